Context: an optimization exercise on an open-source flow, tuned for small area. The choices shown serve that exercise and are no tape-out recipe.
RTL that was checked went through simulation tests only; none was proved equivalent to the original.
Runs are listed by start time; runs that overlapped did not see each other's results, and the first one shown may already differ from the original design.
Not every run is shown, and edits may drop behaviour that the tests do not exercise.
The RTL of runs 2 and 3 was laid out without a check of its function.
Power figures rest on the tool's default switching activity, not on a simulated workload.

--- flow/design.v ---
module ahb (
            hclk
           ,hresetn
           ,htrans
           ,haddr
           ,hwdata
           ,hready_in
           ,hsel
           ,hwrite
           ,hsize
           ,hresp
           ,hready_out
           ,hrdata
           ,frame_num    
           ,sample_in_frame
           ,com_2_ovl
           ,max_point_fft_core
           ,alpha
           ,quarter
           ,fft_num
           ,fft_stage_number
           ,mel_num
           ,cep_num
           ,trigger
           );
input hclk;                       
input hresetn;                    
input [1:0]htrans;
input [11:0]haddr;
input [31:0]hwdata;
input hready_in;
input hsel;
input hwrite;
input [2:0]hsize;
output [1:0]hresp;
output hready_out;
output [31:0]hrdata; 
output [31:0]frame_num;            
output [31:0]sample_in_frame;      
output [31:0]com_2_ovl;            
output [31:0]max_point_fft_core;   
output [31:0]alpha;                
output [31:0]quarter;              
output [31:0]fft_num;              
output [31:0]fft_stage_number;     
output [31:0]mel_num;              
output [31:0]cep_num;              
output trigger;                    
wire hclk;
wire hresetn;
wire [1:0]htrans;
wire [11:0]haddr;
wire [31:0]hwdata;
wire hready_in;
wire hsel;
wire hwrite;
wire [2:0]hsize;
wire [1:0]hresp;
wire hready_out;
reg [31:0]hrdata; 
reg [31:0]frame_num;
reg [31:0]sample_in_frame;
reg [31:0]com_2_ovl;
reg [31:0]max_point_fft_core;
reg [31:0]alpha;
reg [31:0]quarter;
reg [31:0]fft_num;
reg [31:0]fft_stage_number;
reg [31:0]mel_num;
reg [31:0]cep_num;
reg [31:0]trigger_reg;
wire trigger;
reg wr_frame_num_sel;          
reg wr_sample_in_frame_sel;
reg wr_com_2_ovl_sel;
reg wr_max_point_fft_core_sel;
reg wr_alpha_sel;
reg wr_quarter_sel;
reg wr_fft_num_sel;
reg wr_fft_stage_number_sel;
reg wr_mel_num_sel;
reg wr_cep_num_sel;
reg wr_trigger_sel;
wire rd_frame_num_sel;
wire rd_sample_in_frame_sel;
wire rd_com_2_ovl_sel;
wire rd_max_point_fft_core_sel;
wire rd_alpha_sel;
wire rd_quarter_sel;
wire rd_fft_num_sel;
wire rd_fft_stage_number_sel;
wire rd_mel_num_sel;
wire rd_cep_num_sel;
wire rd_trigger_sel;
wire [31:0]nxt_frame_num;
wire [31:0]nxt_sample_in_frame;
wire [31:0]nxt_com_2_ovl;
wire [31:0]nxt_max_point_fft_core;
wire [31:0]nxt_alpha;
wire [31:0]nxt_quarter;
wire [31:0]nxt_fft_num;
wire [31:0]nxt_fft_stage_number;
wire [31:0]nxt_mel_num;
wire [31:0]nxt_cep_num;
wire [31:0]nxt_trigger_reg;
reg [2:0]temp_hsize;
wire [10:0]rd_sel_reg;
reg [31:0]nxt_hrdata;
wire wr_en;
wire rd_en;
assign wr_en = htrans[1] & hready_in & hsel & hwrite;
assign rd_en = htrans[1] & hready_in & hsel & ~hwrite;
always @(posedge hclk or negedge hresetn) begin
  if (!hresetn) begin
    wr_frame_num_sel <= 1'b0; 
  end
  else begin
    if (wr_en && (haddr[11:0] == 12'h000)) begin      
      wr_frame_num_sel <= 1'b1;
    end
    else begin
      wr_frame_num_sel <= 1'b0;
    end        
  end        
end        
always @(posedge hclk or negedge hresetn) begin
  if (!hresetn) begin
    wr_sample_in_frame_sel <= 1'b0; 
  end
  else begin
    if (wr_en && (haddr[11:0] == 12'h001)) begin      
      wr_sample_in_frame_sel <= 1'b1;
    end
    else begin
      wr_sample_in_frame_sel <= 1'b0;
    end        
  end        
end        
always @(posedge hclk or negedge hresetn) begin
  if (!hresetn) begin
    wr_com_2_ovl_sel <= 1'b0; 
  end
  else begin
    if (wr_en && (haddr[11:0] == 12'h002)) begin      
      wr_com_2_ovl_sel <= 1'b1;
    end
    else begin
      wr_com_2_ovl_sel <= 1'b0;
    end        
  end        
end        
always @(posedge hclk or negedge hresetn) begin
  if (!hresetn) begin
    wr_max_point_fft_core_sel <= 1'b0; 
  end
  else begin
    if (wr_en && (haddr[11:0] == 12'h003)) begin      
      wr_max_point_fft_core_sel <= 1'b1;
    end
    else begin
      wr_max_point_fft_core_sel <= 1'b0;
    end        
  end        
end        
always @(posedge hclk or negedge hresetn) begin
  if (!hresetn) begin
    wr_alpha_sel <= 1'b0; 
  end
  else begin
    if (wr_en && (haddr[11:0] == 12'h004)) begin      
      wr_alpha_sel <= 1'b1;
    end
    else begin
      wr_alpha_sel <= 1'b0;
    end        
  end        
end        
always @(posedge hclk or negedge hresetn) begin
  if (!hresetn) begin
    wr_quarter_sel <= 1'b0; 
  end
  else begin
    if (wr_en && (haddr[11:0] == 12'h005)) begin      
      wr_quarter_sel <= 1'b1;
    end
    else begin
      wr_quarter_sel <= 1'b0;
    end        
  end        
end        
always @(posedge hclk or negedge hresetn) begin
  if (!hresetn) begin
    wr_fft_num_sel <= 1'b0; 
  end
  else begin
    if (wr_en && (haddr[11:0] == 12'h006)) begin      
      wr_fft_num_sel <= 1'b1;
    end
    else begin
      wr_fft_num_sel <= 1'b0;
    end        
  end        
end        
always @(posedge hclk or negedge hresetn) begin
  if (!hresetn) begin
    wr_fft_stage_number_sel <= 1'b0; 
  end
  else begin
    if (wr_en && (haddr[11:0] == 12'h007)) begin      
      wr_fft_stage_number_sel <= 1'b1;
    end
    else begin
      wr_fft_stage_number_sel <= 1'b0;
    end        
  end        
end        
always @(posedge hclk or negedge hresetn) begin
  if (!hresetn) begin
    wr_mel_num_sel <= 1'b0; 
  end
  else begin
    if (wr_en && (haddr[11:0] == 12'h008)) begin      
      wr_mel_num_sel <= 1'b1;
    end
    else begin
      wr_mel_num_sel <= 1'b0;
    end        
  end        
end        
always @(posedge hclk or negedge hresetn) begin
  if (!hresetn) begin
    wr_cep_num_sel <= 1'b0; 
  end
  else begin
    if (wr_en && (haddr[11:0] == 12'h009)) begin      
      wr_cep_num_sel <= 1'b1;
    end
    else begin
      wr_cep_num_sel <= 1'b0;
    end        
  end        
end        
always @(posedge hclk or negedge hresetn) begin
  if (!hresetn) begin
    wr_trigger_sel <= 1'b0; 
  end
  else begin
    if (wr_en && (haddr[11:0] == 12'h00a)) begin      
      wr_trigger_sel <= 1'b1;
    end
    else begin
      wr_trigger_sel <= 1'b0;
    end        
  end        
end        
assign rd_frame_num_sel =          (rd_en & (haddr[11:0] == 12'h000))? 1'b1:1'b0;
assign rd_sample_in_frame_sel =    (rd_en & (haddr[11:0] == 12'h001))? 1'b1:1'b0;
assign rd_com_2_ovl_sel =          (rd_en & (haddr[11:0] == 12'h002))? 1'b1:1'b0;
assign rd_max_point_fft_core_sel = (rd_en & (haddr[11:0] == 12'h003))? 1'b1:1'b0;
assign rd_alpha_sel =              (rd_en & (haddr[11:0] == 12'h004))? 1'b1:1'b0;
assign rd_quarter_sel =            (rd_en & (haddr[11:0] == 12'h005))? 1'b1:1'b0;
assign rd_fft_num_sel =            (rd_en & (haddr[11:0] == 12'h006))? 1'b1:1'b0;
assign rd_fft_stage_number_sel =   (rd_en & (haddr[11:0] == 12'h007))? 1'b1:1'b0;
assign rd_mel_num_sel =            (rd_en & (haddr[11:0] == 12'h008))? 1'b1:1'b0;
assign rd_cep_num_sel =            (rd_en & (haddr[11:0] == 12'h009))? 1'b1:1'b0;
assign rd_trigger_sel =            (rd_en & (haddr[11:0] == 12'h00a))? 1'b1:1'b0;
always @(posedge hclk or negedge hresetn) begin
  if (!hresetn) begin
    temp_hsize <= 3'b0; 
  end
  else begin
    temp_hsize <= hsize; 
  end
end        
assign nxt_frame_num =          (wr_frame_num_sel &          (temp_hsize == 2'h2))? hwdata[31:0]:frame_num;
assign nxt_sample_in_frame =    (wr_sample_in_frame_sel &    (temp_hsize == 2'h2))? hwdata[31:0]:sample_in_frame;
assign nxt_com_2_ovl =          (wr_com_2_ovl_sel &          (temp_hsize == 2'h2))? hwdata[31:0]:com_2_ovl;
assign nxt_max_point_fft_core = (wr_max_point_fft_core_sel & (temp_hsize == 2'h2))? hwdata[31:0]:max_point_fft_core;
assign nxt_alpha =              (wr_alpha_sel &              (temp_hsize == 2'h2))? hwdata[31:0]:alpha;
assign nxt_quarter =            (wr_quarter_sel &            (temp_hsize == 2'h2))? hwdata[31:0]:quarter;
assign nxt_fft_num =            (wr_fft_num_sel &            (temp_hsize == 2'h2))? hwdata[31:0]:fft_num;
assign nxt_fft_stage_number =   (wr_fft_stage_number_sel &   (temp_hsize == 2'h2))? hwdata[31:0]:fft_stage_number;
assign nxt_mel_num =            (wr_mel_num_sel &            (temp_hsize == 2'h2))? hwdata[31:0]:mel_num;
assign nxt_cep_num =            (wr_cep_num_sel &            (temp_hsize == 2'h2))? hwdata[31:0]:cep_num;
assign nxt_trigger_reg =        (wr_trigger_sel &            (temp_hsize == 2'h2))? {31'b0,hwdata[0]}:trigger_reg;
always @(posedge hclk or negedge hresetn) begin
  if (!hresetn) begin
    frame_num <= 32'b0; 
  end
  else begin
    frame_num <= nxt_frame_num;
  end        
end        
always @(posedge hclk or negedge hresetn) begin
  if (!hresetn) begin
    sample_in_frame <= 32'b0; 
  end
  else begin
    sample_in_frame <= nxt_sample_in_frame;
  end        
end        
always @(posedge hclk or negedge hresetn) begin
  if (!hresetn) begin
    com_2_ovl <= 32'b0; 
  end
  else begin
    com_2_ovl <= nxt_com_2_ovl;
  end        
end        
always @(posedge hclk or negedge hresetn) begin
  if (!hresetn) begin
    max_point_fft_core <= 32'b0; 
  end
  else begin
    max_point_fft_core <= nxt_max_point_fft_core;
  end        
end        
always @(posedge hclk or negedge hresetn) begin
  if (!hresetn) begin
    alpha <= 32'b0; 
  end
  else begin
    alpha <= nxt_alpha;
  end        
end        
always @(posedge hclk or negedge hresetn) begin
  if (!hresetn) begin
    quarter <= 32'b0; 
  end
  else begin
    quarter <= nxt_quarter;
  end        
end        
always @(posedge hclk or negedge hresetn) begin
  if (!hresetn) begin
    fft_num <= 32'b0; 
  end
  else begin
    fft_num <= nxt_fft_num;
  end        
end        
always @(posedge hclk or negedge hresetn) begin
  if (!hresetn) begin
    fft_stage_number <= 32'b0; 
  end
  else begin
    fft_stage_number <= nxt_fft_stage_number;
  end        
end        
always @(posedge hclk or negedge hresetn) begin
  if (!hresetn) begin
    mel_num <= 32'b0; 
  end
  else begin
    mel_num <= nxt_mel_num;
  end        
end        
always @(posedge hclk or negedge hresetn) begin
  if (!hresetn) begin
    cep_num <= 32'b0; 
  end
  else begin
    cep_num <= nxt_cep_num;
  end        
end        
always @(posedge hclk or negedge hresetn) begin
  if (!hresetn) begin
    trigger_reg <= 32'b0; 
  end
  else begin
    trigger_reg <= nxt_trigger_reg;
  end        
end        
assign trigger = trigger_reg[0];
assign rd_sel_reg = {rd_trigger_sel,rd_cep_num_sel,rd_mel_num_sel,rd_fft_stage_number_sel,rd_fft_num_sel,rd_quarter_sel,rd_alpha_sel,rd_max_point_fft_core_sel,rd_com_2_ovl_sel,rd_sample_in_frame_sel,rd_frame_num_sel}; 
always @(rd_sel_reg or nxt_frame_num or nxt_sample_in_frame or nxt_com_2_ovl or nxt_max_point_fft_core or nxt_alpha or nxt_quarter or nxt_fft_num or nxt_fft_stage_number or nxt_mel_num or nxt_cep_num or nxt_trigger_reg) begin
  case (rd_sel_reg)
    11'b000_0000_0001: nxt_hrdata = nxt_frame_num;
    11'b000_0000_0010: nxt_hrdata = nxt_sample_in_frame;
    11'b000_0000_0100: nxt_hrdata = nxt_com_2_ovl;
    11'b000_0000_1000: nxt_hrdata = nxt_max_point_fft_core;
    11'b000_0001_0000: nxt_hrdata = nxt_alpha;
    11'b000_0010_0000: nxt_hrdata = nxt_quarter;
    11'b000_0100_0000: nxt_hrdata = nxt_fft_num;
    11'b000_1000_0000: nxt_hrdata = nxt_fft_stage_number;
    11'b001_0000_0000: nxt_hrdata = nxt_mel_num;
    11'b010_0000_0000: nxt_hrdata = nxt_cep_num;
    11'b100_0000_0000: nxt_hrdata = {31'b0, nxt_trigger_reg[0]};
    default:           nxt_hrdata = 32'b0;
  endcase        
end        
always @(posedge hclk or negedge hresetn) begin
  if (!hresetn) begin
    hrdata <= 32'b0; 
  end
  else begin
    hrdata <= nxt_hrdata;
  end        
end        
assign hresp = 2'b0;
assign hready_out = 1'b1;
endmodule
--- flow/config.mk ---
export PLATFORM = sky130hd
export DESIGN_NAME = ahb
export DESIGN_NICKNAME = ahb
export VERILOG_FILES = /design/flow/design.v
export SDC_FILE = /design/flow/constraint.sdc
export NUM_CORES = 4
export LEC_CHECK = 0
export CAP_MARGIN = 20
export CORE_MARGIN = 2
export CORE_UTILIZATION = 40
export SLEW_MARGIN = 20
--- flow/run.sh ---
#!/bin/bash
# synth_recipe.tcl (not shown) runs the flow's synth.tcl, then flattens the netlist and writes it again
# the make line also repeats each setting of config.mk as NAME=value (left out here)
make -C /OpenROAD-flow-scripts/flow DESIGN_CONFIG=/design/flow/config.mk WORK_HOME=/design/flow/orfs CLKGATE_MAP_FILE= SYNTH_SCRIPT=/design/flow/synth_recipe.tcl finish
--- flow/constraint.sdc ---
create_clock -name core_clock -period 10.0 [get_ports {hclk}]
set_input_delay 2.0000 -clock core_clock [delete_from_list [all_inputs] [get_ports {hclk}]]
set_output_delay 2.0000 -clock core_clock [all_outputs]
set_load 0.01 [all_outputs]
==> results.txt, run 1 <==
Clocking:
- The number of levels in the clock H-tree is 2.
- Clock-pin slew was measured on the worst setup and hold paths at 0.06 ns.
- The number of setup buffers added after CTS is 0.
- Buffers inserted to repair hold after CTS numbered 0.
- The clock insertion delay at the later pin of the skew report is 0.56 ns.
- The maximum number of buffers from clock root to sink is 3.
- The CTS tree is built.
- The clock tree root buffer cell is sky130_fd_sc_hd__clkbuf_16.
- The total clock sinks is 367.
- TritonCTS created 41 clock buffers.
- Post-CTS repair changed the size of 0 cells.

Logic synthesis:
- After synthesis the netlist holds a flip-flop and latch count of 367.
- The warning count from the yosys run is 1.
- Synthesis produced a netlist whose cell count is 1100.
- The synthesized netlist occupies a cell area of 15900 um^2.
- The main flop type after synthesis is sky130_fd_sc_hd__dfrtp_1.
- The share of the Yosys chip area taken by registers is 0.579.
- The number of enable-type register cells in the synthesized netlist is 0.
- The async set-reset flop share out of synthesis is 1.00.
- The number of distinct library cell variants in the gate-level netlist after synthesis is 36.
- The average size of a mapped cell is 14.4 um^2.

Power:
- The ratio of total power to cell area is 143 nW/um^2.
- The clock network fraction of total power is 0.491.
- The fraction of power spent switching nets is 0.218.
- Internal power comes to 2410 uW.
- The leakage power is 0.0104 uW.
- Of the total power, combinational logic draws 0.026.
- The share of total power dissipated in sequential elements is 0.483.
- The worst IR drop on VDD is 111 uV.
- The total power consumption of the routed design is 3080 uW.
- The switching power summed over all nets is 672 uW.

STA:
- The setup-violating endpoint count in the final report is 0.
- The worst path needs 4.38 ns of the cycle, external delays included.
- The final-layout setup total negative slack is 0 ns.
- The final number of max-transition violations came to 0.
- For the pin with the worst max-slew slack, the measured transition is 1.16 ns.
- The ratio of final minimum period to clock period is 0.438.
- The worst clock skew is 0.0144 ns.
- Setup repair after global routing left no endpoint under its margin.
- The headroom to the max-slew limit is 0.225.
- The maximum achievable frequency is 229 MHz.
- The final number of hold-violating endpoints came to 0.

Detailed routing:
- After detailed routing, the number of remaining DRC violations is 0.
- The overall via count from detail_route is 11200.
- The final layout contains routed wiring with a total length of 56100 um.
- Using the TritonRoute via totals, the vias-per-cell ratio works out to 5.55.
- The detailed router finished its first iteration with 521 violations.
- The first TritonRoute pass finished after 5 iterations.
- The post-route antenna net violation count is 0.
- In the final routed layout, each cell accounts on average for 27.8 um.

Setup path:
- The signal on the critical path passes through clkdlybuf4s50_1, nor4bb_1, and4_2, buf_4, a22o_1, a2111o_1, a2111o_1.
- The family with the most delay on the worst path is compound AO/OA/AOI/OAI gates.
- The slowest stage of the critical path belongs to the cell sky130_fd_sc_hd__clkdlybuf4s50_1.
- The worst register-to-register path ends at hrdata[13].
- The type of element launching the critical path is a primary input.
- Along the worst path, the maximum fanout reaches 15.
- The critical path in this run is classified as primary input to flop.
- For this run, the slowest stage of the critical path takes 0.67 ns.
- The most numerous cell type found on the critical path is sky130_fd_sc_hd__a2111o_1.
- In this run the worst setup path terminates at hrdata[26].
- The number of cell instances on the worst register-to-register path is 6.
- The register-to-register path setup slack is 6.65 ns.
- STA classifies the critical path endpoint as a flop.
- At the worst endpoint, the arrival time is 4.80 ns.
- The number of gates on the worst path with buffers counted is 7.
- The critical path data required time is 10.42 ns.
- The number of buffers and inverters on the critical path is 2.
- In this run the worst setup path begins at haddr[3].
- The launching point of the worst reg2reg path is temp_hsize[2].

Global route:
- The first global-routing pass estimated 81000 um of wire.
- The global-route total usage across every layer is 0.269.
- The largest net degree at the start of global routing is 115.
- The number of global-route vias before repair is 11900.
- The number of antenna violations at the first check in global routing is 0.
- Summed over all layers, the global routing overflow is 0.

Finish:
- The share of post-route cells with drive strength above 1 is 0.261.
- The filler cell count is 3340.
- At the end of the flow, the number of nets in the layout was 1528.
- The finished cells cover 21600 um^2.
- The repair_antennas step left the layout with diodes totalling 0.
- The area growth from synthesis to final layout is 36.1%.

Die:
- The initialized floorplan defines 72 standard-cell rows.
- The number of ports placed on the die boundary is 410.
- The initial utilization of the core area, before any placement, comes to 0.408.
- The die covers 41300 um^2.
- The height of the die is 203 um.
- The die boundary width is 203 um.
- The placeable core region is 38900 um^2.

Status:
- The run finished with no timing, DRC or antenna violations.

Placed design:
- Buffers placed on the I/O ports in this run total 405.
- The weighted congestion at the end of routability-driven global placement is 0.835.
- The HPWL after detailed placement is 35400 um.
- The standard cell area after detailed placement is 20200 um^2.

Hold path:
- The class of the most critical hold timing path is flop to flop.

Run:
- The number of max-cap violations is 0.
[synthesized netlist by cell type (8+ instances only)]
library cell | n | area [um^2]
sky130_fd_sc_hd__dfrtp_1 | 367 | 9180
sky130_fd_sc_hd__nand4_1 | 8 | 50.1
sky130_fd_sc_hd__and4_1 | 12 | 105
sky130_fd_sc_hd__mux2i_1 | 26 | 260
sky130_fd_sc_hd__mux2_4 | 17 | 255
sky130_fd_sc_hd__inv_1 | 26 | 97.6
sky130_fd_sc_hd__mux2_2 | 274 | 3090
sky130_fd_sc_hd__a2111o_1 | 56 | 631
sky130_fd_sc_hd__buf_6 | 11 | 124
sky130_fd_sc_hd__buf_2 | 32 | 160
sky130_fd_sc_hd__o22ai_1 | 13 | 81.3
sky130_fd_sc_hd__clkbuf_1 | 41 | 154
sky130_fd_sc_hd__and2_1 | 51 | 319
sky130_fd_sc_hd__a22o_1 | 83 | 727
sky130_fd_sc_hd__nor2_1 | 13 | 48.8
[per-stage QoR]
| step | util | cells | setup WS (ns) | hold WS, ns |
|---|---|---|---|---|
| CTS | 0.554 | 2021 | 5.69 | 0.521 |
| global placement | 0.520 | 1948 | 5.13 | 0.500 |
| finish | 0.555 | 2022 | 5.62 | 0.517 |
| global route | 0.555 | 2022 | 5.53 | 0.537 |
| detailed placement | 0.520 | 1948 | 5.11 | 0.500 |
| floorplan | - | 1101 | 6.07 | 0.542 |
[worst min-delay path by stage]
stage	from	end	slack [ns]	cells past startpoint
2_1_floorplan	fft_stage_number[3]	fft_stage_number[3]	0.54	2
3_3_place_gp	quarter[4]	quarter[4]	0.50	2
3_5_place_dp	quarter[1]	quarter[1]	0.50	2
4_1_cts	com_2_ovl[2]	com_2_ovl[2]	0.52	2
5_1_grt	fft_num[11]	fft_num[11]	0.54	1
6_report	quarter[1]	quarter[1]	0.52	2
[power by group through the flow]
| stage | sequential, uW | clock [uW] | combinational, uW |
|---|---|---|---|
| after floorplan | 1510 | 0 | 13.6 |
| final | 1490 | 1510 | 81.3 |
| after detailed placement | 1510 | 0 | 81.2 |
| after global placement | 1510 | 0 | 80.4 |
| after CTS | 1490 | 1550 | 81.2 |
| after global routing | 1490 | 1600 | 90.0 |
[cells in the final DEF (no fill, tap or decap), drive strengths merged, types with 4 or more instances in the layout]
cell type	count
clkdlybuf4s50	404
dfrtp	367
mux2	295
a22o	83
clkbuf	64
a2111o	56
and2	54
inv	27
mux2i	26
buf	19
o22ai	13
nor2	13
and4	12
and4bb	11
nand4	8
nor2b	7
clkinv	6
nand2	5
nor4bb	5
nor4b	4
nor4	4
[cells by family after synthesis]
family                 count (synthesis)  share of synthesized area
multiplexers                         321                      0.230
buffers and inverters                119                     0.0380
other                                  2                   0.000473
flip-flops                           367                      0.579
AND/OR/NAND/NOR                      132                     0.0582
AO/OA/AOI/OAI                        159                     0.0945
[per-layer routing]
| layer | GRT usage | wire length, um | part of all wire |
|---|---|---|---|
| met5 | 0 | 0 | 0 |
| met4 | 0.0722 | 1380 | 0.025 |
| met3 | 0.0802 | 4360 | 0.078 |
| met2 | 0.428 | 26100 | 0.47 |
| met1 | 0.360 | 24300 | 0.43 |
[worst reg2reg max path: cells and delay by family (launching register included)]
family                 cells  cell delay [ns]
flip-flops                 1             0.47
multiplexers               1             0.42
buffers and inverters      1             0.53
AO/OA/AOI/OAI              3             0.97
AND/OR/NAND/NOR            1             0.84
[cell type report]
cell class	instances	area, um^2	area share
Clock buffer	64	1230	0.0572
Clock inverter	9	98.8	0.00458
Sequential cell	367	9180	0.426
Inverter	26	97.6	0.00452
Multi-Input combinational cell	615	6110	0.283
Timing Repair Buffer	423	4210	0.195
Tap cell	518	648	0.0300
==> inputs of run 2 (changes only) <==
==> flow/design.v (replaced) <==
module ahb (
            hclk
           ,hresetn
           ,htrans
           ,haddr
           ,hwdata
           ,hready_in
           ,hsel
           ,hwrite
           ,hsize
           ,hresp
           ,hready_out
           ,hrdata
           ,frame_num
           ,sample_in_frame
           ,com_2_ovl
           ,max_point_fft_core
           ,alpha
           ,quarter
           ,fft_num
           ,fft_stage_number
           ,mel_num
           ,cep_num
           ,trigger
           );
input hclk;                       
input hresetn;                    
input [1:0]htrans;
input [11:0]haddr;
input [31:0]hwdata;
input hready_in;
input hsel;
input hwrite;
input [2:0]hsize;
output [1:0]hresp;
output hready_out;
output [31:0]hrdata;
output [31:0]frame_num;            
output [31:0]sample_in_frame;      
output [31:0]com_2_ovl;            
output [31:0]max_point_fft_core;   
output [31:0]alpha;                
output [31:0]quarter;              
output [31:0]fft_num;              
output [31:0]fft_stage_number;     
output [31:0]mel_num;              
output [31:0]cep_num;              
output trigger;                    
reg [31:0]hrdata;
reg [31:0]frame_num;
reg [31:0]sample_in_frame;
reg [31:0]com_2_ovl;
reg [31:0]max_point_fft_core;
reg [31:0]alpha;
reg [31:0]quarter;
reg [31:0]fft_num;
reg [31:0]fft_stage_number;
reg [31:0]mel_num;
reg [31:0]cep_num;
reg trigger;
reg [3:0]addr_q;
reg wr_q;
wire xfer = htrans[1] & hready_in & hsel;
always @(posedge hclk) begin
  addr_q <= haddr[3:0] | {4{|haddr[11:4]}};
end
always @(posedge hclk or negedge hresetn) begin
  if (!hresetn) wr_q <= 1'b0;
  else          wr_q <= xfer & hwrite & (hsize == 3'b010);
end
wire we0  = wr_q & (addr_q == 4'h0);
wire we1  = wr_q & (addr_q == 4'h1);
wire we2  = wr_q & (addr_q == 4'h2);
wire we3  = wr_q & (addr_q == 4'h3);
wire we4  = wr_q & (addr_q == 4'h4);
wire we5  = wr_q & (addr_q == 4'h5);
wire we6  = wr_q & (addr_q == 4'h6);
wire we7  = wr_q & (addr_q == 4'h7);
wire we8  = wr_q & (addr_q == 4'h8);
wire we9  = wr_q & (addr_q == 4'h9);
wire we10 = wr_q & (addr_q == 4'ha);
always @(posedge hclk or negedge hresetn) begin
  if (!hresetn) begin
    frame_num          <= 32'b0;
    sample_in_frame    <= 32'b0;
    com_2_ovl          <= 32'b0;
    max_point_fft_core <= 32'b0;
    alpha              <= 32'b0;
    quarter            <= 32'b0;
    fft_num            <= 32'b0;
    fft_stage_number   <= 32'b0;
    mel_num            <= 32'b0;
    cep_num            <= 32'b0;
    trigger            <= 1'b0;
  end
  else begin
    if (we0)  frame_num          <= hwdata;
    if (we1)  sample_in_frame    <= hwdata;
    if (we2)  com_2_ovl          <= hwdata;
    if (we3)  max_point_fft_core <= hwdata;
    if (we4)  alpha              <= hwdata;
    if (we5)  quarter            <= hwdata;
    if (we6)  fft_num            <= hwdata;
    if (we7)  fft_stage_number   <= hwdata;
    if (we8)  mel_num            <= hwdata;
    if (we9)  cep_num            <= hwdata;
    if (we10) trigger            <= hwdata[0];
  end
end
always @(*) begin
  case (addr_q)
    4'h0:    hrdata = frame_num;
    4'h1:    hrdata = sample_in_frame;
    4'h2:    hrdata = com_2_ovl;
    4'h3:    hrdata = max_point_fft_core;
    4'h4:    hrdata = alpha;
    4'h5:    hrdata = quarter;
    4'h6:    hrdata = fft_num;
    4'h7:    hrdata = fft_stage_number;
    4'h8:    hrdata = mel_num;
    4'h9:    hrdata = cep_num;
    4'ha:    hrdata = {31'b0, trigger};
    default: hrdata = 32'b0;
  endcase
end
assign hresp = 2'b0;
assign hready_out = 1'b1;
endmodule
==> flow/flow/run.sh (new file) <==
#!/bin/bash
# Standard ORFS layout, but the port buffers are the smallest buffer
# (sky130_fd_sc_hd__buf_1) instead of the one buffer_ports picks itself.
set -euo pipefail
bash standard.sh 'BUFFER_PORTS_ARGS=-buffer_cell sky130_fd_sc_hd__buf_1' finish > make_finish.log 2>&1
==> flow/standard.sh (new file) <==
#!/bin/bash
# synth_recipe.tcl (not shown) runs the flow's synth.tcl, then flattens the netlist and writes it again
# the make line also repeats each setting of config.mk as NAME=value (left out here)
make -C /OpenROAD-flow-scripts/flow DESIGN_CONFIG=/design/flow/config.mk WORK_HOME=/design/flow/orfs CLKGATE_MAP_FILE= SYNTH_SCRIPT=/design/flow/synth_recipe.tcl "${@:-finish}"
removed: flow/run.sh
==> results.txt, run 2 <==
Detailed routing:
- The routed length per instance is 28.8 um (+3.7%).
- The total wire length after detailed routing came to 56500 um (+0.74%).
- The number of optimization iterations in the first detailed-route pass is 5 (unchanged).
- The overall via count from detail_route is 11300 (+0.77%).
- The detailed router's first-iteration violation count was 690 (+32%).
- The number of vias per cell after detailed routing is 5.76 (+3.7%).
- The remaining routing DRC violations is 0 (unchanged).
- The post-route antenna net violation count came to 0 (unchanged).

Clocking:
- The TritonCTS buffer count came to 37 (-9.8%).
- The CTS tree is built.
- The clock insertion delay at the later pin of the skew report is 0.55 ns (about the same).
- The total clock sinks is 326 (-11%).
- The number of buffers added to fix hold violations after cts came to 0 (unchanged).
- The number of gates resized after cts is 0 (unchanged).
- The number of levels in the clock H-tree came to 2 (unchanged).
- The clock transition time at the flip-flop clock pins of the worst setup and hold paths is 0.06 ns (about the same).
- The maximum number of buffers from clock root to sink is 3 (unchanged).
- The clock tree root buffer cell is sky130_fd_sc_hd__clkbuf_16.
- The number of setup buffers added after CTS is 0 (unchanged).

Global route:
- The largest net degree at the start of global routing was 81 (-30%).
- The total congestion overflow after global routing was 0 (unchanged).
- The global-route total usage across every layer was 0.288 (+0.0183).
- The wire length of the first global-routing pass is 80100 um (-1.2%).
- The number of antenna violations at the first check in global routing is 0 (unchanged).
- The number of global-route vias before repair is 11500 (-3.6%).

Power:
- The total power consumption of the routed design is 2870 uW (-6.9%).
- The worst IR drop on VDD is 130 uV (+17%).
- The leakage power is 0.00795 uW (-23%).
- The ratio of total power to cell area was 160 nW/um^2 (+12%).

STA:
- The ratio of final minimum period to clock period came to 0.578 (+0.140).
- The slew at the pin closest to its max-slew limit is 1.13 ns (-0.0352 ns).
- The worst clock skew was 0.0122 ns (-0.00215 ns).
- Setup repair after global routing left no endpoint under its margin.
- The final-layout setup total negative slack is 0 ns (unchanged).
- The final critical-path required period is 5.78 ns (+1.40 ns).
- The setup-violating endpoint count in the final report came to 0 (unchanged).
- The final worst hold slack came to 0.519 ns (+0.00188 ns).
- The maximum achievable frequency was 173 MHz (-24%).
- The final number of hold-violating endpoints is 0 (unchanged).
- The headroom to the max-slew limit is 0.248 (+0.0235).
- The final number of max-transition violations is 0 (unchanged).

Setup path:
- The type of destination of the critical path is an output pin.
- The standard cell with the maximum stage delay on the critical path is sky130_fd_sc_hd__dfxtp_4.
- The data arrival time of the worst path came to 3.78 ns (-1.02 ns).
- The register-to-register path setup slack came to 6.06 ns (-0.59 ns).
- The delay of the slowest cell on the worst path came to 0.63 ns (-0.04 ns).
- The critical path data required time is 8.00 ns (-2.42 ns).
- STA classifies the critical path startpoint as a flop.
- The critical path is of the flop to output pin type.
- The largest driver fanout on the critical path is 36 (+21).
- The signal on the critical path passes through buf_4, or2_2, nor2_1, a221oi_1, o221ai_1, buf_1.

Finish:
- The final non-filler cell area is 17900 um^2 (-17%).
- The share of post-route cells with drive strength above 1 is 0.295 (+0.0333).
- The final standard cell utilization of the core was 0.491 (-0.0639).
- The library cell used most frequently in the layout, excluding fill and tap cells, is sky130_fd_sc_hd__buf_1.
- The top cell types in the final layout, fill and taps aside, are sky130_fd_sc_hd__buf_1, sky130_fd_sc_hd__mux2_2, sky130_fd_sc_hd__dfrtp_1.
- The number of antenna repair diodes came to 0 (unchanged).
- Relative to the synthesized area, the layout overhead comes to 21.1%.
- The number of nets in the finished design is 1523 (-0.33%).

Logic synthesis:
- The portion of the post-synthesis area used by sequential elements is 0.550 (-0.0293).
- The synthesis-stage register bit count was 326 (-11%).
- The synthesized cell area is 14800 um^2 (-6.7%).
- The synthesized design spends more area on one cell type than any other, namely sky130_fd_sc_hd__dfrtp_1.
- The number of cells produced by synthesis was 1113 (+1.2%).
- The number of enable-type register cells in the synthesized netlist is 0 (unchanged).
- After synthesis, the cell types taking the most area are sky130_fd_sc_hd__dfrtp_1, sky130_fd_sc_hd__mux2_2, sky130_fd_sc_hd__a22oi_1.
- The async set-reset flop share out of synthesis was 0.988 (-0.0123).
- The average size of a mapped cell is 13.3 um^2 (-7.8%).
- Counting instances in the post-synthesis netlist gives the leading cell types as sky130_fd_sc_hd__dfrtp_1, sky130_fd_sc_hd__mux2_2, sky130_fd_sc_hd__a22oi_1, sky130_fd_sc_hd__buf_2, sky130_fd_sc_hd__buf_1.
- The warning count from the yosys run is 1 (unchanged).
- The portion of synthesized cell area occupied by the leading cell type is 0.544 (-0.0347).
- The main flop type after synthesis is sky130_fd_sc_hd__dfrtp_1.
- The number of distinct library cell variants in the gate-level netlist after synthesis is 49 (+36%).

Placed design:
- The weighted congestion at the end of routability-driven global placement is 0.815 (-2.4%).
- The standard cell area after detailed placement is 16700 um^2 (-17%).
- The number of buffer cells added on primary ports is 405 (unchanged).
- The HPWL after detailed placement is 36900 um (+4.2%).

Status:
- The run finished with no timing, DRC or antenna violations.

Die:
- The die boundary width is 196 um (-3.3%).
- The placeable core region was 36500 um^2 (-6.2%).
- The row count is 70 (-2.8%).
- The total die area is 38600 um^2 (-6.5%).
- The number of ports placed on the die boundary is 410 (unchanged).
- The starting utilization of the core area is 0.405 (-0.00222).
- The height of the die is 196 um (-3.3%).

Run:
- The number of max-cap violations is 0 (unchanged).

Hold path:
- In this run the worst hold path is classified as flop to flop.
## run 2: changes by cell type after synthesis, sizes merged, moves of 17 or more
cell | before | now
a2111o | 56 | 2
a21oi | 0 | 17
a22o | 83 | 7
a22oi | 1 | 81
and2 | 54 | 4
buf | 50 | 97
clkbuf | 43 | 17
dfrtp | 367 | 322
inv | 26 | 2
mux2 | 295 | 340
o22ai | 13 | 31
## run 2: final cells by class
| cell class | instances | area, um^2 |
|---|---|---|
| inverters | 2 | 7.51 |
| multi-input cells | 672 | 6230 |
| well taps | 468 | 586 |
| flip-flops and latches | 326 | 8150 |
| repair buffers | 430 | 1720 |
| clock buffers | 56 | 1140 |
| fillers | 3382 | 18600 |
| clock inverters | 11 | 92.6 |
## run 2: cell families after synthesis
family	synth area share
mux	0.276
flops	0.550
compound gates	0.103
buf+inv	0.0358
simple gates	0.0359
other cells	0.000507
## run 2: report_power, final
part	internal, uW	leakage, uW	switching [uW]
logic	39.2	0.00311	84.1
clock network	815	0.000608	565
registers	1350	0.00423	21.5
total	2200	0.00795	670
## run 2: through the flow
| stage | setup WS [ns] | std cells |
|---|---|---|
| after floorplan | 6.40 | 1114 |
| after global placement | 4.81 | 1898 |
| after detailed placement | 4.84 | 1898 |
| after CTS | 4.19 | 1965 |
| after global routing | 4.15 | 1965 |
| final | 4.22 | 1965 |
## run 2: worst paths after layout
kind | startpoint | cells after the start | end
max | addr_q[2] | 6 | hrdata[28]
max reg2reg | addr_q[2] | 6 | alpha[29]
max in group asynchronous | hresetn | 3 | frame_num[20]
min in group asynchronous | hresetn | 1 | frame_num[25]
min reg2reg | max_point_fft_core[6] | 1 | max_point_fft_core[6]
min | max_point_fft_core[6] | 1 | max_point_fft_core[6]
## run 2: worst max-delay path, delay by kind of cell (launching register included)
kind,cells,cell delay [ns]
buf+inv,2,0.77
flops,1,0.63
simple gates,2,0.98
compound gates,2,0.83
## run 2: per-layer routing
layer | vias up | GRT usage | share of wire
li1 | 4846 | - | -
met3 | 105 | 0.0631 | 0.070
met2 | 467 | 0.464 | 0.47
met1 | 5898 | 0.377 | 0.42
met5 | - | 0 | 0
met4 | 0 | 0.120 | 0.038
==> inputs of run 3 (changes only) <==
==> flow/run.sh (new file) <==
#!/bin/bash
# synth_recipe.tcl (not shown) runs the flow's synth.tcl, then flattens the netlist and writes it again
# the make line also repeats each setting of config.mk as NAME=value (left out here)
make -C /OpenROAD-flow-scripts/flow DESIGN_CONFIG=/design/flow/config.mk WORK_HOME=/design/flow/orfs CLKGATE_MAP_FILE= SYNTH_SCRIPT=/design/flow/synth_recipe.tcl finish
removed: flow/flow/run.sh
removed: flow/standard.sh
==> results.txt, run 3 <==
Detailed routing:
- The total wire length after detailed routing is 57200 um (+1.2%).
- The routed length per instance is 29.2 um (+1.4%).
- The detailed router's first-iteration violation count is 595 (-14%).
- The remaining routing DRC violations is 0 (unchanged).
- The post-route antenna net violation count is 0 (unchanged).
- The number of vias per cell after detailed routing is 5.77 (+0.26%).
- The overall via count from detail_route is 11300 (+0.0088%).
- The number of optimization iterations in the first detailed-route pass is 5 (unchanged).

Logic synthesis:
- The main flop type after synthesis is sky130_fd_sc_hd__dfrtp_1.
- By area the synthesized netlist is led by sky130_fd_sc_hd__dfrtp_1, sky130_fd_sc_hd__mux2_2, sky130_fd_sc_hd__a22oi_1.
- The average size of a mapped cell is 13.3 um^2 (unchanged).
- The number of cells produced by synthesis is 1113 (unchanged).
- The fraction of the mapped netlist area in compound gates came to 0.103 (unchanged).
- The synthesis-stage register bit count is 326 (unchanged).
- The post-synthesis xor/xnor area fraction is 0 (unchanged).
- The main combinational cell family by area after synthesis is multiplexers.
- sky130_fd_sc_hd__dfrtp_1 takes more of the synthesized area than any other cell.
- Ranked by instance count, the synthesized netlist is headed by sky130_fd_sc_hd__dfrtp_1, sky130_fd_sc_hd__mux2_2, sky130_fd_sc_hd__a22oi_1, sky130_fd_sc_hd__buf_2, sky130_fd_sc_hd__buf_1.
- The number of enable-type register cells in the synthesized netlist came to 0 (unchanged).
- The portion of the post-synthesis area used by sequential elements is 0.550 (unchanged).
- The multiplexer share of the synthesized area came to 0.276 (unchanged).
- The portion of synthesized cell area occupied by the leading cell type is 0.544 (unchanged).
- The number of distinct library cell variants in the gate-level netlist after synthesis came to 49 (unchanged).
- The warning count from the yosys run came to 1 (unchanged).
- The post-synthesis adder-cell area fraction is 0 (unchanged).
- The synthesized cell area was 14800 um^2 (unchanged).
- The simple-gate share of the synthesized area is 0.0359 (unchanged).
- The async set-reset flop share out of synthesis was 0.988 (unchanged).

Clocking:
- The maximum number of buffers from clock root to sink is 3 (unchanged).
- The number of levels in the clock H-tree is 2 (unchanged).
- The number of gates resized after cts is 0 (unchanged).
- The clock tree root buffer cell is sky130_fd_sc_hd__clkbuf_16.
- The total clock sinks was 326 (unchanged).
- The clock insertion delay at the later pin of the skew report is 0.52 ns (-0.03 ns).
- The number of setup buffers added after CTS came to 0 (unchanged).
- The number of buffers added to fix hold violations after cts is 0 (unchanged).
- The clock transition time at the flip-flop clock pins of the worst setup and hold paths is 0.06 ns (about the same).
- TritonCTS built the clock tree.
- The TritonCTS buffer count came to 38 (+2.7%).

STA:
- The headroom to the max-slew limit was 0.214 (-0.0337).
- The setup-violating endpoint count in the final report was 0 (unchanged).
- The final number of hold-violating endpoints came to 0 (unchanged).
- The final-layout setup total negative slack came to 0 ns (unchanged).
- The final number of max-transition violations is 0 (unchanged).
- The slew at the pin closest to its max-slew limit was 1.18 ns (+0.0477 ns).
- The ratio of final minimum period to clock period came to 0.606 (+0.0288).
- The final critical-path required period is 6.06 ns (+0.288 ns).
- The worst clock skew came to 0.0125 ns (+0.000295 ns).
- The final worst hold slack is 0.518 ns (-0.00163 ns).
- The maximum achievable frequency is 165 MHz (-4.8%).
- Setup repair after global routing left no endpoint under its margin.

Run:
- The number of max-cap violations came to 0 (unchanged).

Setup path:
- The critical path data required time is 8.00 ns (about the same).
- The critical path start-end classification is flop to output pin.
- The largest driver fanout on the critical path is 54 (+50%).
- The worst setup path is captured at an output pin.
- The type of element launching the critical path is a flop.
- The data arrival time of the worst path is 4.06 ns (+0.28 ns).

Global route:
- The number of global-route vias before repair is 11600 (+1.3%).
- The wire length of the first global-routing pass is 82200 um (+2.6%).
- The number of antenna violations at the first check in global routing is 0 (unchanged).
- The largest net degree at the start of global routing came to 143 (+77%).
- The total congestion overflow after global routing came to 0 (unchanged).
- The global-route total usage across every layer came to 0.293 (+0.00587).

Finish:
- The final standard cell utilization of the core is 0.562 (+0.0714).
- The number of antenna repair diodes is 0 (unchanged).
- The area growth from synthesis to final layout is 38.7%.
- The most frequent standard cell in the layout excluding fill and tap cells is sky130_fd_sc_hd__clkdlybuf4s50_1.
- The share of post-route cells with drive strength above 1 came to 0.292 (-0.00303).
- The library cells used most frequently in the layout, excluding fill and tap cells, are sky130_fd_sc_hd__clkdlybuf4s50_1, sky130_fd_sc_hd__mux2_2, sky130_fd_sc_hd__dfrtp_1.
- The non-filler instance count after layout is 1960 (-0.25%).
- The filler cell count came to 3092 (-8.6%).
- The number of nets in the finished design is 1521 (-0.13%).

Status:
- The run finished with no timing, DRC or antenna violations.

Die:
- The row count is 70 (unchanged).
- The starting utilization of the core area is 0.405 (unchanged).
- The number of ports placed on the die boundary is 410 (unchanged).
- The height of the die was 196 um (unchanged).
- The die boundary width is 196 um (unchanged).
- The total die area is 38600 um^2 (unchanged).
- The placeable core region is 36500 um^2 (unchanged).

Placed design:
- The cell total after placement came to 1895 (-0.16%).
- The weighted congestion at the end of routability-driven global placement was 0.805 (-1.2%).
- The number of buffer cells added on primary ports is 405 (unchanged).
- The HPWL after detailed placement is 37800 um (+2.3%).

Power:
- The worst IR drop on VDD came to 107 uV (-18%).
- The ratio of total power to cell area came to 144 nW/um^2 (-9.9%).
- The leakage power is 0.00896 uW (+13%).

Hold path:
- The worst hold path belongs to the class flop to flop.
[run 3: cell counts after synthesis]
Identical to the previous run, type by type.
[run 3: final cells by class]
class,instances,area [um^2],share of cell area
tap,468,586,0.0285
clock inverter,4,70.1,0.00341
inverter,2,7.51,0.000366
multi-input combinational,672,6240,0.304
sequential,326,8150,0.397
clock buffer,61,1220,0.0595
timing repair buffer,427,4260,0.208
[run 3: routing by layer]
metal | vias up | wire [um] | global-route usage
li1 | 4855 | - | -
met1 | 5926 | 23700 | 0.384
met2 | 437 | 27000 | 0.472
met3 | 99 | 4740 | 0.0825
met4 | 0 | 1820 | 0.0965
met5 | - | 0 | 0
[run 3: worst paths after layout]
kind                                    startpoint                 end  depth (start not counted)  slack [ns]
worst max-delay path                     addr_q[0]          hrdata[29]                          5        3.94
worst min-delay path            sample_in_frame[7]  sample_in_frame[7]                          1        0.52
worst max register to register           addr_q[2]           alpha[14]                          7        5.87
worst min register to register  sample_in_frame[7]  sample_in_frame[7]                          1        0.52
max in group asynchronous                  hresetn         mel_num[11]                          2        7.05
min in group asynchronous                  hresetn         quarter[27]                          1        1.54
[run 3: logic make-up after synthesis]
group,count (synthesis)
AOI/OAI and AO/OA,206
buffers and inverters,116
DFF,326
muxes,365
other,2
and+or+nand+nor,98
[run 3: metrics by stage]
| step | power, uW | instance area, um^2 | setup slack, ns |
|---|---|---|---|
| final | 2960 | 20500 | 3.94 |
| after global routing | 3050 | 20500 | 3.91 |
| after CTS | 2990 | 20500 | 4.03 |
| after detailed placement | 1560 | 19200 | 4.58 |
| after global placement | 1560 | 19200 | 4.45 |
| after floorplan | 1440 | 14800 | 6.40 |
[run 3: critical path, cell delays in order (launching register included)]
cell                              delay [ns]
sky130_fd_sc_hd__dfxtp_2                0.31
sky130_fd_sc_hd__buf_4                  0.58
sky130_fd_sc_hd__and3b_1                0.96
sky130_fd_sc_hd__and2_1                 0.81
sky130_fd_sc_hd__a211o_1                0.25
sky130_fd_sc_hd__clkdlybuf4s50_1        0.57
[run 3: report_power, final]
part / internal (uW) / switching, uW
combinational: 86.1 / 85.4
sequential: 1350 / 22.1
clock: 882 / 541
==> inputs of run 4 (changes only) <==
--- a/flow/design.v
+++ b/flow/design.v
@@ -47,5 +47,5 @@
 output [31:0]cep_num;              
 output trigger;                    
-reg [31:0]hrdata;
+wire [31:0]hrdata;
 reg [31:0]frame_num;
 reg [31:0]sample_in_frame;
@@ -69,15 +69,30 @@
   else          wr_q <= xfer & hwrite & (hsize == 3'b010);
 end
-wire we0  = wr_q & (addr_q == 4'h0);
-wire we1  = wr_q & (addr_q == 4'h1);
-wire we2  = wr_q & (addr_q == 4'h2);
-wire we3  = wr_q & (addr_q == 4'h3);
-wire we4  = wr_q & (addr_q == 4'h4);
-wire we5  = wr_q & (addr_q == 4'h5);
-wire we6  = wr_q & (addr_q == 4'h6);
-wire we7  = wr_q & (addr_q == 4'h7);
-wire we8  = wr_q & (addr_q == 4'h8);
-wire we9  = wr_q & (addr_q == 4'h9);
-wire we10 = wr_q & (addr_q == 4'ha);
+wire [10:0]sel;
+wire [10:0]we;
+wire [10:0]nwe;
+ahb_dec u_dec (.a(addr_q), .w(wr_q), .sel(sel), .we(we), .nwe(nwe));
+wire [31:0]rv [0:9];
+wire [31:0]nx [0:9];
+assign rv[0] = frame_num;
+assign rv[1] = sample_in_frame;
+assign rv[2] = com_2_ovl;
+assign rv[3] = max_point_fft_core;
+assign rv[4] = alpha;
+assign rv[5] = quarter;
+assign rv[6] = fft_num;
+assign rv[7] = fft_stage_number;
+assign rv[8] = mel_num;
+assign rv[9] = cep_num;
+genvar k, i;
+generate
+  for (k = 0; k < 10; k = k + 1) begin : g_reg
+    for (i = 0; i < 32; i = i + 1) begin : g_bit
+      ahb_wmux u_wm (.s(we[k]), .sn(nwe[k]), .d(hwdata[i]), .q(rv[k][i]), .y(nx[k][i]));
+    end
+  end
+endgenerate
+wire nx_trigger;
+ahb_wmux u_wm_trig (.s(we[10]), .sn(nwe[10]), .d(hwdata[0]), .q(trigger), .y(nx_trigger));
 always @(posedge hclk or negedge hresetn) begin
   if (!hresetn) begin
@@ -95,34 +110,78 @@
   end
   else begin
-    if (we0)  frame_num          <= hwdata;
-    if (we1)  sample_in_frame    <= hwdata;
-    if (we2)  com_2_ovl          <= hwdata;
-    if (we3)  max_point_fft_core <= hwdata;
-    if (we4)  alpha              <= hwdata;
-    if (we5)  quarter            <= hwdata;
-    if (we6)  fft_num            <= hwdata;
-    if (we7)  fft_stage_number   <= hwdata;
-    if (we8)  mel_num            <= hwdata;
-    if (we9)  cep_num            <= hwdata;
-    if (we10) trigger            <= hwdata[0];
+    frame_num          <= nx[0];
+    sample_in_frame    <= nx[1];
+    com_2_ovl          <= nx[2];
+    max_point_fft_core <= nx[3];
+    alpha              <= nx[4];
+    quarter            <= nx[5];
+    fft_num            <= nx[6];
+    fft_stage_number   <= nx[7];
+    mel_num            <= nx[8];
+    cep_num            <= nx[9];
+    trigger            <= nx_trigger;
   end
 end
-always @(*) begin
-  case (addr_q)
-    4'h0:    hrdata = frame_num;
-    4'h1:    hrdata = sample_in_frame;
-    4'h2:    hrdata = com_2_ovl;
-    4'h3:    hrdata = max_point_fft_core;
-    4'h4:    hrdata = alpha;
-    4'h5:    hrdata = quarter;
-    4'h6:    hrdata = fft_num;
-    4'h7:    hrdata = fft_stage_number;
-    4'h8:    hrdata = mel_num;
-    4'h9:    hrdata = cep_num;
-    4'ha:    hrdata = {31'b0, trigger};
-    default: hrdata = 32'b0;
-  endcase
-end
+ahb_rmux11 u_rm0 (.s(sel), .d({trigger, rv[9][0], rv[8][0], rv[7][0], rv[6][0], rv[5][0], rv[4][0], rv[3][0], rv[2][0], rv[1][0], rv[0][0]}), .y(hrdata[0]));
+generate
+  for (i = 1; i < 32; i = i + 1) begin : g_rd
+    ahb_rmux10 u_rm (.s(sel[9:0]), .d({rv[9][i], rv[8][i], rv[7][i], rv[6][i], rv[5][i], rv[4][i], rv[3][i], rv[2][i], rv[1][i], rv[0][i]}), .y(hrdata[i]));
+  end
+endgenerate
 assign hresp = 2'b0;
 assign hready_out = 1'b1;
 endmodule
+module ahb_dec (
+  input  [3:0]a,
+  input  w,
+  output [10:0]sel,
+  output [10:0]we,
+  output [10:0]nwe
+);
+genvar k;
+generate
+  for (k = 0; k < 11; k = k + 1) begin : g
+    assign sel[k] = (a == k);
+    assign we[k]  = w & sel[k];
+    assign nwe[k] = ~we[k];
+  end
+endgenerate
+endmodule
+module ahb_wmux (
+  input  s,
+  input  sn,
+  input  d,
+  input  q,
+  output y
+);
+assign y = (s & d) | (sn & q);
+endmodule
+module ahb_rmux10 (
+  input  [9:0]s,
+  input  [9:0]d,
+  output y
+);
+wire [2:0]n;
+ahb_aoi222 u_a0 (.a(s[2:0]), .b(d[2:0]), .y(n[0]));
+ahb_aoi222 u_a1 (.a(s[5:3]), .b(d[5:3]), .y(n[1]));
+ahb_aoi222 u_a2 (.a(s[8:6]), .b(d[8:6]), .y(n[2]));
+assign y = ~(n[0] & n[1] & n[2] & ~(s[9] & d[9]));
+endmodule
+module ahb_rmux11 (
+  input  [10:0]s,
+  input  [10:0]d,
+  output y
+);
+wire [2:0]n;
+ahb_aoi222 u_a0 (.a(s[2:0]), .b(d[2:0]), .y(n[0]));
+ahb_aoi222 u_a1 (.a(s[5:3]), .b(d[5:3]), .y(n[1]));
+ahb_aoi222 u_a2 (.a(s[8:6]), .b(d[8:6]), .y(n[2]));
+assign y = ~(n[0] & n[1] & n[2] & ~((s[9] & d[9]) | (s[10] & d[10])));
+endmodule
+module ahb_aoi222 (
+  input  [2:0]a,
+  input  [2:0]b,
+  output y
+);
+assign y = ~|(a & b);
+endmodule
==> flow/flow/run.sh (new file) <==
#!/bin/bash
# Standard ORFS layout, but the port buffers are the smallest buffer
# (sky130_fd_sc_hd__buf_1) instead of the one buffer_ports picks itself.
set -euo pipefail
bash standard.sh 'BUFFER_PORTS_ARGS=-buffer_cell sky130_fd_sc_hd__buf_1' finish > make_finish.log 2>&1
==> flow/standard.sh (new file) <==
#!/bin/bash
# synth_recipe.tcl (not shown) runs the flow's synth.tcl, then flattens the netlist and writes it again
# the make line also repeats each setting of config.mk as NAME=value (left out here)
make -C /OpenROAD-flow-scripts/flow DESIGN_CONFIG=/design/flow/config.mk WORK_HOME=/design/flow/orfs CLKGATE_MAP_FILE= SYNTH_SCRIPT=/design/flow/synth_recipe.tcl "${@:-finish}"
--- a/flow/config.mk
+++ b/flow/config.mk
@@ -10,2 +10,3 @@
 export CORE_UTILIZATION = 40
 export SLEW_MARGIN = 20
+export SYNTH_HIERARCHICAL = 1
removed: flow/run.sh
==> results.txt, run 4 <==
Status:
- The run finished with no timing, DRC or antenna violations.

Setup path:
- The number of buffers and inverters on the critical path is 2 (unchanged).
- The most critical setup path has its startpoint at addr_q[0].
- The number of cell instances on the worst register-to-register path was 3 (-4).
- The critical path start-end classification is flop to output pin.
- On the critical path, the stage with the largest delay is an instance of sky130_fd_sc_hd__nor3_2.
- The endpoint identified for the worst register-to-register timing path is max_point_fft_core[27].
- The family with the most delay on the worst path is simple AND/OR/NAND/NOR gates.
- The delay of the slowest cell on the worst path was 0.99 ns (+0.03 ns).
- The critical path data required time came to 8.00 ns (about the same).
- The data arrival time of the worst path is 3.45 ns (-0.61 ns).
- STA classifies the critical path startpoint as a flop.
- The largest driver fanout on the critical path is 22 (-59%).
- The register-to-register path setup slack is 7.23 ns (+1.36 ns).
- The type of destination of the critical path is an output pin.
- The worst register-to-register path begins at wr_q.
- The critical path goes through nand2b_1, nor3_2, buf_4, a222oi_1, nand4_1, buf_1.

STA:
- The final-layout setup total negative slack is 0 ns (unchanged).
- The ratio of final minimum period to clock period is 0.545 (-0.0617).
- The setup-violating endpoint count in the final report is 0 (unchanged).
- The maximum achievable frequency came to 184 MHz (+11%).
- The headroom to the max-slew limit is 0.219 (+0.00413).
- The final critical-path required period is 5.45 ns (-0.617 ns).
- Setup repair after global routing left no endpoint under its margin.
- The final worst hold slack is 0.517 ns (-0.000807 ns).
- The slew at the pin closest to its max-slew limit is 1.17 ns (-0.00970 ns).
- The setup slack of the critical path after layout was 4.55 ns (+0.617 ns).
- The final number of max-transition violations is 0 (unchanged).
- The final number of hold-violating endpoints is 0 (unchanged).
- The worst clock skew came to 0.0104 ns (-0.00213 ns).

Placed design:
- The pre-CTS setup slack is 5.14 ns (+0.555 ns).
- The weighted congestion at the end of routability-driven global placement is 0.800 (-0.71%).
- The number of buffer cells added on primary ports is 405 (unchanged).
- The HPWL after detailed placement came to 33700 um (-11%).

Logic synthesis:
- The most numerous cell in the Yosys netlist is sky130_fd_sc_hd__dfrtp_1.
- The average size of a mapped cell is 14.4 um^2 (+8.5%).
- The number of cells produced by synthesis is 873 (-22%).
- Yosys attributes the largest share of cell area to sky130_fd_sc_hd__dfrtp_1, sky130_fd_sc_hd__a22o_1, sky130_fd_sc_hd__a222oi_1.
- After synthesis, the most frequently instantiated cells are sky130_fd_sc_hd__dfrtp_1, sky130_fd_sc_hd__a22o_1, sky130_fd_sc_hd__a222oi_1, sky130_fd_sc_hd__nand2_1, sky130_fd_sc_hd__nand4_1.
- sky130_fd_sc_hd__dfrtp_1 takes more of the synthesized area than any other cell.
- For this run, the leading register cell type out of synthesis is sky130_fd_sc_hd__dfrtp_1.
- The synthesis-stage register bit count is 326 (unchanged).
- The async set-reset flop share out of synthesis is 0.988 (unchanged).
- The portion of the post-synthesis area used by sequential elements is 0.646 (+0.0961).
- The number of enable-type register cells in the synthesized netlist was 0 (unchanged).
- The portion of synthesized cell area occupied by the leading cell type is 0.639 (+0.0952).
- The synthesized cell area came to 12600 um^2 (-15%).
- The number of distinct library cell variants in the gate-level netlist after synthesis is 25 (-49%).
- The warning count from the yosys run is 7 (+6).

Detailed routing:
- The routed length per instance is 31.6 um (+8.3%).
- The detailed router's first-iteration violation count came to 1686 (+180%).
- The overall via count from detail_route is 11900 (+5.4%).
- The number of vias per cell after detailed routing was 6.77 (+17%).
- The total wire length after detailed routing is 55700 um (-2.6%).
- The post-route antenna net violation count is 0 (unchanged).
- The number of optimization iterations in the first detailed-route pass is 8 (+3).
- The remaining routing DRC violations is 0 (unchanged).

Hold path:
- The startpoint of the most critical hold path is fft_num[22].
- The count of cells along the worst hold path is 1 (unchanged).
- The endpoint of the worst hold-timing path is fft_num[22].
- The class of the most critical hold timing path is flop to flop.

Die:
- The height of the die is 181 um (-7.6%).
- The total die area is 32900 um^2 (-15%).
- The number of ports placed on the die boundary is 410 (unchanged).
- The starting utilization of the core area is 0.409 (+0.00339).
- The row count is 64 (-8.6%).
- The placeable core region is 30800 um^2 (-16%).
- The die boundary width is 181 um (-7.6%).

Clocking:
- The maximum number of buffers from clock root to sink was 3 (unchanged).
- The CTS tree is built.
- The number of setup buffers added after CTS is 0 (unchanged).
- The number of levels in the clock H-tree is 2 (unchanged).
- The number of gates resized after cts came to 0 (unchanged).
- The number of buffers added to fix hold violations after cts came to 0 (unchanged).
- The clock transition time at the flip-flop clock pins of the worst setup and hold paths is 0.06 ns (about the same).
- The root buffer cell chosen for the clock tree is sky130_fd_sc_hd__clkbuf_16.
- The clock insertion delay at the later pin of the skew report is 0.50 ns (-0.02 ns).
- The TritonCTS buffer count is 37 (-2.6%).
- The total clock sinks is 326 (unchanged).

Power:
- The leakage power is 0.00719 uW (-20%).
- The worst IR drop on VDD came to 120 uV (+12%).
- The ratio of total power to cell area is 168 nW/um^2 (+17%).

Finish:
- The filler cell count came to 2772 (-10%).
- The number of antenna repair diodes is 0 (unchanged).
- In the layout the commonest cells are sky130_fd_sc_hd__buf_1, sky130_fd_sc_hd__dfrtp_1, sky130_fd_sc_hd__a22o_1.
- The area growth from synthesis to layout is 29.1%.
- Leaving out fill and tap cells, the most frequent cell in the layout is sky130_fd_sc_hd__buf_1.
- The share of post-route cells with drive strength above 1 is 0.0900 (-0.202).
- The number of nets in the finished design is 1394 (-8.3%).

Global route:
- The wire length of the first global-routing pass is 80900 um (-1.5%).
- The number of global-route vias before repair is 11900 (+2.7%).
- The number of antenna violations at the first check in global routing is 0 (unchanged).
- The total congestion overflow after global routing came to 0 (unchanged).
- The largest net degree at the start of global routing is 150 (+4.9%).
- The global-route total usage across every layer is 0.332 (+0.0382).

Run:
- The number of max-cap violations is 0 (unchanged).
[run 4: cell types whose count changed in the layout (fill, tap and decap cells not counted), moves of 32 or more]
cell / delta
sky130_fd_sc_hd__nand4_1: +32
sky130_fd_sc_hd__clkdlybuf4s50_1: -404
sky130_fd_sc_hd__a222oi_1: +95
sky130_fd_sc_hd__a22oi_1: -80
sky130_fd_sc_hd__a22o_1: +314
sky130_fd_sc_hd__mux2_2: -322
sky130_fd_sc_hd__buf_1: +404
[run 4: cells by family (layout without fill, tap and decap cells)]
| logic type | after synthesis | in the layout | share of synthesized area |
|---|---|---|---|
| AOI/OAI and AO/OA | 418 | 418 | 0.300 |
| and+or+nand+nor | 119 | 119 | 0.0497 |
| buffers and inverters | 8 | 500 | 0.00397 |
| other | 2 | 3 | 0.000596 |
| DFF | 326 | 326 | 0.646 |
[run 4: cell type report]
type                    instances  area [um^2]  share of cell area
clock inverters                11          134             0.00823
flip-flops and latches        326         8140               0.500
repair buffers                435         1820               0.112
multi-input cells             540         4590               0.282
well taps                     396          495              0.0304
clock buffers                  54         1090              0.0670
[run 4: metrics by stage]
step	total power, uW	utilization	std cells	cell area (um^2)
6_report	2740	0.528	1762	16300
5_1_grt	2820	0.528	1762	16300
4_1_cts	2760	0.528	1762	16300
3_5_place_dp	1400	0.488	1697	15000
3_3_place_gp	1400	0.485	1694	15000
2_1_floorplan	1350	-	874	12600
[run 4: layer usage]
metal,up-vias,global-route usage,routed length (um)
li1,4743,-,-
met1,6165,0.452,22200
met2,874,0.514,25400
met3,151,0.0762,5910
met4,0,0.135,2180
met5,-,0,0
[run 4: worst max path at each step]
stage	to	slack [ns]	depth (start not counted)
final	hrdata[28]	4.55	6
after global routing	hrdata[17]	4.42	6
after CTS	hrdata[28]	4.60	6
after detailed placement	hrdata[28]	5.14	6
after global placement	hrdata[28]	5.11	6
after floorplan	hrdata[0]	5.06	6
[run 4: where the power goes]
part | leakage [uW] | switching (uW) | total, uW | internal (uW)
Combinational | 0.00205 | 48.4 | 56.7 | 8.27
Sequential | 0.00453 | 0.226 | 1320 | 1320
Clock | 0.000610 | 534 | 1370 | 832
[run 4: Yosys stat by module, one instance, submodules excluded]
module,flops+latches,times used
ahb_aoi222,0,96
ahb_rmux10,0,31
ahb,326,1
ahb_wmux,0,321
ahb_rmux11,0,1
ahb_dec,0,1
==> inputs of run 5 (changes only) <==
--- a/flow/config.mk
+++ b/flow/config.mk
@@ -8,5 +8,6 @@
 export CAP_MARGIN = 20
 export CORE_MARGIN = 2
-export CORE_UTILIZATION = 40
+export CORE_UTILIZATION = 70
+export CTS_BUF_LIST = sky130_fd_sc_hd__clkbuf_4
 export SLEW_MARGIN = 20
 export SYNTH_HIERARCHICAL = 1
==> results.txt, run 5 <==
Detailed routing:
- The remaining routing DRC violations is 0 (unchanged).
- The number of optimization iterations in the first detailed-route pass is 11 (+3).
- The post-route antenna net violation count is 0 (unchanged).
- The overall via count from detail_route came to 12900 (+8.0%).
- The detailed router's first-iteration violation count is 2825 (+68%).
- The routed length per instance is 31.2 um (-1.5%).
- The number of vias per cell after detailed routing is 7.79 (+15%).
- The total wire length after detailed routing is 51600 um (-7.5%).

Placed design:
- The weighted congestion at the end of routability-driven global placement was 0.886 (+11%).
- The HPWL after detailed placement is 28400 um (-16%).
- The number of buffer cells added on primary ports came to 405 (unchanged).
- The cell total after placement is 1510 (-11%).

Die:
- The starting utilization of the core area is 0.706 (+0.298).
- The number of ports placed on the die boundary was 410 (unchanged).
- The height of the die is 138 um (-24%).
- The total die area is 19100 um^2 (-42%).
- The die boundary width is 138 um (-24%).
- The placeable core region is 17800 um^2 (-42%).
- The row count is 49 (-23%).

Logic synthesis:
- The most common cell in the synthesized netlist is sky130_fd_sc_hd__dfrtp_1.
- The number of distinct library cell variants in the gate-level netlist after synthesis is 25 (unchanged).
- The leading area contributor after synthesis is sky130_fd_sc_hd__dfrtp_1.
- The warning count from the yosys run is 7 (unchanged).
- The number of cells produced by synthesis came to 873 (unchanged).
- After synthesis, the most frequently instantiated cells are sky130_fd_sc_hd__dfrtp_1, sky130_fd_sc_hd__a22o_1, sky130_fd_sc_hd__a222oi_1, sky130_fd_sc_hd__nand2_1, sky130_fd_sc_hd__nand4_1.
- The number of enable-type register cells in the synthesized netlist is 0 (unchanged).
- In the synthesized netlist the dominant register cell turns out to be sky130_fd_sc_hd__dfrtp_1.
- The synthesis-stage register bit count is 326 (unchanged).
- The async set-reset flop share out of synthesis came to 0.988 (unchanged).
- The synthesized cell area is 12600 um^2 (unchanged).
- The portion of synthesized cell area occupied by the leading cell type is 0.639 (unchanged).
- The average size of a mapped cell was 14.4 um^2 (unchanged).
- After synthesis, the cell types taking the most area are sky130_fd_sc_hd__dfrtp_1, sky130_fd_sc_hd__a22o_1, sky130_fd_sc_hd__a222oi_1.
- The portion of the post-synthesis area used by sequential elements came to 0.646 (unchanged).

Setup path:
- The delay of the slowest cell on the worst path is 1.06 ns (+0.07 ns).
- The launching point of the worst reg2reg path is wr_q.
- The number of cell instances on the worst register-to-register path was 3 (unchanged).
- The critical path is of the flop to output pin type.
- The standard cell with the maximum stage delay on the critical path is sky130_fd_sc_hd__nor2_4.
- The largest driver fanout on the critical path is 32 (+45%).
- The register-to-register path setup slack was 7.22 ns (about the same).
- The capture instance of the worst register-to-register path is max_point_fft_core[13].
- The data arrival time of the worst path is 3.47 ns (+0.02 ns).
- The critical path goes through nand2b_1, nor2_4, a222oi_1, nand4_1, buf_1.
- The critical path data required time was 8.00 ns (about the same).
- The worst setup path is launched from a flop.
- The type of destination of the critical path is an output pin.

Finish:
- The multi-input logic area is 4590 um^2 (unchanged).
- The most frequent standard cell in the layout excluding fill and tap cells is sky130_fd_sc_hd__buf_1.
- The number of nets in the finished design came to 1420 (+1.9%).
- The filler cell count came to 875 (-68%).
- The area growth from synthesis to layout is 24.6%.
- The non-filler instance count after layout was 1655 (-6.1%).
- The combined flip-flop and latch cell area came to 8140 um^2 (unchanged).
- The top cell types in the final layout, fill and taps aside, are sky130_fd_sc_hd__buf_1, sky130_fd_sc_hd__dfrtp_1, sky130_fd_sc_hd__a22o_1.
- The share of post-route cells with drive strength above 1 is 0.118 (+0.0276).

Power:
- The leakage power is 0.00708 uW (-1.6%).
- The fraction of power spent switching nets is 0.239 (+0.0268).
- The ratio of total power to cell area was 157 nW/um^2 (-6.9%).
- The share of total power in sequential cells is 0.535 (+0.054).
- The switching power summed over all nets is 589 uW (+1.2%).
- The cell internal power dissipation came to 1870 uW (-13%).
- The proportion of power drawn by combinational gates is 0.022 (about the same).
- The clock network fraction of total power was 0.442 (-0.056).
- The worst IR drop on VDD is 120 uV (about the same).

Clocking:
- CTS placed an instance of sky130_fd_sc_hd__clkbuf_4 at the clock tree root.
- The TritonCTS buffer count is 79 (+110%).
- The maximum number of buffers from clock root to sink came to 3 (unchanged).
- The clock insertion delay at the later pin of the skew report is 0.71 ns (+0.21 ns).
- The number of setup buffers added after CTS is 0 (unchanged).
- The clock transition time at the flip-flop clock pins of the worst setup and hold paths is 0.07 ns (about the same).
- TritonCTS built the clock tree.
- The number of levels in the clock H-tree came to 3 (+1).
- The number of buffers added to fix hold violations after cts is 0 (unchanged).
- The total clock sinks is 326 (unchanged).
- The number of gates resized after cts came to 0 (unchanged).

STA:
- The setup-violating endpoint count in the final report is 0 (unchanged).
- The maximum achievable frequency came to 183 MHz (-0.52%).
- The final number of max-transition violations is 0 (unchanged).
- Setup repair after global routing left no endpoint under its margin.
- The final number of hold-violating endpoints is 0 (unchanged).
- The final-layout setup total negative slack is 0 ns (unchanged).
- The headroom to the max-slew limit is 0.117 (-0.101).
- The final critical-path required period is 5.47 ns (+0.0286 ns).
- The slew at the pin closest to its max-slew limit came to 1.32 ns (+0.155 ns).
- The worst clock skew is 0.0369 ns (+0.0265 ns).
- The ratio of final minimum period to clock period is 0.547 (+0.00286).

Run:
- The number of max-cap violations is 0 (unchanged).

Global route:
- The largest net degree at the start of global routing came to 185 (+23%).
- The wire length of the first global-routing pass came to 76800 um (-5.1%).
- The number of antenna violations at the first check in global routing is 3 (+3).
- The global-route total usage across every layer is 0.530 (+0.199).
- The number of global-route vias before repair was 12900 (+8.1%).
- The total congestion overflow after global routing is 0 (unchanged).

Status:
- The flow ran to the end and the layout has no timing, DRC or antenna violations.

Hold path:
- The endpoint of the worst hold-timing path is frame_num[6].
- The class of the most critical hold timing path is flop to flop.
- The count of cells along the worst hold path is 1 (unchanged).
- The startpoint of the most critical hold path is frame_num[6].
[run 5: cell counts after synthesis]
Identical to the previous run, type by type.
[run 5: cell type report]
| type | instances | share of cell area |
|---|---|---|
| clock inverter | 21 | 0.00678 |
| antenna | 6 | 0.000957 |
| sequential | 326 | 0.518 |
| multi-input combinational | 540 | 0.293 |
| clock buffer | 114 | 0.0545 |
| timing repair buffer | 419 | 0.108 |
| tap | 229 | 0.0183 |
[run 5: modules after synthesis, one instance, submodules excluded]
module / times used / cell area, um^2 / flip-flops and latches / cells
ahb: 1 / 8240 / 326 / 339
ahb_rmux11: 1 / 13.8 / 0 / 2
ahb_wmux: 321 / 8.76 / 0 / 1
ahb_dec: 1 / 264 / 0 / 53
ahb_aoi222: 96 / 10.0 / 0 / 1
ahb_rmux10: 31 / 10.0 / 0 / 2
[run 5: worst max-delay path: cells and delay by family, from the launching register on]
family	cells	cell delay [ns]
AO/OA/AOI/OAI	1	0.36
flip-flops	1	0.61
AND/OR/NAND/NOR	3	1.58
buffers and inverters	1	0.22
[run 5: cells by family after synthesis]
group / after synthesis / synth area share
buffers and inverters: 8 / 0.00397
DFF: 326 / 0.646
other: 2 / 0.000596
AOI/OAI and AO/OA: 418 / 0.300
and+or+nand+nor: 119 / 0.0497
[run 5: per-layer routing]
metal / track usage / routed length (um) / share of wire / vias up
met3: 0.200 / 9430 / 0.18 / 392
met5: 0 / 0 / 0 / -
met1: 0.670 / 16000 / 0.31 / 6103
li1: - / - / - / 4855
met2: 0.760 / 22100 / 0.43 / 1540
met4: 0.381 / 4000 / 0.078 / 0
[run 5: worst max-delay path by stage]
stage                          from          to  slack, ns  depth (start not counted)
final                     addr_q[2]   hrdata[2]       4.53                          5
after global routing      addr_q[2]   hrdata[2]       4.57                          5
after CTS                 addr_q[2]  hrdata[11]       4.72                          5
after detailed placement  addr_q[2]  hrdata[11]       5.51                          5
after global placement    addr_q[2]  hrdata[11]       5.55                          5
after floorplan           addr_q[1]   hrdata[0]       5.06                          6
[run 5: metrics by stage]
step / setup WS, ns / total power [uW] / instance area (um^2) / util / hold slack, ns
2_1_floorplan: 5.06 / 1350 / 12600 / - / 0.551
3_3_place_gp: 5.55 / 1400 / 14600 / 0.820 / 0.501
3_5_place_dp: 5.51 / 1400 / 14600 / 0.820 / 0.503
4_1_cts: 4.72 / 2450 / 15600 / 0.874 / 0.523
5_1_grt: 4.57 / 2530 / 15700 / 0.879 / 0.536
6_report: 4.53 / 2460 / 15700 / 0.880 / 0.524
[run 5: power groups by stage]
stage / Clock [uW] / Sequential, uW / Combinational (uW)
6_report: 1090 / 1320 / 55.1
5_1_grt: 1150 / 1320 / 61.5
4_1_cts: 1080 / 1320 / 54.6
3_5_place_dp: 0 / 1340 / 54.6
3_3_place_gp: 0 / 1340 / 53.5
2_1_floorplan: 0 / 1340 / 4.10
==> inputs of run 6 (changes only) <==
--- a/flow/config.mk
+++ b/flow/config.mk
@@ -8,6 +8,8 @@
 export CAP_MARGIN = 20
 export CORE_MARGIN = 2
-export CORE_UTILIZATION = 70
-export CTS_BUF_LIST = sky130_fd_sc_hd__clkbuf_4
+export CORE_UTILIZATION = 55
+export CTS_BUF_LIST = sky130_fd_sc_hd__clkbuf_8
+export CTS_CLUSTER_DIAMETER = 60
+export CTS_CLUSTER_SIZE = 14
 export SLEW_MARGIN = 20
 export SYNTH_HIERARCHICAL = 1
==> results.txt, run 6 <==
Logic synthesis:
- The number of enable-type register cells in the synthesized netlist is 0 (unchanged).
- After synthesis, the largest family of logic cells by area is compound AO/OA/AOI/OAI gates.
- The warning count from the yosys run is 7 (unchanged).
- The number of distinct library cell variants in the gate-level netlist after synthesis is 25 (unchanged).
- The multiplexer share of the synthesized area is 0 (unchanged).
- The async set-reset flop share out of synthesis is 0.988 (unchanged).
- The number of cells produced by synthesis is 873 (unchanged).
- Counting instances in the post-synthesis netlist gives the leading cell types as sky130_fd_sc_hd__dfrtp_1, sky130_fd_sc_hd__a22o_1, sky130_fd_sc_hd__a222oi_1, sky130_fd_sc_hd__nand2_1, sky130_fd_sc_hd__nand4_1.
- Ranked by total cell area, the synthesized netlist is headed by sky130_fd_sc_hd__dfrtp_1, sky130_fd_sc_hd__a22o_1, sky130_fd_sc_hd__a222oi_1.
- The synthesized cell area is 12600 um^2 (unchanged).
- The synthesis-stage register bit count was 326 (unchanged).
- The average size of a mapped cell is 14.4 um^2 (unchanged).
- The simple-gate share of the synthesized area is 0.0497 (unchanged).
- The post-synthesis xor/xnor area fraction is 0 (unchanged).
- The portion of the post-synthesis area used by sequential elements is 0.646 (unchanged).
- The portion of synthesized cell area occupied by the leading cell type came to 0.639 (unchanged).
- The largest total area in the synthesized netlist belongs to sky130_fd_sc_hd__dfrtp_1.
- The main flop type after synthesis is sky130_fd_sc_hd__dfrtp_1.
- The fraction of the mapped netlist area in compound gates is 0.300 (unchanged).
- The post-synthesis adder-cell area fraction is 0 (unchanged).
- The most numerous cell in the Yosys netlist is sky130_fd_sc_hd__dfrtp_1.

Detailed routing:
- The number of optimization iterations in the first detailed-route pass is 10 (-1).
- The remaining routing DRC violations is 0 (unchanged).
- The number of vias per cell after detailed routing is 7.35 (-5.7%).
- The overall via count from detail_route is 11900 (-7.6%).
- The routed length per instance is 32.1 um (+3.1%).
- The post-route antenna net violation count came to 0 (unchanged).
- The detailed router's first-iteration violation count was 1939 (-31%).
- The total wire length after detailed routing is 52100 um (+0.95%).

Finish:
- The share of post-route cells with drive strength above 1 was 0.0667 (-0.0509).
- Compared with the post-synthesis result, the final layout area differs by 22.5%.
- The number of nets in the finished design is 1378 (-3.0%).
- The non-filler instance count after layout is 1621 (-2.1%).
- The library cell used most frequently in the layout, excluding fill and tap cells, is sky130_fd_sc_hd__buf_1.
- The filler cell count came to 1819 (+110%).
- Leaving out fill and tap cells, the most frequent cells in the layout are sky130_fd_sc_hd__buf_1, sky130_fd_sc_hd__dfrtp_1, sky130_fd_sc_hd__a22o_1.

STA:
- Setup repair after global routing left no endpoint under its margin.
- The setup-violating endpoint count in the final report is 0 (unchanged).
- The worst clock skew is 0.0324 ns (-0.00449 ns).
- The final number of hold-violating endpoints came to 0 (unchanged).
- The maximum achievable frequency was 182 MHz (-0.30%).
- The ratio of final minimum period to clock period is 0.549 (+0.00167).
- The final critical-path required period is 5.49 ns (+0.0167 ns).
- The setup slack of the critical path after layout was 4.51 ns (-0.0167 ns).
- The final number of max-transition violations was 0 (unchanged).
- The slew at the pin closest to its max-slew limit is 1.22 ns (-0.101 ns).
- The headroom to the max-slew limit is 0.185 (+0.0672).
- The final-layout setup total negative slack is 0 ns (unchanged).

Die:
- The row count came to 55 (+12%).
- The total die area was 24100 um^2 (+26%).
- The placeable core region came to 22600 um^2 (+27%).
- The number of ports placed on the die boundary is 410 (unchanged).
- The height of the die is 155 um (+12%).
- The die boundary width is 155 um (+12%).
- The starting utilization of the core area was 0.558 (-0.148).

Clocking:
- The number of setup buffers added after CTS is 0 (unchanged).
- The total clock sinks is 326 (unchanged).
- The CTS tree is built.
- The TritonCTS buffer count is 27 (-66%).
- The clock transition time at the flip-flop clock pins of the worst setup and hold paths is 0.08 ns (about the same).
- The number of levels in the clock H-tree came to 1 (-2).
- The number of gates resized after cts came to 0 (unchanged).
- Clock tree synthesis selected as its root buffer the cell sky130_fd_sc_hd__clkbuf_8.
- The maximum number of buffers from clock root to sink is 3 (unchanged).
- The number of buffers added to fix hold violations after cts is 0 (unchanged).
- The clock insertion delay at the later pin of the skew report came to 0.59 ns (-0.12 ns).

Placed design:
- The HPWL after detailed placement is 30900 um (+8.7%).
- The cell total after placement came to 1575 (+4.3%).
- The pre-CTS setup slack is 5.33 ns (-0.178 ns).
- The number of buffer cells added on primary ports is 405 (unchanged).
- The weighted congestion at the end of routability-driven global placement is 0.880 (-0.61%).

Power:
- The worst IR drop on VDD was 105 uV (-12%).
- The ratio of total power to cell area is 135 nW/um^2 (-14%).
- The leakage power is 0.00686 uW (-3.1%).

Hold path:
- The count of cells along the worst hold path is 1 (unchanged).
- The startpoint of the most critical hold path is frame_num[10].
- In this run the worst hold path is classified as flop to flop.
- For hold timing, the worst endpoint is frame_num[10].

Setup path:
- The worst setup path is launched from a flop.
- The critical path data required time came to 8.00 ns (about the same).
- The delay of the slowest cell on the worst path is 0.85 ns (-0.21 ns).
- The number of buffers and inverters on the critical path is 2 (+1).
- The register-to-register path setup slack was 7.18 ns (-0.04 ns).
- The largest driver fanout on the critical path is 25 (-22%).
- Walking the worst path, the cells encountered are nand2b_1, nor3_2, buf_4, a222oi_1, nand4_1, buf_1.
- The type of destination of the critical path is an output pin.
- The data arrival time of the worst path is 3.49 ns (+0.02 ns).
- The launching point of the worst reg2reg path is addr_q[3].
- Among cell families on the critical path, the largest total delay comes from simple AND/OR/NAND/NOR gates.
- The standard cell with the maximum stage delay on the critical path is sky130_fd_sc_hd__nor3_2.
- The number of gates on the worst path with buffers counted is 6 (+1).
- The critical path start-end classification is flop to output pin.
- The number of cell instances on the worst register-to-register path is 3 (unchanged).
- The worst register-to-register path ends at max_point_fft_core[31].

Global route:
- The number of global-route vias before repair is 11500 (-11%).
- The wire length of the first global-routing pass is 75500 um (-1.7%).
- The global-route total usage across every layer was 0.421 (-0.109).
- The total congestion overflow after global routing is 0 (unchanged).
- The largest net degree at the start of global routing is 78 (-58%).
- The number of antenna violations at the first check in global routing is 2 (-1).

Status:
- The flow ran to the end and the layout has no timing, DRC or antenna violations.

Run:
- The number of max-cap violations was 0 (unchanged).
## run 6: cell families (layout without fill, tap and decap cells)
family          Yosys count  after routing
simple gates            119            119
other cells               2              5
buf+inv                   8            468
compound gates          418            418
flops                   326            326
## run 6: layer usage
metal  vias to the layer above  GRT usage  wire, um
met5                         -          0         0
met4                         0      0.168      2120
met2                      1017      0.646     23900
li1                       4700          -         -
met1                      6034      0.569     19000
met3                       159      0.128      7020
## run 6: power breakdown
| group | leakage, uW | internal (uW) | total [uW] | switching [uW] |
|---|---|---|---|---|
| Sequential | 0.00453 | 1320 | 1320 | 0.236 |
| Clock | 0.000271 | 289 | 714 | 425 |
| Combinational | 0.00205 | 7.99 | 55.7 | 47.7 |
| Total | 0.00686 | 1610 | 2090 | 473 |
## run 6: worst max path at each step
| stage | slack, ns | endpoint | startpoint |
|---|---|---|---|
| floorplan | 5.06 | hrdata[0] | addr_q[1] |
| global placement | 5.40 | hrdata[14] | addr_q[0] |
| detailed placement | 5.33 | hrdata[14] | addr_q[0] |
| CTS | 4.70 | hrdata[14] | addr_q[0] |
| global route | 4.56 | hrdata[11] | addr_q[0] |
| finish | 4.51 | hrdata[14] | addr_q[0] |
## run 6: layout make-up
type	count	area [um^2]	area share
tap	285	357	0.0231
timing repair buffer	429	1880	0.122
antenna	2	5.00	0.000324
multi-input combinational	540	4590	0.298
sequential	326	8140	0.527
clock buffer	29	399	0.0259
clock inverter	10	63.8	0.00413
## run 6: Yosys stat by module, one instance, submodules excluded
module,flops+latches,cells,times used,cell area (um^2)
ahb,326,339,1,8240
ahb_aoi222,0,1,96,10.0
ahb_dec,0,53,1,264
ahb_rmux10,0,2,31,10.0
ahb_rmux11,0,2,1,13.8
ahb_wmux,0,1,321,8.76
## run 6: per-stage QoR
stage	utilization	area, um^2	hold WS, ns	total power (uW)
global placement	0.652	14700	0.499	1400
global route	0.684	15400	0.543	2140
floorplan	-	12600	0.551	1350
CTS	0.678	15300	0.527	2090
finish	0.684	15400	0.527	2090
detailed placement	0.657	14800	0.506	1400
==> inputs of run 7 (changes only) <==
==> flow/flow/run.sh (replaced) <==
#!/bin/bash
# Standard ORFS layout, with the smallest buffer (sky130_fd_sc_hd__buf_1)
# on every port and a clock tree built without dummy loads.
set -euo pipefail
CTS="-sink_clustering_enable -repair_clock_nets -dont_use_dummy_load -buf_list sky130_fd_sc_hd__clkbuf_16 -sink_clustering_size 30 -sink_clustering_max_diameter 100"
bash standard.sh 'BUFFER_PORTS_ARGS=-buffer_cell sky130_fd_sc_hd__buf_1' "CTS_ARGS=$CTS" finish > make_finish.log 2>&1
==> flow/config.mk (replaced) <==
export PLATFORM = sky130hd
export DESIGN_NAME = ahb
export DESIGN_NICKNAME = ahb
export VERILOG_FILES = /design/flow/design.v
export SDC_FILE = /design/flow/constraint.sdc
export NUM_CORES = 4
export LEC_CHECK = 0
export CAP_MARGIN = 0
export CORE_MARGIN = 2
export CORE_UTILIZATION = 55
export SLEW_MARGIN = 0
export SYNTH_HIERARCHICAL = 1
==> results.txt, run 7 <==
Status:
- The flow ran to the end and the layout has no timing, DRC or antenna violations.

STA:
- The ratio of final minimum period to clock period is 0.524 (-0.0249).
- The setup slack of the critical path after layout is 4.76 ns (+0.249 ns).
- The final worst hold slack came to 0.533 ns (+0.00560 ns).
- The maximum achievable frequency came to 191 MHz (+4.7%).
- The final number of max-transition violations is 0 (unchanged).
- Setup repair after global routing left no endpoint under its margin.
- The headroom to the max-slew limit is 0.0547 (-0.130).
- The slew at the pin closest to its max-slew limit is 1.41 ns (+0.194 ns).
- The final number of hold-violating endpoints came to 0 (unchanged).
- The setup-violating endpoint count in the final report is 0 (unchanged).
- The final-layout setup total negative slack was 0 ns (unchanged).
- The final critical-path required period is 5.24 ns (-0.249 ns).
- The worst clock skew is 0.0392 ns (+0.00680 ns).

Logic synthesis:
- The portion of synthesized cell area occupied by the leading cell type came to 0.639 (unchanged).
- The number of distinct library cell variants in the gate-level netlist after synthesis was 25 (unchanged).
- In the post-synthesis netlist, the cell with the most instances is sky130_fd_sc_hd__dfrtp_1.
- Ranked by instance count, the synthesized netlist is headed by sky130_fd_sc_hd__dfrtp_1, sky130_fd_sc_hd__a22o_1, sky130_fd_sc_hd__a222oi_1, sky130_fd_sc_hd__nand2_1, sky130_fd_sc_hd__nand4_1.
- The synthesis-stage register bit count is 326 (unchanged).
- Yosys attributes the largest share of cell area to sky130_fd_sc_hd__dfrtp_1, sky130_fd_sc_hd__a22o_1, sky130_fd_sc_hd__a222oi_1.
- The average size of a mapped cell is 14.4 um^2 (unchanged).
- The warning count from the yosys run is 7 (unchanged).
- The portion of the post-synthesis area used by sequential elements came to 0.646 (unchanged).
- The async set-reset flop share out of synthesis is 0.988 (unchanged).
- The synthesized cell area is 12600 um^2 (unchanged).
- The number of cells produced by synthesis is 873 (unchanged).
- The main flop type after synthesis is sky130_fd_sc_hd__dfrtp_1.
- sky130_fd_sc_hd__dfrtp_1 takes more of the synthesized area than any other cell.
- The number of enable-type register cells in the synthesized netlist is 0 (unchanged).

Clocking:
- The number of setup buffers added after CTS is 0 (unchanged).
- The total clock sinks is 326 (unchanged).
- The number of gates resized after cts is 0 (unchanged).
- The cell sitting at the root of the clock tree is a sky130_fd_sc_hd__clkbuf_16.
- The number of buffers added to fix hold violations after cts is 0 (unchanged).
- The number of levels in the clock H-tree came to 1 (unchanged).
- The clock insertion delay at the later pin of the skew report came to 0.51 ns (-0.08 ns).
- The maximum number of buffers from clock root to sink is 3 (unchanged).
- TritonCTS built the clock tree.
- The TritonCTS buffer count was 14 (-48%).
- The clock transition time at the flip-flop clock pins of the worst setup and hold paths is 0.11 ns (+0.03 ns).

Die:
- The number of ports placed on the die boundary is 410 (unchanged).
- The placeable core region came to 22600 um^2 (unchanged).
- The die boundary width was 155 um (unchanged).
- The starting utilization of the core area is 0.558 (unchanged).
- The total die area is 24100 um^2 (unchanged).
- The row count was 55 (unchanged).
- The height of the die is 155 um (unchanged).

Power:
- The total power consumption of the routed design came to 2020 uW (-3.3%).
- The ratio of total power to cell area is 134 nW/um^2 (-1.0%).
- The worst IR drop on VDD is 108 uV (+2.3%).
- The leakage power is 0.00666 uW (-2.9%).

Setup path:
- The critical path start-end classification is flop to output pin.
- The data arrival time of the worst path came to 3.24 ns (-0.25 ns).
- The critical path data required time is 8.00 ns (about the same).
- STA classifies the critical path startpoint as a flop.
- The delay of the slowest cell on the worst path was 0.74 ns (-0.11 ns).
- The type of destination of the critical path is an output pin.
- Traced cell by cell, the critical path runs through nand2b_1, nor3_2, buf_4, a222oi_1, nand4_1, buf_1.
- The standard cell with the maximum stage delay on the critical path is sky130_fd_sc_hd__nor3_2.
- The largest driver fanout on the critical path was 25 (unchanged).

Global route:
- The global-route total usage across every layer is 0.416 (-0.00515).
- The largest net degree at the start of global routing came to 78 (unchanged).
- The number of global-route vias before repair is 11400 (-1.3%).
- The number of antenna violations at the first check in global routing is 1 (-1).
- The total congestion overflow after global routing is 0 (unchanged).
- The wire length of the first global-routing pass came to 74500 um (-1.3%).

Detailed routing:
- The detailed router's first-iteration violation count is 1912 (-1.4%).
- The remaining routing DRC violations is 0 (unchanged).
- The total wire length after detailed routing came to 51300 um (-1.4%).
- The number of vias per cell after detailed routing is 7.46 (+1.5%).
- The number of optimization iterations in the first detailed-route pass was 9 (-1).
- The overall via count from detail_route is 11800 (-0.71%).
- The post-route antenna net violation count was 0 (unchanged).
- The routed length per instance is 32.4 um (+0.75%).

Finish:
- The area growth from synthesis to final layout is 19.6%.
- The final non-filler cell area came to 15100 um^2 (-2.3%).
- The number of nets in the finished design came to 1356 (-1.6%).
- The filler cell count is 1847 (+1.5%).
- The most frequent standard cell in the layout excluding fill and tap cells is sky130_fd_sc_hd__buf_1.
- The share of post-route cells with drive strength above 1 is 0.0492 (-0.0175).
- The top cell types in the final layout, fill and taps aside, are sky130_fd_sc_hd__buf_1, sky130_fd_sc_hd__dfrtp_1, sky130_fd_sc_hd__a22o_1.

Placed design:
- The weighted congestion at the end of routability-driven global placement is 0.880 (unchanged).
- The pre-CTS setup slack is 5.38 ns (+0.0498 ns).
- The standard cell area after detailed placement is 14700 um^2 (-0.74%).
- The number of buffer cells added on primary ports was 405 (unchanged).
- The HPWL after detailed placement was 30000 um (-2.8%).

Hold path:
- The class of the most critical hold timing path is flop to flop.

Run:
- The number of max-cap violations is 0 (unchanged).
run 7: cells by family after synthesis:
kind of cell,Yosys count,synth area share
AOI/OAI and AO/OA,418,0.300
buffers and inverters,8,0.00397
DFF,326,0.646
other,2,0.000596
and+or+nand+nor,119,0.0497
run 7: final timing paths:
kind | start | end | slack (ns) | cells after the start
max in group asynchronous | hresetn | alpha[22] | 6.45 | 3
min in group asynchronous | hresetn | frame_num[7] | 1.63 | 1
worst min-delay path | fft_num[7] | fft_num[7] | 0.53 | 1
worst max register to register | wr_q | max_point_fft_core[4] | 7.21 | 3
worst min register to register | fft_num[7] | fft_num[7] | 0.53 | 1
worst max-delay path | addr_q[0] | hrdata[11] | 4.76 | 6
run 7: layout make-up:
class                           count  area [um^2]  area share
Multi-Input combinational cell    540         4590       0.305
Antenna cell                        1         2.50    0.000166
Sequential cell                   326         8140       0.540
Timing Repair Buffer              420         1640       0.109
Tap cell                          285          357      0.0237
Clock buffer                       14          350      0.0232
run 7: routing by layer:
layer / global-route usage / vias to the layer above / share of wire
met5: 0 / - / 0
met4: 0.151 / 0 / 0.044
met3: 0.125 / 179 / 0.14
met2: 0.647 / 1024 / 0.46
met1: 0.561 / 5973 / 0.36
li1: - / 4649 / -
run 7: stage by stage:
step / util / std cells
4_1_cts: 0.668 / 1585
5_1_grt: 0.668 / 1586
2_1_floorplan: - / 874
3_5_place_dp: 0.652 / 1571
6_report: 0.668 / 1586
3_3_place_gp: 0.652 / 1571
run 7: worst max-delay path, delay by kind of cell (launching register included):
kind            cells  cell delay (ns)
flops               1             0.51
buf+inv             2             0.82
compound gates      1             0.16
simple gates        3             1.25
run 7: per-module statistics from Yosys, one instance, submodules excluded:
module,copies in the design,flip-flops and latches,area [um^2],cells inside
ahb_dec,1,0,264,53
ahb_rmux10,31,0,10.0,2
ahb_wmux,321,0,8.76,1
ahb_aoi222,96,0,10.0,1
ahb_rmux11,1,0,13.8,2
ahb,1,326,8240,339
run 7: power breakdown:
part	switching (uW)	total (uW)	internal [uW]
Combinational	47.7	55.7	7.99
Sequential	0.231	1320	1320
Clock	388	644	255
==> inputs of run 8 (changes only) <==
==> flow/flow/run.sh (replaced) <==
#!/bin/bash
# Standard ORFS layout, but the port buffers are the smallest buffer
# (sky130_fd_sc_hd__buf_1) instead of the one buffer_ports picks itself.
set -euo pipefail
bash standard.sh 'BUFFER_PORTS_ARGS=-buffer_cell sky130_fd_sc_hd__buf_1' finish > make_finish.log 2>&1
--- a/flow/config.mk
+++ b/flow/config.mk
@@ -6,7 +6,10 @@
 export NUM_CORES = 4
 export LEC_CHECK = 0
-export CAP_MARGIN = 0
+export CAP_MARGIN = 20
 export CORE_MARGIN = 2
 export CORE_UTILIZATION = 55
-export SLEW_MARGIN = 0
+export CTS_BUF_LIST = sky130_fd_sc_hd__clkbuf_16
+export CTS_CLUSTER_DIAMETER = 80
+export CTS_CLUSTER_SIZE = 24
+export SLEW_MARGIN = 20
 export SYNTH_HIERARCHICAL = 1
==> results.txt, run 8 <==
Placed design:
- The HPWL after detailed placement is 30900 um (+2.9%).
- The pre-CTS setup slack came to 5.33 ns (-0.0498 ns).
- The cell total after placement is 1575 (+0.25%).
- The weighted congestion at the end of routability-driven global placement is 0.880 (unchanged).
- The number of buffer cells added on primary ports was 405 (unchanged).

Logic synthesis:
- The fraction of the mapped netlist area in compound gates came to 0.300 (unchanged).
- The post-synthesis adder-cell area fraction is 0 (unchanged).
- The synthesis-stage register bit count is 326 (unchanged).
- The average size of a mapped cell was 14.4 um^2 (unchanged).
- The async set-reset flop share out of synthesis was 0.988 (unchanged).
- The synthesized cell area is 12600 um^2 (unchanged).
- The multiplexer share of the synthesized area is 0 (unchanged).
- The warning count from the yosys run was 7 (unchanged).
- The number of enable-type register cells in the synthesized netlist is 0 (unchanged).
- The most numerous cell in the Yosys netlist is sky130_fd_sc_hd__dfrtp_1.
- The simple-gate share of the synthesized area is 0.0497 (unchanged).
- The post-synthesis xor/xnor area fraction was 0 (unchanged).
- In the post-synthesis netlist, the biggest area contributors are sky130_fd_sc_hd__dfrtp_1, sky130_fd_sc_hd__a22o_1, sky130_fd_sc_hd__a222oi_1.
- Among all flip-flop cells after synthesis, the most frequent one is sky130_fd_sc_hd__dfrtp_1.
- By area, the combinational part of the netlist is dominated by compound AO/OA/AOI/OAI gates.
- The commonest cells after synthesis are sky130_fd_sc_hd__dfrtp_1, sky130_fd_sc_hd__a22o_1, sky130_fd_sc_hd__a222oi_1, sky130_fd_sc_hd__nand2_1, sky130_fd_sc_hd__nand4_1.
- The portion of synthesized cell area occupied by the leading cell type is 0.639 (unchanged).
- The portion of the post-synthesis area used by sequential elements is 0.646 (unchanged).
- The number of cells produced by synthesis is 873 (unchanged).
- The number of distinct library cell variants in the gate-level netlist after synthesis was 25 (unchanged).
- The leading area contributor after synthesis is sky130_fd_sc_hd__dfrtp_1.

STA:
- The final worst hold slack came to 0.532 ns (-0.000671 ns).
- The ratio of final minimum period to clock period is 0.537 (+0.0128).
- The headroom to the max-slew limit is 0.195 (+0.140).
- The maximum achievable frequency is 186 MHz (-2.4%).
- The worst clock skew is 0.0211 ns (-0.0182 ns).
- The setup-violating endpoint count in the final report is 0 (unchanged).
- The setup slack of the critical path after layout was 4.63 ns (-0.128 ns).
- The slew at the pin closest to its max-slew limit came to 1.20 ns (-0.210 ns).
- The final-layout setup total negative slack is 0 ns (unchanged).
- The final number of max-transition violations is 0 (unchanged).
- The final critical-path required period is 5.37 ns (+0.128 ns).
- Setup repair after global routing left no endpoint under its margin.
- The final number of hold-violating endpoints is 0 (unchanged).

Clocking:
- The total clock sinks is 326 (unchanged).
- The number of setup buffers added after CTS is 0 (unchanged).
- The clock transition time at the flip-flop clock pins of the worst setup and hold paths is 0.09 ns (-0.02 ns).
- The number of gates resized after cts is 0 (unchanged).
- The TritonCTS buffer count is 17 (+3).
- The number of levels in the clock H-tree is 1 (unchanged).
- The clock insertion delay at the later pin of the skew report is 0.52 ns (about the same).
- The maximum number of buffers from clock root to sink is 3 (unchanged).
- The number of buffers added to fix hold violations after cts came to 0 (unchanged).
- The clock tree root buffer cell is sky130_fd_sc_hd__clkbuf_16.
- TritonCTS built the clock tree.

Detailed routing:
- The overall via count from detail_route is 11900 (+0.47%).
- The total wire length after detailed routing came to 51900 um (+1.1%).
- The detailed router's first-iteration violation count was 2142 (+12%).
- The number of vias per cell after detailed routing is 7.40 (-0.72%).
- The number of optimization iterations in the first detailed-route pass was 7 (-2).
- The post-route antenna net violation count is 0 (unchanged).
- The routed length per instance is 32.3 um (about the same).
- The remaining routing DRC violations was 0 (unchanged).

Die:
- The total die area came to 24100 um^2 (unchanged).
- The placeable core region is 22600 um^2 (unchanged).
- The starting utilization of the core area is 0.558 (unchanged).
- The row count is 55 (unchanged).
- The number of ports placed on the die boundary came to 410 (unchanged).
- The height of the die is 155 um (unchanged).
- The die boundary width is 155 um (unchanged).

Setup path:
- The worst setup path endpoint is hrdata[14].
- The type of element launching the critical path is a flop.
- The startpoint identified for the worst register-to-register timing path is wr_q.
- The worst setup path is of the flop to output pin kind.
- The beginning of the critical path is addr_q[0].
- The largest driver fanout on the critical path came to 25 (unchanged).
- The register-to-register path setup slack is 7.25 ns (+0.04 ns).
- The critical path data required time is 8.00 ns (about the same).
- The type of destination of the critical path is an output pin.
- The capture instance of the worst register-to-register path is max_point_fft_core[31].
- The data arrival time of the worst path is 3.37 ns (+0.13 ns).
- The number of cell instances on the worst register-to-register path was 3 (unchanged).

Finish:
- The number of nets in the finished design is 1368 (+0.88%).
- Leaving out fill and tap cells, the most frequent cell in the layout is sky130_fd_sc_hd__buf_1.
- The non-filler instance count after layout was 1605 (+1.2%).
- The final standard cell utilization of the core is 0.683 (+0.0153).
- The library cells used most frequently in the layout, excluding fill and tap cells, are sky130_fd_sc_hd__buf_1, sky130_fd_sc_hd__dfrtp_1, sky130_fd_sc_hd__a22o_1.
- The multi-input logic area is 4590 um^2 (unchanged).
- The combined flip-flop and latch cell area is 8140 um^2 (unchanged).
- The share of post-route cells with drive strength above 1 was 0.0584 (+0.00919).
- Relative to the synthesized area, the layout overhead comes to 22.4%.
- The filler cell count is 1818 (-1.6%).

Global route:
- met2 is the most crowded layer.
- The number of global-route vias before repair is 11500 (+0.87%).
- The global-route total usage across every layer is 0.420 (+0.00390).
- The total congestion overflow after global routing was 0 (unchanged).
- The largest net degree at the start of global routing is 78 (unchanged).
- The met2 demand-to-capacity share in global routing was 0.643 (-0.00400).
- The met3 layer usage reported by global route was 0.125 (-0.000279).
- The wire length of the first global-routing pass is 74900 um (+0.67%).
- The met1 usage in global routing is 0.568 (+0.00608).
- The number of antenna violations at the first check in global routing is 2 (+1).

Power:
- The worst IR drop on VDD came to 133 uV (+24%).
- The ratio of total power to cell area is 136 nW/um^2 (+1.8%).
- The leakage power came to 0.00682 uW (+2.5%).

Status:
- The flow ran to the end and the layout has no timing, DRC or antenna violations.

Run:
- The number of max-cap violations is 0 (unchanged).

Hold path:
- The class of the most critical hold timing path is flop to flop.
[run 8: cell counts after synthesis]
Identical to the previous run, type by type.
[run 8: worst max-delay path, cell delays in order (launching register included)]
cell                       delay, ns
sky130_fd_sc_hd__dfxtp_1        0.53
sky130_fd_sc_hd__nand2b_1       0.41
sky130_fd_sc_hd__nor3_2         0.82
sky130_fd_sc_hd__buf_4          0.56
sky130_fd_sc_hd__a222oi_1       0.14
sky130_fd_sc_hd__nand4_1        0.12
sky130_fd_sc_hd__buf_1          0.29
[run 8: modules after synthesis, one instance, submodules excluded]
module / flops+latches / area [um^2]
ahb_rmux10: 0 / 10.0
ahb_aoi222: 0 / 10.0
ahb_dec: 0 / 264
ahb: 326 / 8240
ahb_rmux11: 0 / 13.8
ahb_wmux: 0 / 8.76
[run 8: how the worst min path moves through the flow]
stage	start	to	slack, ns	cells past startpoint
2_1_floorplan	fft_num[0]	fft_num[0]	0.55	1
3_3_place_gp	frame_num[13]	frame_num[13]	0.50	1
3_5_place_dp	fft_stage_number[17]	fft_stage_number[17]	0.51	1
4_1_cts	frame_num[10]	frame_num[10]	0.53	1
5_1_grt	frame_num[7]	frame_num[7]	0.54	1
6_report	quarter[7]	quarter[7]	0.53	1
[run 8: stage by stage]
stage / total power (uW) / cell area (um^2)
final: 2100 / 15400
after global placement: 1400 / 14700
after detailed placement: 1400 / 14800
after floorplan: 1350 / 12600
after global routing: 2160 / 15400
after CTS: 2100 / 15300
[run 8: cell type report]
class / instances / share of cell area
sequential: 326 / 0.528
tap: 285 / 0.0231
multi-input combinational: 540 / 0.298
clock inverter: 6 / 0.00178
antenna: 2 / 0.000325
timing repair buffer: 429 / 0.122
clock buffer: 17 / 0.0276
[run 8: logic make-up after synthesis]
logic type / Yosys count
buf+inv: 8
flops: 326
other cells: 2
simple gates: 119
compound gates: 418
[run 8: power by group]
group          switching (uW)  internal [uW]  total [uW]
Combinational            47.7           7.99        55.7
Clock                     417            311         728
Sequential              0.235           1320        1320
[run 8: layer usage]
| layer | part of all wire | wire length [um] |
|---|---|---|
| met5 | 0 | 0 |
| met4 | 0.048 | 2480 |
| met1 | 0.36 | 18600 |
| met2 | 0.46 | 23600 |
| met3 | 0.14 | 7180 |
==> inputs of run 9 (changes only) <==
==> flow/flow/run.sh (replaced) <==
#!/bin/bash
# Standard ORFS layout, with the smallest buffer (sky130_fd_sc_hd__buf_1)
# on every port and a clock tree built without dummy loads.
set -euo pipefail
CTS="-sink_clustering_enable -repair_clock_nets -dont_use_dummy_load -buf_list sky130_fd_sc_hd__clkbuf_16 -sink_clustering_size 28 -sink_clustering_max_diameter 90"
bash standard.sh 'BUFFER_PORTS_ARGS=-buffer_cell sky130_fd_sc_hd__buf_1' "CTS_ARGS=$CTS" finish > make_finish.log 2>&1
==> flow/config.mk (replaced) <==
export PLATFORM = sky130hd
export DESIGN_NAME = ahb
export DESIGN_NICKNAME = ahb
export VERILOG_FILES = /design/flow/design.v
export SDC_FILE = /design/flow/constraint.sdc
export NUM_CORES = 4
export LEC_CHECK = 0
export CAP_MARGIN = 0
export CORE_MARGIN = 2
export CORE_UTILIZATION = 45
export SLEW_MARGIN = 0
export SYNTH_HIERARCHICAL = 1
==> results.txt, run 9 <==
Logic synthesis:
- The multiplexer share of the synthesized area is 0 (unchanged).
- The post-synthesis xor/xnor area fraction is 0 (unchanged).
- The portion of the post-synthesis area used by sequential elements is 0.646 (unchanged).
- The leading area contributor after synthesis is sky130_fd_sc_hd__dfrtp_1.
- By count the netlist is led by sky130_fd_sc_hd__dfrtp_1, sky130_fd_sc_hd__a22o_1, sky130_fd_sc_hd__a222oi_1, sky130_fd_sc_hd__nand2_1, sky130_fd_sc_hd__nand4_1.
- The portion of synthesized cell area occupied by the leading cell type is 0.639 (unchanged).
- By area the synthesized netlist is led by sky130_fd_sc_hd__dfrtp_1, sky130_fd_sc_hd__a22o_1, sky130_fd_sc_hd__a222oi_1.
- The most numerous cell in the Yosys netlist is sky130_fd_sc_hd__dfrtp_1.
- The simple-gate share of the synthesized area was 0.0497 (unchanged).
- The warning count from the yosys run came to 7 (unchanged).
- After synthesis, the largest family of logic cells by area is compound AO/OA/AOI/OAI gates.
- The post-synthesis adder-cell area fraction came to 0 (unchanged).
- The number of cells produced by synthesis is 873 (unchanged).
- The average size of a mapped cell came to 14.4 um^2 (unchanged).
- The synthesis-stage register bit count is 326 (unchanged).
- The async set-reset flop share out of synthesis was 0.988 (unchanged).
- The main flop type after synthesis is sky130_fd_sc_hd__dfrtp_1.
- The fraction of the mapped netlist area in compound gates came to 0.300 (unchanged).
- The synthesized cell area was 12600 um^2 (unchanged).
- The number of distinct library cell variants in the gate-level netlist after synthesis is 25 (unchanged).
- The number of enable-type register cells in the synthesized netlist is 0 (unchanged).

Global route:
- The number of global-route vias before repair came to 11000 (-4.1%).
- The largest net degree at the start of global routing is 155 (+99%).
- The wire length of the first global-routing pass came to 74200 um (-0.97%).
- The number of antenna violations at the first check in global routing is 0 (-2).
- The global-route total usage across every layer was 0.346 (-0.0742).
- The total congestion overflow after global routing is 0 (unchanged).

Clocking:
- The maximum number of buffers from clock root to sink is 3 (unchanged).
- The TritonCTS buffer count came to 15 (-2).
- The total clock sinks is 326 (unchanged).
- The number of setup buffers added after CTS came to 0 (unchanged).
- The clock transition time at the flip-flop clock pins of the worst setup and hold paths is 0.11 ns (+0.02 ns).
- The number of gates resized after cts came to 0 (unchanged).
- The CTS tree is built.
- The clock insertion delay at the later pin of the skew report is 0.51 ns (about the same).
- The clock tree root buffer cell is sky130_fd_sc_hd__clkbuf_16.
- The number of buffers added to fix hold violations after cts is 0 (unchanged).
- The number of levels in the clock H-tree is 1 (unchanged).

Power:
- The total power consumption of the routed design was 2050 uW (-2.2%).
- The leakage power is 0.00674 uW (-1.2%).
- The ratio of total power to cell area is 134 nW/um^2 (-1.6%).
- The worst IR drop on VDD is 125 uV (-6.0%).

Setup path:
- The largest driver fanout on the critical path is 17 (-32%).
- The delay of the slowest cell on the worst path came to 0.68 ns (-0.14 ns).
- Walking the worst path, the cells encountered are nand2b_1, nor2_4, buf_4, a222oi_1, nand4_1, buf_1.
- The type of destination of the critical path is an output pin.
- The data arrival time of the worst path is 3.13 ns (-0.24 ns).
- The critical path data required time is 8.00 ns (about the same).
- By startpoint and endpoint, the worst setup path is classified as flop to output pin.
- The type of element launching the critical path is a flop.
- The slowest stage of the critical path belongs to the cell sky130_fd_sc_hd__nor2_4.

STA:
- The slew at the pin closest to its max-slew limit came to 1.19 ns (-0.0194 ns).
- The final worst hold slack is 0.528 ns (-0.00401 ns).
- The final number of max-transition violations was 0 (unchanged).
- The final critical-path required period is 5.13 ns (-0.245 ns).
- Setup repair after global routing left no endpoint under its margin.
- The headroom to the max-slew limit is 0.209 (+0.0140).
- The worst clock skew came to 0.0180 ns (-0.00310 ns).
- The ratio of final minimum period to clock period came to 0.513 (-0.0245).
- The final-layout setup total negative slack is 0 ns (unchanged).
- The setup-violating endpoint count in the final report is 0 (unchanged).
- The maximum achievable frequency was 195 MHz (+4.8%).
- The final number of hold-violating endpoints came to 0 (unchanged).

Die:
- The die boundary width is 171 um (+10%).
- The height of the die was 171 um (+10%).
- The starting utilization of the core area was 0.455 (-0.103).
- The total die area was 29400 um^2 (+22%).
- The placeable core region is 27700 um^2 (+23%).
- The row count came to 61 (+11%).
- The number of ports placed on the die boundary is 410 (unchanged).

Run:
- The number of max-cap violations is 0 (unchanged).

Placed design:
- The number of buffer cells added on primary ports is 405 (unchanged).
- The weighted congestion at the end of routability-driven global placement is 0.836 (-5.1%).
- The HPWL after detailed placement came to 31900 um (+3.3%).

Status:
- The run finished with no timing, DRC or antenna violations.

Detailed routing:
- The total wire length after detailed routing came to 52700 um (+1.6%).
- The number of vias per cell after detailed routing is 6.84 (-7.6%).
- The number of optimization iterations in the first detailed-route pass was 8 (+1).
- The routed length per instance is 31.2 um (-3.5%).
- The remaining routing DRC violations is 0 (unchanged).
- The post-route antenna net violation count was 0 (unchanged).
- The detailed router's first-iteration violation count is 1776 (-17%).
- The overall via count from detail_route is 11600 (-2.7%).

Finish:
- Leaving out fill and tap cells, the most frequent cell in the layout is sky130_fd_sc_hd__buf_1.
- The number of nets in the finished design is 1369 (+0.073%).
- The share of post-route cells with drive strength above 1 is 0.0586 (+0.000222).
- The filler cell count is 2507 (+38%).
- The number of antenna repair diodes came to 0 (-2).
- Compared with the post-synthesis result, the final layout area differs by 21.6%.
- The top cell types in the final layout, fill and taps aside, are sky130_fd_sc_hd__buf_1, sky130_fd_sc_hd__dfrtp_1, sky130_fd_sc_hd__a22o_1.
- The final standard cell utilization of the core is 0.553 (-0.130).

Hold path:
- The class of the most critical hold timing path is flop to flop.
run 9: logic make-up after synthesis:
logic type | after synthesis
compound gates | 418
buf+inv | 8
flops | 326
other cells | 2
simple gates | 119
run 9: final cells by class:
type | instances | area (um^2) | share of cell area
flip-flops and latches | 326 | 8140 | 0.531
multi-input cells | 540 | 4590 | 0.300
repair buffers | 432 | 1740 | 0.114
well taps | 378 | 473 | 0.0309
clock buffers | 15 | 375 | 0.0245
run 9: modules after synthesis, one instance, submodules excluded:
| module | times used | flip-flops and latches |
|---|---|---|
| ahb_rmux11 | 1 | 0 |
| ahb_rmux10 | 31 | 0 |
| ahb_dec | 1 | 0 |
| ahb | 1 | 326 |
| ahb_aoi222 | 96 | 0 |
| ahb_wmux | 321 | 0 |
run 9: path summary, 6_finish.rpt:
path	depth (start not counted)	slack (ns)	from	endpoint
hold / removal	1	0.53	max_point_fft_core[12]	max_point_fft_core[12]
setup / recovery	6	4.87	addr_q[2]	hrdata[2]
hold reg to reg	1	0.53	max_point_fft_core[12]	max_point_fft_core[12]
setup reg to reg	3	7.17	wr_q	max_point_fft_core[14]
min in group asynchronous	1	1.49	hresetn	max_point_fft_core[6]
max in group asynchronous	3	6.41	hresetn	alpha[0]
run 9: per-stage QoR:
step / cells / setup slack, ns / cell area, um^2
after floorplan: 874 / 5.06 / 12600
after global placement: 1676 / 5.54 / 14900
after detailed placement: 1676 / 5.54 / 14900
after CTS: 1691 / 4.97 / 15300
after global routing: 1691 / 4.82 / 15300
final: 1691 / 4.87 / 15300
run 9: per-layer routing:
metal / track usage / up-vias / share of wire
met5: 0 / - / 0
met4: 0.113 / 0 / 0.034
met3: 0.0835 / 117 / 0.11
met2: 0.526 / 877 / 0.45
met1: 0.490 / 5905 / 0.40
li1: - / 4663 / -
run 9: worst max-delay path: cells and delay by family (launching register included):
kind	cells	cell delay, ns
buffers and inverters	2	0.66
flip-flops	1	0.63
AO/OA/AOI/OAI	1	0.17
AND/OR/NAND/NOR	3	1.14
run 9: where the power goes:
part	switching, uW	internal [uW]
sequential	0.235	1320
combinational	48.0	8.27
clock	408	273
==> inputs of run 10 (changes only) <==
--- a/flow/config.mk
+++ b/flow/config.mk
@@ -8,5 +8,5 @@
 export CAP_MARGIN = 0
 export CORE_MARGIN = 2
-export CORE_UTILIZATION = 45
+export CORE_UTILIZATION = 55
 export SLEW_MARGIN = 0
 export SYNTH_HIERARCHICAL = 1
==> results.txt, run 10 <==
Placed design:
- The standard cell area after detailed placement is 14700 um^2 (-1.5%).
- The number of buffer cells added on primary ports is 405 (unchanged).
- The HPWL after detailed placement was 30000 um (-5.9%).
- The weighted congestion at the end of routability-driven global placement is 0.880 (+5.4%).

Hold path:
- The class of the most critical hold timing path is flop to flop.

Setup path:
- The type of destination of the critical path is an output pin.
- In this design, the largest share of critical-path delay is due to simple AND/OR/NAND/NOR gates.
- The number of gates on the worst path with buffers counted came to 6 (unchanged).
- The delay of the slowest cell on the worst path is 0.82 ns (+0.14 ns).
- The number of cell instances on the worst register-to-register path is 3 (unchanged).
- The critical path data required time was 8.00 ns (about the same).
- The register-to-register path setup slack was 7.26 ns (+0.09 ns).
- The worst setup path endpoint is hrdata[11].
- The critical path start-end classification is flop to output pin.
- The largest driver fanout on the critical path is 25 (+8).
- The number of buffers and inverters on the critical path is 2 (unchanged).
- The launching point of the worst reg2reg path is addr_q[3].
- The beginning of the critical path is addr_q[0].
- The signal on the critical path passes through nand2b_1, nor3_2, buf_4, a222oi_1, nand4_1, buf_1.
- The capture instance of the worst register-to-register path is max_point_fft_core[27].
- The data arrival time of the worst path is 3.30 ns (+0.17 ns).
- The standard cell with the maximum stage delay on the critical path is sky130_fd_sc_hd__nor3_2.
- The type of element launching the critical path is a flop.

Detailed routing:
- The detailed router's first-iteration violation count is 1967 (+11%).
- The routed length per instance is 32.3 um (+3.7%).
- The post-route antenna net violation count came to 0 (unchanged).
- The total wire length after detailed routing was 51300 um (-2.6%).
- The remaining routing DRC violations is 0 (unchanged).
- The overall via count from detail_route is 11900 (+2.9%).
- The number of optimization iterations in the first detailed-route pass is 10 (+2).
- The number of vias per cell after detailed routing is 7.50 (+9.6%).

STA:
- The worst clock skew is 0.0156 ns (-0.00234 ns).
- The final-layout setup total negative slack is 0 ns (unchanged).
- The final number of hold-violating endpoints was 0 (unchanged).
- The headroom to the max-slew limit is 0.0726 (-0.136).
- The setup-violating endpoint count in the final report is 0 (unchanged).
- The ratio of final minimum period to clock period is 0.530 (+0.0171).
- The slew at the pin closest to its max-slew limit is 1.39 ns (+0.203 ns).
- The final number of max-transition violations is 0 (unchanged).
- The final critical-path required period is 5.30 ns (+0.171 ns).
- Setup repair after global routing left no endpoint under its margin.
- The maximum achievable frequency is 189 MHz (-3.2%).

Finish:
- The final non-filler cell area came to 15100 um^2 (-1.4%).
- The area growth from synthesis to final layout is 19.8%.
- Leaving out fill and tap cells, the most frequent cell in the layout is sky130_fd_sc_hd__buf_1.
- The library cells used most frequently in the layout, excluding fill and tap cells, are sky130_fd_sc_hd__buf_1, sky130_fd_sc_hd__dfrtp_1, sky130_fd_sc_hd__a22o_1.
- The share of post-route cells with drive strength above 1 is 0.0500 (-0.00868).
- The number of nets in the finished design was 1357 (-0.88%).

Die:
- The die boundary width is 155 um (-9.3%).
- The number of ports placed on the die boundary is 410 (unchanged).
- The row count is 55 (-9.8%).
- The starting utilization of the core area is 0.558 (+0.103).
- The total die area is 24100 um^2 (-18%).
- The placeable core region is 22600 um^2 (-19%).
- The height of the die is 155 um (-9.3%).

Global route:
- The number of global-route vias before repair came to 11400 (+3.5%).
- met2 is the most crowded layer.
- The total congestion overflow after global routing is 0 (unchanged).
- The met2 demand-to-capacity share in global routing is 0.643 (+0.117).
- The number of antenna violations at the first check in global routing is 1 (+1).
- The met3 layer usage reported by global route is 0.111 (+0.0276).
- The global-route total usage across every layer came to 0.415 (+0.0695).
- The largest net degree at the start of global routing came to 78 (-50%).
- The met1 usage in global routing came to 0.568 (+0.0785).
- The wire length of the first global-routing pass is 74300 um (+0.17%).

Logic synthesis:
- The portion of the post-synthesis area used by sequential elements is 0.646 (unchanged).
- By count the netlist is led by sky130_fd_sc_hd__dfrtp_1, sky130_fd_sc_hd__a22o_1, sky130_fd_sc_hd__a222oi_1, sky130_fd_sc_hd__nand2_1, sky130_fd_sc_hd__nand4_1.
- The portion of synthesized cell area occupied by the leading cell type is 0.639 (unchanged).
- The number of distinct library cell variants in the gate-level netlist after synthesis is 25 (unchanged).
- The number of enable-type register cells in the synthesized netlist is 0 (unchanged).
- The most numerous cell in the Yosys netlist is sky130_fd_sc_hd__dfrtp_1.
- In the post-synthesis netlist, the biggest area contributors are sky130_fd_sc_hd__dfrtp_1, sky130_fd_sc_hd__a22o_1, sky130_fd_sc_hd__a222oi_1.
- The synthesized cell area came to 12600 um^2 (unchanged).
- Summed over all instances, the cell type with the most area after synthesis is sky130_fd_sc_hd__dfrtp_1.
- The async set-reset flop share out of synthesis was 0.988 (unchanged).
- The number of cells produced by synthesis is 873 (unchanged).
- The synthesis-stage register bit count is 326 (unchanged).
- The warning count from the yosys run is 7 (unchanged).
- The most used flip-flop cell after synthesis is sky130_fd_sc_hd__dfrtp_1.
- The average size of a mapped cell was 14.4 um^2 (unchanged).

Clocking:
- The CTS tree is built.
- The number of levels in the clock H-tree is 1 (unchanged).
- The clock transition time at the flip-flop clock pins of the worst setup and hold paths is 0.10 ns (about the same).
- The total clock sinks is 326 (unchanged).
- The TritonCTS buffer count is 15 (unchanged).
- The clock insertion delay at the later pin of the skew report is 0.50 ns (about the same).
- The clock tree root buffer cell is sky130_fd_sc_hd__clkbuf_16.
- The number of gates resized after cts is 0 (unchanged).
- The number of setup buffers added after CTS is 0 (unchanged).
- The maximum number of buffers from clock root to sink is 3 (unchanged).
- The number of buffers added to fix hold violations after cts was 0 (unchanged).

Run:
- The number of max-cap violations is 0 (unchanged).

Power:
- The worst IR drop on VDD is 117 uV (-6.7%).
- The leakage power is 0.00667 uW (-1.0%).
- The ratio of total power to cell area was 135 nW/um^2 (+0.77%).

Status:
- The flow ran to the end and the layout has no timing, DRC or antenna violations.
run 10: cell count changes in the layout (fill, tap and decap cells not counted):
| cell | change |
|---|---|
| sky130_fd_sc_hd__diode_2 | +1 |
| sky130_fd_sc_hd__buf_4 | -11 |
| sky130_fd_sc_hd__buf_12 | -1 |
run 10: area by class of cell:
type	instances	area (um^2)
sequential	326	8140
multi-input combinational	540	4590
timing repair buffer	420	1640
tap	285	357
antenna	1	2.50
fill	1838	7470
clock buffer	15	375
run 10: metrics by stage:
step           cells  setup WS, ns  utilization  total power (uW)  hold slack, ns
2_1_floorplan    874          5.06            -              1350           0.551
3_3_place_gp    1571          5.40        0.652              1400           0.499
3_5_place_dp    1571          5.38        0.652              1400           0.505
4_1_cts         1586          4.85        0.669              2040           0.530
5_1_grt         1587          4.71        0.669              2090           0.547
6_report        1587          4.70        0.669              2040           0.531
run 10: worst min-delay path by stage:
stage | slack [ns] | startpoint | depth (start not counted) | to
global placement | 0.50 | frame_num[13] | 1 | frame_num[13]
floorplan | 0.55 | fft_num[0] | 1 | fft_num[0]
finish | 0.53 | frame_num[10] | 1 | frame_num[10]
detailed placement | 0.51 | sample_in_frame[9] | 1 | sample_in_frame[9]
CTS | 0.53 | com_2_ovl[20] | 1 | com_2_ovl[20]
global route | 0.55 | alpha[27] | 1 | alpha[27]
run 10: Yosys stat by module, one instance, submodules excluded:
module / cells inside / flip-flops and latches / area (um^2) / times used
ahb_dec: 53 / 0 / 264 / 1
ahb_aoi222: 1 / 0 / 10.0 / 96
ahb_rmux10: 2 / 0 / 10.0 / 31
ahb_rmux11: 2 / 0 / 13.8 / 1
ahb_wmux: 1 / 0 / 8.76 / 321
ahb: 339 / 326 / 8240 / 1
run 10: cells by family (layout without fill, tap and decap cells):
logic type / count (synthesis) / in the layout / share of synthesized area
flops: 326 / 326 / 0.646
simple gates: 119 / 119 / 0.0497
other cells: 2 / 4 / 0.000596
compound gates: 418 / 418 / 0.300
buf+inv: 8 / 435 / 0.00397
run 10: where the power goes:
part	switching [uW]	internal, uW	leakage [uW]
logic	47.9	7.98	0.00195
clock network	395	272	0.000185
registers	0.227	1320	0.00453
run 10: metal layers:
layer / routed length [um] / vias to the layer above / part of all wire
met2: 23600 / 1058 / 0.46
met3: 6870 / 163 / 0.13
met1: 18800 / 6015 / 0.37
met5: 0 / - / 0
met4: 2120 / 0 / 0.041
li1: - / 4662 / -
==> inputs of run 11 (changes only) <==
--- a/flow/design.v
+++ b/flow/design.v
@@ -139,12 +139,42 @@
   output [10:0]nwe
 );
-genvar k;
+wire [3:0]lo;
+wire [3:0]nlo;
+wire [2:0]hi;
+wire [2:0]nhi;
+wire [2:0]hiw;
+wire [2:0]nhiw;
+genvar j, k;
 generate
+  for (j = 0; j < 4; j = j + 1) begin : g_lo
+    assign lo[j]  = (a[1:0] == j);
+    assign nlo[j] = ~lo[j];
+  end
+  for (j = 0; j < 3; j = j + 1) begin : g_hi
+    assign hi[j]   = (a[3:2] == j);
+    assign nhi[j]  = ~hi[j];
+    assign hiw[j]  = hi[j] & w;
+    assign nhiw[j] = ~hiw[j];
+  end
   for (k = 0; k < 11; k = k + 1) begin : g
-    assign sel[k] = (a == k);
-    assign we[k]  = w & sel[k];
-    assign nwe[k] = ~we[k];
+    ahb_nor2  u_sel (.a(nlo[k % 4]), .b(nhi[k / 4]),  .y(sel[k]));
+    ahb_nor2  u_we  (.a(nlo[k % 4]), .b(nhiw[k / 4]), .y(we[k]));
+    ahb_nand2 u_nwe (.a(lo[k % 4]),  .b(hiw[k / 4]),  .y(nwe[k]));
   end
 endgenerate
+endmodule
+module ahb_nor2 (
+  input  a,
+  input  b,
+  output y
+);
+assign y = ~(a | b);
+endmodule
+module ahb_nand2 (
+  input  a,
+  input  b,
+  output y
+);
+assign y = ~(a & b);
 endmodule
 module ahb_wmux (
==> results.txt, run 11 <==
Logic synthesis:
- The portion of the post-synthesis area used by sequential elements is 0.647 (+0.00109).
- The number of enable-type register cells in the synthesized netlist is 0 (unchanged).
- The number of distinct library cell variants in the gate-level netlist after synthesis is 23 (-8.0%).
- For this run, the leading register cell type out of synthesis is sky130_fd_sc_hd__dfrtp_1.
- Ranked by total cell area, the synthesized netlist is headed by sky130_fd_sc_hd__dfrtp_1, sky130_fd_sc_hd__a22o_1, sky130_fd_sc_hd__a222oi_1.
- The most numerous cell in the Yosys netlist is sky130_fd_sc_hd__dfrtp_1.
- The number of cells produced by synthesis is 870 (-0.34%).
- The synthesis-stage register bit count came to 326 (unchanged).
- The biggest area contributor in the post-synthesis netlist is sky130_fd_sc_hd__dfrtp_1.
- The async set-reset flop share out of synthesis was 0.988 (unchanged).
- In the synthesized netlist, the cells that appear most often are sky130_fd_sc_hd__dfrtp_1, sky130_fd_sc_hd__a22o_1, sky130_fd_sc_hd__a222oi_1, sky130_fd_sc_hd__nand2_1, sky130_fd_sc_hd__nand4_1.
- The warning count from the yosys run is 7 (unchanged).
- The synthesized cell area came to 12600 um^2 (-0.17%).
- The average size of a mapped cell was 14.5 um^2 (+0.18%).
- The portion of synthesized cell area occupied by the leading cell type is 0.640 (+0.00108).

Detailed routing:
- The number of vias per cell after detailed routing came to 7.31 (-2.5%).
- The overall via count from detail_route is 11600 (-2.5%).
- The routed length per instance is 31.6 um (-2.2%).
- The remaining routing DRC violations came to 0 (unchanged).
- The detailed router's first-iteration violation count is 1780 (-9.5%).
- The number of optimization iterations in the first detailed-route pass is 9 (-1).
- The total wire length after detailed routing is 50200 um (-2.2%).
- The post-route antenna net violation count came to 0 (unchanged).

Clocking:
- The number of gates resized after cts was 0 (unchanged).
- The total clock sinks is 326 (unchanged).
- The TritonCTS buffer count is 15 (unchanged).
- The number of setup buffers added after CTS is 0 (unchanged).
- The number of buffers added to fix hold violations after cts is 0 (unchanged).
- The clock tree root buffer cell is sky130_fd_sc_hd__clkbuf_16.
- The number of levels in the clock H-tree is 1 (unchanged).
- The maximum number of buffers from clock root to sink is 3 (unchanged).
- The clock insertion delay at the later pin of the skew report came to 0.50 ns (about the same).
- TritonCTS built the clock tree.
- The clock transition time at the flip-flop clock pins of the worst setup and hold paths is 0.11 ns (about the same).

Finish:
- The area growth from synthesis to final layout is 19.9% (about the same).
- The number of nets in the finished design is 1358 (+0.074%).
- The number of antenna repair diodes was 0 (-1).
- The final standard cell utilization of the core is 0.668 (-0.000943).
- The final non-filler cell area came to 15100 um^2 (-0.14%).
- The share of post-route cells with drive strength above 1 was 0.0461 (-0.00388).
- The filler cell count came to 1781 (-3.1%).
- The library cell used most frequently in the layout, excluding fill and tap cells, is sky130_fd_sc_hd__buf_1.
- In the layout the commonest cells are sky130_fd_sc_hd__buf_1, sky130_fd_sc_hd__dfrtp_1, sky130_fd_sc_hd__a22o_1.

Die:
- The row count is 55 (unchanged).
- The placeable core region is 22600 um^2 (unchanged).
- The height of the die was 155 um (about the same).
- The number of ports placed on the die boundary came to 410 (unchanged).
- The starting utilization of the core area is 0.557 (-0.000942).
- The total die area was 24100 um^2 (-0.17%).
- The die boundary width is 155 um (about the same).

Global route:
- The largest net degree at the start of global routing is 82 (+5.1%).
- The number of antenna violations at the first check in global routing is 0 (-1).
- The number of global-route vias before repair is 11200 (-1.6%).
- The wire length of the first global-routing pass was 72700 um (-2.2%).
- The global-route total usage across every layer is 0.405 (-0.0102).
- The total congestion overflow after global routing is 0 (unchanged).

Placed design:
- The standard cell area after detailed placement is 14700 um^2 (-0.13%).
- The HPWL after detailed placement is 29400 um (-2.1%).
- The weighted congestion at the end of routability-driven global placement is 0.872 (-0.95%).
- The number of buffer cells added on primary ports is 405 (unchanged).

Setup path:
- The family with the most delay on the worst path is simple AND/OR/NAND/NOR gates.
- STA classifies the critical path endpoint as an output pin.
- The slowest stage of the critical path belongs to the cell sky130_fd_sc_hd__nor2_4.
- The type of element launching the critical path is a flop.
- The data arrival time of the worst path came to 3.25 ns (-0.05 ns).
- Walking the worst path, the cells encountered are or2b_2, nor2_4, a222oi_1, nand4_1, buf_1.
- The number of buffers and inverters on the critical path is 1 (-1).
- The critical path in this run is classified as flop to output pin.
- The delay of the slowest cell on the worst path was 1.06 ns (+0.24 ns).
- The critical path data required time is 8.00 ns (about the same).
- The largest driver fanout on the critical path is 32 (+28%).

STA:
- The final number of max-transition violations is 0 (unchanged).
- The worst clock skew is 0.0183 ns (+0.00266 ns).
- The maximum achievable frequency came to 190 MHz (+0.82%).
- The ratio of final minimum period to clock period is 0.525 (-0.00431).
- The final number of hold-violating endpoints is 0 (unchanged).
- The final-layout setup total negative slack is 0 ns (unchanged).
- The setup-violating endpoint count in the final report is 0 (unchanged).
- The slew at the pin closest to its max-slew limit is 1.35 ns (-0.0363 ns).
- The final critical-path required period is 5.25 ns (-0.0431 ns).
- The headroom to the max-slew limit is 0.0969 (+0.0242).
- Setup repair after global routing left no endpoint under its margin.

Status:
- The run finished with no timing, DRC or antenna violations.

Power:
- The leakage power was 0.00666 uW (-0.13%).
- The worst IR drop on VDD is 97.5 uV (-16%).
- The ratio of total power to cell area is 135 nW/um^2 (+0.10%).

Run:
- The number of max-cap violations came to 0 (unchanged).

Hold path:
- The class of the most critical hold timing path is flop to flop.
[run 11: changes by cell type after synthesis, sizes merged, moves of 3 or more]
cell / previous run / this run
nor3: 4 / 0
buf: 6 / 3
nor2: 19 / 23
nand2: 38 / 43
nand3: 5 / 0
[run 11: cells by family (layout without fill, tap and decap cells)]
kind of cell / after synthesis / count (layout) / synth area share
AO/OA/AOI/OAI: 418 / 418 / 0.300
other: 2 / 3 / 0.000597
buffers and inverters: 3 / 434 / 0.00179
AND/OR/NAND/NOR: 121 / 121 / 0.0503
flip-flops: 326 / 326 / 0.647
[run 11: path summary, 6_finish.rpt]
check | from | cells past startpoint | slack [ns] | end
max reg2reg | wr_q | 3 | 7.62 | max_point_fft_core[26]
min reg2reg | com_2_ovl[25] | 1 | 0.53 | com_2_ovl[25]
max in group asynchronous | hresetn | 3 | 6.22 | cep_num[18]
min | com_2_ovl[25] | 1 | 0.53 | com_2_ovl[25]
min in group asynchronous | hresetn | 1 | 1.52 | com_2_ovl[22]
max | addr_q[2] | 5 | 4.75 | hrdata[12]
[run 11: area by class of cell]
| class | instances | area, um^2 | share of cell area |
|---|---|---|---|
| tap | 285 | 357 | 0.0236 |
| clock buffer | 15 | 375 | 0.0249 |
| sequential | 326 | 8140 | 0.540 |
| timing repair buffer | 419 | 1630 | 0.108 |
| multi-input combinational | 542 | 4580 | 0.304 |
[run 11: per-layer routing]
metal  routed length (um)  vias to the layer above  global-route usage  share of wire
met5                    0                        -                   0              0
met4                 2470                        0               0.187          0.049
met3                 6170                      200              0.0916           0.12
met2                23400                      987               0.648           0.47
met1                18200                     5786               0.534           0.36
li1                     -                     4631                   -              -
[run 11: where the power goes]
part           leakage [uW]  internal [uW]  switching, uW  total (uW)
Combinational       0.00194           7.98           47.4        55.3
Sequential          0.00453           1320          0.171        1320
Clock              0.000185            272            395         667
[run 11: stage by stage]
stage	hold WS [ns]	total power, uW	setup slack, ns	instances
finish	0.530	2040	4.75	1587
global route	0.547	2090	4.77	1587
CTS	0.531	2050	4.88	1587
detailed placement	0.506	1400	5.44	1572
global placement	0.503	1400	5.48	1572
floorplan	0.551	1350	5.80	871
[run 11: Yosys stat by module (local to each module, per instance)]
module,times used,cell area [um^2],flops+latches
ahb,1,8240,326
ahb_nor2,22,3.75,0
ahb_rmux11,1,13.8,0
ahb_nand2,11,3.75,0
ahb_aoi222,96,10.0,0
ahb_wmux,321,8.76,0
ahb_rmux10,31,10.0,0
ahb_dec,1,119,0
==> inputs of run 12 (changes only) <==
==> flow/flow/run.sh (replaced) <==
#!/bin/bash
# Standard ORFS layout, with the smallest buffer (sky130_fd_sc_hd__buf_1)
# on every port and a clock tree built without dummy loads.
set -euo pipefail
CTS="-sink_clustering_enable -repair_clock_nets -dont_use_dummy_load -buf_list sky130_fd_sc_hd__clkbuf_16 -sink_clustering_size 34 -sink_clustering_max_diameter 60"
bash standard.sh 'BUFFER_PORTS_ARGS=-buffer_cell sky130_fd_sc_hd__buf_1' "CTS_ARGS=$CTS" finish > make_finish.log 2>&1
==> results.txt, run 12 <==
Status:
- The flow ran to the end and the layout has no timing, DRC or antenna violations.

Logic synthesis:
- The portion of the post-synthesis area used by sequential elements came to 0.647 (unchanged).
- The most numerous cell in the Yosys netlist is sky130_fd_sc_hd__dfrtp_1.
- The simple-gate share of the synthesized area was 0.0503 (unchanged).
- The async set-reset flop share out of synthesis came to 0.988 (unchanged).
- The post-synthesis adder-cell area fraction is 0 (unchanged).
- The synthesized cell area is 12600 um^2 (unchanged).
- The leading area contributor after synthesis is sky130_fd_sc_hd__dfrtp_1.
- In the post-synthesis netlist, the biggest area contributors are sky130_fd_sc_hd__dfrtp_1, sky130_fd_sc_hd__a22o_1, sky130_fd_sc_hd__a222oi_1.
- The portion of synthesized cell area occupied by the leading cell type is 0.640 (unchanged).
- The fraction of the mapped netlist area in compound gates came to 0.300 (unchanged).
- The average size of a mapped cell is 14.5 um^2 (unchanged).
- The warning count from the yosys run was 7 (unchanged).
- The synthesis-stage register bit count is 326 (unchanged).
- In the synthesized netlist, the cells that appear most often are sky130_fd_sc_hd__dfrtp_1, sky130_fd_sc_hd__a22o_1, sky130_fd_sc_hd__a222oi_1, sky130_fd_sc_hd__nand2_1, sky130_fd_sc_hd__nand4_1.
- The number of cells produced by synthesis is 870 (unchanged).
- The main flop type after synthesis is sky130_fd_sc_hd__dfrtp_1.
- The number of distinct library cell variants in the gate-level netlist after synthesis is 23 (unchanged).
- The post-synthesis xor/xnor area fraction came to 0 (unchanged).
- After synthesis, the largest family of logic cells by area is compound AO/OA/AOI/OAI gates.
- The number of enable-type register cells in the synthesized netlist was 0 (unchanged).
- The multiplexer share of the synthesized area was 0 (unchanged).

Placed design:
- The cell total after placement is 1572 (unchanged).
- The HPWL after detailed placement came to 29400 um (unchanged).
- The number of buffer cells added on primary ports came to 405 (unchanged).
- The standard cell area after detailed placement was 14700 um^2 (unchanged).
- The weighted congestion at the end of routability-driven global placement is 0.872 (unchanged).

Setup path:
- In this run the critical register-to-register path is captured at max_point_fft_core[18].
- STA classifies the critical path endpoint as an output pin.
- The data arrival time of the worst path is 3.24 ns (about the same).
- The critical path is of the flop to output pin type.
- The beginning of the critical path is addr_q[2].
- The delay of the slowest cell on the worst path was 1.04 ns (-0.02 ns).
- The number of cell instances on the worst register-to-register path was 3 (unchanged).
- The critical path data required time is 8.00 ns (about the same).
- Walking the worst path, the cells encountered are or2b_2, nor2_4, a222oi_1, nand4_1, buf_1.
- The type of element launching the critical path is a flop.
- The standard cell with the maximum stage delay on the critical path is sky130_fd_sc_hd__nor2_4.
- The number of gates on the worst path with buffers counted came to 5 (unchanged).
- The worst register-to-register path begins at wr_q.
- Following the worst setup path forward leads to its endpoint at hrdata[12].
- The number of buffers and inverters on the critical path is 1 (unchanged).
- The register-to-register path setup slack is 7.62 ns (about the same).
- In this design, the largest share of critical-path delay is due to simple AND/OR/NAND/NOR gates.
- The largest driver fanout on the critical path is 32 (unchanged).

Die:
- The height of the die came to 155 um (unchanged).
- The number of ports placed on the die boundary came to 410 (unchanged).
- The starting utilization of the core area came to 0.557 (unchanged).
- The total die area came to 24100 um^2 (unchanged).
- The row count is 55 (unchanged).
- The placeable core region is 22600 um^2 (unchanged).
- The die boundary width is 155 um (unchanged).

Hold path:
- The startpoint identified for the worst hold timing path is fft_stage_number[22].
- The class of the most critical hold timing path is flop to flop.

Power:
- The ratio of total power to cell area is 142 nW/um^2 (+5.0%).
- The worst IR drop on VDD came to 116 uV (+19%).
- The total power consumption of the routed design is 2160 uW (+6.1%).
- The leakage power is 0.00673 uW (+1.1%).

Detailed routing:
- The number of vias per cell after detailed routing is 7.31 (about the same).
- The number of optimization iterations in the first detailed-route pass is 9 (unchanged).
- The overall via count from detail_route is 11600 (+0.39%).
- The detailed router's first-iteration violation count is 1575 (-12%).
- The routed length per instance is 31.6 um (about the same).
- The remaining routing DRC violations is 0 (unchanged).
- The post-route antenna net violation count is 0 (unchanged).
- The total wire length after detailed routing is 50400 um (+0.33%).

Global route:
- The largest net degree at the start of global routing is 82 (unchanged).
- The number of global-route vias before repair was 11300 (+0.60%).
- The number of antenna violations at the first check in global routing is 0 (unchanged).
- The total congestion overflow after global routing was 0 (unchanged).
- The wire length of the first global-routing pass is 72900 um (+0.31%).
- The global-route total usage across every layer is 0.407 (+0.00169).

STA:
- The maximum achievable frequency is 191 MHz (+0.31%).
- The final number of hold-violating endpoints is 0 (unchanged).
- The final-layout setup total negative slack is 0 ns (unchanged).
- The slew at the pin closest to its max-slew limit was 1.37 ns (+0.0180 ns).
- The final number of max-transition violations is 0 (unchanged).
- The final critical-path required period is 5.24 ns (-0.0160 ns).
- Setup repair after global routing left no endpoint under its margin.
- The ratio of final minimum period to clock period is 0.524 (-0.00160).
- The setup-violating endpoint count in the final report is 0 (unchanged).
- The headroom to the max-slew limit is 0.0848 (-0.0120).
- The worst clock skew is 0.0567 ns (+0.0384 ns).

Finish:
- The number of antenna repair diodes is 0 (unchanged).
- The share of post-route cells with drive strength above 1 was 0.0505 (+0.00438).
- The final non-filler cell area is 15200 um^2 (+1.0%).
- The library cell used most frequently in the layout, excluding fill and tap cells, is sky130_fd_sc_hd__buf_1.
- The filler cell count came to 1768 (-0.73%).
- The area growth from synthesis to final layout is 21.1%.
- The final standard cell utilization of the core is 0.675 (+0.00665).
- The combined flip-flop and latch cell area is 8140 um^2 (unchanged).
- The number of nets in the finished design came to 1364 (+0.44%).
- The multi-input logic area is 4580 um^2 (unchanged).
- The library cells used most frequently in the layout, excluding fill and tap cells, are sky130_fd_sc_hd__buf_1, sky130_fd_sc_hd__dfrtp_1, sky130_fd_sc_hd__a22o_1.
- The non-filler instance count after layout was 1593 (+0.38%).

Clocking:
- The TritonCTS buffer count is 21 (+6).
- The number of setup buffers added after CTS is 0 (unchanged).
- The clock tree root buffer cell is sky130_fd_sc_hd__clkbuf_16.
- The clock transition time at the flip-flop clock pins of the worst setup and hold paths is 0.07 ns (-0.04 ns).
- The number of gates resized after cts is 0 (unchanged).
- The number of buffers added to fix hold violations after cts came to 0 (unchanged).
- The clock insertion delay at the later pin of the skew report is 0.54 ns (+0.04 ns).
- The number of levels in the clock H-tree was 1 (unchanged).
- TritonCTS built the clock tree.
- The total clock sinks is 326 (unchanged).
- The maximum number of buffers from clock root to sink came to 3 (unchanged).

Run:
- The number of max-cap violations is 0 (unchanged).
run 12: cell types whose count changed in the layout (fill, tap and decap cells not counted), sizes merged:
cell and change:
clkbuf +6
run 12: worst register-to-register path, stage by stage (launching register included):
cell	delay [ns]
sky130_fd_sc_hd__dfrtp_1	0.43
sky130_fd_sc_hd__or3b_1	0.54
sky130_fd_sc_hd__nor2_4	1.05
sky130_fd_sc_hd__a22o_1	0.30
run 12: power breakdown:
part | internal (uW) | total (uW) | leakage, uW | switching [uW]
clock | 373 | 792 | 0.000259 | 418
sequential | 1320 | 1320 | 0.00453 | 0.172
combinational | 7.98 | 55.1 | 0.00194 | 47.2
total | 1700 | 2160 | 0.00673 | 466
run 12: per-layer routing:
metal / vias to the layer above / share of wire / track usage
met3: 177 / 0.12 / 0.0930
met2: 997 / 0.47 / 0.657
met1: 5830 / 0.37 / 0.535
met5: - / 0 / 0
met4: 0 / 0.045 / 0.177
li1: 4645 / - / -
run 12: layout make-up:
cell class / count / share of cell area
flip-flops and latches: 326 / 0.534
multi-input cells: 542 / 0.301
repair buffers: 419 / 0.107
clock buffers: 21 / 0.0345
well taps: 285 / 0.0234
run 12: cell families after synthesis:
family,count (synthesis)
compound gates,418
buf+inv,3
flops,326
other cells,2
simple gates,121
run 12: per-module statistics from Yosys (local to each module, per instance), excerpt:
module      flops+latches  copies in the design  cell area (um^2)  cells
ahb_aoi222              0                    96              10.0      1
ahb_nand2               0                    11              3.75      1
ahb_wmux                0                   321              8.76      1
ahb_rmux10              0                    31              10.0      2
ahb_rmux11              0                     1              13.8      2
ahb                   326                     1              8240    339
ahb_dec                 0                     1               119     17
run 12: worst min-delay path by stage:
stage	endpoint	slack, ns	cells past startpoint
after floorplan	fft_num[0]	0.55	1
after global placement	mel_num[12]	0.50	1
after detailed placement	fft_stage_number[12]	0.51	1
after CTS	fft_stage_number[1]	0.52	1
after global routing	com_2_ovl[25]	0.54	1
final	fft_stage_number[22]	0.53	1
run 12: per-stage QoR:
stage                     setup WS [ns]  hold WS, ns
after floorplan                    5.80        0.551
final                              4.76        0.527
after CTS                          4.90        0.525
after detailed placement           5.44        0.506
after global routing               4.79        0.538
after global placement             5.48        0.503
==> inputs of run 13 (changes only) <==
==> flow/flow/run.sh (replaced) <==
#!/bin/bash
# Standard ORFS layout, with the smallest buffer (sky130_fd_sc_hd__buf_1)
# on every port and a clock tree built without dummy loads.
set -euo pipefail
CTS="-sink_clustering_enable -repair_clock_nets -dont_use_dummy_load -buf_list sky130_fd_sc_hd__clkbuf_16 -sink_clustering_size 28 -sink_clustering_max_diameter 90"
bash standard.sh 'BUFFER_PORTS_ARGS=-buffer_cell sky130_fd_sc_hd__buf_1' "CTS_ARGS=$CTS" finish > make_finish.log 2>&1
--- a/flow/config.mk
+++ b/flow/config.mk
@@ -8,5 +8,5 @@
 export CAP_MARGIN = 0
 export CORE_MARGIN = 2
-export CORE_UTILIZATION = 55
+export CORE_UTILIZATION = 65
 export SLEW_MARGIN = 0
 export SYNTH_HIERARCHICAL = 1
==> results.txt, run 13 <==
STA:
- The final number of hold-violating endpoints is 0 (unchanged).
- The final number of max-transition violations is 0 (unchanged).
- The ratio of final minimum period to clock period is 0.521 (-0.00221).
- The final critical-path required period is 5.21 ns (-0.0221 ns).
- The maximum achievable frequency is 192 MHz (+0.42%).
- The headroom to the max-slew limit is 0.0753 (-0.00958).
- The setup-violating endpoint count in the final report was 0 (unchanged).
- The setup slack of the critical path after layout is 4.79 ns (+0.0221 ns).
- The slew at the pin closest to its max-slew limit is 1.38 ns (+0.0143 ns).
- The worst clock skew is 0.0317 ns (-0.0250 ns).
- Setup repair after global routing left no endpoint under its margin.
- The final-layout setup total negative slack is 0 ns (unchanged).

Setup path:
- The critical path data required time is 8.00 ns (about the same).
- The data arrival time of the worst path is 3.21 ns (-0.03 ns).
- STA classifies the critical path startpoint as a flop.
- The worst setup path is captured at an output pin.
- The largest driver fanout on the critical path is 32 (unchanged).
- The critical path is of the flop to output pin type.

Clocking:
- The total clock sinks is 326 (unchanged).
- The TritonCTS buffer count came to 15 (-29%).
- The number of gates resized after cts came to 0 (unchanged).
- The number of setup buffers added after CTS is 0 (unchanged).
- The clock insertion delay at the later pin of the skew report was 0.50 ns (-0.04 ns).
- The clock transition time at the flip-flop clock pins of the worst setup and hold paths came to 0.11 ns (+0.04 ns).
- The maximum number of buffers from clock root to sink is 3 (unchanged).
- TritonCTS built the clock tree.
- The number of buffers added to fix hold violations after cts is 0 (unchanged).
- The tree is rooted in a sky130_fd_sc_hd__clkbuf_16.
- The number of levels in the clock H-tree is 1 (unchanged).

Finish:
- The final standard cell utilization of the core was 0.797 (+0.122).
- The share of post-route cells with drive strength above 1 is 0.0426 (-0.00786).
- The combined flip-flop and latch cell area was 8140 um^2 (unchanged).
- The final non-filler cell area is 15000 um^2 (-1.5%).
- Leaving out fill and tap cells, the most frequent cells in the layout are sky130_fd_sc_hd__buf_1, sky130_fd_sc_hd__dfrtp_1, sky130_fd_sc_hd__a22o_1.
- The number of nets in the finished design is 1347 (-1.2%).
- The area growth from synthesis to layout is 19.2%.
- The multi-input logic area is 4600 um^2 (+0.33%).
- The filler cell count is 1209 (-32%).
- The most frequent standard cell in the layout excluding fill and tap cells is sky130_fd_sc_hd__buf_1.

Logic synthesis:
- The number of enable-type register cells in the synthesized netlist is 0 (unchanged).
- The most numerous cell in the Yosys netlist is sky130_fd_sc_hd__dfrtp_1.
- By count the netlist is led by sky130_fd_sc_hd__dfrtp_1, sky130_fd_sc_hd__a22o_1, sky130_fd_sc_hd__a222oi_1, sky130_fd_sc_hd__nand2_1, sky130_fd_sc_hd__nand4_1.
- The synthesis-stage register bit count came to 326 (unchanged).
- The portion of synthesized cell area occupied by the leading cell type was 0.640 (unchanged).
- The warning count from the yosys run is 7 (unchanged).
- The main flop type after synthesis is sky130_fd_sc_hd__dfrtp_1.
- The average size of a mapped cell is 14.5 um^2 (unchanged).
- The async set-reset flop share out of synthesis is 0.988 (unchanged).
- The number of distinct library cell variants in the gate-level netlist after synthesis is 23 (unchanged).
- The portion of the post-synthesis area used by sequential elements is 0.647 (unchanged).
- By area the synthesized netlist is led by sky130_fd_sc_hd__dfrtp_1, sky130_fd_sc_hd__a22o_1, sky130_fd_sc_hd__a222oi_1.
- The leading area contributor after synthesis is sky130_fd_sc_hd__dfrtp_1.
- The synthesized cell area is 12600 um^2 (unchanged).
- The number of cells produced by synthesis came to 870 (unchanged).

Global route:
- The total congestion overflow after global routing came to 0 (unchanged).
- The largest net degree at the start of global routing is 176 (+110%).
- The global-route total usage across every layer is 0.476 (+0.0694).
- The number of antenna violations at the first check in global routing is 0 (unchanged).
- The wire length of the first global-routing pass is 72300 um (-0.79%).
- The number of global-route vias before repair was 11900 (+5.3%).

Run:
- The number of max-cap violations is 0 (unchanged).

Placed design:
- The standard cell area after detailed placement is 14600 um^2 (-0.59%).
- The number of buffer cells added on primary ports was 405 (unchanged).
- The weighted congestion at the end of routability-driven global placement is 0.901 (+3.4%).
- The HPWL after detailed placement is 27700 um (-5.9%).
- The pre-CTS setup slack is 5.56 ns (+0.118 ns).

Detailed routing:
- The post-route antenna net violation count is 0 (unchanged).
- The routed length per instance is 31.9 um (+0.94%).
- The number of optimization iterations in the first detailed-route pass is 10 (+1).
- The detailed router's first-iteration violation count is 2290 (+45%).
- The total wire length after detailed routing is 49600 um (-1.6%).
- The remaining routing DRC violations is 0 (unchanged).
- The overall via count from detail_route was 12100 (+3.6%).
- The number of vias per cell after detailed routing is 7.77 (+6.2%).

Die:
- The number of ports placed on the die boundary came to 410 (unchanged).
- The starting utilization of the core area is 0.668 (+0.111).
- The placeable core region is 18800 um^2 (-17%).
- The die boundary width was 143 um (-7.8%).
- The height of the die is 143 um (-7.8%).
- The row count is 50 (-9.1%).
- The total die area is 20500 um^2 (-15%).

Status:
- The flow ran to the end and the layout has no timing, DRC or antenna violations.

Power:
- The share of total power in sequential cells is 0.647 (+0.038).
- The ratio of total power to cell area came to 136 nW/um^2 (-4.4%).
- The total power consumption of the routed design was 2040 uW (-5.9%).
- The worst IR drop on VDD was 105 uV (-9.1%).
- The fraction of power spent switching nets is 0.216 (+0.000732).
- The cell internal power dissipation is 1600 uW (-6.0%).
- The switching power summed over all nets is 440 uW (-5.6%).
- The clock network fraction of total power is 0.326 (-0.040).
- The leakage power is 0.00662 uW (-1.7%).
- The proportion of power drawn by combinational gates is 0.027 (+0.002).

Hold path:
- The path class of the tightest hold or removal check is flop to flop.
## run 13: cell type report
cell class / instances / area share
repair buffers: 408 / 0.104
diodes: 2 / 0.000334
multi-input cells: 542 / 0.306
flip-flops and latches: 326 / 0.543
clock buffers: 15 / 0.0250
well taps: 260 / 0.0217
## run 13: cells by family after synthesis
logic type             after synthesis  share of synthesized area
other                                2                   0.000597
AOI/OAI and AO/OA                  418                      0.300
and+or+nand+nor                    121                     0.0503
buffers and inverters                3                    0.00179
DFF                                326                      0.647
## run 13: metrics by stage
| step | instances | hold WS [ns] |
|---|---|---|
| 5_1_grt | 1551 | 0.545 |
| 3_5_place_dp | 1536 | 0.501 |
| 3_3_place_gp | 1536 | 0.501 |
| 6_report | 1553 | 0.525 |
| 2_1_floorplan | 871 | 0.551 |
| 4_1_cts | 1551 | 0.523 |
## run 13: layer usage
metal / wire length (um) / track usage
met5: 0 / 0
met2: 22000 / 0.702
met3: 8310 / 0.169
met1: 15700 / 0.623
met4: 3530 / 0.260
## run 13: worst max-delay path: stages (launching register included)
cell                       delay, ns
sky130_fd_sc_hd__dfxtp_1        0.46
sky130_fd_sc_hd__or2b_2         0.42
sky130_fd_sc_hd__nor2_4         1.04
sky130_fd_sc_hd__a222oi_1       0.32
sky130_fd_sc_hd__nand4_1        0.18
sky130_fd_sc_hd__buf_1          0.27
## run 13: worst paths after layout
| kind | startpoint | to | slack (ns) | cells after the start |
|---|---|---|---|---|
| max in group asynchronous | hresetn | mel_num[9] | 6.76 | 2 |
| worst min-delay path | cep_num[18] | cep_num[18] | 0.52 | 1 |
| worst max-delay path | addr_q[2] | hrdata[28] | 4.79 | 5 |
| min in group asynchronous | hresetn | fft_stage_number[21] | 1.70 | 1 |
| worst max register to register | wr_q | com_2_ovl[1] | 7.54 | 3 |
| worst min register to register | cep_num[18] | cep_num[18] | 0.52 | 1 |
## run 13: power groups by stage
| stage | logic, uW | clock network [uW] | registers [uW] |
|---|---|---|---|
| final | 55.1 | 664 | 1320 |
| after global routing | 61.7 | 714 | 1320 |
| after CTS | 55.1 | 665 | 1320 |
| after detailed placement | 55.0 | 0 | 1340 |
| after global placement | 54.3 | 0 | 1340 |
| after floorplan | 4.04 | 0 | 1340 |
## run 13: Yosys stat by module, one instance, submodules excluded
module | flip-flops and latches | area, um^2 | cells | times used
ahb_aoi222 | 0 | 10.0 | 1 | 96
ahb_nor2 | 0 | 3.75 | 1 | 22
ahb_dec | 0 | 119 | 17 | 1
ahb_rmux11 | 0 | 13.8 | 2 | 1
ahb_nand2 | 0 | 3.75 | 1 | 11
ahb | 326 | 8240 | 339 | 1
ahb_wmux | 0 | 8.76 | 1 | 321
ahb_rmux10 | 0 | 10.0 | 2 | 31
==> inputs of run 14 (changes only) <==
==> flow/flow/run.sh (replaced) <==
#!/bin/bash
# Standard ORFS layout, with the smallest buffer (sky130_fd_sc_hd__buf_1)
# on every port and a clock tree built without dummy loads.
set -euo pipefail
CTS="-sink_clustering_enable -repair_clock_nets -dont_use_dummy_load -buf_list sky130_fd_sc_hd__clkbuf_16 -root_buf sky130_fd_sc_hd__clkbuf_4 -tree_buf sky130_fd_sc_hd__clkbuf_4 -sink_clustering_size 28 -sink_clustering_max_diameter 150"
bash standard.sh 'BUFFER_PORTS_ARGS=-buffer_cell sky130_fd_sc_hd__buf_1' "CTS_ARGS=$CTS" finish > make_finish.log 2>&1
==> results.txt, run 14 <==
Power:
- The total power consumption of the routed design came to 1990 uW (-2.4%).
- The ratio of total power to cell area is 133 nW/um^2 (-2.0%).
- The worst IR drop on VDD is 104 uV (-0.92%).
- The leakage power is 0.00660 uW (-0.35%).

Clocking:
- The number of buffers added to fix hold violations after cts is 0 (unchanged).
- The maximum number of buffers from clock root to sink is 3 (unchanged).
- The total clock sinks is 326 (unchanged).
- The tree is rooted in a sky130_fd_sc_hd__clkbuf_4.
- TritonCTS built the clock tree.
- The TritonCTS buffer count was 15 (unchanged).
- The number of gates resized after cts is 0 (unchanged).
- The clock transition time at the flip-flop clock pins of the worst setup and hold paths was 0.11 ns (about the same).
- The number of levels in the clock H-tree was 1 (unchanged).
- The clock insertion delay at the later pin of the skew report is 0.70 ns (+0.20 ns).
- The number of setup buffers added after CTS came to 0 (unchanged).

Status:
- The run finished with no timing, DRC or antenna violations.

Setup path:
- The critical path start-end classification is flop to output pin.
- The beginning of the critical path is addr_q[2].
- The worst setup path is captured at an output pin.
- The launching point of the worst reg2reg path is wr_q.
- The largest driver fanout on the critical path is 32 (unchanged).
- The number of cell instances on the worst register-to-register path is 3 (unchanged).
- The critical path data required time is 8.00 ns (about the same).
- The data arrival time of the worst path is 3.43 ns (+0.22 ns).
- STA classifies the critical path startpoint as a flop.
- The register-to-register path setup slack is 7.54 ns (about the same).
- The capture instance of the worst register-to-register path is com_2_ovl[1].
- The critical path ends at hrdata[28].

Logic synthesis:
- The synthesized cell area is 12600 um^2 (unchanged).
- The synthesized design spends more area on one cell type than any other, namely sky130_fd_sc_hd__dfrtp_1.
- The most numerous cell in the Yosys netlist is sky130_fd_sc_hd__dfrtp_1.
- The post-synthesis adder-cell area fraction is 0 (unchanged).
- By area, the combinational part of the netlist is dominated by compound AO/OA/AOI/OAI gates.
- The number of distinct library cell variants in the gate-level netlist after synthesis was 23 (unchanged).
- The number of cells produced by synthesis is 870 (unchanged).
- The post-synthesis xor/xnor area fraction is 0 (unchanged).
- The portion of the post-synthesis area used by sequential elements is 0.647 (unchanged).
- The main flop type after synthesis is sky130_fd_sc_hd__dfrtp_1.
- The warning count from the yosys run came to 7 (unchanged).
- After synthesis, the cell types taking the most area are sky130_fd_sc_hd__dfrtp_1, sky130_fd_sc_hd__a22o_1, sky130_fd_sc_hd__a222oi_1.
- The average size of a mapped cell is 14.5 um^2 (unchanged).
- The number of enable-type register cells in the synthesized netlist was 0 (unchanged).
- The fraction of the mapped netlist area in compound gates is 0.300 (unchanged).
- The portion of synthesized cell area occupied by the leading cell type came to 0.640 (unchanged).
- By count the netlist is led by sky130_fd_sc_hd__dfrtp_1, sky130_fd_sc_hd__a22o_1, sky130_fd_sc_hd__a222oi_1, sky130_fd_sc_hd__nand2_1, sky130_fd_sc_hd__nand4_1.
- The multiplexer share of the synthesized area is 0 (unchanged).
- The synthesis-stage register bit count was 326 (unchanged).
- The async set-reset flop share out of synthesis is 0.988 (unchanged).
- The simple-gate share of the synthesized area came to 0.0503 (unchanged).

Finish:
- The filler cell count is 1210 (+0.083%).
- The number of nets in the finished design was 1347 (unchanged).
- The area growth from synthesis to final layout is 18.8%.
- In the layout the commonest cells are sky130_fd_sc_hd__buf_1, sky130_fd_sc_hd__dfrtp_1, sky130_fd_sc_hd__a22o_1.
- The non-filler instance count after layout is 1552 (-0.064%).
- The share of post-route cells with drive strength above 1 was 0.0426 (unchanged).
- Leaving out fill and tap cells, the most frequent cell in the layout is sky130_fd_sc_hd__buf_1.

Die:
- The placeable core region is 18800 um^2 (unchanged).
- The die boundary width is 143 um (unchanged).
- The number of ports placed on the die boundary was 410 (unchanged).
- The height of the die was 143 um (unchanged).
- The row count came to 50 (unchanged).
- The starting utilization of the core area came to 0.668 (unchanged).
- The total die area came to 20500 um^2 (unchanged).

Detailed routing:
- The remaining routing DRC violations is 0 (unchanged).
- The number of vias per cell after detailed routing is 7.80 (+0.36%).
- The post-route antenna net violation count is 0 (unchanged).
- The routed length per instance came to 31.9 um (about the same).
- The number of optimization iterations in the first detailed-route pass is 8 (-2).
- The overall via count from detail_route is 12100 (+0.30%).
- The detailed router's first-iteration violation count came to 2263 (-1.2%).
- The total wire length after detailed routing was 49600 um (about the same).

STA:
- The ratio of final minimum period to clock period is 0.543 (+0.0216).
- The final-layout setup total negative slack came to 0 ns (unchanged).
- The final number of max-transition violations came to 0 (unchanged).
- The final number of hold-violating endpoints is 0 (unchanged).
- The final worst hold slack came to 0.524 ns (-0.000833 ns).
- The slew at the pin closest to its max-slew limit came to 1.37 ns (-0.0157 ns).
- The worst clock skew is 0.0291 ns (-0.00266 ns).
- The setup-violating endpoint count in the final report was 0 (unchanged).
- Setup repair after global routing left no endpoint under its margin.
- The headroom to the max-slew limit was 0.0857 (+0.0105).
- The maximum achievable frequency is 184 MHz (-4.0%).
- The final critical-path required period is 5.43 ns (+0.216 ns).

Global route:
- The number of antenna violations at the first check in global routing came to 0 (unchanged).
- The global-route total usage across every layer came to 0.475 (-0.00173).
- The wire length of the first global-routing pass came to 72000 um (-0.47%).
- The number of global-route vias before repair came to 11900 (+0.10%).
- The largest net degree at the start of global routing was 176 (unchanged).
- The total congestion overflow after global routing came to 0 (unchanged).

Run:
- The number of max-cap violations is 0 (unchanged).

Hold path:
- The tightest min-delay check is of the flop to flop type.

Placed design:
- The cell total after placement is 1536 (unchanged).
- The number of buffer cells added on primary ports is 405 (unchanged).
- The HPWL after detailed placement is 27700 um (unchanged).
- The weighted congestion at the end of routability-driven global placement was 0.901 (unchanged).
## run 14: worst min-delay path by stage
stage                            from                endpoint  slack [ns]  cells past startpoint
3_3_place_gp   max_point_fft_core[21]  max_point_fft_core[21]        0.50                      1
5_1_grt                    fft_num[0]              fft_num[0]        0.55                      1
6_report                  cep_num[18]             cep_num[18]        0.52                      1
4_1_cts                   cep_num[18]             cep_num[18]        0.52                      1
2_1_floorplan              fft_num[0]              fft_num[0]        0.55                      1
3_5_place_dp   max_point_fft_core[25]  max_point_fft_core[25]        0.50                      1
## run 14: cell families (layout without fill, tap and decap cells)
family          Yosys count  in the layout
simple gates            121            121
other cells               2              4
flops                   326            326
buf+inv                   3            423
compound gates          418            418
## run 14: critical path: stages, from the launching register on
cell and delay (ns):
sky130_fd_sc_hd__dfxtp_1 0.46, sky130_fd_sc_hd__or2b_2 0.42, sky130_fd_sc_hd__nor2_4 1.06, sky130_fd_sc_hd__a222oi_1 0.33
sky130_fd_sc_hd__nand4_1 0.18, sky130_fd_sc_hd__buf_1 0.27
## run 14: modules after synthesis (local to each module, per instance)
module | area (um^2) | cells | flops+latches
ahb | 8240 | 339 | 326
ahb_dec | 119 | 17 | 0
ahb_rmux11 | 13.8 | 2 | 0
ahb_aoi222 | 10.0 | 1 | 0
ahb_rmux10 | 10.0 | 2 | 0
ahb_wmux | 8.76 | 1 | 0
ahb_nand2 | 3.75 | 1 | 0
ahb_nor2 | 3.75 | 1 | 0
## run 14: layout make-up
cell class / instances / area [um^2] / share of cell area
tap: 260 / 325 / 0.0218
sequential: 326 / 8140 / 0.545
timing repair buffer: 408 / 1560 / 0.104
antenna: 1 / 2.50 / 0.000167
multi-input combinational: 542 / 4600 / 0.308
clock buffer: 15 / 323 / 0.0216
## run 14: where the power goes
part | total [uW] | switching, uW | internal, uW
Clock | 616 | 389 | 227
Combinational | 55.2 | 47.2 | 8.03
Sequential | 1320 | 0.170 | 1320
## run 14: stage by stage
step / setup WS [ns] / area (um^2) / util
6_report: 4.57 / 14900 / 0.794
5_1_grt: 4.60 / 14900 / 0.793
4_1_cts: 4.80 / 14900 / 0.793
3_5_place_dp: 5.56 / 14600 / 0.776
3_3_place_gp: 5.55 / 14600 / 0.776
2_1_floorplan: 5.80 / 12600 / -
## run 14: layer usage
layer | up-vias | track usage | part of all wire
met5 | - | 0.00752 | 0
met4 | 0 | 0.257 | 0.063
met3 | 288 | 0.176 | 0.17
met2 | 1308 | 0.695 | 0.45
met1 | 5899 | 0.619 | 0.32
li1 | 4604 | - | -
==> inputs of run 15 (changes only) <==
--- a/flow/config.mk
+++ b/flow/config.mk
@@ -9,4 +9,5 @@
 export CORE_MARGIN = 2
 export CORE_UTILIZATION = 65
+export GPL_TIMING_DRIVEN = 0
 export SLEW_MARGIN = 0
 export SYNTH_HIERARCHICAL = 1
==> results.txt, run 15 <==
Status:
- The flow ran to the end and the layout has no timing, DRC or antenna violations.

Setup path:
- The capture instance of the worst register-to-register path is frame_num[31].
- The data arrival time of the worst path was 3.03 ns (-0.40 ns).
- STA classifies the critical path endpoint as an output pin.
- STA classifies the critical path startpoint as a flop.
- The startpoint identified for the worst register-to-register timing path is wr_q.
- The largest driver fanout on the critical path came to 18 (-44%).
- The worst setup path is of the flop to output pin kind.
- The critical path data required time is 8.00 ns (about the same).
- The register-to-register path setup slack came to 7.45 ns (-0.09 ns).
- The number of cell instances on the worst register-to-register path came to 3 (unchanged).

Logic synthesis:
- The portion of synthesized cell area occupied by the leading cell type was 0.640 (unchanged).
- The number of cells produced by synthesis was 870 (unchanged).
- Summed over all instances, the cell type with the most area after synthesis is sky130_fd_sc_hd__dfrtp_1.
- The synthesized cell area is 12600 um^2 (unchanged).
- The async set-reset flop share out of synthesis was 0.988 (unchanged).
- By instance count, the leading cell after synthesis is sky130_fd_sc_hd__dfrtp_1.
- The average size of a mapped cell is 14.5 um^2 (unchanged).
- The number of distinct library cell variants in the gate-level netlist after synthesis is 23 (unchanged).
- The commonest cells after synthesis are sky130_fd_sc_hd__dfrtp_1, sky130_fd_sc_hd__a22o_1, sky130_fd_sc_hd__a222oi_1, sky130_fd_sc_hd__nand2_1, sky130_fd_sc_hd__nand4_1.
- The portion of the post-synthesis area used by sequential elements is 0.647 (unchanged).
- The synthesis-stage register bit count is 326 (unchanged).
- By area the synthesized netlist is led by sky130_fd_sc_hd__dfrtp_1, sky130_fd_sc_hd__a22o_1, sky130_fd_sc_hd__a222oi_1.
- For this run, the leading register cell type out of synthesis is sky130_fd_sc_hd__dfrtp_1.
- The warning count from the yosys run was 7 (unchanged).
- The number of enable-type register cells in the synthesized netlist came to 0 (unchanged).

Global route:
- The total congestion overflow after global routing is 0 (unchanged).
- The number of global-route vias before repair is 12300 (+3.4%).
- The largest net degree at the start of global routing is 42 (-76%).
- The number of antenna violations at the first check in global routing is 2 (+2).
- The global-route total usage across every layer is 0.492 (+0.0175).
- The wire length of the first global-routing pass is 74800 um (+3.9%).

Power:
- The ratio of total power to cell area is 128 nW/um^2 (-3.6%).
- The leakage power is 0.00689 uW (+4.4%).
- The worst IR drop on VDD is 125 uV (+20%).

STA:
- The setup-violating endpoint count in the final report is 0 (unchanged).
- The final number of hold-violating endpoints came to 0 (unchanged).
- The final number of max-transition violations is 0 (unchanged).
- The final worst hold slack is 0.528 ns (+0.00460 ns).
- The headroom to the max-slew limit came to 0.238 (+0.152).
- The final-layout setup total negative slack came to 0 ns (unchanged).
- The final critical-path required period is 5.03 ns (-0.406 ns).
- The maximum achievable frequency is 199 MHz (+8.1%).
- The worst clock skew is 0.0297 ns (+0.000648 ns).
- Setup repair after global routing left no endpoint under its margin.
- The slew at the pin closest to its max-slew limit was 1.14 ns (-0.229 ns).
- The ratio of final minimum period to clock period was 0.503 (-0.0406).
- The setup slack of the critical path after layout is 4.97 ns (+0.406 ns).

Clocking:
- The maximum number of buffers from clock root to sink is 3 (unchanged).
- The number of levels in the clock H-tree is 1 (unchanged).
- The number of buffers added to fix hold violations after cts is 0 (unchanged).
- TritonCTS built the clock tree.
- The clock transition time at the flip-flop clock pins of the worst setup and hold paths was 0.11 ns (about the same).
- The number of gates resized after cts came to 0 (unchanged).
- The total clock sinks is 326 (unchanged).
- The clock insertion delay at the later pin of the skew report is 0.69 ns (about the same).
- The tree is rooted in a sky130_fd_sc_hd__clkbuf_4.
- The number of setup buffers added after CTS came to 0 (unchanged).
- The TritonCTS buffer count was 15 (unchanged).

Finish:
- The share of post-route cells with drive strength above 1 is 0.0658 (+0.0232).
- The top cell types in the final layout, fill and taps aside, are sky130_fd_sc_hd__buf_1, sky130_fd_sc_hd__dfrtp_1, sky130_fd_sc_hd__a22o_1.
- The combined flip-flop and latch cell area is 8140 um^2 (unchanged).
- The number of nets in the finished design is 1378 (+2.3%).
- From synthesis to final layout, the design area changed by 24.1%.
- The non-filler instance count after layout is 1584 (+2.1%).
- The multi-input logic area was 4600 um^2 (about the same).
- The library cell used most frequently in the layout, excluding fill and tap cells, is sky130_fd_sc_hd__buf_1.
- The filler cell count is 1079 (-11%).

Placed design:
- The weighted congestion at the end of routability-driven global placement came to 0.882 (-2.2%).
- The number of buffer cells added on primary ports is 405 (unchanged).
- The cell total after placement is 1567 (+2.0%).
- The HPWL after detailed placement is 31800 um (+15%).
- The pre-CTS setup slack is 5.81 ns (+0.247 ns).

Detailed routing:
- The overall via count from detail_route was 12400 (+2.3%).
- The routed length per instance is 32.4 um (+1.4%).
- The number of vias per cell after detailed routing is 7.82 (+0.26%).
- The detailed router's first-iteration violation count is 2263 (unchanged).
- The total wire length after detailed routing is 51300 um (+3.4%).
- The post-route antenna net violation count is 0 (unchanged).
- The number of optimization iterations in the first detailed-route pass is 8 (unchanged).
- The remaining routing DRC violations is 0 (unchanged).

Run:
- The number of max-cap violations came to 0 (unchanged).

Die:
- The die boundary width is 143 um (unchanged).
- The height of the die was 143 um (unchanged).
- The starting utilization of the core area is 0.668 (unchanged).
- The total die area was 20500 um^2 (unchanged).
- The row count is 50 (unchanged).
- The number of ports placed on the die boundary came to 410 (unchanged).
- The placeable core region came to 18800 um^2 (unchanged).

Hold path:
- The startpoint of the most critical hold path is mel_num[26].
- The count of cells along the worst hold path is 1 (unchanged).
- The class of the most critical hold timing path is flop to flop.
- The endpoint of the worst hold-timing path is mel_num[26].
-- run 15: report_power, final --
group	switching [uW]	internal (uW)
sequential	0.186	1320
clock	394	228
combinational	48.9	14.8
total	443	1560
-- run 15: kinds of logic (layout without fill, tap and decap cells) --
family	count (synthesis)	after routing	share of synthesized area
and+or+nand+nor	121	121	0.0503
other	2	5	0.000597
AOI/OAI and AO/OA	418	418	0.300
DFF	326	326	0.647
buffers and inverters	3	454	0.00179
-- run 15: critical path, stage by stage (launching register included) --
cell	delay, ns
sky130_fd_sc_hd__dfxtp_1	0.46
sky130_fd_sc_hd__nand2b_1	0.59
sky130_fd_sc_hd__nor2_4	0.29
sky130_fd_sc_hd__buf_16	0.26
sky130_fd_sc_hd__a222oi_1	0.33
sky130_fd_sc_hd__nand4_1	0.22
sky130_fd_sc_hd__buf_1	0.19
-- run 15: worst max path at each step --
stage / startpoint / to / slack, ns / cells after the start
finish: addr_q[1] / hrdata[6] / 4.97 / 6
global route: addr_q[1] / hrdata[20] / 4.92 / 6
CTS: addr_q[1] / hrdata[6] / 5.05 / 6
detailed placement: addr_q[1] / hrdata[6] / 5.81 / 6
global placement: hresetn / cep_num[13] / -8.55 / 1
floorplan: addr_q[2] / hrdata[0] / 5.80 / 4
-- run 15: per-module statistics from Yosys (local to each module, per instance) --
module | cell area [um^2] | copies in the design
ahb | 8240 | 1
ahb_aoi222 | 10.0 | 96
ahb_dec | 119 | 1
ahb_nand2 | 3.75 | 11
ahb_nor2 | 3.75 | 22
ahb_rmux10 | 10.0 | 31
ahb_rmux11 | 13.8 | 1
ahb_wmux | 8.76 | 321
-- run 15: routing by layer --
layer	GRT usage	vias to the layer above	share of wire
li1	-	4679	-
met1	0.621	5984	0.32
met2	0.731	1384	0.44
met3	0.182	333	0.16
met4	0.295	0	0.072
met5	0	-	0
-- run 15: through the flow --
| stage | area (um^2) | power, uW | util |
|---|---|---|---|
| 2_1_floorplan | 12600 | 1350 | - |
| 3_3_place_gp | 14400 | 1400 | 0.766 |
| 3_5_place_dp | 15300 | 1410 | 0.812 |
| 4_1_cts | 15600 | 1990 | 0.829 |
| 5_1_grt | 15600 | 2050 | 0.829 |
| 6_report | 15600 | 2000 | 0.829 |
-- run 15: final cells by class --
type | count | area share
sequential | 326 | 0.521
multi-input combinational | 542 | 0.295
timing repair buffer | 436 | 0.141
tap | 260 | 0.0208
clock buffer | 15 | 0.0207
buffer | 3 | 0.00144
antenna | 2 | 0.000321
==> inputs of run 16 (changes only) <==
--- a/flow/config.mk
+++ b/flow/config.mk
@@ -9,5 +9,5 @@
 export CORE_MARGIN = 2
 export CORE_UTILIZATION = 65
-export GPL_TIMING_DRIVEN = 0
+export PLACE_DENSITY = 0.85
 export SLEW_MARGIN = 0
 export SYNTH_HIERARCHICAL = 1
==> results.txt, run 16 <==
Power:
- The leakage power came to 0.00663 uW (-3.8%).
- The worst IR drop on VDD is 121 uV (-2.9%).
- The ratio of total power to cell area is 132 nW/um^2 (+3.1%).

STA:
- The setup-violating endpoint count in the final report was 0 (unchanged).
- The ratio of final minimum period to clock period is 0.539 (+0.0365).
- The worst clock skew is 0.0257 ns (-0.00403 ns).
- The slew at the pin closest to its max-slew limit is 1.33 ns (+0.186 ns).
- The maximum achievable frequency is 186 MHz (-6.8%).
- Setup repair after global routing left no endpoint under its margin.
- The headroom to the max-slew limit is 0.115 (-0.123).
- The final-layout setup total negative slack is 0 ns (unchanged).
- The final number of hold-violating endpoints is 0 (unchanged).
- The final critical-path required period is 5.39 ns (+0.365 ns).
- The final number of max-transition violations is 0 (unchanged).
- The final worst hold slack came to 0.529 ns (+0.00123 ns).

Logic synthesis:
- By count the netlist is led by sky130_fd_sc_hd__dfrtp_1, sky130_fd_sc_hd__a22o_1, sky130_fd_sc_hd__a222oi_1, sky130_fd_sc_hd__nand2_1, sky130_fd_sc_hd__nand4_1.
- The number of distinct library cell variants in the gate-level netlist after synthesis was 23 (unchanged).
- The portion of the post-synthesis area used by sequential elements was 0.647 (unchanged).
- The async set-reset flop share out of synthesis is 0.988 (unchanged).
- In the post-synthesis netlist, the biggest area contributors are sky130_fd_sc_hd__dfrtp_1, sky130_fd_sc_hd__a22o_1, sky130_fd_sc_hd__a222oi_1.
- The most numerous cell in the Yosys netlist is sky130_fd_sc_hd__dfrtp_1.
- The warning count from the yosys run was 7 (unchanged).
- The leading area contributor after synthesis is sky130_fd_sc_hd__dfrtp_1.
- The number of cells produced by synthesis is 870 (unchanged).
- The average size of a mapped cell is 14.5 um^2 (unchanged).
- The number of enable-type register cells in the synthesized netlist is 0 (unchanged).
- The most used flip-flop cell after synthesis is sky130_fd_sc_hd__dfrtp_1.
- The synthesis-stage register bit count was 326 (unchanged).
- The portion of synthesized cell area occupied by the leading cell type is 0.640 (unchanged).
- The synthesized cell area is 12600 um^2 (unchanged).

Finish:
- The most frequent standard cell in the layout excluding fill and tap cells is sky130_fd_sc_hd__buf_1.
- The share of post-route cells with drive strength above 1 was 0.0423 (-0.0235).
- In the layout the commonest cells are sky130_fd_sc_hd__buf_1, sky130_fd_sc_hd__dfrtp_1, sky130_fd_sc_hd__a22o_1.
- The multi-input logic area is 4570 um^2 (-0.54%).
- The combined flip-flop and latch cell area is 8140 um^2 (unchanged).
- The filler cell count came to 1194 (+11%).
- The number of nets in the finished design is 1356 (-1.6%).
- From synthesis to final layout, the design area changed by 19.2%.

Detailed routing:
- The total wire length after detailed routing is 49300 um (-3.8%).
- The number of optimization iterations in the first detailed-route pass came to 9 (+1).
- The number of vias per cell after detailed routing is 7.71 (-1.3%).
- The met3 wire length is 8030 um (-4.8%).
- The met2 layer wire length in the routed design came to 21700 um (-4.7%).
- The overall via count from detail_route was 12100 (-2.6%).
- The routed length per instance was 31.5 um (-2.5%).
- The post-route antenna net violation count is 0 (unchanged).
- The detailed router's first-iteration violation count is 2051 (-9.4%).
- The remaining routing DRC violations came to 0 (unchanged).
- The routed metal-1 wirelength is 16500 um (+0.75%).
- The detailed router used layers up to and including met4.

Die:
- The height of the die was 143 um (unchanged).
- The total die area came to 20500 um^2 (unchanged).
- The starting utilization of the core area was 0.668 (unchanged).
- The placeable core region is 18800 um^2 (unchanged).
- The row count is 50 (unchanged).
- The die boundary width was 143 um (unchanged).
- The number of ports placed on the die boundary is 410 (unchanged).

Clocking:
- The number of setup buffers added after CTS came to 0 (unchanged).
- The maximum number of buffers from clock root to sink came to 3 (unchanged).
- TritonCTS built the clock tree.
- The TritonCTS buffer count is 15 (unchanged).
- The clock tree root buffer cell is sky130_fd_sc_hd__clkbuf_4.
- The total clock sinks is 326 (unchanged).
- The number of buffers added to fix hold violations after cts is 0 (unchanged).
- The clock insertion delay at the later pin of the skew report is 0.68 ns (about the same).
- The number of gates resized after cts was 0 (unchanged).
- The clock transition time at the flip-flop clock pins of the worst setup and hold paths is 0.11 ns (about the same).
- The number of levels in the clock H-tree is 1 (unchanged).

Placed design:
- The HPWL after detailed placement is 28900 um (-9.3%).
- The number of buffer cells added on primary ports is 405 (unchanged).
- The weighted congestion at the end of routability-driven global placement is 0.939 (+6.5%).

Status:
- The run finished with no timing, DRC or antenna violations.

Setup path:
- The critical path data required time is 8.00 ns (about the same).
- The worst setup path is launched from a flop.
- The most critical setup path has its startpoint at addr_q[2].
- The worst register-to-register path ends at max_point_fft_core[1].
- The number of cell instances on the worst register-to-register path is 3 (unchanged).
- The data arrival time of the worst path came to 3.39 ns (+0.36 ns).
- The register-to-register path setup slack came to 7.61 ns (+0.16 ns).
- The critical path start-end classification is flop to output pin.
- The worst setup path is captured at an output pin.
- The launching point of the worst reg2reg path is wr_q.
- The largest driver fanout on the critical path was 32 (+14).

Hold path:
- The tightest min-delay check is of the flop to flop type.
- The worst hold path begins at alpha[13].
- The endpoint of the worst hold-timing path is alpha[13].
- The count of cells along the worst hold path is 1 (unchanged).

Run:
- The number of max-cap violations is 0 (unchanged).

Global route:
- The number of antenna violations at the first check in global routing was 3 (+1).
- The number of global-route vias before repair came to 11500 (-6.3%).
- The largest net degree at the start of global routing is 182 (+330%).
- The wire length of the first global-routing pass is 71500 um (-4.5%).
- The global-route total usage across every layer is 0.474 (-0.0181).
- The total congestion overflow after global routing was 0 (unchanged).
## run 16: cell type report
type | instances | share of cell area
well taps | 260 | 0.0217
clock buffers | 15 | 0.0215
diodes | 3 | 0.000501
multi-input cells | 542 | 0.305
repair buffers | 417 | 0.108
flip-flops and latches | 326 | 0.543
## run 16: logic make-up (layout without fill, tap and decap cells)
group | count (synthesis) | count (layout) | synth area share
buffers and inverters | 3 | 432 | 0.00179
other | 2 | 6 | 0.000597
AOI/OAI and AO/OA | 418 | 418 | 0.300
DFF | 326 | 326 | 0.647
and+or+nand+nor | 121 | 121 | 0.0503
## run 16: routing by layer
| layer | GRT usage | up-vias |
|---|---|---|
| li1 | - | 4635 |
| met1 | 0.648 | 5900 |
| met2 | 0.688 | 1283 |
| met3 | 0.148 | 238 |
| met4 | 0.249 | 0 |
| met5 | 0.0100 | - |
## run 16: power by group
group          switching (uW)  total [uW]  internal (uW)
sequential              0.185        1320           1320
clock                     383         611            228
combinational            47.1        55.2           8.02
## run 16: worst max-delay path by stage
stage,to,slack [ns],cells past startpoint
after floorplan,hrdata[0],5.80,4
after global routing,hrdata[20],4.63,5
after detailed placement,hrdata[20],5.55,5
final,hrdata[20],4.61,5
after CTS,hrdata[20],4.83,5
after global placement,hrdata[20],5.60,5
## run 16: modules after synthesis (local to each module, per instance), a selection
module	copies in the design	cells	cell area [um^2]	flip-flops and latches
ahb_aoi222	96	1	10.0	0
ahb_dec	1	17	119	0
ahb	1	339	8240	326
ahb_nand2	11	1	3.75	0
ahb_rmux10	31	2	10.0	0
ahb_rmux11	1	2	13.8	0
ahb_nor2	22	1	3.75	0
## run 16: worst max-delay path, cell delays in order, from the launching register on
cell and delay, ns:
sky130_fd_sc_hd__dfxtp_1 0.47, sky130_fd_sc_hd__or2b_2 0.43, sky130_fd_sc_hd__nor2_4 1.04, sky130_fd_sc_hd__a222oi_1 0.34
sky130_fd_sc_hd__nand4_1 0.18, sky130_fd_sc_hd__buf_1 0.23
## run 16: per-stage QoR
step	area, um^2	power, uW	setup WS (ns)	std cells	utilization
finish	15000	1980	4.61	1563	0.796
global route	15000	2040	4.63	1562	0.796
CTS	15000	1980	4.83	1560	0.796
detailed placement	14700	1400	5.55	1545	0.779
global placement	14700	1400	5.60	1545	0.779
floorplan	12600	1350	5.80	871	-
==> inputs of run 17 (changes only) <==
--- a/flow/config.mk
+++ b/flow/config.mk
@@ -8,6 +8,5 @@
 export CAP_MARGIN = 0
 export CORE_MARGIN = 2
-export CORE_UTILIZATION = 65
-export PLACE_DENSITY = 0.85
+export CORE_UTILIZATION = 72
 export SLEW_MARGIN = 0
 export SYNTH_HIERARCHICAL = 1
==> results.txt, run 17 <==
Finish:
- The combined flip-flop and latch cell area was 8140 um^2 (unchanged).
- In the layout the commonest cells are sky130_fd_sc_hd__buf_1, sky130_fd_sc_hd__dfrtp_1, sky130_fd_sc_hd__a22o_1.
- The non-filler instance count after layout is 1519 (-2.8%).
- Leaving out fill and tap cells, the most frequent cell in the layout is sky130_fd_sc_hd__buf_1.
- The area growth from synthesis to final layout is 18.5%.
- The share of post-route cells with drive strength above 1 is 0.0434 (+0.00107).
- The final non-filler cell area is 14900 um^2 (-0.58%).
- The number of nets in the finished design is 1347 (-0.66%).
- The filler cell count is 898 (-25%).
- The multi-input logic area is 4600 um^2 (+0.55%).

Setup path:
- The type of destination of the critical path is an output pin.
- The worst setup path is of the flop to output pin kind.
- The most critical setup path has its startpoint at addr_q[0].
- STA classifies the critical path startpoint as a flop.
- The slowest stage of the critical path belongs to the cell sky130_fd_sc_hd__nor2_4.
- The number of cell instances on the worst register-to-register path was 3 (unchanged).
- The signal on the critical path passes through nand2b_1, nor2_4, a222oi_1, nand4_1, buf_1.
- The register-to-register path setup slack came to 7.50 ns (-0.11 ns).
- The critical path data required time is 8.00 ns (about the same).
- The delay of the slowest cell on the worst path is 1.12 ns (+0.08 ns).
- The data arrival time of the worst path is 3.33 ns (-0.06 ns).
- The capture instance of the worst register-to-register path is com_2_ovl[0].
- The largest driver fanout on the critical path is 32 (unchanged).
- The launching point of the worst reg2reg path is wr_q.

Global route:
- The number of global-route vias before repair is 11900 (+3.3%).
- The total congestion overflow after global routing is 0 (unchanged).
- The number of antenna violations at the first check in global routing is 2 (-1).
- The largest net degree at the start of global routing came to 161 (-12%).
- The global-route total usage across every layer is 0.516 (+0.0416).
- The wire length of the first global-routing pass is 70600 um (-1.2%).

Clocking:
- The number of buffers added to fix hold violations after cts was 0 (unchanged).
- TritonCTS built the clock tree.
- The clock insertion delay at the later pin of the skew report is 0.68 ns (about the same).
- The number of setup buffers added after CTS is 0 (unchanged).
- The clock transition time at the flip-flop clock pins of the worst setup and hold paths is 0.10 ns (about the same).
- The maximum number of buffers from clock root to sink is 3 (unchanged).
- The total clock sinks is 326 (unchanged).
- The TritonCTS buffer count is 15 (unchanged).
- The number of levels in the clock H-tree is 1 (unchanged).
- The clock tree root buffer cell is sky130_fd_sc_hd__clkbuf_4.
- The number of gates resized after cts is 0 (unchanged).

Power:
- The proportion of power drawn by combinational gates is 0.028 (about the same).
- The share of total power in sequential cells is 0.664 (about the same).
- The switching power summed over all nets is 432 uW (+0.34%).
- The fraction of power spent switching nets is 0.218 (+0.000559).
- The leakage power is 0.00660 uW (-0.41%).
- The ratio of total power to cell area is 133 nW/um^2 (+0.66%).
- The clock network fraction of total power is 0.309 (about the same).
- The worst IR drop on VDD is 122 uV (+0.73%).
- The cell internal power dissipation came to 1550 uW (about the same).

Hold path:
- The worst hold path terminates at fft_stage_number[10].
- The count of cells along the worst hold path came to 1 (unchanged).
- The startpoint of the most critical hold path is fft_stage_number[10].
- The tightest min-delay check is of the flop to flop type.

Logic synthesis:
- The post-synthesis xor/xnor area fraction was 0 (unchanged).
- The fraction of the mapped netlist area in compound gates was 0.300 (unchanged).
- Ranked by total cell area, the synthesized netlist is headed by sky130_fd_sc_hd__dfrtp_1, sky130_fd_sc_hd__a22o_1, sky130_fd_sc_hd__a222oi_1.
- The post-synthesis adder-cell area fraction is 0 (unchanged).
- The warning count from the yosys run came to 7 (unchanged).
- The most numerous cell in the Yosys netlist is sky130_fd_sc_hd__dfrtp_1.
- After synthesis, the largest family of logic cells by area is compound AO/OA/AOI/OAI gates.
- The synthesized cell area was 12600 um^2 (unchanged).
- The number of enable-type register cells in the synthesized netlist was 0 (unchanged).
- The portion of synthesized cell area occupied by the leading cell type is 0.640 (unchanged).
- By count the netlist is led by sky130_fd_sc_hd__dfrtp_1, sky130_fd_sc_hd__a22o_1, sky130_fd_sc_hd__a222oi_1, sky130_fd_sc_hd__nand2_1, sky130_fd_sc_hd__nand4_1.
- The number of distinct library cell variants in the gate-level netlist after synthesis is 23 (unchanged).
- The number of cells produced by synthesis is 870 (unchanged).
- The async set-reset flop share out of synthesis came to 0.988 (unchanged).
- The simple-gate share of the synthesized area is 0.0503 (unchanged).
- The main flop type after synthesis is sky130_fd_sc_hd__dfrtp_1.
- The multiplexer share of the synthesized area came to 0 (unchanged).
- The leading area contributor after synthesis is sky130_fd_sc_hd__dfrtp_1.
- The average size of a mapped cell is 14.5 um^2 (unchanged).
- The synthesis-stage register bit count is 326 (unchanged).
- The portion of the post-synthesis area used by sequential elements was 0.647 (unchanged).

Die:
- The total die area is 18500 um^2 (-9.5%).
- The placeable core region came to 17200 um^2 (-8.8%).
- The row count is 48 (-4.0%).
- The starting utilization of the core area is 0.732 (+0.0643).
- The number of ports placed on the die boundary is 410 (unchanged).
- The die boundary width is 136 um (-4.8%).
- The height of the die is 136 um (-4.8%).

Detailed routing:
- The number of vias per cell after detailed routing is 8.10 (+5.0%).
- The overall via count from detail_route is 12300 (+2.0%).
- The post-route antenna net violation count came to 0 (unchanged).
- The total wire length after detailed routing came to 49100 um (-0.42%).
- The routed length per instance is 32.3 um (+2.5%).
- The remaining routing DRC violations is 0 (unchanged).
- The met3 wire length is 8310 um (+3.5%).
- The met2 layer wire length in the routed design was 21400 um (-1.6%).
- The detailed router's first-iteration violation count is 2655 (+29%).
- The number of optimization iterations in the first detailed-route pass is 14 (+5).
- The uppermost layer routed is met4.
- The routed metal-1 wirelength is 15200 um (-7.8%).

STA:
- The ratio of final minimum period to clock period was 0.533 (-0.00626).
- The final critical-path required period came to 5.33 ns (-0.0626 ns).
- The final number of hold-violating endpoints is 0 (unchanged).
- The setup-violating endpoint count in the final report is 0 (unchanged).
- The final number of max-transition violations was 0 (unchanged).
- Setup repair after global routing left no endpoint under its margin.
- The worst clock skew came to 0.0298 ns (+0.00411 ns).
- The headroom to the max-slew limit is 0.122 (+0.00748).
- The final-layout setup total negative slack is 0 ns (unchanged).
- The slew at the pin closest to its max-slew limit is 1.31 ns (-0.0112 ns).
- The maximum achievable frequency was 188 MHz (+1.2%).
- The final worst hold slack came to 0.533 ns (+0.00354 ns).

Placed design:
- The weighted congestion at the end of routability-driven global placement is 0.870 (-7.3%).
- The number of buffer cells added on primary ports is 405 (unchanged).
- The HPWL after detailed placement is 28200 um (-2.2%).
- The cell total after placement is 1501 (-2.8%).
- The standard cell area after detailed placement is 14600 um^2 (-0.59%).

Run:
- The number of max-cap violations is 0 (unchanged).

Status:
- The run finished with no timing, DRC or antenna violations.
## run 17: routing by layer
layer | vias to the layer above | GRT usage
met5 | - | 0.00278
met4 | 0 | 0.354
met3 | 395 | 0.204
met2 | 1424 | 0.743
met1 | 5880 | 0.644
li1 | 4603 | -
## run 17: power by group through the flow
stage	clock network, uW	registers [uW]	logic, uW
global route	651	1320	61.4
global placement	0	1340	53.4
finish	613	1320	55.0
CTS	605	1320	54.7
floorplan	0	1340	4.04
detailed placement	0	1340	54.4
## run 17: through the flow
step	total power, uW	setup slack, ns	utilization
after floorplan	1350	5.80	-
after global placement	1400	5.60	0.849
after detailed placement	1400	5.56	0.849
after CTS	1980	4.85	0.867
after global routing	2030	4.66	0.868
final	1990	4.67	0.868
## run 17: cell type report
cell class	instances	area share
clock buffer	15	0.0217
multi-input combinational	542	0.309
timing repair buffer	408	0.105
sequential	326	0.546
antenna	3	0.000504
tap	225	0.0189
## run 17: worst max path at each step
stage | to | slack, ns | cells after the start
after floorplan | hrdata[0] | 5.80 | 4
after global placement | hrdata[22] | 5.60 | 5
after detailed placement | hrdata[24] | 5.56 | 5
after CTS | hrdata[24] | 4.85 | 5
after global routing | hrdata[24] | 4.66 | 5
final | hrdata[24] | 4.67 | 5
## run 17: logic make-up (layout without fill, tap and decap cells)
kind of cell / count (synthesis) / after routing
buffers and inverters: 3 / 423
flip-flops: 326 / 326
AO/OA/AOI/OAI: 418 / 418
AND/OR/NAND/NOR: 121 / 121
other: 2 / 6
## run 17: modules after synthesis (local to each module, per instance)
| module | times used | cells |
|---|---|---|
| ahb_nor2 | 22 | 1 |
| ahb_nand2 | 11 | 1 |
| ahb_rmux10 | 31 | 2 |
| ahb_dec | 1 | 17 |
| ahb_aoi222 | 96 | 1 |
| ahb | 1 | 339 |
| ahb_wmux | 321 | 1 |
| ahb_rmux11 | 1 | 2 |
## run 17: critical path: cells and delay by family (launching register included)
family / cells / cell delay, ns
compound gates: 1 / 0.23
simple gates: 3 / 1.76
buf+inv: 1 / 0.17
flops: 1 / 0.47
==> inputs of run 18 (changes only) <==
--- a/flow/design.v
+++ b/flow/design.v
@@ -140,34 +140,28 @@
 );
 wire [3:0]lo;
-wire [3:0]nlo;
 wire [2:0]hi;
-wire [2:0]nhi;
 wire [2:0]hiw;
-wire [2:0]nhiw;
 genvar j, k;
 generate
   for (j = 0; j < 4; j = j + 1) begin : g_lo
-    assign lo[j]  = (a[1:0] == j);
-    assign nlo[j] = ~lo[j];
+    assign lo[j] = (a[1:0] == j);
   end
   for (j = 0; j < 3; j = j + 1) begin : g_hi
-    assign hi[j]   = (a[3:2] == j);
-    assign nhi[j]  = ~hi[j];
-    assign hiw[j]  = hi[j] & w;
-    assign nhiw[j] = ~hiw[j];
+    assign hi[j]  = (a[3:2] == j);
+    assign hiw[j] = hi[j] & w;
   end
   for (k = 0; k < 11; k = k + 1) begin : g
-    ahb_nor2  u_sel (.a(nlo[k % 4]), .b(nhi[k / 4]),  .y(sel[k]));
-    ahb_nor2  u_we  (.a(nlo[k % 4]), .b(nhiw[k / 4]), .y(we[k]));
-    ahb_nand2 u_nwe (.a(lo[k % 4]),  .b(hiw[k / 4]),  .y(nwe[k]));
+    ahb_and2  u_sel (.a(lo[k % 4]), .b(hi[k / 4]),  .y(sel[k]));
+    ahb_and2  u_we  (.a(lo[k % 4]), .b(hiw[k / 4]), .y(we[k]));
+    ahb_nand2 u_nwe (.a(lo[k % 4]), .b(hiw[k / 4]), .y(nwe[k]));
   end
 endgenerate
 endmodule
-module ahb_nor2 (
+module ahb_and2 (
   input  a,
   input  b,
   output y
 );
-assign y = ~(a | b);
+assign y = a & b;
 endmodule
 module ahb_nand2 (
--- a/flow/config.mk
+++ b/flow/config.mk
@@ -8,5 +8,5 @@
 export CAP_MARGIN = 0
 export CORE_MARGIN = 2
-export CORE_UTILIZATION = 72
+export CORE_UTILIZATION = 65
 export SLEW_MARGIN = 0
 export SYNTH_HIERARCHICAL = 1
==> results.txt, run 18 <==
Finish:
- The number of nets in the finished design is 1340 (-0.52%).
- The multi-input logic area came to 4470 um^2 (-2.7%).
- The non-filler instance count after layout is 1547 (+1.8%).
- Leaving out fill and tap cells, the most frequent cells in the layout are sky130_fd_sc_hd__buf_1, sky130_fd_sc_hd__dfrtp_1, sky130_fd_sc_hd__a22o_1.
- The final standard cell utilization of the core is 0.787 (-0.0806).
- From synthesis to final layout, the design area changed by 17.9%.
- The filler cell count is 1258 (+40%).
- The combined flip-flop and latch cell area was 8140 um^2 (unchanged).
- The share of post-route cells with drive strength above 1 is 0.0397 (-0.00366).
- The library cell used most frequently in the layout, excluding fill and tap cells, is sky130_fd_sc_hd__buf_1.

Die:
- The total die area is 20500 um^2 (+10%).
- The number of ports placed on the die boundary is 410 (unchanged).
- The height of the die is 143 um (+5.1%).
- The row count is 50 (+4.2%).
- The starting utilization of the core area is 0.668 (-0.0643).
- The die boundary width is 143 um (+5.1%).
- The placeable core region is 18800 um^2 (+9.6%).

Detailed routing:
- The routed length per instance was 32.1 um (-0.84%).
- The number of optimization iterations in the first detailed-route pass was 10 (-4).
- The overall via count from detail_route is 12000 (-2.3%).
- The post-route antenna net violation count is 0 (unchanged).
- The number of vias per cell after detailed routing is 7.77 (-4.1%).
- The remaining routing DRC violations is 0 (unchanged).
- The detailed router's first-iteration violation count was 2397 (-9.7%).
- The total wire length after detailed routing is 49600 um (+0.99%).

Logic synthesis:
- The warning count from the yosys run is 7 (unchanged).
- The number of cells produced by synthesis is 863 (-0.80%).
- The main flop type after synthesis is sky130_fd_sc_hd__dfrtp_1.
- After synthesis, the largest family of logic cells by area is compound AO/OA/AOI/OAI gates.
- The portion of synthesized cell area occupied by the leading cell type came to 0.640 (unchanged).
- The most numerous cell in the Yosys netlist is sky130_fd_sc_hd__dfrtp_1.
- The average size of a mapped cell is 14.6 um^2 (+0.81%).
- The fraction of the mapped netlist area in compound gates is 0.300 (unchanged).
- The leading area contributor after synthesis is sky130_fd_sc_hd__dfrtp_1.
- The synthesis-stage register bit count was 326 (unchanged).
- The post-synthesis xor/xnor area fraction is 0 (unchanged).
- The number of enable-type register cells in the synthesized netlist is 0 (unchanged).
- The async set-reset flop share out of synthesis is 0.988 (unchanged).
- The number of distinct library cell variants in the gate-level netlist after synthesis is 18 (-22%).
- The portion of the post-synthesis area used by sequential elements is 0.647 (unchanged).
- The multiplexer share of the synthesized area is 0 (unchanged).
- The simple-gate share of the synthesized area came to 0.0503 (about the same).
- Counting instances in the post-synthesis netlist gives the leading cell types as sky130_fd_sc_hd__dfrtp_1, sky130_fd_sc_hd__a22o_1, sky130_fd_sc_hd__a222oi_1, sky130_fd_sc_hd__nand2_1, sky130_fd_sc_hd__nand4_1.
- By area the synthesized netlist is led by sky130_fd_sc_hd__dfrtp_1, sky130_fd_sc_hd__a22o_1, sky130_fd_sc_hd__a222oi_1.
- The synthesized cell area is 12600 um^2 (unchanged).
- The post-synthesis adder-cell area fraction is 0 (unchanged).

STA:
- The slew at the pin closest to its max-slew limit was 1.15 ns (-0.159 ns).
- The setup-violating endpoint count in the final report is 0 (unchanged).
- The maximum achievable frequency is 191 MHz (+1.5%).
- The ratio of final minimum period to clock period is 0.525 (-0.00792).
- The headroom to the max-slew limit came to 0.230 (+0.108).
- The final-layout setup total negative slack is 0 ns (unchanged).
- The final critical-path required period is 5.25 ns (-0.0792 ns).
- Setup repair after global routing left no endpoint under its margin.
- The final worst hold slack was 0.531 ns (-0.00175 ns).
- The final number of hold-violating endpoints is 0 (unchanged).
- The setup slack of the critical path after layout is 4.75 ns (+0.0792 ns).
- The worst clock skew was 0.0233 ns (-0.00651 ns).
- The final number of max-transition violations came to 0 (unchanged).

Clocking:
- The TritonCTS buffer count is 15 (unchanged).
- The clock transition time at the flip-flop clock pins of the worst setup and hold paths is 0.10 ns (about the same).
- The clock insertion delay at the later pin of the skew report is 0.68 ns (about the same).
- The maximum number of buffers from clock root to sink is 3 (unchanged).
- The number of gates resized after cts came to 0 (unchanged).
- The CTS tree is built.
- The number of setup buffers added after CTS is 0 (unchanged).
- The tree is rooted in a sky130_fd_sc_hd__clkbuf_4.
- The total clock sinks came to 326 (unchanged).
- The number of buffers added to fix hold violations after cts is 0 (unchanged).
- The number of levels in the clock H-tree was 1 (unchanged).

Placed design:
- The pre-CTS setup slack is 5.65 ns (+0.0837 ns).
- The cell total after placement is 1529 (+1.9%).
- The HPWL after detailed placement was 27800 um (-1.7%).
- The weighted congestion at the end of routability-driven global placement is 0.879 (+1.1%).
- The number of buffer cells added on primary ports is 405 (unchanged).

Global route:
- The total congestion overflow after global routing is 0 (unchanged).
- The global-route total usage across every layer is 0.472 (-0.0436).
- The wire length of the first global-routing pass is 71100 um (+0.76%).
- The number of antenna violations at the first check in global routing was 2 (unchanged).
- The number of global-route vias before repair is 11800 (-1.1%).
- The largest net degree at the start of global routing came to 175 (+8.7%).

Hold path:
- The class of the most critical hold timing path is flop to flop.

Power:
- The worst IR drop on VDD came to 159 uV (+30%).
- The ratio of total power to cell area is 134 nW/um^2 (+0.62%).
- The leakage power is 0.00665 uW (+0.74%).

Status:
- The flow ran to the end and the layout has no timing, DRC or antenna violations.

Setup path:
- On the critical path, the stage with the largest delay is an instance of sky130_fd_sc_hd__and2_2.
- STA classifies the critical path endpoint as an output pin.
- The critical path data required time is 8.00 ns (about the same).
- Traced cell by cell, the critical path runs through nor2b_1, and2_2, a222oi_1, nand4_1, buf_1.
- The type of element launching the critical path is a flop.
- The data arrival time of the worst path is 3.25 ns (-0.08 ns).
- The largest driver fanout on the critical path was 32 (unchanged).
- The delay of the slowest cell on the worst path is 1.03 ns (-0.09 ns).
- The critical path start-end classification is flop to output pin.

Run:
- The number of max-cap violations was 0 (unchanged).
-- run 18: path summary, 6_finish.rpt --
kind / from / endpoint / slack [ns] / cells past startpoint
min in group asynchronous: hresetn / com_2_ovl[12] / 1.49 / 2
max reg2reg: wr_q / sample_in_frame[1] / 7.12 / 3
max: addr_q[0] / hrdata[26] / 4.75 / 5
min reg2reg: fft_num[17] / fft_num[17] / 0.53 / 1
min: fft_num[17] / fft_num[17] / 0.53 / 1
max in group asynchronous: hresetn / sample_in_frame[1] / 6.88 / 3
-- run 18: cells by family (layout without fill, tap and decap cells) --
family                 Yosys count  after routing
and+or+nand+nor                114            114
AOI/OAI and AO/OA              418            418
buffers and inverters            3            423
other                            2              6
DFF                            326            326
-- run 18: worst max-delay path: cells and delay by family (launching register included) --
kind / cells / cell delay [ns]
compound gates: 1 / 0.23
simple gates: 3 / 1.72
buf+inv: 1 / 0.23
flops: 1 / 0.38
-- run 18: modules after synthesis, one instance, submodules excluded --
module / cells inside / flops+latches / cell area (um^2) / times used
ahb: 339 / 326 / 8240 / 1
ahb_aoi222: 1 / 0 / 10.0 / 96
ahb_rmux11: 2 / 0 / 13.8 / 1
ahb_wmux: 1 / 0 / 8.76 / 321
ahb_and2: 1 / 0 / 6.26 / 22
ahb_rmux10: 2 / 0 / 10.0 / 31
ahb_dec: 10 / 0 / 63.8 / 1
ahb_nand2: 1 / 0 / 3.75 / 11
-- run 18: cell type report --
type	count	area share
Clock buffer	15	0.0218
Sequential cell	326	0.549
Timing Repair Buffer	408	0.105
Antenna cell	3	0.000506
Tap cell	260	0.0219
Multi-Input combinational cell	535	0.302
-- run 18: power by group --
group          switching, uW  total (uW)  internal (uW)
clock                    387         614            227
combinational           46.5        54.8           8.23
sequential             0.138        1320           1320
total                    434        1990           1550
-- run 18: through the flow --
stage               instance area [um^2]  power, uW
finish                             14800       1990
global route                       14800       2040
CTS                                14800       1980
detailed placement                 14500       1400
global placement                   14500       1400
floorplan                          12600       1350
-- run 18: layer usage --
layer,vias up,part of all wire,GRT usage
met5,-,0,0
met4,0,0.065,0.296
met3,274,0.16,0.152
met2,1253,0.45,0.716
met1,5907,0.32,0.592
li1,4580,-,-
==> inputs of run 19 (changes only) <==
==> flow/flow/run.sh (replaced) <==
#!/bin/bash
# Standard ORFS layout, with the smallest buffer (sky130_fd_sc_hd__buf_1)
# on every port and a clock tree built without dummy loads.
set -euo pipefail
CTS="-sink_clustering_enable -repair_clock_nets -dont_use_dummy_load -buf_list sky130_fd_sc_hd__clkbuf_16 -root_buf sky130_fd_sc_hd__clkbuf_4 -tree_buf sky130_fd_sc_hd__clkbuf_4 -sink_clustering_size 32 -sink_clustering_max_diameter 150"
bash standard.sh 'BUFFER_PORTS_ARGS=-buffer_cell sky130_fd_sc_hd__buf_1' "CTS_ARGS=$CTS" finish > make_finish.log 2>&1
==> results.txt, run 19 <==
Status:
- The run finished with no timing, DRC or antenna violations.

Clocking:
- The number of setup buffers added after CTS is 0 (unchanged).
- The number of buffers added to fix hold violations after cts was 0 (unchanged).
- The total clock sinks was 326 (unchanged).
- The number of levels in the clock H-tree is 1 (unchanged).
- The clock transition time at the flip-flop clock pins of the worst setup and hold paths is 0.11 ns (about the same).
- The clock tree root buffer cell is sky130_fd_sc_hd__clkbuf_4.
- TritonCTS built the clock tree.
- The clock insertion delay at the later pin of the skew report is 0.69 ns (about the same).
- The maximum number of buffers from clock root to sink is 3 (unchanged).
- The TritonCTS buffer count is 14 (-1).
- The number of gates resized after cts is 0 (unchanged).

Hold path:
- The count of cells along the worst hold path is 1 (unchanged).
- The class of the most critical hold timing path is flop to flop.

Finish:
- The filler cell count came to 1255 (-0.24%).
- The number of nets in the finished design came to 1339 (-0.075%).
- In the layout the commonest cells are sky130_fd_sc_hd__buf_1, sky130_fd_sc_hd__dfrtp_1, sky130_fd_sc_hd__a22o_1.
- Compared with the post-synthesis result, the final layout area differs by 17.7%.
- The share of post-route cells with drive strength above 1 is 0.0390 (-0.000748).
- The final standard cell utilization of the core is 0.786 (-0.00120).
- The multi-input logic area is 4470 um^2 (unchanged).
- The final non-filler cell area is 14800 um^2 (-0.15%).
- Leaving out fill and tap cells, the most frequent cell in the layout is sky130_fd_sc_hd__buf_1.
- The combined flip-flop and latch cell area is 8140 um^2 (unchanged).

Setup path:
- The largest driver fanout on the critical path came to 32 (unchanged).
- The type of element launching the critical path is a flop.
- The critical path start-end classification is flop to output pin.
- The type of destination of the critical path is an output pin.
- The number of cell instances on the worst register-to-register path is 3 (unchanged).
- The critical path data required time is 8.00 ns (about the same).
- The data arrival time of the worst path is 3.29 ns (+0.04 ns).

Global route:
- The wire length of the first global-routing pass is 70800 um (-0.43%).
- The largest net degree at the start of global routing is 175 (unchanged).
- The total congestion overflow after global routing is 0 (unchanged).
- The number of antenna violations at the first check in global routing is 2 (unchanged).
- The global-route total usage across every layer came to 0.471 (-0.00142).
- The number of global-route vias before repair is 11700 (-0.48%).

Logic synthesis:
- The synthesized cell area is 12600 um^2 (unchanged).
- The number of distinct library cell variants in the gate-level netlist after synthesis was 18 (unchanged).
- Sorting the synthesized cells by area gives the leading types as sky130_fd_sc_hd__dfrtp_1, sky130_fd_sc_hd__a22o_1, sky130_fd_sc_hd__a222oi_1.
- The synthesis-stage register bit count is 326 (unchanged).
- The warning count from the yosys run is 7 (unchanged).
- The number of enable-type register cells in the synthesized netlist is 0 (unchanged).
- The main flop type after synthesis is sky130_fd_sc_hd__dfrtp_1.
- The average size of a mapped cell is 14.6 um^2 (unchanged).
- The synthesized design spends more area on one cell type than any other, namely sky130_fd_sc_hd__dfrtp_1.
- The portion of the post-synthesis area used by sequential elements is 0.647 (unchanged).
- The number of cells produced by synthesis is 863 (unchanged).
- After synthesis, the most frequently instantiated cells are sky130_fd_sc_hd__dfrtp_1, sky130_fd_sc_hd__a22o_1, sky130_fd_sc_hd__a222oi_1, sky130_fd_sc_hd__nand2_1, sky130_fd_sc_hd__nand4_1.
- The async set-reset flop share out of synthesis is 0.988 (unchanged).
- In the post-synthesis netlist, the cell with the most instances is sky130_fd_sc_hd__dfrtp_1.
- The portion of synthesized cell area occupied by the leading cell type is 0.640 (unchanged).

STA:
- The worst clock skew is 0.0593 ns (+0.0360 ns).
- The headroom to the max-slew limit is 0.216 (-0.0138).
- The ratio of final minimum period to clock period came to 0.529 (+0.00413).
- The final number of hold-violating endpoints came to 0 (unchanged).
- The final worst hold slack is 0.531 ns (-0.000775 ns).
- The final critical-path required period is 5.29 ns (+0.0413 ns).
- The slew at the pin closest to its max-slew limit came to 1.18 ns (+0.0207 ns).
- The setup-violating endpoint count in the final report is 0 (unchanged).
- Setup repair after global routing left no endpoint under its margin.
- The maximum achievable frequency was 189 MHz (-0.78%).
- The final number of max-transition violations is 0 (unchanged).
- The final-layout setup total negative slack is 0 ns (unchanged).

Die:
- The placeable core region is 18800 um^2 (unchanged).
- The starting utilization of the core area is 0.668 (unchanged).
- The height of the die came to 143 um (unchanged).
- The die boundary width was 143 um (unchanged).
- The row count was 50 (unchanged).
- The total die area is 20500 um^2 (unchanged).
- The number of ports placed on the die boundary is 410 (unchanged).

Power:
- The switching power summed over all nets is 426 uW (-1.7%).
- The cell internal power dissipation is 1540 uW (-1.0%).
- The clock network fraction of total power is 0.301 (-0.008).
- The ratio of total power to cell area is 133 nW/um^2 (-1.0%).
- The share of total power in sequential cells is 0.671 (+0.008).
- The fraction of power spent switching nets was 0.217 (-0.00120).
- The proportion of power drawn by combinational gates came to 0.028 (about the same).
- The leakage power is 0.00663 uW (-0.19%).
- The worst IR drop on VDD is 128 uV (-19%).

Detailed routing:
- The detailed router's first-iteration violation count came to 2118 (-12%).
- The post-route antenna net violation count is 0 (unchanged).
- The remaining routing DRC violations is 0 (unchanged).
- The number of optimization iterations in the first detailed-route pass is 10 (unchanged).
- The overall via count from detail_route is 12000 (+0.083%).
- The total wire length after detailed routing is 49400 um (-0.40%).
- The number of vias per cell after detailed routing is 7.77 (about the same).
- The routed length per instance came to 31.9 um (-0.40%).

Placed design:
- The standard cell area after detailed placement is 14500 um^2 (unchanged).
- The weighted congestion at the end of routability-driven global placement is 0.879 (unchanged).
- The HPWL after detailed placement is 27800 um (unchanged).
- The number of buffer cells added on primary ports came to 405 (unchanged).

Run:
- The number of max-cap violations was 0 (unchanged).
-- run 19: worst paths after layout --
check / start / to / slack, ns
max reg2reg: addr_q[3] / sample_in_frame[18] / 7.19
min: fft_num[17] / fft_num[17] / 0.53
max: addr_q[1] / hrdata[24] / 4.71
min reg2reg: fft_num[17] / fft_num[17] / 0.53
max in group asynchronous: hresetn / fft_stage_number[27] / 6.86
min in group asynchronous: hresetn / fft_num[9] / 1.53
-- run 19: layout make-up --
class / instances / area share
antenna: 4 / 0.000676
clock buffer: 14 / 0.0201
multi-input combinational: 535 / 0.302
sequential: 326 / 0.550
tap: 260 / 0.0220
timing repair buffer: 408 / 0.105
-- run 19: power groups by stage --
stage          Sequential (uW)  Combinational [uW]  Clock (uW)
3_3_place_gp              1340                54.0           0
4_1_cts                   1320                54.6         587
6_report                  1320                54.9         590
3_5_place_dp              1340                54.6           0
5_1_grt                   1320                61.2         634
2_1_floorplan             1340                4.00           0
-- run 19: kinds of logic (layout without fill, tap and decap cells) --
group | count (synthesis) | in the layout | share of synthesized area
other cells | 2 | 7 | 0.000597
simple gates | 114 | 114 | 0.0503
compound gates | 418 | 418 | 0.300
flops | 326 | 326 | 0.647
buf+inv | 3 | 422 | 0.00179
-- run 19: per-stage QoR --
stage          worst slack (ns)  std cells  total power, uW
2_1_floorplan              6.30        864             1350
3_3_place_gp               5.69       1529             1400
3_5_place_dp               5.65       1529             1400
4_1_cts                    4.89       1543             1960
5_1_grt                    4.71       1545             2010
6_report                   4.71       1547             1960
-- run 19: modules after synthesis, one instance, submodules excluded, a selection --
module / times used / cell area, um^2 / cells
ahb: 1 / 8240 / 339
ahb_dec: 1 / 63.8 / 10
ahb_rmux11: 1 / 13.8 / 2
ahb_aoi222: 96 / 10.0 / 1
ahb_wmux: 321 / 8.76 / 1
ahb_nand2: 11 / 3.75 / 1
-- run 19: worst max-delay path, cell delays in order (launching register included) --
cell and delay [ns]:
sky130_fd_sc_hd__dfxtp_1 0.37, sky130_fd_sc_hd__nor2b_1 0.50, sky130_fd_sc_hd__and2_2 0.98, sky130_fd_sc_hd__a222oi_1 0.32, sky130_fd_sc_hd__nand4_1 0.19, sky130_fd_sc_hd__buf_1 0.22
-- run 19: layer usage --
metal | track usage | part of all wire | vias to the layer above
met3 | 0.141 | 0.16 | 269
met5 | 0 | 0 | -
li1 | - | - | 4587
met2 | 0.720 | 0.45 | 1229
met4 | 0.285 | 0.065 | 0
met1 | 0.596 | 0.32 | 5939

==> separate check: timing with driven ports <==
No port has a modelled driver above. Below, the same layouts with a new extraction and two added sets of constraints. Step 1 assumes that a clkbuf_16 drives the clock port and a buf_2 every other input. Step 2 moves the port delays by t, midway between the first and last clock arrival at a register: inputs arrive t later, outputs are due t later. That takes back most of the time a late clock gives input paths. a / b / c = ideal / step 1 / step 2; a / b = the first two.
run	t (ns)	slack for setup (ns)	hold WS [ns]	worst setup path after step 2	pins driven straight from the clock port
run 1	0.607	5.625 / 5.650 / 5.043	0.517 / 0.517 / 0.517	input to register	1
run 2	0.596	4.225 / 4.174 / 4.770	0.519 / 0.519 / 0.519	register to output	1
run 3	0.567	3.936 / 3.886 / 4.452	0.518 / 0.518 / 0.518	register to output	1
run 4	0.549	4.554 / 4.503 / 5.052	0.517 / 0.517 / 0.517	register to output	1
run 5	0.734	4.525 / 4.479 / 5.213	0.524 / 0.524 / 0.524	register to output	1
run 6	0.623	4.508 / 4.458 / 5.081	0.527 / 0.527 / 0.527	register to output	1
run 7	0.540	4.757 / 4.709 / 5.249	0.533 / 0.533 / 0.533	register to output	1
run 8	0.553	4.629 / 4.581 / 5.134	0.532 / 0.532 / 0.532	register to output	1
run 9	0.550	4.875 / 4.823 / 5.373	0.528 / 0.528 / 0.528	register to output	1
run 10	0.542	4.704 / 4.655 / 5.197	0.530 / 0.530 / 0.530	register to output	1
run 11	0.543	4.747 / 4.697 / 5.240	0.530 / 0.530 / 0.530	register to output	1
run 12	0.560	4.763 / 4.714 / 5.274	0.527 / 0.527 / 0.527	register to output	1
run 13	0.538	4.785 / 4.737 / 5.274	0.525 / 0.525 / 0.525	register to output	1
run 14	0.733	4.569 / 4.523 / 5.256	0.524 / 0.524 / 0.524	register to output	1
run 15	0.718	4.975 / 4.929 / 5.647	0.528 / 0.528 / 0.528	register to output	1
run 16	0.714	4.610 / 4.567 / 5.281	0.529 / 0.529 / 0.529	register to output	1
run 17	0.708	4.672 / 4.631 / 5.339	0.533 / 0.533 / 0.533	register to output	1
run 18	0.710	4.752 / 4.709 / 5.419	0.531 / 0.531 / 0.531	register to output	1
run 19	0.710	4.710 / 4.665 / 5.375	0.531 / 0.531 / 0.531	register to output	1
After both steps setup and hold are still met in every run listed. For run 1, which loses most, drivers alone change the setup slack by +0.025 ns; drivers and shift together by -0.582 ns.
